What follows belongs to an exercise in optimizing a design on an open flow for small area, a short achievable clock period and few clock cycles; a production flow would make more cautious choices. Function was checked by simulation only, so behaviour that the tests miss may differ from the original. Order is by start time. A run may have started before the one above it ended, and the first run may already hold edits. Not every run is shown, and edits may drop behaviour that the tests do not exercise.

**run.sh**
```bash
#!/bin/bash
# synth_recipe.tcl (not shown) runs the flow's synth.tcl, then flattens the netlist and writes it again
# the make line also repeats each setting of config.mk as NAME=value (left out here)
make -C /OpenROAD-flow-scripts/flow DESIGN_CONFIG=/design/flow/config.mk WORK_HOME=/design/flow/orfs CLKGATE_MAP_FILE= SYNTH_SCRIPT=/design/flow/synth_recipe.tcl finish
```
**constraint.sdc**
```tcl
create_clock -name core_clock -period 10.0 [get_ports {clk_i}]
set_input_delay 2.0000 -clock core_clock [delete_from_list [all_inputs] [get_ports {clk_i}]]
set_output_delay 2.0000 -clock core_clock [all_outputs]
set_load 0.01 [all_outputs]
```
**design.v**
```verilog
module lm32_adder (
    adder_op_x,
    adder_op_x_n,
    operand_0_x,
    operand_1_x,
    adder_result_x,
    adder_carry_n_x,
    adder_overflow_x
    );
input adder_op_x;                                        
input adder_op_x_n;                                      
input [(32-1):0] operand_0_x;                      
input [(32-1):0] operand_1_x;                      
output [(32-1):0] adder_result_x;                  
wire   [(32-1):0] adder_result_x;
output adder_carry_n_x;                                  
wire   adder_carry_n_x;
output adder_overflow_x;                                 
reg    adder_overflow_x;
wire a_sign;                                             
wire b_sign;                                             
wire result_sign;                                        
lm32_addsub addsub (
    .DataA          (operand_0_x), 
    .DataB          (operand_1_x), 
    .Cin            (adder_op_x), 
    .Add_Sub        (adder_op_x_n), 
    .Result         (adder_result_x), 
    .Cout           (adder_carry_n_x)
    );
assign a_sign = operand_0_x[32-1];
assign b_sign = operand_1_x[32-1];
assign result_sign = adder_result_x[32-1];
always @(*)
begin    
    if  (   (!a_sign & b_sign & result_sign)
         || (a_sign & !b_sign & !result_sign)
        )
        adder_overflow_x = 1'b1;
    else
        adder_overflow_x = 1'b0;
end
endmodule
module lm32_addsub (
    DataA, 
    DataB, 
    Cin, 
    Add_Sub, 
    Result, 
    Cout
    );
input [31:0] DataA;
input [31:0] DataB;
input Cin;
input Add_Sub;
output [31:0] Result;
wire   [31:0] Result;
output Cout;
wire   Cout;
	     wire [32:0] tmp_addResult = DataA + DataB + Cin;
	     wire [32:0] tmp_subResult = DataA - DataB - !Cin;   
	     assign  Result = (Add_Sub == 1) ? tmp_addResult[31:0] : tmp_subResult[31:0];
	     assign  Cout = (Add_Sub == 1) ? tmp_addResult[32] : !tmp_subResult[32];
endmodule
module lm32_logic_op (
    logic_op_x,
    operand_0_x,
    operand_1_x,
    logic_result_x
    );
input [3:0] logic_op_x;
input [(32-1):0] operand_0_x;
input [(32-1):0] operand_1_x;
output [(32-1):0] logic_result_x;
reg    [(32-1):0] logic_result_x;
integer logic_idx;
always @(*)
begin
    for(logic_idx = 0; logic_idx < 32; logic_idx = logic_idx + 1)
        logic_result_x[logic_idx] = logic_op_x[{operand_1_x[logic_idx], operand_0_x[logic_idx]}];
end
endmodule
module lm32_shifter (
    clk_i,
    rst_i,
    stall_x,
    direction_x,
    sign_extend_x,
    operand_0_x,
    operand_1_x,
    shifter_result_m
    );
input clk_i;                                 
input rst_i;                                 
input stall_x;                               
input direction_x;                           
input sign_extend_x;                         
input [(32-1):0] operand_0_x;          
input [(32-1):0] operand_1_x;          
output [(32-1):0] shifter_result_m;    
wire   [(32-1):0] shifter_result_m;
reg direction_m;
wire [32*2-1:0] right_shift_result_x;
reg [(32-1):0] left_shift_result;
reg [(32-1):0] right_shift_result_m;
reg [(32-1):0] left_shift_operand;
wire [(32-1):0] right_shift_operand;
wire fill_value;
wire [(32-1):0] right_shift_in;
integer shift_idx_0;
integer shift_idx_1;
always @(*)
begin
    for (shift_idx_0 = 0; shift_idx_0 < 32; shift_idx_0 = shift_idx_0 + 1)
        left_shift_operand[32-1-shift_idx_0] = operand_0_x[shift_idx_0];
end
assign right_shift_operand = direction_x == 1'b1 ? left_shift_operand : operand_0_x;
assign fill_value = (sign_extend_x == 1'b1) && (direction_x == 1'b0) 
                      ? operand_0_x[32-1] 
                      : 1'b0;
assign right_shift_in = {32{fill_value}};
assign right_shift_result_x = {right_shift_in, right_shift_operand} >> operand_1_x[(5-1):0];
always @(*)
begin
    for (shift_idx_1 = 0; shift_idx_1 < 32; shift_idx_1 = shift_idx_1 + 1)
        left_shift_result[32-1-shift_idx_1] = right_shift_result_m[shift_idx_1];
end
assign shifter_result_m = direction_m == 1'b1 ? left_shift_result : right_shift_result_m;
always @(posedge clk_i )
begin
    if (rst_i == 1'b1)
    begin
        right_shift_result_m <= {32{1'b0}};
        direction_m <= 1'b0;
    end
    else
    begin
        if (stall_x == 1'b0)
        begin
            right_shift_result_m <= right_shift_result_x[(32-1):0];
            direction_m <= direction_x;
        end
    end
end 
endmodule
module lm32_multiplier (
    clk_i,
    rst_i,
    stall_x,
    stall_m,
    operand_0,
    operand_1,
    result
    );
input clk_i;                             
input rst_i;                             
input stall_x;                           
input stall_m;                           
input [(32-1):0] operand_0;     	 
input [(32-1):0] operand_1;     	 
output [(32-1):0] result;       	 
wire   [(32-1):0] result;
reg [((32/2)-1):0] a0, a1, b0, b1;
reg [((32/2)-1):0] c0, c1;
reg [((32/2)-1):0] d1, e1;
reg [((32/2)-1):0] result0, result1;
assign result = {result1, result0};
always @(posedge clk_i )
begin
    if (rst_i == 1'b1)
    begin
        a0 <= {(32/2){1'b0}};
        a1 <= {(32/2){1'b0}};
        b0 <= {(32/2){1'b0}};
        b1 <= {(32/2){1'b0}};
		  c0 <= {(32/2){1'b0}};
		  c1 <= {(32/2){1'b0}};
		  d1 <= {(32/2){1'b0}};
		  e1 <= {(32/2){1'b0}};
        result0 <= {(32/2){1'b0}};
        result1 <= {(32/2){1'b0}};
    end
    else
    begin
        if (stall_x == 1'b0)
        begin    
            {a1, a0} <= operand_0;
            {b1, b0} <= operand_1;
        end
        if (stall_m == 1'b0)
		  begin
            {c1, c0} <= a0 * b0;
				d1 <= a0 * b1;
				e1 <= a1 * b0;
		  end
        result0 <= c0;
		  result1 <= c1 + d1 + e1;
    end
end
endmodule
module lm32_dp_ram(
	clk_i,
	rst_i,
	we_i,
	waddr_i,
	wdata_i,
	raddr_i,
	rdata_o);
parameter addr_width = 32;
parameter addr_depth = 1024;
parameter data_width = 8;
input clk_i;
input rst_i;
input we_i;
input [addr_width-1:0] waddr_i;
input [data_width-1:0] wdata_i;
input [addr_width-1:0] raddr_i;
output [data_width-1:0] rdata_o;
reg [data_width-1:0] ram[addr_depth-1:0];
reg [addr_width-1:0] raddr_r;
assign rdata_o = ram[raddr_r];
always @ (posedge clk_i)
begin
	if (we_i)
		ram[waddr_i] <= wdata_i;
	raddr_r <= raddr_i;
end
endmodule
module lm32_top_medium (
    clk_i,
    rst_i,
    interrupt,
    I_DAT_I,
    I_ACK_I,
    I_ERR_I,
    I_RTY_I,
    D_DAT_I,
    D_ACK_I,
    D_ERR_I,
    D_RTY_I,
    I_DAT_O,
    I_ADR_O,
    I_CYC_O,
    I_SEL_O,
    I_STB_O,
    I_WE_O,
    I_CTI_O,
    I_LOCK_O,
    I_BTE_O,
    D_DAT_O,
    D_ADR_O,
    D_CYC_O,
    D_SEL_O,
    D_STB_O,
    D_WE_O,
    D_CTI_O,
    D_LOCK_O,
    D_BTE_O
    );
parameter eba_reset = 32'h00000000;
parameter sdb_address = 32'h00000000;
input clk_i;
input rst_i;
input [31:0] interrupt;
input [31:0] I_DAT_I;
input I_ACK_I;
input I_ERR_I;
input I_RTY_I;
input [31:0] D_DAT_I;
input D_ACK_I;
input D_ERR_I;
input D_RTY_I;
output [31:0] I_DAT_O;
output [31:0] I_ADR_O;
output I_CYC_O;
output [3:0] I_SEL_O;
output I_STB_O;
output I_WE_O;
output [2:0] I_CTI_O;
output I_LOCK_O;
output [1:0] I_BTE_O;
output [31:0] D_DAT_O;
output [31:0] D_ADR_O;
output D_CYC_O;
output [3:0] D_SEL_O;
output D_STB_O;
output D_WE_O;
output [2:0] D_CTI_O;
output D_LOCK_O;
output [1:0] D_BTE_O;
reg        ireq;             
reg [31:2] iadr;             
reg        ikill;            
reg [31:2] fpc;              
reg        fvalid;           
reg        ibuf_v;           
reg [31:0] ibuf;
reg [31:2] ibuf_pc;
reg        ex_v;             
reg        mem_v;            
reg        mul_v;            
reg [31:0] ir;
reg [31:2] pc_e;
reg [31:0] opa, opb;
reg        e_exc;            
reg        e_load, e_store, e_mul;
reg        ie, eie;
reg [31:0] im, ip;
reg [31:8] eba;
reg [3:0]  edly;
reg [31:0] macc;
reg [31:0] rf [0:31];
wire        iack   = ireq & I_ACK_I;
wire        arrive = iack & ~ikill;
wire [31:0] dinst  = ibuf_v ? ibuf : I_DAT_I;
wire [31:2] dpc    = ibuf_v ? ibuf_pc : iadr;
wire        davail = ibuf_v | arrive;
wire        mem_done  = (ex_v | mem_v) & (e_load | e_store) & D_ACK_I;
wire        ld_done   = mem_done & e_load;
wire        core_free = ~ex_v & ~mul_v & (~mem_v | D_ACK_I);
wire        dec       = davail & core_free;
wire        irq       = ie & (|(ip & im));
wire        dec_irq   = dec & irq;
wire [5:0]  dop = dinst[31:26];
wire [4:0]  dra = dinst[25:21];
wire [4:0]  drb = dinst[20:16];
wire [1:0]  ladr = opa[1:0] + ir[1:0];
reg  [31:0] ld_data;
always @(*)
begin
    casez ({ir[27:26], ladr})
    4'b00_11: ld_data = {{24{ir[28] & D_DAT_I[7]}},  D_DAT_I[7:0]};
    4'b00_10: ld_data = {{24{ir[28] & D_DAT_I[15]}}, D_DAT_I[15:8]};
    4'b00_01: ld_data = {{24{ir[28] & D_DAT_I[23]}}, D_DAT_I[23:16]};
    4'b00_00: ld_data = {{24{ir[28] & D_DAT_I[31]}}, D_DAT_I[31:24]};
    4'b11_1?: ld_data = {{16{ir[28] & D_DAT_I[15]}}, D_DAT_I[15:0]};
    4'b11_0?: ld_data = {{16{ir[28] & D_DAT_I[31]}}, D_DAT_I[31:16]};
    default:  ld_data = D_DAT_I;
    endcase
end
wire [4:0]  e_widx = ir[31] ? ir[15:11] : ir[20:16];
wire        byp_a  = ld_done & (e_widx == dra);
wire        byp_b  = ld_done & (e_widx == drb);
wire [31:0] rfa    = byp_a ? ld_data : rf[dra];
wire [31:0] rfb    = byp_b ? ld_data : rf[drb];
wire d_zext = (dop[4:0] == 5'b01000) | (dop[4:0] == 5'b11100) | (dop[4:0] == 5'b11101)
            | (dop[4:0] == 5'b00001) | (dop[4:0] == 5'b01110) | (dop[4:0] == 5'b01001)
            | (dop[4:0] == 5'b00110);
wire d_hi   = (dop == 6'h18) | (dop == 6'h1e);
wire [31:0] dimm = d_hi ? {dinst[15:0], 16'h0000}
                        : {{16{~d_zext & dinst[15]}}, dinst[15:0]};
wire d_store  = (dop == 6'h03) | (dop == 6'h0c) | (dop == 6'h16);
wire d_condbr = (dop == 6'h11) | (dop == 6'h12) | (dop == 6'h13) | (dop == 6'h14)
              | (dop == 6'h15) | (dop == 6'h17);
wire d_load   = (dop == 6'h04) | (dop == 6'h07) | (dop == 6'h0a) | (dop == 6'h0b) | (dop == 6'h10);
wire d_useimm = ~dop[5] & ~d_store & ~d_condbr;
wire d_breg  = (dop == 6'h30) | (dop == 6'h36);
wire d_redir  = dec & ~irq & d_breg;
wire [5:0]  aop     = I_DAT_I[31:26];
wire        a_jmp   = (aop == 6'h38) | (aop == 6'h3e);
wire        a_cond  = (aop == 6'h11) | (aop == 6'h12) | (aop == 6'h13) | (aop == 6'h14)
                    | (aop == 6'h15) | (aop == 6'h17);
wire        a_take  = a_cond & (I_DAT_I[15] | (aop == 6'h17));
wire        a_fall  = a_cond & ~I_DAT_I[15] & (aop == 6'h11);
wire        a_stop  = (a_cond & ~a_take & ~a_fall) | (aop == 6'h30) | (aop == 6'h36) | (aop == 6'h2b);
wire [31:2] a_off   = a_jmp ? {{4{I_DAT_I[25]}}, I_DAT_I[25:0]}
                            : a_take ? {{14{I_DAT_I[15]}}, I_DAT_I[15:0]} : 30'd1;
wire [31:2] a_next  = iadr + a_off;
wire [5:0]  op = ir[31:26];
wire        e_condbr = (op == 6'h11) | (op == 6'h12) | (op == 6'h13) | (op == 6'h14)
                     | (op == 6'h15) | (op == 6'h17);
wire        e_sub  = (op == 6'h32) | (op[4:0] == 5'b11001) | (op[4:0] == 5'b11010)
                   | (op[4:0] == 5'b11011) | (op[4:0] == 5'b11100) | (op[4:0] == 5'b11101)
                   | (op[4:0] == 5'b11111) | e_condbr;
wire [32:0] sum    = {1'b0, opa} + {1'b0, e_sub ? ~opb : opb} + {32'd0, e_sub};
wire        eq     = (opa == opb);
wire        ovf    = (opa[31] == ~opb[31]) & (sum[31] != opa[31]);
wire        ge_s   = sum[31] == ovf;
wire        ge_u   = sum[32];
reg         cond;
always @(*)
begin
    case (ir[28:26])
    3'b001:  cond = eq;
    3'b111:  cond = ~eq;
    3'b010:  cond = ge_s & ~eq;
    3'b011:  cond = ge_s;
    3'b100:  cond = ge_u;
    3'b101:  cond = ge_u & ~eq;
    default: cond = 1'b1;
    endcase
end
wire        sh_left = (op[4:0] == 5'b01111);
wire        sh_arith = (op[4:0] == 5'b00101);
wire [31:0] sh_rev;
genvar k;
generate
for (k = 0; k < 32; k = k + 1)
begin : g_rev
    assign sh_rev[k] = opa[31-k];
end
endgenerate
wire [31:0] sh_x   = sh_left ? sh_rev : opa;
wire [63:0] sh_ext = {{32{sh_arith & opa[31]}}, sh_x};
wire [31:0] sh_y   = sh_ext >> opb[4:0];
wire [31:0] sh_out;
generate
for (k = 0; k < 32; k = k + 1)
begin : g_sho
    assign sh_out[k] = sh_left ? sh_y[31-k] : sh_y[k];
end
endgenerate
wire [31:0] lg;
generate
for (k = 0; k < 32; k = k + 1)
begin : g_lg
    assign lg[k] = op[{opb[k], opa[k]}];
end
endgenerate
wire [31:0] sext = ir[27] ? {{16{opa[15]}}, opa[15:0]} : {{24{opa[7]}}, opa[7:0]};
reg  [31:0] csr_rd;
always @(*)
begin
    case (ir[24:21])
    4'h0:    csr_rd = {29'd0, 1'b0, eie, ie};
    4'h1:    csr_rd = im;
    4'h2:    csr_rd = ip;
    4'h6:    csr_rd = {6'h02, 4'd0, 4'd0, 6'd32, 8'd0, 4'b1101};
    4'h7:    csr_rd = {eba, 8'h00};
    4'hb:    csr_rd = sdb_address;
    default: csr_rd = 32'd0;
    endcase
end
wire        o_logic = (op[4:0] == 5'b01000) | (op == 6'h18) | (op[4:0] == 5'b00001)
                    | (op[4:0] == 5'b01110) | (op == 6'h1e) | (op[4:0] == 5'b00110)
                    | (op[4:0] == 5'b01001);
wire        o_cmp   = (op[4:0] == 5'b11001) | (op[4:0] == 5'b11010) | (op[4:0] == 5'b11011)
                    | (op[4:0] == 5'b11100) | (op[4:0] == 5'b11101) | (op[4:0] == 5'b11111);
wire        o_shift = sh_left | sh_arith | (op[4:0] == 5'b00000);
wire        o_sext  = (op == 6'h2c) | (op == 6'h37);
wire        o_rcsr  = (op == 6'h24);
wire        o_wcsr  = (op == 6'h34);
wire        o_call  = (op == 6'h36) | (op == 6'h3e);
wire        o_raise = (op == 6'h2b);
wire        o_scall = o_raise & ir[2];
wire        o_bra   = (op == 6'h30) | (op == 6'h38) | e_condbr;
wire        o_eret  = (op == 6'h30) & (ir[25:21] == 5'd30);
wire [31:2] pc_inc = pc_e + 30'd1;
wire [31:2] br_tgt = pc_e + {{14{ir[15]}}, ir[15:0]};
reg  [31:0] ex_res;
always @(*)
begin
    if (e_exc | o_scall)
        ex_res = {pc_e, 2'b00};
    else if (o_call)
        ex_res = {pc_inc, 2'b00};
    else if (o_rcsr)
        ex_res = csr_rd;
    else if (o_sext)
        ex_res = sext;
    else if (o_logic)
        ex_res = lg;
    else if (o_cmp)
        ex_res = {31'd0, cond};
    else if (o_shift)
        ex_res = sh_out;
    else
        ex_res = sum[31:0];
end
wire [15:0] mul_b   = mul_v ? opb[31:16] : opb[15:0];
wire [31:0] mul_p   = opa * mul_b;
wire [31:0] mul_res = {macc[31:16] + mul_p[15:0], macc[15:0]};
wire        ex_wen  = ex_v & (e_exc | o_scall |
                              ~(o_bra | o_raise | e_store | o_wcsr | e_load | e_mul));
wire        wen     = ex_wen | mul_v | ld_done;
wire [4:0]  widx    = (e_exc | o_scall) ? 5'd30 : o_call ? 5'd29 : e_widx;
wire [31:0] wdata   = ld_done ? ld_data : mul_v ? mul_res : ex_res;
always @(posedge clk_i)
    if (wen)
        rf[widx] <= wdata;
wire        p_take  = e_condbr & (ir[15] | (op == 6'h17));
wire        p_fall  = e_condbr & ~ir[15] & (op == 6'h11);
wire        exc     = ex_v & (e_exc | o_scall);
wire        br_red  = ex_v & ~e_exc & e_condbr &
                      ((~p_take & ~p_fall) | (p_take & ~cond) | (p_fall & cond));
wire        brk_red = ex_v & ~e_exc & o_raise & ~ir[2];
wire        ex_red  = exc | br_red | brk_red;
wire [31:2] ex_tgt  = exc ? {eba, e_exc ? 3'd6 : 3'd7, 3'b000}
                          : (e_condbr & cond) ? br_tgt : pc_inc;
wire [31:0] ea = opa + {{16{ir[15]}}, ir[15:0]};
reg  [3:0]  bsel;
always @(*)
begin
    casez ({ir[27:26], ea[1:0]})
    4'b00_11: bsel = 4'b0001;
    4'b00_10: bsel = 4'b0010;
    4'b00_01: bsel = 4'b0100;
    4'b00_00: bsel = 4'b1000;
    4'b11_1?: bsel = 4'b0011;
    4'b11_0?: bsel = 4'b1100;
    default:  bsel = 4'b1111;
    endcase
end
wire d_act = (ex_v | mem_v) & (e_load | e_store);
assign D_STB_O  = d_act;
assign D_CYC_O  = d_act;
assign D_ADR_O  = ea;
assign D_WE_O   = e_store;
assign D_SEL_O  = bsel;
assign D_DAT_O  = (ir[27:26] == 2'b00) ? {4{opb[7:0]}}
                : (ir[27:26] == 2'b11) ? {2{opb[15:0]}} : opb;
assign D_CTI_O  = 3'b111;
assign D_LOCK_O = 1'b0;
assign D_BTE_O  = 2'b00;
assign I_STB_O  = ireq;
assign I_CYC_O  = ireq;
assign I_ADR_O  = {iadr, 2'b00};
assign I_DAT_O  = 32'd0;
assign I_SEL_O  = 4'b1111;
assign I_WE_O   = 1'b0;
assign I_CTI_O  = 3'b111;
assign I_LOCK_O = 1'b0;
assign I_BTE_O  = 2'b00;
wire ex_v_n  = dec;
wire mem_v_n = (ex_v | mem_v) & (e_load | e_store) & ~D_ACK_I;
wire mul_v_n = ex_v & e_mul;
reg        ireq_n, ikill_n, fvalid_n, ibuf_v_n;
reg [31:2] fpc_n, iadr_n;
reg        ibuf_ld;
always @(*)
begin
    ireq_n   = ireq;
    ikill_n  = ikill;
    iadr_n   = iadr;
    fpc_n    = fpc;
    fvalid_n = fvalid;
    ibuf_ld  = 1'b0;
    ibuf_v_n = ibuf_v & ~dec;
    if (iack)
    begin
        ireq_n  = 1'b0;
        ikill_n = 1'b0;
    end
    if (arrive)
    begin
        if (ibuf_v & ~dec)
        begin
            fpc_n    = iadr;
            fvalid_n = 1'b1;
        end
        else
        begin
            fpc_n    = a_next;
            fvalid_n = ~a_stop;
            if (ibuf_v | ~dec)
            begin
                ibuf_ld  = 1'b1;
                ibuf_v_n = 1'b1;
            end
        end
    end
    if (ex_red | d_redir)
    begin
        fpc_n    = ex_red ? ex_tgt : rfa[31:2];
        fvalid_n = 1'b1;
        ibuf_v_n = 1'b0;
        if (ireq & ~I_ACK_I)
            ikill_n = 1'b1;
    end
    if (~ireq_n & fvalid_n & (~ibuf_v_n | (~ex_v_n & ~mul_v_n)))
    begin
        ireq_n   = 1'b1;
        iadr_n   = fpc_n;
        fvalid_n = 1'b0;
        ikill_n  = 1'b0;
    end
end
always @(posedge clk_i)
begin
    if (rst_i)
    begin
        ireq   <= 1'b0;
        ikill  <= 1'b0;
        iadr   <= 30'd0;
        fpc    <= 30'd0;
        fvalid <= 1'b1;
        ibuf_v <= 1'b0;
        ex_v   <= 1'b0;
        mem_v  <= 1'b0;
        mul_v  <= 1'b0;
        e_load <= 1'b0;
        e_store <= 1'b0;
        e_mul  <= 1'b0;
        e_exc  <= 1'b0;
    end
    else
    begin
        ireq   <= ireq_n;
        ikill  <= ikill_n;
        iadr   <= iadr_n;
        fpc    <= fpc_n;
        fvalid <= fvalid_n;
        ibuf_v <= ibuf_v_n;
        ex_v   <= ex_v_n;
        mem_v  <= mem_v_n;
        mul_v  <= mul_v_n;
        if (dec)
        begin
            e_exc   <= irq;
            e_load  <= ~irq & d_load;
            e_store <= ~irq & d_store;
            e_mul   <= ~irq & (dop[4:0] == 5'b00010);
        end
    end
end
always @(posedge clk_i)
begin
    if (ibuf_ld)
    begin
        ibuf    <= I_DAT_I;
        ibuf_pc <= iadr;
    end
    if (dec)
    begin
        ir   <= dinst;
        pc_e <= dpc;
        opa  <= rfa;
        opb  <= d_useimm ? dimm : rfb;
    end
    if (ex_v)
        macc <= mul_p;
end
always @(posedge clk_i)
begin
    if (rst_i)
    begin
        ie   <= 1'b0;
        eie  <= 1'b0;
        im   <= 32'd0;
        ip   <= 32'd0;
        eba  <= eba_reset[31:8];
        edly <= 4'd0;
    end
    else
    begin
        ip <= ip | interrupt;
        if (edly != 4'd0)
            edly <= edly - 4'd1;
        if (edly == 4'd1)
            ie <= eie;
        if (exc)
        begin
            eie <= ie;
            ie  <= 1'b0;
        end
        else if (ex_v & o_eret)
            edly <= 4'd11;
        else if (ex_v & o_wcsr)
        begin
            case (ir[24:21])
            4'h0: begin ie <= opb[0]; eie <= opb[1]; end
            4'h1: im <= opb;
            4'h2: ip <= (ip | interrupt) & ~opb;
            4'h7: eba <= opb[31:8];
            default: ;
            endcase
        end
    end
end
endmodule
```
**config.mk**
```make
export PLATFORM = sky130hd
export DESIGN_NAME = lm32_top_medium
export DESIGN_NICKNAME = lm32_top_medium
export VERILOG_FILES = /design/flow/design.v
export SDC_FILE = /design/flow/constraint.sdc
export NUM_CORES = 4
export LEC_CHECK = 0
export CAP_MARGIN = 20
export CORE_MARGIN = 2
export CORE_UTILIZATION = 40
export SLEW_MARGIN = 20
```
==> results_dict.tcl, run 1 <==
set metrics [dict create \
    cts.sinks 1409 \
    gr-usage-all-layers_pct 33.25 \
    dp_hpwl_mm 270.0 \
    yosysUniqueCellTypes 92 \
    slew_headroom_pct 10.29 \
    min_delay_path_depth 2 \
    die_height_um 485.9 \
    hp-class "register to register" \
    hold_violations 0 \
    final_cell_mix "2675 x nand2_1, 1244 x edfxtp_1, 1097 x nand3_1, 401 x a21oi_1, 376 x inv_1" \
    ctsHtreeMaxLevel 4 \
    drive_gt1_share_pct 8.018 \
    rsz0062_at_grt "false" \
    async_flop_share_pct 0 \
    synth_compound_area_share_pct 12.35 \
    cts_buffer_depth 3 \
    tightestPinTransition_ns 1.308 \
    ys.flop_type "edfxtp_1" \
    cp.required_ns 8.00 \
    preCtsSetupSlack_ns 1.357 \
    min-delay-start "eba[29]" \
    synth_top_area_cell "edfxtp_1" \
    r2r_cells 26 \
    fin_ws_ns 1.231 \
    crit_start "opa[2]" \
    setup_viol 0 \
    path_class "register to output port" \
    grt_pass1_vias 78610 \
    cap_violations 0 \
    firstDrtPassIters 8 \
    postRouteAntennaNets 0 \
    ys_ff_latch 1409 \
    critPathArrivalTime_ns 6.77 \
    ios 258 \
    netlist_instances 10130 \
    routedWlPerCell_um 30.74 \
    drc 0 \
    yosys.area_share.adder_pct 9.489 \
    drt_iter0_drc 12370 \
    vias 83800 \
    die_w_um 485.9 \
    hold_buffers 0 \
    synth_edf_count 1244 \
    worstSetupEndpointType "output port" \
    start_kind "register" \
    finalSetupTns_ns 0 \
    core_area_um2 230300 \
    synthMuxAreaShare_pct 4.176 \
    skew_ns 0.03519 \
    rows 176 \
    min_period_ns 8.769 \
    finalWeightedCongestion 1.028 \
    dieArea_um2 236100 \
    fin_crit_sh_pct 87.69 \
    cts_setup_buffers 0 \
    syn_area_per_cell_um2 9.172 \
    grt_pass1_wl_mm 571.2 \
    status "no timing/DRC/antenna violations" \
    final_common_cell "nand2_1" \
    slew_violations 0 \
    ys_warn_count 1 \
    avgViaCountPerCell 6.368 \
    overflow 0 \
    yosys-top-cells-area "edfxtp_1 40%, nand2_1 11%, fa_1 6.7%" \
    clk_pin_slew_ns 0.06 \
    cts_resized 0 \
    syn_area_um2 92880 \
    r2r-start "mul_v" \
    root_buffer "clkbuf_16" \
    synth_top_family_by_area "simple AND/OR/NAND/NOR gates" \
    finalWirelength_mm 404.6 \
    initial_core_util_pct 40.32 \
    antenna_found_initial 30 \
    nNetsFinal 10620 \
    fin_hold_ws_ns 0.4678 \
    numPortBuffers 202 \
    area_delta_synth_final_pct 11.88 \
    worst_skew_pair.late_latency_ns 0.84 \
    yosysSeqAreaShare_pct 43.78 \
    cts_made_buffers 160 \
    crit_path_max_fanout 9 \
    yosysTopAreaCellShare_pct 40.22 \
    yosys.area_share.xor_xnor_pct 2.687 \
    synthSimpleGateAreaFrac_pct 22.19 \
    cts_tree "built" \
    fmax_mhz 114.0 \
    grt_max_degree 138 \
]
==> Yosys cell counts, types with 26 or more instances <==
library cell and instances:
a211oi_1 132, mux4_2 76, buf_1 111, xnor2_1 172
a22oi_1 44, o211ai_1 35, ha_1 210, o21a_1 27
dfxtp_1 165, edfxtp_1 1244, fa_1 309, and3_1 166
nor3_1 72, a31oi_1 98, clkbuf_1 642, nand2b_1 32
nand2_1 2677, mux2i_1 158, mux2_2 52, nor2_1 368
and2_1 127, a21oi_1 408, a311oi_1 325, nand3_1 1098
a21o_1 60, xor2_1 113, o21ai_0 239, o31ai_1 26
o221ai_1 27, nor2b_1 85, buf_4 63, inv_1 380
==> metrics by stage <==
stage / utilization (%) / cells / instance area, µm²
finish: 45.11 / 13160 / 103900
detailed placement: 42.83 / 12860 / 98660
global route: 45.10 / 13150 / 103900
CTS: 45.08 / 13150 / 103800
floorplan: - / 10180 / 93060
global placement: 42.76 / 12850 / 98490
==> final cells by class <==
type / count / area, µm²
Fill cell: 21670 / 126400
Multi-Input combinational cell: 7536 / 48090
Sequential cell: 1409 / 40670
Timing Repair Buffer: 506 / 4695
Clock buffer: 205 / 4372
Tap cell: 3026 / 3786
Inverter: 386 / 1488
Clock inverter: 85 / 799.5
Antenna cell: 7 / 17.52
==> per-layer routing <==
metal	track usage (%)	wire length (µm)
met1	43.72	154400
met2	50.46	176500
met3	7.382	45750
met4	19.21	27910
met5	0	87
==> logic make-up after synthesis <==
family | Yosys count
other | 2
adder cells (fa/ha/maj) | 519
AO/OA/AOI/OAI | 1659
buffers and inverters | 1231
flip-flops | 1409
AND/OR/NAND/NOR | 4736
XOR/XNOR | 285
multiplexers | 286
==> critical path: stages (launching register included) <==
cell,delay (ns)
edfxtp_1,0.89
ha_1,0.42
a21o_1,0.18
a21oi_1,0.26
o21ai_0,0.20
a41oi_1,1.05
nor3_1,0.19
a2111oi_0,0.56
o31ai_1,0.17
a21oi_1,0.72
nor2b_1,0.13
or2_2,0.31
a21oi_1,0.18
xnor2_1,0.13
clkdlybuf4s50_1,0.55
==> path summary, 6_finish.rpt <==
kind                                    end  slack [ns]
worst max register to register     macc[30]        1.27
worst min register to register      eba[29]        0.47
worst min-delay path                eba[29]        0.47
worst max-delay path            D_ADR_O[26]        1.23
==> registers in the layout, summed over array words and instances (netlist names), 32 cells and up, named ones only <==
signal	cells
ibuf	32
im	32
ip	32
ir	32
macc	32
opa	32
opb	32
rf	1024
Testbench counts, summed over its fixed seeds: cycles 146,751.
Power of run 1 is not shown: the default activity estimate is doubtful for this run.
## Run 2: large edit since run 1, in outline
design.v: 670 -> 3738 lines; modules unchanged: 6
  lm32_top_medium: edited, 442 -> 487 lines
  lm32_pfx_add: new, 37 lines
  lm32_mul_csa: new, 2986 lines, shown in part
==> module lm32_top_medium as of run 2 <==
module lm32_top_medium (
    clk_i,
    rst_i,
    interrupt,
    I_DAT_I,
    I_ACK_I,
    I_ERR_I,
    I_RTY_I,
    D_DAT_I,
    D_ACK_I,
    D_ERR_I,
    D_RTY_I,
    I_DAT_O,
    I_ADR_O,
    I_CYC_O,
    I_SEL_O,
    I_STB_O,
    I_WE_O,
    I_CTI_O,
    I_LOCK_O,
    I_BTE_O,
    D_DAT_O,
    D_ADR_O,
    D_CYC_O,
    D_SEL_O,
    D_STB_O,
    D_WE_O,
    D_CTI_O,
    D_LOCK_O,
    D_BTE_O
    );
parameter eba_reset = 32'h00000000;
parameter sdb_address = 32'h00000000;
input clk_i;
input rst_i;
input [31:0] interrupt;
input [31:0] I_DAT_I;
input I_ACK_I;
input I_ERR_I;
input I_RTY_I;
input [31:0] D_DAT_I;
input D_ACK_I;
input D_ERR_I;
input D_RTY_I;
output [31:0] I_DAT_O;
output [31:0] I_ADR_O;
output I_CYC_O;
output [3:0] I_SEL_O;
output I_STB_O;
output I_WE_O;
output [2:0] I_CTI_O;
output I_LOCK_O;
output [1:0] I_BTE_O;
output [31:0] D_DAT_O;
output [31:0] D_ADR_O;
output D_CYC_O;
output [3:0] D_SEL_O;
output D_STB_O;
output D_WE_O;
output [2:0] D_CTI_O;
output D_LOCK_O;
output [1:0] D_BTE_O;
reg        ireq;             
reg [31:2] iadr;             
reg        ikill;            
reg [31:2] fpc;              
reg        fvalid;           
reg        ibuf_v;           
reg [31:0] ibuf;
reg [31:0] ibuf_sa, ibuf_sb;   
reg [31:2] ibuf_pc;
reg        ex_v;             
reg        mem_v;            
reg        mul_v;            
reg [31:0] ir;
reg [31:2] pc_e;
reg [31:0] opa, opb;
reg        e_exc;            
reg        e_load, e_store, e_mul;
reg        ie, eie;
reg [31:0] im, ip;
reg [31:8] eba;
reg [3:0]  edly;
reg        dstb, dwe;
reg [31:0] dadr, ddat;
reg [3:0]  dsel;
reg [31:0] rf [0:31];
wire        iack   = ireq & I_ACK_I;
wire        arrive = iack & ~ikill;
wire [31:0] dinst  = ibuf;
wire [31:2] dpc    = ibuf_pc;
wire        davail = ibuf_v;
wire        mem_done  = dstb & D_ACK_I;
wire        ld_done   = mem_done & e_load;
wire [4:0]  e_widx = ir[31] ? ir[15:11] : ir[20:16];
wire        mul_dep   = mul_v & ((e_widx == ibuf[25:21]) | (e_widx == ibuf[20:16]));
wire        core_free = ~ex_v & ~mul_dep & (~mem_v | D_ACK_I);
wire        ea_haz    = ld_done & (e_widx == dinst[25:21]) &
                        ((dinst[31:26] == 6'h03) | (dinst[31:26] == 6'h0c) | (dinst[31:26] == 6'h16) |
                         (dinst[31:26] == 6'h04) | (dinst[31:26] == 6'h07) | (dinst[31:26] == 6'h0a) |
                         (dinst[31:26] == 6'h0b) | (dinst[31:26] == 6'h10));
wire        dec       = davail & core_free & ~ea_haz;
wire        irq       = ie & (|(ip & im));
wire        dec_irq   = dec & irq;
wire [5:0]  dop = dinst[31:26];
wire [4:0]  dra = dinst[25:21];
wire [4:0]  drb = dinst[20:16];
wire [1:0]  ladr = dadr[1:0];
reg  [31:0] ld_data;
always @(*)
begin
    casez ({ir[27:26], ladr})
    4'b00_11: ld_data = {{24{ir[28] & D_DAT_I[7]}},  D_DAT_I[7:0]};
    4'b00_10: ld_data = {{24{ir[28] & D_DAT_I[15]}}, D_DAT_I[15:8]};
    4'b00_01: ld_data = {{24{ir[28] & D_DAT_I[23]}}, D_DAT_I[23:16]};
    4'b00_00: ld_data = {{24{ir[28] & D_DAT_I[31]}}, D_DAT_I[31:24]};
    4'b11_1?: ld_data = {{16{ir[28] & D_DAT_I[15]}}, D_DAT_I[15:0]};
    4'b11_0?: ld_data = {{16{ir[28] & D_DAT_I[31]}}, D_DAT_I[31:16]};
    default:  ld_data = D_DAT_I;
    endcase
end
wire        byp_a  = ld_done & (e_widx == dra);
wire        byp_b  = ld_done & (e_widx == drb);
reg  [31:0] rf_ra, rf_rb;
integer q;
always @(*)
begin
    rf_ra = 32'd0;
    rf_rb = 32'd0;
    for (q = 0; q < 32; q = q + 1)
    begin
        rf_ra = rf_ra | ({32{ibuf_sa[q]}} & rf[q]);
        rf_rb = rf_rb | ({32{ibuf_sb[q]}} & rf[q]);
    end
end
wire [31:0] rfa    = byp_a ? ld_data : rf_ra;
wire [31:0] rfb    = byp_b ? ld_data : rf_rb;
wire d_zext = (dop[4:0] == 5'b01000) | (dop[4:0] == 5'b11100) | (dop[4:0] == 5'b11101)
            | (dop[4:0] == 5'b00001) | (dop[4:0] == 5'b01110) | (dop[4:0] == 5'b01001)
            | (dop[4:0] == 5'b00110);
wire d_hi   = (dop == 6'h18) | (dop == 6'h1e);
wire [31:0] dimm = d_hi ? {dinst[15:0], 16'h0000}
                        : {{16{~d_zext & dinst[15]}}, dinst[15:0]};
wire d_store  = (dop == 6'h03) | (dop == 6'h0c) | (dop == 6'h16);
wire d_condbr = (dop == 6'h11) | (dop == 6'h12) | (dop == 6'h13) | (dop == 6'h14)
              | (dop == 6'h15) | (dop == 6'h17);
wire d_load   = (dop == 6'h04) | (dop == 6'h07) | (dop == 6'h0a) | (dop == 6'h0b) | (dop == 6'h10);
wire d_useimm = ~dop[5] & ~d_store & ~d_condbr;
wire d_breg  = (dop == 6'h30) | (dop == 6'h36);
wire [31:0] d_base = rf_ra;
wire [31:0] d_ea;
lm32_pfx_add #(.N(32)) u_ea (.a(d_base), .b({{16{dinst[15]}}, dinst[15:0]}), .ci(1'b0), .s(d_ea), .co());
reg  [3:0]  d_bsel;
always @(*)
begin
    casez ({dop[1:0], d_ea[1:0]})
    4'b00_11: d_bsel = 4'b0001;
    4'b00_10: d_bsel = 4'b0010;
    4'b00_01: d_bsel = 4'b0100;
    4'b00_00: d_bsel = 4'b1000;
    4'b11_1?: d_bsel = 4'b0011;
    4'b11_0?: d_bsel = 4'b1100;
    default:  d_bsel = 4'b1111;
    endcase
end
wire d_redir  = dec & ~irq & d_breg;
wire [5:0]  aop     = I_DAT_I[31:26];
wire        a_jmp   = (aop == 6'h38) | (aop == 6'h3e);
wire        a_cond  = (aop == 6'h11) | (aop == 6'h12) | (aop == 6'h13) | (aop == 6'h14)
                    | (aop == 6'h15) | (aop == 6'h17);
wire        a_take  = a_cond & (I_DAT_I[15] | (aop == 6'h17));
wire        a_fall  = a_cond & ~a_take;
wire        a_stop  = (a_cond & ~a_take & ~a_fall) | (aop == 6'h30) | (aop == 6'h36) | (aop == 6'h2b);
wire [31:2] a_next;
wire [31:2] a_inc, a_t16, a_t26;
lm32_pfx_add #(.N(30)) u_ainc (.a(iadr), .b(30'd0), .ci(1'b1), .s(a_inc), .co());
lm32_pfx_add #(.N(30)) u_at16 (.a(iadr), .b({{14{I_DAT_I[15]}}, I_DAT_I[15:0]}), .ci(1'b0), .s(a_t16), .co());
lm32_pfx_add #(.N(30)) u_at26 (.a(iadr), .b({{4{I_DAT_I[25]}}, I_DAT_I[25:0]}), .ci(1'b0), .s(a_t26), .co());
assign a_next = a_jmp ? a_t26 : a_take ? a_t16 : a_inc;
wire [5:0]  op = ir[31:26];
reg         e_condbr, e_sub, p_take, p_fall;
wire [32:0] sum;
lm32_pfx_add #(.N(32)) u_sum (.a(opa), .b(e_sub ? ~opb : opb), .ci(e_sub), .s(sum[31:0]), .co(sum[32]));
wire        eq     = (opa == opb);
wire        ge_u;
lm32_pfx_add #(.N(32)) u_cmp (.a(opa), .b(~opb), .ci(1'b1), .s(), .co(ge_u));
wire        ge_s   = (opa[31] ^ opb[31]) ? ~opa[31] : ge_u;
reg         cond;
always @(*)
begin
    case (ir[28:26])
    3'b001:  cond = eq;
    3'b111:  cond = ~eq;
    3'b010:  cond = ge_s & ~eq;
    3'b011:  cond = ge_s;
    3'b100:  cond = ge_u;
    3'b101:  cond = ge_u & ~eq;
    default: cond = 1'b1;
    endcase
end
wire        sh_left = (op[4:0] == 5'b01111);
wire        sh_arith = (op[4:0] == 5'b00101);
wire [31:0] sh_rev;
genvar k;
generate
for (k = 0; k < 32; k = k + 1)
begin : g_rev
    assign sh_rev[k] = opa[31-k];
end
endgenerate
wire [31:0] sh_x   = sh_left ? sh_rev : opa;
wire [63:0] sh_ext = {{32{sh_arith & opa[31]}}, sh_x};
wire [31:0] sh_y   = sh_ext >> opb[4:0];
wire [31:0] sh_out;
generate
for (k = 0; k < 32; k = k + 1)
begin : g_sho
    assign sh_out[k] = sh_left ? sh_y[31-k] : sh_y[k];
end
endgenerate
wire [31:0] lg;
generate
for (k = 0; k < 32; k = k + 1)
begin : g_lg
    assign lg[k] = op[{opb[k], opa[k]}];
end
endgenerate
wire [31:0] sext = ir[27] ? {{16{opa[15]}}, opa[15:0]} : {{24{opa[7]}}, opa[7:0]};
reg  [31:0] csr_rd;
always @(*)
begin
    case (ir[24:21])
    4'h0:    csr_rd = {29'd0, 1'b0, eie, ie};
    4'h1:    csr_rd = im;
    4'h2:    csr_rd = ip;
    4'h6:    csr_rd = {6'h02, 4'd0, 4'd0, 6'd32, 8'd0, 4'b1101};
    4'h7:    csr_rd = {eba, 8'h00};
    4'hb:    csr_rd = sdb_address;
    default: csr_rd = 32'd0;
    endcase
end
wire        o_logic = (op[4:0] == 5'b01000) | (op == 6'h18) | (op[4:0] == 5'b00001)
                    | (op[4:0] == 5'b01110) | (op == 6'h1e) | (op[4:0] == 5'b00110)
                    | (op[4:0] == 5'b01001);
wire        o_cmp   = (op[4:0] == 5'b11001) | (op[4:0] == 5'b11010) | (op[4:0] == 5'b11011)
                    | (op[4:0] == 5'b11100) | (op[4:0] == 5'b11101) | (op[4:0] == 5'b11111);
wire        o_shift = sh_left | sh_arith | (op[4:0] == 5'b00000);
wire        o_sext  = (op == 6'h2c) | (op == 6'h37);
wire        o_rcsr  = (op == 6'h24);
wire        o_wcsr  = (op == 6'h34);
wire        o_call  = (op == 6'h36) | (op == 6'h3e);
wire        o_raise = (op == 6'h2b);
wire        o_scall = o_raise & ir[2];
wire        o_bra   = (op == 6'h30) | (op == 6'h38) | e_condbr;
wire        o_eret  = (op == 6'h30) & (ir[25:21] == 5'd30);
wire [31:2] pc_inc, br_tgt;
lm32_pfx_add #(.N(30)) u_pinc (.a(pc_e), .b(30'd0), .ci(1'b1), .s(pc_inc), .co());
lm32_pfx_add #(.N(30)) u_btgt (.a(pc_e), .b({{14{ir[15]}}, ir[15:0]}), .ci(1'b0), .s(br_tgt), .co());
reg  [31:0] ex_res;
always @(*)
begin
    if (e_exc | o_scall)
        ex_res = {pc_e, 2'b00};
    else if (o_call)
        ex_res = {pc_inc, 2'b00};
    else if (o_rcsr)
        ex_res = csr_rd;
    else if (o_sext)
        ex_res = sext;
    else if (o_logic)
        ex_res = lg;
    else if (o_cmp)
        ex_res = {31'd0, cond};
    else if (o_shift)
        ex_res = sh_out;
    else
        ex_res = sum[31:0];
end
reg  [31:0] ms, mc;
wire [31:0] mul_s, mul_c, mul_res;
lm32_mul_csa u_mul (.a(opa), .b(opb), .s(mul_s), .c(mul_c));
lm32_pfx_add #(.N(32)) u_madd (.a(ms), .b(mc), .ci(1'b0), .s(mul_res), .co());
wire        ex_wen  = ex_v & (e_exc | o_scall |
                              ~(o_bra | o_raise | e_store | o_wcsr | e_load | e_mul));
wire        wen     = ex_wen | mul_v | ld_done;
wire [4:0]  widx    = (e_exc | o_scall) ? 5'd30 : o_call ? 5'd29 : e_widx;
wire [31:0] wdata   = ld_done ? ld_data : mul_v ? mul_res : ex_res;
always @(posedge clk_i)
    if (wen)
        rf[widx] <= wdata;
wire        exc     = ex_v & (e_exc | o_scall);
wire        br_red  = ex_v & ~e_exc & e_condbr &
                      ((~p_take & ~p_fall) | (p_take & ~cond) | (p_fall & cond));
wire        brk_red = ex_v & ~e_exc & o_raise & ~ir[2];
wire        ex_red  = exc | br_red | brk_red;
wire [31:2] ex_tgt  = exc ? {eba, e_exc ? 3'd6 : 3'd7, 3'b000}
                          : (e_condbr & cond) ? br_tgt : pc_inc;
assign D_STB_O  = dstb;
assign D_CYC_O  = dstb;
assign D_ADR_O  = dadr;
assign D_WE_O   = dwe;
assign D_SEL_O  = dsel;
assign D_DAT_O  = ddat;
assign D_CTI_O  = 3'b111;
assign D_LOCK_O = 1'b0;
assign D_BTE_O  = 2'b00;
assign I_STB_O  = ireq;
assign I_CYC_O  = ireq;
assign I_ADR_O  = {iadr, 2'b00};
assign I_DAT_O  = 32'd0;
assign I_SEL_O  = 4'b1111;
assign I_WE_O   = 1'b0;
assign I_CTI_O  = 3'b111;
assign I_LOCK_O = 1'b0;
assign I_BTE_O  = 2'b00;
wire ex_v_n  = dec;
wire mem_v_n = dstb & ~D_ACK_I;
wire mul_v_n = ex_v & e_mul;
reg        ireq_n, ikill_n, fvalid_n, ibuf_v_n;
reg [31:2] fpc_n, iadr_n;
reg        ibuf_ld;
always @(*)
begin
    ireq_n   = ireq;
    ikill_n  = ikill;
    iadr_n   = iadr;
    fpc_n    = fpc;
    fvalid_n = fvalid;
    ibuf_ld  = 1'b0;
    ibuf_v_n = ibuf_v & ~dec;
    if (iack)
    begin
        ireq_n  = 1'b0;
        ikill_n = 1'b0;
    end
    if (arrive)
    begin
        if (ibuf_v & ~dec)
        begin
            fpc_n    = iadr;
            fvalid_n = 1'b1;
        end
        else
        begin
            fpc_n    = a_next;
            fvalid_n = ~a_stop;
            if (ibuf_v | ~dec)
            begin
                ibuf_ld  = 1'b1;
                ibuf_v_n = 1'b1;
            end
        end
    end
    if (ex_red | d_redir)
    begin
        fpc_n    = ex_red ? ex_tgt : rfa[31:2];
        fvalid_n = 1'b1;
        ibuf_v_n = 1'b0;
        if (ireq & ~I_ACK_I)
            ikill_n = 1'b1;
    end
    if (~ireq_n & fvalid_n & (~ibuf_v_n | (~ex_v_n & ~mul_v_n)))
    begin
        ireq_n   = 1'b1;
        iadr_n   = fpc_n;
        fvalid_n = 1'b0;
        ikill_n  = 1'b0;
    end
end
always @(posedge clk_i)
begin
    if (rst_i)
    begin
        ireq   <= 1'b0;
        ikill  <= 1'b0;
        iadr   <= 30'd0;
        fpc    <= 30'd0;
        fvalid <= 1'b1;
        ibuf_v <= 1'b0;
        ex_v   <= 1'b0;
        mem_v  <= 1'b0;
        mul_v  <= 1'b0;
        e_load <= 1'b0;
        e_store <= 1'b0;
        e_mul  <= 1'b0;
        e_exc  <= 1'b0;
        dstb   <= 1'b0;
        e_condbr <= 1'b0;
        e_sub  <= 1'b0;
        p_take <= 1'b0;
        p_fall <= 1'b0;
    end
    else
    begin
        ireq   <= ireq_n;
        ikill  <= ikill_n;
        iadr   <= iadr_n;
        fpc    <= fpc_n;
        fvalid <= fvalid_n;
        ibuf_v <= ibuf_v_n;
        ex_v   <= ex_v_n;
        mem_v  <= mem_v_n;
        mul_v  <= mul_v_n;
        if (dec & ~irq & (d_load | d_store))
            dstb <= 1'b1;
        else if (D_ACK_I)
            dstb <= 1'b0;
        if (dec)
        begin
            e_exc   <= irq;
            e_load  <= ~irq & d_load;
            e_store <= ~irq & d_store;
            e_mul   <= ~irq & (dop[4:0] == 5'b00010);
            e_condbr <= d_condbr;
            e_sub   <= (dop == 6'h32) | (dop[4:0] == 5'b11001) | (dop[4:0] == 5'b11010)
                     | (dop[4:0] == 5'b11011) | (dop[4:0] == 5'b11100) | (dop[4:0] == 5'b11101)
                     | (dop[4:0] == 5'b11111) | d_condbr;
            p_take  <= d_condbr & (dinst[15] | (dop == 6'h17));
            p_fall  <= d_condbr & ~dinst[15] & (dop != 6'h17);
        end
    end
end
always @(posedge clk_i)
begin
    if (ibuf_ld)
    begin
        ibuf    <= I_DAT_I;
        ibuf_pc <= iadr;
        ibuf_sa <= 32'd1 << I_DAT_I[25:21];
        ibuf_sb <= 32'd1 << I_DAT_I[20:16];
    end
    if (dec)
    begin
        ir   <= dinst;
        pc_e <= dpc;
        opa  <= rfa;
        opb  <= d_useimm ? dimm : rfb;
        dadr <= d_ea;
        dwe  <= d_store;
        dsel <= d_bsel;
        ddat <= (dop[1:0] == 2'b00) ? {4{rfb[7:0]}}
              : (dop[1:0] == 2'b11) ? {2{rfb[15:0]}} : rfb;
    end
    if (ex_v)
    begin
        ms <= mul_s;
        mc <= mul_c;
    end
end
always @(posedge clk_i)
begin
    if (rst_i)
    begin
        ie   <= 1'b0;
        eie  <= 1'b0;
        im   <= 32'd0;
        ip   <= 32'd0;
        eba  <= eba_reset[31:8];
        edly <= 4'd0;
    end
    else
    begin
        ip <= ip | interrupt;
        if (edly != 4'd0)
            edly <= edly - 4'd1;
        if (edly == 4'd1)
            ie <= eie;
        if (exc)
        begin
            eie <= ie;
            ie  <= 1'b0;
        end
        else if (ex_v & o_eret)
            edly <= 4'd11;
        else if (ex_v & o_wcsr)
        begin
            case (ir[24:21])
            4'h0: begin ie <= opb[0]; eie <= opb[1]; end
            4'h1: im <= opb;
            4'h2: ip <= (ip | interrupt) & ~opb;
            4'h7: eba <= opb[31:8];
            default: ;
            endcase
        end
    end
end
endmodule
==> module lm32_pfx_add as of run 2 <==
module lm32_pfx_add (a, b, ci, s, co);
parameter N = 32;
input  [N-1:0] a;
input  [N-1:0] b;
input          ci;
output [N-1:0] s;
output         co;
localparam L = (N <= 2) ? 1 : (N <= 4) ? 2 : (N <= 8) ? 3 : (N <= 16) ? 4 : (N <= 32) ? 5 : 6;
wire [N-1:0] p0 = a ^ b;
wire [N-1:0] g0 = (a & b) | {{(N-1){1'b0}}, p0[0] & ci};
wire [N*(L+1)-1:0] gg;
wire [N*(L+1)-1:0] pp;
assign gg[N-1:0] = g0;
assign pp[N-1:0] = p0;
genvar l, i;
generate
for (l = 0; l < L; l = l + 1)
begin : g_lvl
    for (i = 0; i < N; i = i + 1)
    begin : g_bit
        if ((i >> l) & 1)
        begin : g_op
            assign gg[N*(l+1)+i] = gg[N*l+i] | (pp[N*l+i] & gg[N*l+((i>>l)<<l)-1]);
            assign pp[N*(l+1)+i] = pp[N*l+i] & pp[N*l+((i>>l)<<l)-1];
        end
        else
        begin : g_pass
            assign gg[N*(l+1)+i] = gg[N*l+i];
            assign pp[N*(l+1)+i] = pp[N*l+i];
        end
    end
end
endgenerate
wire [N-1:0] gl = gg[N*(L+1)-1:N*L];
assign s  = p0 ^ {gl[N-2:0], ci};
assign co = gl[N-1];
endmodule
==> module lm32_mul_csa as of run 2, first 169 of 2986 lines <==
module lm32_mul_csa (a, b, s, c);
input  [31:0] a;
input  [31:0] b;
output [31:0] s;
output [31:0] c;
wire p0;
wire p1;
wire p2;
wire p3;
wire p4;
wire p5;
wire p6;
wire p7;
wire p8;
wire p9;
wire p10;
wire p11;
wire p12;
wire p13;
wire p14;
wire p15;
wire p16;
wire p17;
wire p18;
wire p19;
wire p20;
wire p21;
wire p22;
wire p23;
wire p24;
wire p25;
wire p26;
wire p27;
wire p28;
wire p29;
wire p30;
wire p31;
wire p32;
wire p33;
wire p34;
wire p35;
wire p36;
wire p37;
wire p38;
wire p39;
wire p40;
wire p41;
wire p42;
wire p43;
wire p44;
wire p45;
wire p46;
wire p47;
wire p48;
wire p49;
wire p50;
wire p51;
wire p52;
wire p53;
wire p54;
wire p55;
wire p56;
wire p57;
wire p58;
wire p59;
wire p60;
wire p61;
wire p62;
wire p63;
wire p64;
wire p65;
wire p66;
wire p67;
wire p68;
wire p69;
wire p70;
wire p71;
wire p72;
wire p73;
wire p74;
wire p75;
wire p76;
wire p77;
wire p78;
wire p79;
wire p80;
wire p81;
wire p82;
wire p83;
wire p84;
wire p85;
wire p86;
wire p87;
wire p88;
wire p89;
wire p90;
wire p91;
wire p92;
wire p93;
wire p94;
wire p95;
wire p96;
wire p97;
wire p98;
wire p99;
wire p100;
wire p101;
wire p102;
wire p103;
wire p104;
wire p105;
wire p106;
wire p107;
wire p108;
wire p109;
wire p110;
wire p111;
wire p112;
wire p113;
wire p114;
wire p115;
wire p116;
wire p117;
wire p118;
wire p119;
wire p120;
wire p121;
wire p122;
wire p123;
wire p124;
wire p125;
wire p126;
wire p127;
wire p128;
wire p129;
wire p130;
wire p131;
wire p132;
wire p133;
wire p134;
wire p135;
wire p136;
wire p137;
wire p138;
wire p139;
wire p140;
wire p141;
wire p142;
wire p143;
wire p144;
wire p145;
wire p146;
wire p147;
wire p148;
wire p149;
wire p150;
wire p151;
wire p152;
wire p153;
wire p154;
wire p155;
wire p156;
wire p157;
wire p158;
wire p159;
wire p160;
wire p161;
wire p162;
wire p163;
--- a/config.mk
+++ b/config.mk
@@ -8,4 +8,5 @@
 export CAP_MARGIN = 20
 export CORE_MARGIN = 2
 export CORE_UTILIZATION = 40
+export SETUP_SLACK_MARGIN = 4.5
 export SLEW_MARGIN = 20
==> run 2 against run 1 <==
- still clean
- via count is 0.84% lower
- global-route usage increased by 5.5 points
- area after synthesis is 1.1% higher
- clock skew rose by 0.025 ns
- register-to-register slack improved by 3.1 ns
- first-iteration DRC count is 33% higher
- count of clock-buffer cells in the layout rose by 1
- non-clock buffer count grew 114
- synthesized cell count fell by 18%
- critical path type is now register to register
- largest cell class is now registers
- highest routed layer unchanged
==> results_dict.tcl, run 2 <==
set metrics [dict create \
    grt_pass1_wl_mm 637.5 \
    final_cell_mix "1408 x edfxtp_1, 676 x a22oi_1, 573 x inv_1, 568 x nand2_1, 464 x nor2_1" \
    cts_buffer_depth 3 \
    grt_pass1_vias 77760 \
    initial_core_util_pct 40.30 \
    fin_crit_sh_pct 56.24 \
    routed.top_layer "met5" \
    overflow 0 \
    cp_common_cell "buf_4" \
    ios 258 \
    rows 177 \
    routedWlPerCell_um 40.24 \
    slowest_stage "or4_1" \
    postRouteAntennaNets 0 \
    drive_gt1_share_pct 10.94 \
    rsz0062_at_grt "true" \
    final_common_cell "edfxtp_1" \
    core_area_um2 233000 \
    area_delta_synth_final_pct 14.52 \
    crit_path_max_fanout 28 \
    slew_violations 0 \
    skew_ns 0.06035 \
    syn_area_per_cell_um2 11.32 \
    hold_violations 0 \
    firstDrtPassIters 12 \
    status "no timing/DRC/antenna violations" \
    nNetsFinal 9309 \
    cap_violations 0 \
    hp-class "register to register" \
    yosysTopAreaCellShare_pct 45.03 \
    gr-usage-all-layers_pct 38.72 \
    async_flop_share_pct 0 \
    crit_chain "buf_4 > a22o_1 > a221oi_1 > nand3_1 > or4_1 > ha_1 > nand2_1 > or3_1 > o311ai_4 > buf_4 > a41oi_1 > a211oi_2 > a41o_1 > o21a_1 > nor2_1 > xnor2_1" \
    slew_headroom_pct 6.080 \
    die_w_um 488.5 \
    dpl.cell_count 11420 \
    finalWeightedCongestion 1.064 \
    fin_ws_ns 4.376 \
    cts_made_buffers 167 \
    cts_tree "built" \
    ys_warn_count 1 \
    synth_common_cells "1408 x edfxtp_1, 676 x a22oi_1, 574 x inv_1" \
    syn_area_um2 93890 \
    finalSetupTns_ns 0 \
    root_buffer "clkbuf_16" \
    yosysUniqueCellTypes 93 \
    route.met2.wl_mm 189.4 \
    stdcell_count 11830 \
    synth_top_area_cell "edfxtp_1" \
    ys.flop_type "edfxtp_1" \
    fmax_mhz 177.8 \
    ctsHtreeMaxLevel 4 \
    critPathArrivalTime_ns 6.23 \
    dp_hpwl_mm 305.8 \
    preCtsSetupSlack_ns 2.924 \
    met1_length_mm 161.8 \
    yosysSeqAreaShare_pct 48.66 \
    cp.required_ns 10.60 \
    ys_ff_latch 1578 \
    grt_max_degree 96 \
    worstSetupEndpointType "register" \
    cts.sinks 1578 \
    vias 83100 \
    min_period_ns 5.624 \
    dieArea_um2 238600 \
    top_register "rf" \
    finalWirelength_mm 475.8 \
    critPathMaxStageDelay_ns 0.86 \
    dr_wl_met3_mm 80.36 \
    tightestPinTransition_ns 1.409 \
    netlist_instances 8294 \
    antenna_found_initial 50 \
    worst_skew_pair.late_latency_ns 0.90 \
    yosys-top-cells-area "edfxtp_1 45%, fa_1 9.2%, a22oi_1 5.4%" \
    setup_viol 0 \
    drc 0 \
    path_class "register to register" \
    numPortBuffers 202 \
    clk_pin_slew_ns 0.06 \
    fin_hold_ws_ns 0.4199 \
    synth.most_common_cell "edfxtp_1" \
    die_height_um 488.5 \
    drt_iter0_drc 16440 \
    synth_edf_count 1408 \
    largest_register_ffs 1024 \
    start_kind "register" \
    avgViaCountPerCell 7.027 \
]
==> run 2: changes by cell type after synthesis, sizes merged, moves of 122 or more <==
| cell | delta |
|---|---|
| and2 | +242 |
| inv | +194 |
| fa | +122 |
| a22oi | +631 |
| a311oi | -317 |
| nand2 | -2107 |
| a221oi | +179 |
| nand3 | -935 |
| clkbuf | -175 |
| nand4 | +178 |
| a22o | +186 |
| edfxtp | +164 |
| nor2 | +137 |
| and3 | -132 |
==> run 2: layout make-up <==
type / count / area, µm²
fill: 21460 / 125500
tap: 3132 / 3919
timing repair buffer: 620 / 5605
antenna: 41 / 102.6
inverter: 578 / 2180
clock buffer: 206 / 4439
multi-input combinational: 5571 / 44460
clock inverter: 100 / 1119
sequential: 1578 / 45690
==> run 2: kinds of logic after synthesis <==
logic type      after synthesis  share of synthesized area (%)
flops                      1578                          48.66
fa+ha+maj                   689                          12.63
compound gates             2202                          16.67
other cells                   2                       0.007999
mux                         227                          3.358
simple gates               2160                          11.36
xor+xnor                    241                          2.248
buf+inv                    1195                          5.068
==> run 2: metrics by stage <==
stage	util (%)	instance area, µm²
final	46.15	107500
after global routing	46.11	107400
after CTS	45.79	106700
after detailed placement	43.23	100700
after global placement	43.21	100700
after floorplan	-	94140
==> run 2: routing by layer <==
metal  vias to the layer above  track usage, %
li1                      31420               -
met4                        48           28.11
met2                      8387           53.16
met3                      2357           16.96
met1                     40890           48.09
met5                         -               0
==> run 2: worst paths after layout <==
kind / endpoint / slack [ns] / depth (start not counted) / from
min reg2reg: pc_e[13] / 0.42 / 0 / ibuf_pc[13]
max reg2reg: dadr[31] / 4.38 / 16 / ibuf_sa[22]
min: pc_e[13] / 0.42 / 0 / ibuf_pc[13]
max: dadr[31] / 4.38 / 16 / ibuf_sa[22]
==> run 2: timing repair <==
| item | in CTS | in global routing |
|---|---|---|
| hold buffers | 0 | 0 |
| pin swaps | 7 | 22 |
| gates resized for setup | 60 | 71 |
| setup buffers | 16 | 39 |
| cloned | 2 | 3 |
| setup endpoints to repair | 332 | 480 |
==> run 2: worst max-delay path: cells and delay by family (launching register included) <==
family                   cells  cell delay (ns)
AND/OR/NAND/NOR              5             1.49
XOR/XNOR                     1             0.12
AO/OA/AOI/OAI                7             1.76
flip-flops                   1             0.61
adder cells (fa/ha/maj)      1             0.49
buffers and inverters        2             0.84
Testbench counts for the RTL of run 2, summed over its fixed seeds: cycles 148,963.
Power of run 2 is not shown: the default activity estimate is doubtful for this run.
==> run 3: changes to the inputs <==
==> design.v (replaced) <==
module lm32_adder (
    adder_op_x,
    adder_op_x_n,
    operand_0_x,
    operand_1_x,
    adder_result_x,
    adder_carry_n_x,
    adder_overflow_x
    );
input adder_op_x;                                        
input adder_op_x_n;                                      
input [(32-1):0] operand_0_x;                      
input [(32-1):0] operand_1_x;                      
output [(32-1):0] adder_result_x;                  
wire   [(32-1):0] adder_result_x;
output adder_carry_n_x;                                  
wire   adder_carry_n_x;
output adder_overflow_x;                                 
reg    adder_overflow_x;
wire a_sign;                                             
wire b_sign;                                             
wire result_sign;                                        
lm32_addsub addsub (
    .DataA          (operand_0_x), 
    .DataB          (operand_1_x), 
    .Cin            (adder_op_x), 
    .Add_Sub        (adder_op_x_n), 
    .Result         (adder_result_x), 
    .Cout           (adder_carry_n_x)
    );
assign a_sign = operand_0_x[32-1];
assign b_sign = operand_1_x[32-1];
assign result_sign = adder_result_x[32-1];
always @(*)
begin    
    if  (   (!a_sign & b_sign & result_sign)
         || (a_sign & !b_sign & !result_sign)
        )
        adder_overflow_x = 1'b1;
    else
        adder_overflow_x = 1'b0;
end
endmodule
module lm32_addsub (
    DataA, 
    DataB, 
    Cin, 
    Add_Sub, 
    Result, 
    Cout
    );
input [31:0] DataA;
input [31:0] DataB;
input Cin;
input Add_Sub;
output [31:0] Result;
wire   [31:0] Result;
output Cout;
wire   Cout;
	     wire [32:0] tmp_addResult = DataA + DataB + Cin;
	     wire [32:0] tmp_subResult = DataA - DataB - !Cin;   
	     assign  Result = (Add_Sub == 1) ? tmp_addResult[31:0] : tmp_subResult[31:0];
	     assign  Cout = (Add_Sub == 1) ? tmp_addResult[32] : !tmp_subResult[32];
endmodule
module lm32_logic_op (
    logic_op_x,
    operand_0_x,
    operand_1_x,
    logic_result_x
    );
input [3:0] logic_op_x;
input [(32-1):0] operand_0_x;
input [(32-1):0] operand_1_x;
output [(32-1):0] logic_result_x;
reg    [(32-1):0] logic_result_x;
integer logic_idx;
always @(*)
begin
    for(logic_idx = 0; logic_idx < 32; logic_idx = logic_idx + 1)
        logic_result_x[logic_idx] = logic_op_x[{operand_1_x[logic_idx], operand_0_x[logic_idx]}];
end
endmodule
module lm32_shifter (
    clk_i,
    rst_i,
    stall_x,
    direction_x,
    sign_extend_x,
    operand_0_x,
    operand_1_x,
    shifter_result_m
    );
input clk_i;                                 
input rst_i;                                 
input stall_x;                               
input direction_x;                           
input sign_extend_x;                         
input [(32-1):0] operand_0_x;          
input [(32-1):0] operand_1_x;          
output [(32-1):0] shifter_result_m;    
wire   [(32-1):0] shifter_result_m;
reg direction_m;
wire [32*2-1:0] right_shift_result_x;
reg [(32-1):0] left_shift_result;
reg [(32-1):0] right_shift_result_m;
reg [(32-1):0] left_shift_operand;
wire [(32-1):0] right_shift_operand;
wire fill_value;
wire [(32-1):0] right_shift_in;
integer shift_idx_0;
integer shift_idx_1;
always @(*)
begin
    for (shift_idx_0 = 0; shift_idx_0 < 32; shift_idx_0 = shift_idx_0 + 1)
        left_shift_operand[32-1-shift_idx_0] = operand_0_x[shift_idx_0];
end
assign right_shift_operand = direction_x == 1'b1 ? left_shift_operand : operand_0_x;
assign fill_value = (sign_extend_x == 1'b1) && (direction_x == 1'b0) 
                      ? operand_0_x[32-1] 
                      : 1'b0;
assign right_shift_in = {32{fill_value}};
assign right_shift_result_x = {right_shift_in, right_shift_operand} >> operand_1_x[(5-1):0];
always @(*)
begin
    for (shift_idx_1 = 0; shift_idx_1 < 32; shift_idx_1 = shift_idx_1 + 1)
        left_shift_result[32-1-shift_idx_1] = right_shift_result_m[shift_idx_1];
end
assign shifter_result_m = direction_m == 1'b1 ? left_shift_result : right_shift_result_m;
always @(posedge clk_i )
begin
    if (rst_i == 1'b1)
    begin
        right_shift_result_m <= {32{1'b0}};
        direction_m <= 1'b0;
    end
    else
    begin
        if (stall_x == 1'b0)
        begin
            right_shift_result_m <= right_shift_result_x[(32-1):0];
            direction_m <= direction_x;
        end
    end
end 
endmodule
module lm32_multiplier (
    clk_i,
    rst_i,
    stall_x,
    stall_m,
    operand_0,
    operand_1,
    result
    );
input clk_i;                             
input rst_i;                             
input stall_x;                           
input stall_m;                           
input [(32-1):0] operand_0;     	 
input [(32-1):0] operand_1;     	 
output [(32-1):0] result;       	 
wire   [(32-1):0] result;
reg [((32/2)-1):0] a0, a1, b0, b1;
reg [((32/2)-1):0] c0, c1;
reg [((32/2)-1):0] d1, e1;
reg [((32/2)-1):0] result0, result1;
assign result = {result1, result0};
always @(posedge clk_i )
begin
    if (rst_i == 1'b1)
    begin
        a0 <= {(32/2){1'b0}};
        a1 <= {(32/2){1'b0}};
        b0 <= {(32/2){1'b0}};
        b1 <= {(32/2){1'b0}};
		  c0 <= {(32/2){1'b0}};
		  c1 <= {(32/2){1'b0}};
		  d1 <= {(32/2){1'b0}};
		  e1 <= {(32/2){1'b0}};
        result0 <= {(32/2){1'b0}};
        result1 <= {(32/2){1'b0}};
    end
    else
    begin
        if (stall_x == 1'b0)
        begin    
            {a1, a0} <= operand_0;
            {b1, b0} <= operand_1;
        end
        if (stall_m == 1'b0)
		  begin
            {c1, c0} <= a0 * b0;
				d1 <= a0 * b1;
				e1 <= a1 * b0;
		  end
        result0 <= c0;
		  result1 <= c1 + d1 + e1;
    end
end
endmodule
module lm32_dp_ram(
	clk_i,
	rst_i,
	we_i,
	waddr_i,
	wdata_i,
	raddr_i,
	rdata_o);
parameter addr_width = 32;
parameter addr_depth = 1024;
parameter data_width = 8;
input clk_i;
input rst_i;
input we_i;
input [addr_width-1:0] waddr_i;
input [data_width-1:0] wdata_i;
input [addr_width-1:0] raddr_i;
output [data_width-1:0] rdata_o;
reg [data_width-1:0] ram[addr_depth-1:0];
reg [addr_width-1:0] raddr_r;
assign rdata_o = ram[raddr_r];
always @ (posedge clk_i)
begin
	if (we_i)
		ram[waddr_i] <= wdata_i;
	raddr_r <= raddr_i;
end
endmodule
module lm32_top_medium (
    clk_i,
    rst_i,
    interrupt,
    I_DAT_I,
    I_ACK_I,
    I_ERR_I,
    I_RTY_I,
    D_DAT_I,
    D_ACK_I,
    D_ERR_I,
    D_RTY_I,
    I_DAT_O,
    I_ADR_O,
    I_CYC_O,
    I_SEL_O,
    I_STB_O,
    I_WE_O,
    I_CTI_O,
    I_LOCK_O,
    I_BTE_O,
    D_DAT_O,
    D_ADR_O,
    D_CYC_O,
    D_SEL_O,
    D_STB_O,
    D_WE_O,
    D_CTI_O,
    D_LOCK_O,
    D_BTE_O
    );
parameter eba_reset = 32'h00000000;
parameter sdb_address = 32'h00000000;
input clk_i;
input rst_i;
input [31:0] interrupt;
input [31:0] I_DAT_I;
input I_ACK_I;
input I_ERR_I;
input I_RTY_I;
input [31:0] D_DAT_I;
input D_ACK_I;
input D_ERR_I;
input D_RTY_I;
output [31:0] I_DAT_O;
output [31:0] I_ADR_O;
output I_CYC_O;
output [3:0] I_SEL_O;
output I_STB_O;
output I_WE_O;
output [2:0] I_CTI_O;
output I_LOCK_O;
output [1:0] I_BTE_O;
output [31:0] D_DAT_O;
output [31:0] D_ADR_O;
output D_CYC_O;
output [3:0] D_SEL_O;
output D_STB_O;
output D_WE_O;
output [2:0] D_CTI_O;
output D_LOCK_O;
output [1:0] D_BTE_O;
reg        ireq;             
reg [31:2] iadr;             
reg        ikill;            
reg [31:2] fpc;              
reg        fvalid;           
reg        ibuf_v;           
reg [31:0] ibuf;
reg [31:0] ibuf_sa, ibuf_sb;   
reg [31:2] ibuf_pc;
reg        ex_v;             
reg        mem_v;            
reg        mul_v;            
reg [31:0] ir;
reg [31:2] pc_e;
reg [31:0] opa, opb;
reg        e_exc;            
reg        e_load, e_store, e_mul;
reg        ie, eie;
reg [31:0] im, ip;
reg [31:8] eba;
reg [3:0]  edly;
reg        dstb, dwe;
reg [31:0] dadr, ddat;
reg [3:0]  dsel;
reg [31:0] rf [0:31];
wire        iack   = ireq & I_ACK_I;
wire        arrive = iack & ~ikill;
wire [31:0] dinst  = ibuf;
wire [31:2] dpc    = ibuf_pc;
wire        davail = ibuf_v;
wire        mem_done  = dstb & D_ACK_I;
wire        ld_done   = mem_done & e_load;
wire [4:0]  e_widx = ir[31] ? ir[15:11] : ir[20:16];
wire        mul_dep   = mul_v & ((e_widx == ibuf[25:21]) | (e_widx == ibuf[20:16]));
wire        core_free = ~ex_v & ~mul_dep & (~mem_v | D_ACK_I);
wire        ea_store  = (dinst[31:26] == 6'h03) | (dinst[31:26] == 6'h0c) | (dinst[31:26] == 6'h16);
wire        ea_haz    = ld_done &
                        (((e_widx == dinst[25:21]) &
                          (ea_store | (dinst[31:26] == 6'h04) | (dinst[31:26] == 6'h07) |
                           (dinst[31:26] == 6'h0a) | (dinst[31:26] == 6'h0b) | (dinst[31:26] == 6'h10))) |
                         ((e_widx == dinst[20:16]) & ea_store));
wire        dec       = davail & core_free & ~ea_haz;
wire        irq       = ie & (|(ip & im));
wire        dec_irq   = dec & irq;
wire [5:0]  dop = dinst[31:26];
wire [4:0]  dra = dinst[25:21];
wire [4:0]  drb = dinst[20:16];
wire [1:0]  ladr = dadr[1:0];
reg  [31:0] ld_data;
always @(*)
begin
    casez ({ir[27:26], ladr})
    4'b00_11: ld_data = {{24{ir[28] & D_DAT_I[7]}},  D_DAT_I[7:0]};
    4'b00_10: ld_data = {{24{ir[28] & D_DAT_I[15]}}, D_DAT_I[15:8]};
    4'b00_01: ld_data = {{24{ir[28] & D_DAT_I[23]}}, D_DAT_I[23:16]};
    4'b00_00: ld_data = {{24{ir[28] & D_DAT_I[31]}}, D_DAT_I[31:24]};
    4'b11_1?: ld_data = {{16{ir[28] & D_DAT_I[15]}}, D_DAT_I[15:0]};
    4'b11_0?: ld_data = {{16{ir[28] & D_DAT_I[31]}}, D_DAT_I[31:16]};
    default:  ld_data = D_DAT_I;
    endcase
end
wire        byp_a  = ld_done & (e_widx == dra);
wire        byp_b  = ld_done & (e_widx == drb);
reg  [31:0] rf_ra, rf_rb;
integer q;
always @(*)
begin
    rf_ra = 32'd0;
    rf_rb = 32'd0;
    for (q = 0; q < 32; q = q + 1)
    begin
        rf_ra = rf_ra | ({32{ibuf_sa[q]}} & rf[q]);
        rf_rb = rf_rb | ({32{ibuf_sb[q]}} & rf[q]);
    end
end
wire [31:0] rfa    = byp_a ? ld_data : rf_ra;
wire [31:0] rfb    = byp_b ? ld_data : rf_rb;
wire d_zext = (dop[4:0] == 5'b01000) | (dop[4:0] == 5'b11100) | (dop[4:0] == 5'b11101)
            | (dop[4:0] == 5'b00001) | (dop[4:0] == 5'b01110) | (dop[4:0] == 5'b01001)
            | (dop[4:0] == 5'b00110);
wire d_hi   = (dop == 6'h18) | (dop == 6'h1e);
wire [31:0] dimm = d_hi ? {dinst[15:0], 16'h0000}
                        : {{16{~d_zext & dinst[15]}}, dinst[15:0]};
wire d_store  = (dop == 6'h03) | (dop == 6'h0c) | (dop == 6'h16);
wire d_condbr = (dop == 6'h11) | (dop == 6'h12) | (dop == 6'h13) | (dop == 6'h14)
              | (dop == 6'h15) | (dop == 6'h17);
wire d_load   = (dop == 6'h04) | (dop == 6'h07) | (dop == 6'h0a) | (dop == 6'h0b) | (dop == 6'h10);
wire d_useimm = ~dop[5] & ~d_store & ~d_condbr;
wire d_breg  = (dop == 6'h30) | (dop == 6'h36);
wire [31:0] d_opb = d_useimm ? dimm : rfb;
wire [32:0] d_bx  = {d_opb, 1'b0};
wire [15:0] d_bone, d_btwo, d_bneg;
genvar bk;
generate
for (bk = 0; bk < 16; bk = bk + 1)
begin : g_booth
    assign d_bone[bk] = d_bx[2*bk+1] ^ d_bx[2*bk];
    assign d_btwo[bk] = (d_bx[2*bk+2] & ~d_bx[2*bk+1] & ~d_bx[2*bk]) | (~d_bx[2*bk+2] & d_bx[2*bk+1] & d_bx[2*bk]);
    assign d_bneg[bk] = d_bx[2*bk+2];
end
endgenerate
wire d_rpc   = irq | ((dop == 6'h2b) & dinst[2]);
wire d_call  = (dop == 6'h36) | (dop == 6'h3e);
wire d_rcsr  = (dop == 6'h24);
wire d_sext  = (dop == 6'h2c) | (dop == 6'h37);
wire d_logic = (dop[4:0] == 5'b01000) | (dop == 6'h18) | (dop[4:0] == 5'b00001)
             | (dop[4:0] == 5'b01110) | (dop == 6'h1e) | (dop[4:0] == 5'b00110)
             | (dop[4:0] == 5'b01001);
wire d_cmp   = (dop[4:0] == 5'b11001) | (dop[4:0] == 5'b11010) | (dop[4:0] == 5'b11011)
             | (dop[4:0] == 5'b11100) | (dop[4:0] == 5'b11101) | (dop[4:0] == 5'b11111);
wire d_shift = (dop[4:0] == 5'b01111) | (dop[4:0] == 5'b00101) | (dop[4:0] == 5'b00000);
wire [31:0] d_base = rf_ra;
wire [31:0] d_ea;
lm32_pfx_add #(.N(32)) u_ea (.a(d_base), .b({{16{dinst[15]}}, dinst[15:0]}), .ci(1'b0), .s(d_ea), .co());
reg  [3:0]  d_bsel;
always @(*)
begin
    casez ({dop[1:0], d_ea[1:0]})
    4'b00_11: d_bsel = 4'b0001;
    4'b00_10: d_bsel = 4'b0010;
    4'b00_01: d_bsel = 4'b0100;
    4'b00_00: d_bsel = 4'b1000;
    4'b11_1?: d_bsel = 4'b0011;
    4'b11_0?: d_bsel = 4'b1100;
    default:  d_bsel = 4'b1111;
    endcase
end
wire d_redir  = dec & ~irq & d_breg;
wire [5:0]  aop     = I_DAT_I[31:26];
wire        a_jmp   = (aop == 6'h38) | (aop == 6'h3e);
wire        a_cond  = (aop == 6'h11) | (aop == 6'h12) | (aop == 6'h13) | (aop == 6'h14)
                    | (aop == 6'h15) | (aop == 6'h17);
wire        a_take  = a_cond & (I_DAT_I[15] | (aop == 6'h17));
wire        a_fall  = a_cond & ~a_take;
wire        a_stop  = (a_cond & ~a_take & ~a_fall) | (aop == 6'h30) | (aop == 6'h36) | (aop == 6'h2b);
wire [31:2] a_next;
wire [31:2] a_inc, a_t16, a_t26;
lm32_pfx_add #(.N(30)) u_ainc (.a(iadr), .b(30'd0), .ci(1'b1), .s(a_inc), .co());
lm32_pfx_add #(.N(30)) u_at16 (.a(iadr), .b({{14{I_DAT_I[15]}}, I_DAT_I[15:0]}), .ci(1'b0), .s(a_t16), .co());
lm32_pfx_add #(.N(30)) u_at26 (.a(iadr), .b({{4{I_DAT_I[25]}}, I_DAT_I[25:0]}), .ci(1'b0), .s(a_t26), .co());
assign a_next = a_jmp ? a_t26 : a_take ? a_t16 : a_inc;
wire [5:0]  op = ir[31:26];
reg         e_condbr, e_sub, p_take, p_fall;
wire [32:0] sum;
lm32_pfx_add #(.N(32)) u_sum (.a(opa), .b(e_sub ? ~opb : opb), .ci(e_sub), .s(sum[31:0]), .co(sum[32]));
wire        eq     = (opa == opb);
wire        ge_u;
lm32_pfx_add #(.N(32)) u_cmp (.a(opa), .b(~opb), .ci(1'b1), .s(), .co(ge_u));
wire        ge_s   = (opa[31] ^ opb[31]) ? ~opa[31] : ge_u;
reg         cond;
always @(*)
begin
    case (ir[28:26])
    3'b001:  cond = eq;
    3'b111:  cond = ~eq;
    3'b010:  cond = ge_s & ~eq;
    3'b011:  cond = ge_s;
    3'b100:  cond = ge_u;
    3'b101:  cond = ge_u & ~eq;
    default: cond = 1'b1;
    endcase
end
reg         sh_left, sh_arith;
reg         r_pc, r_call, r_csr, r_sext, r_logic, r_cmp, r_shift, r_add;
wire [31:0] sh_rev;
genvar k;
generate
for (k = 0; k < 32; k = k + 1)
begin : g_rev
    assign sh_rev[k] = opa[31-k];
end
endgenerate
wire [31:0] sh_x   = sh_left ? sh_rev : opa;
wire [63:0] sh_ext = {{32{sh_arith & opa[31]}}, sh_x};
wire [31:0] sh_y   = sh_ext >> opb[4:0];
wire [31:0] sh_out;
generate
for (k = 0; k < 32; k = k + 1)
begin : g_sho
    assign sh_out[k] = sh_left ? sh_y[31-k] : sh_y[k];
end
endgenerate
wire [31:0] lg;
generate
for (k = 0; k < 32; k = k + 1)
begin : g_lg
    assign lg[k] = op[{opb[k], opa[k]}];
end
endgenerate
wire [31:0] sext = ir[27] ? {{16{opa[15]}}, opa[15:0]} : {{24{opa[7]}}, opa[7:0]};
reg  [31:0] csr_rd;
always @(*)
begin
    case (ir[24:21])
    4'h0:    csr_rd = {29'd0, 1'b0, eie, ie};
    4'h1:    csr_rd = im;
    4'h2:    csr_rd = ip;
    4'h6:    csr_rd = {6'h02, 4'd0, 4'd0, 6'd32, 8'd0, 4'b1101};
    4'h7:    csr_rd = {eba, 8'h00};
    4'hb:    csr_rd = sdb_address;
    default: csr_rd = 32'd0;
    endcase
end
wire        o_logic = (op[4:0] == 5'b01000) | (op == 6'h18) | (op[4:0] == 5'b00001)
                    | (op[4:0] == 5'b01110) | (op == 6'h1e) | (op[4:0] == 5'b00110)
                    | (op[4:0] == 5'b01001);
wire        o_cmp   = (op[4:0] == 5'b11001) | (op[4:0] == 5'b11010) | (op[4:0] == 5'b11011)
                    | (op[4:0] == 5'b11100) | (op[4:0] == 5'b11101) | (op[4:0] == 5'b11111);
wire        o_shift = sh_left | sh_arith | (op[4:0] == 5'b00000);
wire        o_sext  = (op == 6'h2c) | (op == 6'h37);
wire        o_rcsr  = (op == 6'h24);
wire        o_wcsr  = (op == 6'h34);
wire        o_call  = (op == 6'h36) | (op == 6'h3e);
wire        o_raise = (op == 6'h2b);
wire        o_scall = o_raise & ir[2];
wire        o_bra   = (op == 6'h30) | (op == 6'h38) | e_condbr;
wire        o_eret  = (op == 6'h30) & (ir[25:21] == 5'd30);
wire [31:2] pc_inc, br_tgt;
lm32_pfx_add #(.N(30)) u_pinc (.a(pc_e), .b(30'd0), .ci(1'b1), .s(pc_inc), .co());
lm32_pfx_add #(.N(30)) u_btgt (.a(pc_e), .b({{14{ir[15]}}, ir[15:0]}), .ci(1'b0), .s(br_tgt), .co());
wire [31:0] ex_res = ({32{r_pc}}    & {pc_e, 2'b00})
                   | ({32{r_call}}  & {pc_inc, 2'b00})
                   | ({32{r_csr}}   & csr_rd)
                   | ({32{r_sext}}  & sext)
                   | ({32{r_logic}} & lg)
                   | ({32{r_cmp}}   & {31'd0, cond})
                   | ({32{r_shift}} & sh_out)
                   | ({32{r_add}}   & sum[31:0]);
reg  [31:0] ms, mc;
reg  [31:0] mopa;                  
reg  [15:0] mb_one, mb_two, mb_neg;
wire [31:0] mul_s, mul_c, mul_res;
lm32_mul_csa u_mul (.a(mopa), .bone(mb_one), .btwo(mb_two), .bneg(mb_neg), .s(mul_s), .c(mul_c));
lm32_pfx_add #(.N(32)) u_madd (.a(ms), .b(mc), .ci(1'b0), .s(mul_res), .co());
wire        ex_wen  = ex_v & (e_exc | o_scall |
                              ~(o_bra | o_raise | e_store | o_wcsr | e_load | e_mul));
wire        wen     = ex_wen | mul_v | ld_done;
wire [4:0]  widx    = (e_exc | o_scall) ? 5'd30 : o_call ? 5'd29 : e_widx;
wire [31:0] wdata   = ld_done ? ld_data : mul_v ? mul_res : ex_res;
always @(posedge clk_i)
    if (wen)
        rf[widx] <= wdata;
wire        exc     = ex_v & (e_exc | o_scall);
wire        br_red  = ex_v & ~e_exc & e_condbr &
                      ((~p_take & ~p_fall) | (p_take & ~cond) | (p_fall & cond));
wire        brk_red = ex_v & ~e_exc & o_raise & ~ir[2];
wire        ex_red  = exc | br_red | brk_red;
wire [31:2] ex_tgt  = exc ? {eba, e_exc ? 3'd6 : 3'd7, 3'b000}
                          : (e_condbr & cond) ? br_tgt : pc_inc;
assign D_STB_O  = dstb;
assign D_CYC_O  = dstb;
assign D_ADR_O  = dadr;
assign D_WE_O   = dwe;
assign D_SEL_O  = dsel;
assign D_DAT_O  = ddat;
assign D_CTI_O  = 3'b111;
assign D_LOCK_O = 1'b0;
assign D_BTE_O  = 2'b00;
assign I_STB_O  = ireq;
assign I_CYC_O  = ireq;
assign I_ADR_O  = {iadr, 2'b00};
assign I_DAT_O  = 32'd0;
assign I_SEL_O  = 4'b1111;
assign I_WE_O   = 1'b0;
assign I_CTI_O  = 3'b111;
assign I_LOCK_O = 1'b0;
assign I_BTE_O  = 2'b00;
wire ex_v_n  = dec;
wire mem_v_n = dstb & ~D_ACK_I;
wire mul_v_n = ex_v & e_mul;
reg        ireq_n, ikill_n, fvalid_n, ibuf_v_n;
reg [31:2] fpc_n;
reg [31:2] iadr_n;
reg        ibuf_ld;
wire        f_red   = ex_red | d_redir;
wire        f_busy  = ireq & ~I_ACK_I;
wire        f_drop  = arrive & ibuf_v & ~dec;
wire        f_room  = ~ibuf_v_n | (~ex_v_n & ~mul_v_n);
wire        f_pred  = arrive & ~f_drop & ~f_red & ~a_stop & f_room;
wire        s_red   = ~f_busy & f_red & f_room;
wire        s_pj    = f_pred & a_jmp;
wire        s_pt    = f_pred & ~a_jmp & a_take;
wire        s_pi    = f_pred & ~a_jmp & ~a_take;
wire        s_fpc   = ~f_busy & ~arrive & ~f_red & fvalid & f_room;
wire        s_keep  = ~(s_red | f_pred | s_fpc);
wire [31:2] red_tgt = ex_red ? ex_tgt : rfa[31:2];
always @(*)
begin
    ireq_n   = ireq;
    ikill_n  = ikill;
    fpc_n    = fpc;
    fvalid_n = fvalid;
    ibuf_ld  = 1'b0;
    ibuf_v_n = ibuf_v & ~dec;
    if (iack)
    begin
        ireq_n  = 1'b0;
        ikill_n = 1'b0;
    end
    if (arrive)
    begin
        if (ibuf_v & ~dec)
        begin
            fpc_n    = iadr;
            fvalid_n = 1'b1;
        end
        else
        begin
            fpc_n    = a_next;
            fvalid_n = ~a_stop;
            if (ibuf_v | ~dec)
            begin
                ibuf_ld  = 1'b1;
                ibuf_v_n = 1'b1;
            end
        end
    end
    if (ex_red | d_redir)
    begin
        fpc_n    = red_tgt;
        fvalid_n = 1'b1;
        ibuf_v_n = 1'b0;
        if (ireq & ~I_ACK_I)
            ikill_n = 1'b1;
    end
    if (~ireq_n & fvalid_n & (~ibuf_v_n | (~ex_v_n & ~mul_v_n)))
    begin
        ireq_n   = 1'b1;
        fvalid_n = 1'b0;
        ikill_n  = 1'b0;
    end
end
always @(*)
    iadr_n = ({30{s_red}} & red_tgt) | ({30{s_pj}} & a_t26) | ({30{s_pt}} & a_t16)
           | ({30{s_pi}} & a_inc) | ({30{s_fpc}} & fpc) | ({30{s_keep}} & iadr);
always @(posedge clk_i)
begin
    if (rst_i)
    begin
        ireq   <= 1'b0;
        ikill  <= 1'b0;
        iadr   <= 30'd0;
        fpc    <= 30'd0;
        fvalid <= 1'b1;
        ibuf_v <= 1'b0;
        ex_v   <= 1'b0;
        mem_v  <= 1'b0;
        mul_v  <= 1'b0;
        e_load <= 1'b0;
        e_store <= 1'b0;
        e_mul  <= 1'b0;
        e_exc  <= 1'b0;
        dstb   <= 1'b0;
        e_condbr <= 1'b0;
        e_sub  <= 1'b0;
        p_take <= 1'b0;
        p_fall <= 1'b0;
    end
    else
    begin
        ireq   <= ireq_n;
        ikill  <= ikill_n;
        iadr   <= iadr_n;
        fpc    <= fpc_n;
        fvalid <= fvalid_n;
        ibuf_v <= ibuf_v_n;
        ex_v   <= ex_v_n;
        mem_v  <= mem_v_n;
        mul_v  <= mul_v_n;
        if (dec & ~irq & (d_load | d_store))
            dstb <= 1'b1;
        else if (D_ACK_I)
            dstb <= 1'b0;
        if (dec)
        begin
            e_exc   <= irq;
            e_load  <= ~irq & d_load;
            e_store <= ~irq & d_store;
            e_mul   <= ~irq & (dop[4:0] == 5'b00010);
            e_condbr <= d_condbr;
            e_sub   <= (dop == 6'h32) | (dop[4:0] == 5'b11001) | (dop[4:0] == 5'b11010)
                     | (dop[4:0] == 5'b11011) | (dop[4:0] == 5'b11100) | (dop[4:0] == 5'b11101)
                     | (dop[4:0] == 5'b11111) | d_condbr;
            p_take  <= d_condbr & (dinst[15] | (dop == 6'h17));
            sh_left <= (dop[4:0] == 5'b01111);
            sh_arith <= (dop[4:0] == 5'b00101);
            r_pc    <= d_rpc;
            r_call  <= ~d_rpc & d_call;
            r_csr   <= ~d_rpc & ~d_call & d_rcsr;
            r_sext  <= ~d_rpc & ~d_call & ~d_rcsr & d_sext;
            r_logic <= ~d_rpc & ~d_call & ~d_rcsr & ~d_sext & d_logic;
            r_cmp   <= ~d_rpc & ~d_call & ~d_rcsr & ~d_sext & ~d_logic & d_cmp;
            r_shift <= ~d_rpc & ~d_call & ~d_rcsr & ~d_sext & ~d_logic & ~d_cmp & d_shift;
            r_add   <= ~d_rpc & ~d_call & ~d_rcsr & ~d_sext & ~d_logic & ~d_cmp & ~d_shift;
            p_fall  <= d_condbr & ~dinst[15] & (dop != 6'h17);
        end
    end
end
always @(posedge clk_i)
begin
    if (ibuf_ld)
    begin
        ibuf    <= I_DAT_I;
        ibuf_pc <= iadr;
        ibuf_sa <= 32'd1 << I_DAT_I[25:21];
        ibuf_sb <= 32'd1 << I_DAT_I[20:16];
    end
    if (dec)
    begin
        ir   <= dinst;
        dadr <= d_ea;
        dwe  <= d_store;
        dsel <= d_bsel;
        ddat <= (dop[1:0] == 2'b00) ? {4{rf_rb[7:0]}}
              : (dop[1:0] == 2'b11) ? {2{rf_rb[15:0]}} : rf_rb;
    end
    pc_e <= dpc;
    opa  <= rfa;
    opb  <= d_opb;
    mopa <= rfa;
    mb_one <= d_bone;
    mb_two <= d_btwo;
    mb_neg <= d_bneg;
    ms   <= mul_s;
    mc   <= mul_c;
end
always @(posedge clk_i)
begin
    if (rst_i)
    begin
        ie   <= 1'b0;
        eie  <= 1'b0;
        im   <= 32'd0;
        ip   <= 32'd0;
        eba  <= eba_reset[31:8];
        edly <= 4'd0;
    end
    else
    begin
        ip <= ip | interrupt;
        if (edly != 4'd0)
            edly <= edly - 4'd1;
        if (edly == 4'd1)
            ie <= eie;
        if (exc)
        begin
            eie <= ie;
            ie  <= 1'b0;
        end
        else if (ex_v & o_eret)
            edly <= 4'd11;
        else if (ex_v & o_wcsr)
        begin
            case (ir[24:21])
            4'h0: begin ie <= opb[0]; eie <= opb[1]; end
            4'h1: im <= opb;
            4'h2: ip <= (ip | interrupt) & ~opb;
            4'h7: eba <= opb[31:8];
            default: ;
            endcase
        end
    end
end
endmodule
module lm32_pfx_add (a, b, ci, s, co);
parameter N = 32;
input  [N-1:0] a;
input  [N-1:0] b;
input          ci;
output [N-1:0] s;
output         co;
localparam L = (N <= 2) ? 1 : (N <= 4) ? 2 : (N <= 8) ? 3 : (N <= 16) ? 4 : (N <= 32) ? 5 : 6;
wire [N-1:0] p0 = a ^ b;
wire [N-1:0] g0 = (a & b) | {{(N-1){1'b0}}, p0[0] & ci};
wire [N*(L+1)-1:0] gg;
wire [N*(L+1)-1:0] pp;
assign gg[N-1:0] = g0;
assign pp[N-1:0] = p0;
genvar l, i;
generate
for (l = 0; l < L; l = l + 1)
begin : g_lvl
    for (i = 0; i < N; i = i + 1)
    begin : g_bit
        if ((i >> l) & 1)
        begin : g_op
            assign gg[N*(l+1)+i] = gg[N*l+i] | (pp[N*l+i] & gg[N*l+((i>>l)<<l)-1]);
            assign pp[N*(l+1)+i] = pp[N*l+i] & pp[N*l+((i>>l)<<l)-1];
        end
        else
        begin : g_pass
            assign gg[N*(l+1)+i] = gg[N*l+i];
            assign pp[N*(l+1)+i] = pp[N*l+i];
        end
    end
end
endgenerate
wire [N-1:0] gl = gg[N*(L+1)-1:N*L];
assign s  = p0 ^ {gl[N-2:0], ci};
assign co = gl[N-1];
endmodule
module lm32_mul_csa (a, bone, btwo, bneg, s, c);
input  [31:0] a;
input  [15:0] bone;
input  [15:0] btwo;
input  [15:0] bneg;
output [31:0] s;
output [31:0] c;
wire one0;
wire two0;
wire neg0;
wire pp0_0;
wire pp0_1;
wire pp0_2;
wire pp0_3;
wire pp0_4;
wire pp0_5;
wire pp0_6;
wire pp0_7;
wire pp0_8;
wire pp0_9;
wire pp0_10;
wire pp0_11;
wire pp0_12;
wire pp0_13;
wire pp0_14;
wire pp0_15;
wire pp0_16;
wire pp0_17;
wire pp0_18;
wire pp0_19;
wire pp0_20;
wire pp0_21;
wire pp0_22;
wire pp0_23;
wire pp0_24;
wire pp0_25;
wire pp0_26;
wire pp0_27;
wire pp0_28;
wire pp0_29;
wire pp0_30;
wire pp0_31;
wire one1;
wire two1;
wire neg1;
wire pp1_2;
wire pp1_3;
wire pp1_4;
wire pp1_5;
wire pp1_6;
wire pp1_7;
wire pp1_8;
wire pp1_9;
wire pp1_10;
wire pp1_11;
wire pp1_12;
wire pp1_13;
wire pp1_14;
wire pp1_15;
wire pp1_16;
wire pp1_17;
wire pp1_18;
wire pp1_19;
wire pp1_20;
wire pp1_21;
wire pp1_22;
wire pp1_23;
wire pp1_24;
wire pp1_25;
wire pp1_26;
wire pp1_27;
wire pp1_28;
wire pp1_29;
wire pp1_30;
wire pp1_31;
wire one2;
wire two2;
wire neg2;
wire pp2_4;
wire pp2_5;
wire pp2_6;
wire pp2_7;
wire pp2_8;
wire pp2_9;
wire pp2_10;
wire pp2_11;
wire pp2_12;
wire pp2_13;
wire pp2_14;
wire pp2_15;
wire pp2_16;
wire pp2_17;
wire pp2_18;
wire pp2_19;
wire pp2_20;
wire pp2_21;
wire pp2_22;
wire pp2_23;
wire pp2_24;
wire pp2_25;
wire pp2_26;
wire pp2_27;
wire pp2_28;
wire pp2_29;
wire pp2_30;
wire pp2_31;
wire one3;
wire two3;
wire neg3;
wire pp3_6;
wire pp3_7;
wire pp3_8;
wire pp3_9;
wire pp3_10;
wire pp3_11;
wire pp3_12;
wire pp3_13;
wire pp3_14;
wire pp3_15;
wire pp3_16;
wire pp3_17;
wire pp3_18;
wire pp3_19;
wire pp3_20;
wire pp3_21;
wire pp3_22;
wire pp3_23;
wire pp3_24;
wire pp3_25;
wire pp3_26;
wire pp3_27;
wire pp3_28;
wire pp3_29;
wire pp3_30;
wire pp3_31;
wire one4;
wire two4;
wire neg4;
wire pp4_8;
wire pp4_9;
wire pp4_10;
wire pp4_11;
wire pp4_12;
wire pp4_13;
wire pp4_14;
wire pp4_15;
wire pp4_16;
wire pp4_17;
wire pp4_18;
wire pp4_19;
wire pp4_20;
wire pp4_21;
wire pp4_22;
wire pp4_23;
wire pp4_24;
wire pp4_25;
wire pp4_26;
wire pp4_27;
wire pp4_28;
wire pp4_29;
wire pp4_30;
wire pp4_31;
wire one5;
wire two5;
wire neg5;
wire pp5_10;
wire pp5_11;
wire pp5_12;
wire pp5_13;
wire pp5_14;
wire pp5_15;
wire pp5_16;
wire pp5_17;
wire pp5_18;
wire pp5_19;
wire pp5_20;
wire pp5_21;
wire pp5_22;
wire pp5_23;
wire pp5_24;
wire pp5_25;
wire pp5_26;
wire pp5_27;
wire pp5_28;
wire pp5_29;
wire pp5_30;
wire pp5_31;
wire one6;
wire two6;
wire neg6;
wire pp6_12;
wire pp6_13;
wire pp6_14;
wire pp6_15;
wire pp6_16;
wire pp6_17;
wire pp6_18;
wire pp6_19;
wire pp6_20;
wire pp6_21;
wire pp6_22;
wire pp6_23;
wire pp6_24;
wire pp6_25;
wire pp6_26;
wire pp6_27;
wire pp6_28;
wire pp6_29;
wire pp6_30;
wire pp6_31;
wire one7;
wire two7;
wire neg7;
wire pp7_14;
wire pp7_15;
wire pp7_16;
wire pp7_17;
wire pp7_18;
wire pp7_19;
wire pp7_20;
wire pp7_21;
wire pp7_22;
wire pp7_23;
wire pp7_24;
wire pp7_25;
wire pp7_26;
wire pp7_27;
wire pp7_28;
wire pp7_29;
wire pp7_30;
wire pp7_31;
wire one8;
wire two8;
wire neg8;
wire pp8_16;
wire pp8_17;
wire pp8_18;
wire pp8_19;
wire pp8_20;
wire pp8_21;
wire pp8_22;
wire pp8_23;
wire pp8_24;
wire pp8_25;
wire pp8_26;
wire pp8_27;
wire pp8_28;
wire pp8_29;
wire pp8_30;
wire pp8_31;
wire one9;
wire two9;
wire neg9;
wire pp9_18;
wire pp9_19;
wire pp9_20;
wire pp9_21;
wire pp9_22;
wire pp9_23;
wire pp9_24;
wire pp9_25;
wire pp9_26;
wire pp9_27;
wire pp9_28;
wire pp9_29;
wire pp9_30;
wire pp9_31;
wire one10;
wire two10;
wire neg10;
wire pp10_20;
wire pp10_21;
wire pp10_22;
wire pp10_23;
wire pp10_24;
wire pp10_25;
wire pp10_26;
wire pp10_27;
wire pp10_28;
wire pp10_29;
wire pp10_30;
wire pp10_31;
wire one11;
wire two11;
wire neg11;
wire pp11_22;
wire pp11_23;
wire pp11_24;
wire pp11_25;
wire pp11_26;
wire pp11_27;
wire pp11_28;
wire pp11_29;
wire pp11_30;
wire pp11_31;
wire one12;
wire two12;
wire neg12;
wire pp12_24;
wire pp12_25;
wire pp12_26;
wire pp12_27;
wire pp12_28;
wire pp12_29;
wire pp12_30;
wire pp12_31;
wire one13;
wire two13;
wire neg13;
wire pp13_26;
wire pp13_27;
wire pp13_28;
wire pp13_29;
wire pp13_30;
wire pp13_31;
wire one14;
wire two14;
wire neg14;
wire pp14_28;
wire pp14_29;
wire pp14_30;
wire pp14_31;
wire one15;
wire two15;
wire neg15;
wire pp15_30;
wire pp15_31;
wire s0;
wire c0;
wire s1;
wire c1;
wire s2;
wire c2;
wire s3;
wire c3;
wire s4;
wire c4;
wire s5;
wire c5;
wire s6;
wire c6;
wire s7;
wire c7;
wire s8;
wire c8;
wire s9;
wire c9;
wire s10;
wire c10;
wire s11;
wire c11;
wire s12;
wire c12;
wire s13;
wire c13;
wire s14;
wire c14;
wire s15;
wire c15;
wire s16;
wire c16;
wire s17;
wire c17;
wire s18;
wire c18;
wire s19;
wire c19;
wire s20;
wire c20;
wire s21;
wire c21;
wire s22;
wire c22;
wire s23;
wire c23;
wire s24;
wire c24;
wire s25;
wire c25;
wire s26;
wire c26;
wire s27;
wire c27;
wire s28;
wire c28;
wire s29;
wire c29;
wire s30;
wire c30;
wire s31;
wire c31;
wire s32;
wire c32;
wire s33;
wire c33;
wire s34;
wire c34;
wire s35;
wire c35;
wire s36;
wire c36;
wire s37;
wire c37;
wire s38;
wire c38;
wire s39;
wire c39;
wire s40;
wire c40;
wire s41;
wire c41;
wire s42;
wire c42;
wire s43;
wire c43;
wire s44;
wire c44;
wire s45;
wire c45;
wire s46;
wire c46;
wire s47;
wire c47;
wire s48;
wire c48;
wire s49;
wire c49;
wire s50;
wire c50;
wire s51;
wire c51;
wire s52;
wire c52;
wire s53;
wire c53;
wire s54;
wire c54;
wire s55;
wire c55;
wire s56;
wire c56;
wire s57;
wire c57;
wire s58;
wire c58;
wire s59;
wire c59;
wire s60;
wire c60;
wire s61;
wire c61;
wire s62;
wire c62;
wire s63;
wire c63;
wire s64;
wire c64;
wire s65;
wire c65;
wire s66;
wire c66;
wire s67;
wire c67;
wire s68;
wire c68;
wire s69;
wire c69;
wire s70;
wire c70;
wire s71;
wire c71;
wire s72;
wire c72;
wire s73;
wire c73;
wire s74;
wire c74;
wire s75;
wire c75;
wire s76;
wire c76;
wire s77;
wire c77;
wire s78;
wire c78;
wire s79;
wire c79;
wire s80;
wire c80;
wire s81;
wire c81;
wire s82;
wire c82;
wire s83;
wire c83;
wire s84;
wire c84;
wire s85;
wire c85;
wire s86;
wire c86;
wire s87;
wire c87;
wire s88;
wire c88;
wire s89;
wire c89;
wire s90;
wire c90;
wire s91;
wire c91;
wire s92;
wire c92;
wire s93;
wire c93;
wire s94;
wire c94;
wire s95;
wire c95;
wire s96;
wire c96;
wire s97;
wire c97;
wire s98;
wire c98;
wire s99;
wire c99;
wire s100;
wire c100;
wire s101;
wire c101;
wire s102;
wire c102;
wire s103;
wire c103;
wire s104;
wire c104;
wire s105;
wire c105;
wire s106;
wire c106;
wire s107;
wire c107;
wire s108;
wire c108;
wire s109;
wire c109;
wire s110;
wire c110;
wire s111;
wire c111;
wire s112;
wire c112;
wire s113;
wire c113;
wire s114;
wire c114;
wire s115;
wire c115;
wire s116;
wire c116;
wire s117;
wire c117;
wire s118;
wire c118;
wire s119;
wire c119;
wire s120;
wire c120;
wire s121;
wire c121;
wire s122;
wire c122;
wire s123;
wire c123;
wire s124;
wire c124;
wire s125;
wire c125;
wire s126;
wire c126;
wire s127;
wire c127;
wire s128;
wire c128;
wire s129;
wire c129;
wire s130;
wire c130;
wire s131;
wire c131;
wire s132;
wire c132;
wire s133;
wire c133;
wire s134;
wire c134;
wire s135;
wire c135;
wire s136;
wire c136;
wire s137;
wire c137;
wire s138;
wire c138;
wire s139;
wire c139;
wire s140;
wire c140;
wire s141;
wire c141;
wire s142;
wire c142;
wire s143;
wire c143;
wire s144;
wire c144;
wire s145;
wire c145;
wire s146;
wire c146;
wire s147;
wire c147;
wire s148;
wire c148;
wire s149;
wire c149;
wire s150;
wire c150;
wire s151;
wire c151;
wire s152;
wire c152;
wire s153;
wire c153;
wire s154;
wire c154;
wire s155;
wire c155;
wire s156;
wire c156;
wire s157;
wire c157;
wire s158;
wire c158;
wire s159;
wire c159;
wire s160;
wire c160;
wire s161;
wire c161;
wire s162;
wire c162;
wire s163;
wire c163;
wire s164;
wire c164;
wire s165;
wire c165;
wire s166;
wire c166;
wire s167;
wire c167;
wire s168;
wire c168;
wire s169;
wire c169;
wire s170;
wire c170;
wire s171;
wire c171;
wire s172;
wire c172;
wire s173;
wire c173;
wire s174;
wire c174;
wire s175;
wire c175;
wire s176;
wire c176;
wire s177;
wire c177;
wire s178;
wire c178;
wire s179;
wire c179;
wire s180;
wire c180;
wire s181;
wire c181;
wire s182;
wire c182;
wire s183;
wire c183;
wire s184;
wire c184;
wire s185;
wire c185;
wire s186;
wire c186;
wire s187;
wire c187;
wire s188;
wire c188;
wire s189;
wire c189;
wire s190;
wire c190;
wire s191;
wire c191;
wire s192;
wire c192;
wire s193;
wire c193;
wire s194;
wire c194;
wire s195;
wire c195;
wire s196;
wire c196;
wire s197;
wire c197;
wire s198;
wire c198;
wire s199;
wire c199;
wire s200;
wire c200;
wire s201;
wire c201;
wire s202;
wire c202;
wire s203;
wire c203;
wire s204;
wire c204;
wire s205;
wire c205;
wire s206;
wire c206;
wire s207;
wire c207;
wire s208;
wire c208;
wire s209;
wire c209;
wire s210;
wire c210;
wire s211;
wire c211;
wire s212;
wire c212;
wire s213;
wire c213;
wire s214;
wire c214;
wire s215;
wire c215;
wire s216;
wire c216;
wire s217;
wire c217;
wire s218;
wire c218;
wire s219;
wire c219;
wire s220;
wire c220;
wire s221;
wire c221;
wire s222;
wire c222;
wire s223;
wire c223;
wire s224;
wire c224;
wire s225;
wire c225;
wire s226;
wire c226;
wire s227;
wire c227;
wire s228;
wire c228;
wire s229;
wire c229;
wire s230;
wire c230;
wire s231;
wire c231;
wire s232;
wire c232;
wire s233;
wire c233;
wire s234;
wire c234;
wire s235;
wire c235;
wire s236;
wire c236;
wire s237;
wire c237;
wire s238;
wire c238;
wire s239;
wire c239;
assign one0 = bone[0];
assign two0 = btwo[0];
assign neg0 = bneg[0];
assign pp0_0 = ((one0 & a[0]) | (two0 & 1'b0)) ^ neg0;
assign pp0_1 = ((one0 & a[1]) | (two0 & a[0])) ^ neg0;
assign pp0_2 = ((one0 & a[2]) | (two0 & a[1])) ^ neg0;
assign pp0_3 = ((one0 & a[3]) | (two0 & a[2])) ^ neg0;
assign pp0_4 = ((one0 & a[4]) | (two0 & a[3])) ^ neg0;
assign pp0_5 = ((one0 & a[5]) | (two0 & a[4])) ^ neg0;
assign pp0_6 = ((one0 & a[6]) | (two0 & a[5])) ^ neg0;
assign pp0_7 = ((one0 & a[7]) | (two0 & a[6])) ^ neg0;
assign pp0_8 = ((one0 & a[8]) | (two0 & a[7])) ^ neg0;
assign pp0_9 = ((one0 & a[9]) | (two0 & a[8])) ^ neg0;
assign pp0_10 = ((one0 & a[10]) | (two0 & a[9])) ^ neg0;
assign pp0_11 = ((one0 & a[11]) | (two0 & a[10])) ^ neg0;
assign pp0_12 = ((one0 & a[12]) | (two0 & a[11])) ^ neg0;
assign pp0_13 = ((one0 & a[13]) | (two0 & a[12])) ^ neg0;
assign pp0_14 = ((one0 & a[14]) | (two0 & a[13])) ^ neg0;
assign pp0_15 = ((one0 & a[15]) | (two0 & a[14])) ^ neg0;
assign pp0_16 = ((one0 & a[16]) | (two0 & a[15])) ^ neg0;
assign pp0_17 = ((one0 & a[17]) | (two0 & a[16])) ^ neg0;
assign pp0_18 = ((one0 & a[18]) | (two0 & a[17])) ^ neg0;
assign pp0_19 = ((one0 & a[19]) | (two0 & a[18])) ^ neg0;
assign pp0_20 = ((one0 & a[20]) | (two0 & a[19])) ^ neg0;
assign pp0_21 = ((one0 & a[21]) | (two0 & a[20])) ^ neg0;
assign pp0_22 = ((one0 & a[22]) | (two0 & a[21])) ^ neg0;
assign pp0_23 = ((one0 & a[23]) | (two0 & a[22])) ^ neg0;
assign pp0_24 = ((one0 & a[24]) | (two0 & a[23])) ^ neg0;
assign pp0_25 = ((one0 & a[25]) | (two0 & a[24])) ^ neg0;
assign pp0_26 = ((one0 & a[26]) | (two0 & a[25])) ^ neg0;
assign pp0_27 = ((one0 & a[27]) | (two0 & a[26])) ^ neg0;
assign pp0_28 = ((one0 & a[28]) | (two0 & a[27])) ^ neg0;
assign pp0_29 = ((one0 & a[29]) | (two0 & a[28])) ^ neg0;
assign pp0_30 = ((one0 & a[30]) | (two0 & a[29])) ^ neg0;
assign pp0_31 = ((one0 & a[31]) | (two0 & a[30])) ^ neg0;
assign one1 = bone[1];
assign two1 = btwo[1];
assign neg1 = bneg[1];
assign pp1_2 = ((one1 & a[0]) | (two1 & 1'b0)) ^ neg1;
assign pp1_3 = ((one1 & a[1]) | (two1 & a[0])) ^ neg1;
assign pp1_4 = ((one1 & a[2]) | (two1 & a[1])) ^ neg1;
assign pp1_5 = ((one1 & a[3]) | (two1 & a[2])) ^ neg1;
assign pp1_6 = ((one1 & a[4]) | (two1 & a[3])) ^ neg1;
assign pp1_7 = ((one1 & a[5]) | (two1 & a[4])) ^ neg1;
assign pp1_8 = ((one1 & a[6]) | (two1 & a[5])) ^ neg1;
assign pp1_9 = ((one1 & a[7]) | (two1 & a[6])) ^ neg1;
assign pp1_10 = ((one1 & a[8]) | (two1 & a[7])) ^ neg1;
assign pp1_11 = ((one1 & a[9]) | (two1 & a[8])) ^ neg1;
assign pp1_12 = ((one1 & a[10]) | (two1 & a[9])) ^ neg1;
assign pp1_13 = ((one1 & a[11]) | (two1 & a[10])) ^ neg1;
assign pp1_14 = ((one1 & a[12]) | (two1 & a[11])) ^ neg1;
assign pp1_15 = ((one1 & a[13]) | (two1 & a[12])) ^ neg1;
assign pp1_16 = ((one1 & a[14]) | (two1 & a[13])) ^ neg1;
assign pp1_17 = ((one1 & a[15]) | (two1 & a[14])) ^ neg1;
assign pp1_18 = ((one1 & a[16]) | (two1 & a[15])) ^ neg1;
assign pp1_19 = ((one1 & a[17]) | (two1 & a[16])) ^ neg1;
assign pp1_20 = ((one1 & a[18]) | (two1 & a[17])) ^ neg1;
assign pp1_21 = ((one1 & a[19]) | (two1 & a[18])) ^ neg1;
assign pp1_22 = ((one1 & a[20]) | (two1 & a[19])) ^ neg1;
assign pp1_23 = ((one1 & a[21]) | (two1 & a[20])) ^ neg1;
assign pp1_24 = ((one1 & a[22]) | (two1 & a[21])) ^ neg1;
assign pp1_25 = ((one1 & a[23]) | (two1 & a[22])) ^ neg1;
assign pp1_26 = ((one1 & a[24]) | (two1 & a[23])) ^ neg1;
assign pp1_27 = ((one1 & a[25]) | (two1 & a[24])) ^ neg1;
assign pp1_28 = ((one1 & a[26]) | (two1 & a[25])) ^ neg1;
assign pp1_29 = ((one1 & a[27]) | (two1 & a[26])) ^ neg1;
assign pp1_30 = ((one1 & a[28]) | (two1 & a[27])) ^ neg1;
assign pp1_31 = ((one1 & a[29]) | (two1 & a[28])) ^ neg1;
assign one2 = bone[2];
assign two2 = btwo[2];
assign neg2 = bneg[2];
assign pp2_4 = ((one2 & a[0]) | (two2 & 1'b0)) ^ neg2;
assign pp2_5 = ((one2 & a[1]) | (two2 & a[0])) ^ neg2;
assign pp2_6 = ((one2 & a[2]) | (two2 & a[1])) ^ neg2;
assign pp2_7 = ((one2 & a[3]) | (two2 & a[2])) ^ neg2;
assign pp2_8 = ((one2 & a[4]) | (two2 & a[3])) ^ neg2;
assign pp2_9 = ((one2 & a[5]) | (two2 & a[4])) ^ neg2;
assign pp2_10 = ((one2 & a[6]) | (two2 & a[5])) ^ neg2;
assign pp2_11 = ((one2 & a[7]) | (two2 & a[6])) ^ neg2;
assign pp2_12 = ((one2 & a[8]) | (two2 & a[7])) ^ neg2;
assign pp2_13 = ((one2 & a[9]) | (two2 & a[8])) ^ neg2;
assign pp2_14 = ((one2 & a[10]) | (two2 & a[9])) ^ neg2;
assign pp2_15 = ((one2 & a[11]) | (two2 & a[10])) ^ neg2;
assign pp2_16 = ((one2 & a[12]) | (two2 & a[11])) ^ neg2;
assign pp2_17 = ((one2 & a[13]) | (two2 & a[12])) ^ neg2;
assign pp2_18 = ((one2 & a[14]) | (two2 & a[13])) ^ neg2;
assign pp2_19 = ((one2 & a[15]) | (two2 & a[14])) ^ neg2;
assign pp2_20 = ((one2 & a[16]) | (two2 & a[15])) ^ neg2;
assign pp2_21 = ((one2 & a[17]) | (two2 & a[16])) ^ neg2;
assign pp2_22 = ((one2 & a[18]) | (two2 & a[17])) ^ neg2;
assign pp2_23 = ((one2 & a[19]) | (two2 & a[18])) ^ neg2;
assign pp2_24 = ((one2 & a[20]) | (two2 & a[19])) ^ neg2;
assign pp2_25 = ((one2 & a[21]) | (two2 & a[20])) ^ neg2;
assign pp2_26 = ((one2 & a[22]) | (two2 & a[21])) ^ neg2;
assign pp2_27 = ((one2 & a[23]) | (two2 & a[22])) ^ neg2;
assign pp2_28 = ((one2 & a[24]) | (two2 & a[23])) ^ neg2;
assign pp2_29 = ((one2 & a[25]) | (two2 & a[24])) ^ neg2;
assign pp2_30 = ((one2 & a[26]) | (two2 & a[25])) ^ neg2;
assign pp2_31 = ((one2 & a[27]) | (two2 & a[26])) ^ neg2;
assign one3 = bone[3];
assign two3 = btwo[3];
assign neg3 = bneg[3];
assign pp3_6 = ((one3 & a[0]) | (two3 & 1'b0)) ^ neg3;
assign pp3_7 = ((one3 & a[1]) | (two3 & a[0])) ^ neg3;
assign pp3_8 = ((one3 & a[2]) | (two3 & a[1])) ^ neg3;
assign pp3_9 = ((one3 & a[3]) | (two3 & a[2])) ^ neg3;
assign pp3_10 = ((one3 & a[4]) | (two3 & a[3])) ^ neg3;
assign pp3_11 = ((one3 & a[5]) | (two3 & a[4])) ^ neg3;
assign pp3_12 = ((one3 & a[6]) | (two3 & a[5])) ^ neg3;
assign pp3_13 = ((one3 & a[7]) | (two3 & a[6])) ^ neg3;
assign pp3_14 = ((one3 & a[8]) | (two3 & a[7])) ^ neg3;
assign pp3_15 = ((one3 & a[9]) | (two3 & a[8])) ^ neg3;
assign pp3_16 = ((one3 & a[10]) | (two3 & a[9])) ^ neg3;
assign pp3_17 = ((one3 & a[11]) | (two3 & a[10])) ^ neg3;
assign pp3_18 = ((one3 & a[12]) | (two3 & a[11])) ^ neg3;
assign pp3_19 = ((one3 & a[13]) | (two3 & a[12])) ^ neg3;
assign pp3_20 = ((one3 & a[14]) | (two3 & a[13])) ^ neg3;
assign pp3_21 = ((one3 & a[15]) | (two3 & a[14])) ^ neg3;
assign pp3_22 = ((one3 & a[16]) | (two3 & a[15])) ^ neg3;
assign pp3_23 = ((one3 & a[17]) | (two3 & a[16])) ^ neg3;
assign pp3_24 = ((one3 & a[18]) | (two3 & a[17])) ^ neg3;
assign pp3_25 = ((one3 & a[19]) | (two3 & a[18])) ^ neg3;
assign pp3_26 = ((one3 & a[20]) | (two3 & a[19])) ^ neg3;
assign pp3_27 = ((one3 & a[21]) | (two3 & a[20])) ^ neg3;
assign pp3_28 = ((one3 & a[22]) | (two3 & a[21])) ^ neg3;
assign pp3_29 = ((one3 & a[23]) | (two3 & a[22])) ^ neg3;
assign pp3_30 = ((one3 & a[24]) | (two3 & a[23])) ^ neg3;
assign pp3_31 = ((one3 & a[25]) | (two3 & a[24])) ^ neg3;
assign one4 = bone[4];
assign two4 = btwo[4];
assign neg4 = bneg[4];
assign pp4_8 = ((one4 & a[0]) | (two4 & 1'b0)) ^ neg4;
assign pp4_9 = ((one4 & a[1]) | (two4 & a[0])) ^ neg4;
assign pp4_10 = ((one4 & a[2]) | (two4 & a[1])) ^ neg4;
assign pp4_11 = ((one4 & a[3]) | (two4 & a[2])) ^ neg4;
assign pp4_12 = ((one4 & a[4]) | (two4 & a[3])) ^ neg4;
assign pp4_13 = ((one4 & a[5]) | (two4 & a[4])) ^ neg4;
assign pp4_14 = ((one4 & a[6]) | (two4 & a[5])) ^ neg4;
assign pp4_15 = ((one4 & a[7]) | (two4 & a[6])) ^ neg4;
assign pp4_16 = ((one4 & a[8]) | (two4 & a[7])) ^ neg4;
assign pp4_17 = ((one4 & a[9]) | (two4 & a[8])) ^ neg4;
assign pp4_18 = ((one4 & a[10]) | (two4 & a[9])) ^ neg4;
assign pp4_19 = ((one4 & a[11]) | (two4 & a[10])) ^ neg4;
assign pp4_20 = ((one4 & a[12]) | (two4 & a[11])) ^ neg4;
assign pp4_21 = ((one4 & a[13]) | (two4 & a[12])) ^ neg4;
assign pp4_22 = ((one4 & a[14]) | (two4 & a[13])) ^ neg4;
assign pp4_23 = ((one4 & a[15]) | (two4 & a[14])) ^ neg4;
assign pp4_24 = ((one4 & a[16]) | (two4 & a[15])) ^ neg4;
assign pp4_25 = ((one4 & a[17]) | (two4 & a[16])) ^ neg4;
assign pp4_26 = ((one4 & a[18]) | (two4 & a[17])) ^ neg4;
assign pp4_27 = ((one4 & a[19]) | (two4 & a[18])) ^ neg4;
assign pp4_28 = ((one4 & a[20]) | (two4 & a[19])) ^ neg4;
assign pp4_29 = ((one4 & a[21]) | (two4 & a[20])) ^ neg4;
assign pp4_30 = ((one4 & a[22]) | (two4 & a[21])) ^ neg4;
assign pp4_31 = ((one4 & a[23]) | (two4 & a[22])) ^ neg4;
assign one5 = bone[5];
assign two5 = btwo[5];
assign neg5 = bneg[5];
assign pp5_10 = ((one5 & a[0]) | (two5 & 1'b0)) ^ neg5;
assign pp5_11 = ((one5 & a[1]) | (two5 & a[0])) ^ neg5;
assign pp5_12 = ((one5 & a[2]) | (two5 & a[1])) ^ neg5;
assign pp5_13 = ((one5 & a[3]) | (two5 & a[2])) ^ neg5;
assign pp5_14 = ((one5 & a[4]) | (two5 & a[3])) ^ neg5;
assign pp5_15 = ((one5 & a[5]) | (two5 & a[4])) ^ neg5;
assign pp5_16 = ((one5 & a[6]) | (two5 & a[5])) ^ neg5;
assign pp5_17 = ((one5 & a[7]) | (two5 & a[6])) ^ neg5;
assign pp5_18 = ((one5 & a[8]) | (two5 & a[7])) ^ neg5;
assign pp5_19 = ((one5 & a[9]) | (two5 & a[8])) ^ neg5;
assign pp5_20 = ((one5 & a[10]) | (two5 & a[9])) ^ neg5;
assign pp5_21 = ((one5 & a[11]) | (two5 & a[10])) ^ neg5;
assign pp5_22 = ((one5 & a[12]) | (two5 & a[11])) ^ neg5;
assign pp5_23 = ((one5 & a[13]) | (two5 & a[12])) ^ neg5;
assign pp5_24 = ((one5 & a[14]) | (two5 & a[13])) ^ neg5;
assign pp5_25 = ((one5 & a[15]) | (two5 & a[14])) ^ neg5;
assign pp5_26 = ((one5 & a[16]) | (two5 & a[15])) ^ neg5;
assign pp5_27 = ((one5 & a[17]) | (two5 & a[16])) ^ neg5;
assign pp5_28 = ((one5 & a[18]) | (two5 & a[17])) ^ neg5;
assign pp5_29 = ((one5 & a[19]) | (two5 & a[18])) ^ neg5;
assign pp5_30 = ((one5 & a[20]) | (two5 & a[19])) ^ neg5;
assign pp5_31 = ((one5 & a[21]) | (two5 & a[20])) ^ neg5;
assign one6 = bone[6];
assign two6 = btwo[6];
assign neg6 = bneg[6];
assign pp6_12 = ((one6 & a[0]) | (two6 & 1'b0)) ^ neg6;
assign pp6_13 = ((one6 & a[1]) | (two6 & a[0])) ^ neg6;
assign pp6_14 = ((one6 & a[2]) | (two6 & a[1])) ^ neg6;
assign pp6_15 = ((one6 & a[3]) | (two6 & a[2])) ^ neg6;
assign pp6_16 = ((one6 & a[4]) | (two6 & a[3])) ^ neg6;
assign pp6_17 = ((one6 & a[5]) | (two6 & a[4])) ^ neg6;
assign pp6_18 = ((one6 & a[6]) | (two6 & a[5])) ^ neg6;
assign pp6_19 = ((one6 & a[7]) | (two6 & a[6])) ^ neg6;
assign pp6_20 = ((one6 & a[8]) | (two6 & a[7])) ^ neg6;
assign pp6_21 = ((one6 & a[9]) | (two6 & a[8])) ^ neg6;
assign pp6_22 = ((one6 & a[10]) | (two6 & a[9])) ^ neg6;
assign pp6_23 = ((one6 & a[11]) | (two6 & a[10])) ^ neg6;
assign pp6_24 = ((one6 & a[12]) | (two6 & a[11])) ^ neg6;
assign pp6_25 = ((one6 & a[13]) | (two6 & a[12])) ^ neg6;
assign pp6_26 = ((one6 & a[14]) | (two6 & a[13])) ^ neg6;
assign pp6_27 = ((one6 & a[15]) | (two6 & a[14])) ^ neg6;
assign pp6_28 = ((one6 & a[16]) | (two6 & a[15])) ^ neg6;
assign pp6_29 = ((one6 & a[17]) | (two6 & a[16])) ^ neg6;
assign pp6_30 = ((one6 & a[18]) | (two6 & a[17])) ^ neg6;
assign pp6_31 = ((one6 & a[19]) | (two6 & a[18])) ^ neg6;
assign one7 = bone[7];
assign two7 = btwo[7];
assign neg7 = bneg[7];
assign pp7_14 = ((one7 & a[0]) | (two7 & 1'b0)) ^ neg7;
assign pp7_15 = ((one7 & a[1]) | (two7 & a[0])) ^ neg7;
assign pp7_16 = ((one7 & a[2]) | (two7 & a[1])) ^ neg7;
assign pp7_17 = ((one7 & a[3]) | (two7 & a[2])) ^ neg7;
assign pp7_18 = ((one7 & a[4]) | (two7 & a[3])) ^ neg7;
assign pp7_19 = ((one7 & a[5]) | (two7 & a[4])) ^ neg7;
assign pp7_20 = ((one7 & a[6]) | (two7 & a[5])) ^ neg7;
assign pp7_21 = ((one7 & a[7]) | (two7 & a[6])) ^ neg7;
assign pp7_22 = ((one7 & a[8]) | (two7 & a[7])) ^ neg7;
assign pp7_23 = ((one7 & a[9]) | (two7 & a[8])) ^ neg7;
assign pp7_24 = ((one7 & a[10]) | (two7 & a[9])) ^ neg7;
assign pp7_25 = ((one7 & a[11]) | (two7 & a[10])) ^ neg7;
assign pp7_26 = ((one7 & a[12]) | (two7 & a[11])) ^ neg7;
assign pp7_27 = ((one7 & a[13]) | (two7 & a[12])) ^ neg7;
assign pp7_28 = ((one7 & a[14]) | (two7 & a[13])) ^ neg7;
assign pp7_29 = ((one7 & a[15]) | (two7 & a[14])) ^ neg7;
assign pp7_30 = ((one7 & a[16]) | (two7 & a[15])) ^ neg7;
assign pp7_31 = ((one7 & a[17]) | (two7 & a[16])) ^ neg7;
assign one8 = bone[8];
assign two8 = btwo[8];
assign neg8 = bneg[8];
assign pp8_16 = ((one8 & a[0]) | (two8 & 1'b0)) ^ neg8;
assign pp8_17 = ((one8 & a[1]) | (two8 & a[0])) ^ neg8;
assign pp8_18 = ((one8 & a[2]) | (two8 & a[1])) ^ neg8;
assign pp8_19 = ((one8 & a[3]) | (two8 & a[2])) ^ neg8;
assign pp8_20 = ((one8 & a[4]) | (two8 & a[3])) ^ neg8;
assign pp8_21 = ((one8 & a[5]) | (two8 & a[4])) ^ neg8;
assign pp8_22 = ((one8 & a[6]) | (two8 & a[5])) ^ neg8;
assign pp8_23 = ((one8 & a[7]) | (two8 & a[6])) ^ neg8;
assign pp8_24 = ((one8 & a[8]) | (two8 & a[7])) ^ neg8;
assign pp8_25 = ((one8 & a[9]) | (two8 & a[8])) ^ neg8;
assign pp8_26 = ((one8 & a[10]) | (two8 & a[9])) ^ neg8;
assign pp8_27 = ((one8 & a[11]) | (two8 & a[10])) ^ neg8;
assign pp8_28 = ((one8 & a[12]) | (two8 & a[11])) ^ neg8;
assign pp8_29 = ((one8 & a[13]) | (two8 & a[12])) ^ neg8;
assign pp8_30 = ((one8 & a[14]) | (two8 & a[13])) ^ neg8;
assign pp8_31 = ((one8 & a[15]) | (two8 & a[14])) ^ neg8;
assign one9 = bone[9];
assign two9 = btwo[9];
assign neg9 = bneg[9];
assign pp9_18 = ((one9 & a[0]) | (two9 & 1'b0)) ^ neg9;
assign pp9_19 = ((one9 & a[1]) | (two9 & a[0])) ^ neg9;
assign pp9_20 = ((one9 & a[2]) | (two9 & a[1])) ^ neg9;
assign pp9_21 = ((one9 & a[3]) | (two9 & a[2])) ^ neg9;
assign pp9_22 = ((one9 & a[4]) | (two9 & a[3])) ^ neg9;
assign pp9_23 = ((one9 & a[5]) | (two9 & a[4])) ^ neg9;
assign pp9_24 = ((one9 & a[6]) | (two9 & a[5])) ^ neg9;
assign pp9_25 = ((one9 & a[7]) | (two9 & a[6])) ^ neg9;
assign pp9_26 = ((one9 & a[8]) | (two9 & a[7])) ^ neg9;
assign pp9_27 = ((one9 & a[9]) | (two9 & a[8])) ^ neg9;
assign pp9_28 = ((one9 & a[10]) | (two9 & a[9])) ^ neg9;
assign pp9_29 = ((one9 & a[11]) | (two9 & a[10])) ^ neg9;
assign pp9_30 = ((one9 & a[12]) | (two9 & a[11])) ^ neg9;
assign pp9_31 = ((one9 & a[13]) | (two9 & a[12])) ^ neg9;
assign one10 = bone[10];
assign two10 = btwo[10];
assign neg10 = bneg[10];
assign pp10_20 = ((one10 & a[0]) | (two10 & 1'b0)) ^ neg10;
assign pp10_21 = ((one10 & a[1]) | (two10 & a[0])) ^ neg10;
assign pp10_22 = ((one10 & a[2]) | (two10 & a[1])) ^ neg10;
assign pp10_23 = ((one10 & a[3]) | (two10 & a[2])) ^ neg10;
assign pp10_24 = ((one10 & a[4]) | (two10 & a[3])) ^ neg10;
assign pp10_25 = ((one10 & a[5]) | (two10 & a[4])) ^ neg10;
assign pp10_26 = ((one10 & a[6]) | (two10 & a[5])) ^ neg10;
assign pp10_27 = ((one10 & a[7]) | (two10 & a[6])) ^ neg10;
assign pp10_28 = ((one10 & a[8]) | (two10 & a[7])) ^ neg10;
assign pp10_29 = ((one10 & a[9]) | (two10 & a[8])) ^ neg10;
assign pp10_30 = ((one10 & a[10]) | (two10 & a[9])) ^ neg10;
assign pp10_31 = ((one10 & a[11]) | (two10 & a[10])) ^ neg10;
assign one11 = bone[11];
assign two11 = btwo[11];
assign neg11 = bneg[11];
assign pp11_22 = ((one11 & a[0]) | (two11 & 1'b0)) ^ neg11;
assign pp11_23 = ((one11 & a[1]) | (two11 & a[0])) ^ neg11;
assign pp11_24 = ((one11 & a[2]) | (two11 & a[1])) ^ neg11;
assign pp11_25 = ((one11 & a[3]) | (two11 & a[2])) ^ neg11;
assign pp11_26 = ((one11 & a[4]) | (two11 & a[3])) ^ neg11;
assign pp11_27 = ((one11 & a[5]) | (two11 & a[4])) ^ neg11;
assign pp11_28 = ((one11 & a[6]) | (two11 & a[5])) ^ neg11;
assign pp11_29 = ((one11 & a[7]) | (two11 & a[6])) ^ neg11;
assign pp11_30 = ((one11 & a[8]) | (two11 & a[7])) ^ neg11;
assign pp11_31 = ((one11 & a[9]) | (two11 & a[8])) ^ neg11;
assign one12 = bone[12];
assign two12 = btwo[12];
assign neg12 = bneg[12];
assign pp12_24 = ((one12 & a[0]) | (two12 & 1'b0)) ^ neg12;
assign pp12_25 = ((one12 & a[1]) | (two12 & a[0])) ^ neg12;
assign pp12_26 = ((one12 & a[2]) | (two12 & a[1])) ^ neg12;
assign pp12_27 = ((one12 & a[3]) | (two12 & a[2])) ^ neg12;
assign pp12_28 = ((one12 & a[4]) | (two12 & a[3])) ^ neg12;
assign pp12_29 = ((one12 & a[5]) | (two12 & a[4])) ^ neg12;
assign pp12_30 = ((one12 & a[6]) | (two12 & a[5])) ^ neg12;
assign pp12_31 = ((one12 & a[7]) | (two12 & a[6])) ^ neg12;
assign one13 = bone[13];
assign two13 = btwo[13];
assign neg13 = bneg[13];
assign pp13_26 = ((one13 & a[0]) | (two13 & 1'b0)) ^ neg13;
assign pp13_27 = ((one13 & a[1]) | (two13 & a[0])) ^ neg13;
assign pp13_28 = ((one13 & a[2]) | (two13 & a[1])) ^ neg13;
assign pp13_29 = ((one13 & a[3]) | (two13 & a[2])) ^ neg13;
assign pp13_30 = ((one13 & a[4]) | (two13 & a[3])) ^ neg13;
assign pp13_31 = ((one13 & a[5]) | (two13 & a[4])) ^ neg13;
assign one14 = bone[14];
assign two14 = btwo[14];
assign neg14 = bneg[14];
assign pp14_28 = ((one14 & a[0]) | (two14 & 1'b0)) ^ neg14;
assign pp14_29 = ((one14 & a[1]) | (two14 & a[0])) ^ neg14;
assign pp14_30 = ((one14 & a[2]) | (two14 & a[1])) ^ neg14;
assign pp14_31 = ((one14 & a[3]) | (two14 & a[2])) ^ neg14;
assign one15 = bone[15];
assign two15 = btwo[15];
assign neg15 = bneg[15];
assign pp15_30 = ((one15 & a[0]) | (two15 & 1'b0)) ^ neg15;
assign pp15_31 = ((one15 & a[1]) | (two15 & a[0])) ^ neg15;
assign s0 = pp0_24 ^ pp1_24;
assign c0 = pp0_24 & pp1_24;
assign s1 = pp0_25 ^ pp1_25;
assign c1 = pp0_25 & pp1_25;
assign s2 = pp0_26 ^ pp1_26 ^ pp2_26;
assign c2 = (pp0_26 & pp1_26) | (pp0_26 & pp2_26) | (pp1_26 & pp2_26);
assign s3 = pp3_26 ^ pp4_26;
assign c3 = pp3_26 & pp4_26;
assign s4 = pp0_27 ^ pp1_27 ^ pp2_27;
assign c4 = (pp0_27 & pp1_27) | (pp0_27 & pp2_27) | (pp1_27 & pp2_27);
assign s5 = pp3_27 ^ pp4_27;
assign c5 = pp3_27 & pp4_27;
assign s6 = pp0_28 ^ pp1_28 ^ pp2_28;
assign c6 = (pp0_28 & pp1_28) | (pp0_28 & pp2_28) | (pp1_28 & pp2_28);
assign s7 = pp3_28 ^ pp4_28 ^ pp5_28;
assign c7 = (pp3_28 & pp4_28) | (pp3_28 & pp5_28) | (pp4_28 & pp5_28);
assign s8 = pp6_28 ^ pp7_28;
assign c8 = pp6_28 & pp7_28;
assign s9 = pp0_29 ^ pp1_29 ^ pp2_29;
assign c9 = (pp0_29 & pp1_29) | (pp0_29 & pp2_29) | (pp1_29 & pp2_29);
assign s10 = pp3_29 ^ pp4_29 ^ pp5_29;
assign c10 = (pp3_29 & pp4_29) | (pp3_29 & pp5_29) | (pp4_29 & pp5_29);
assign s11 = pp6_29 ^ pp7_29;
assign c11 = pp6_29 & pp7_29;
assign s12 = pp0_30 ^ pp1_30 ^ pp2_30;
assign c12 = (pp0_30 & pp1_30) | (pp0_30 & pp2_30) | (pp1_30 & pp2_30);
assign s13 = pp3_30 ^ pp4_30 ^ pp5_30;
assign c13 = (pp3_30 & pp4_30) | (pp3_30 & pp5_30) | (pp4_30 & pp5_30);
assign s14 = pp6_30 ^ pp7_30 ^ pp8_30;
assign c14 = (pp6_30 & pp7_30) | (pp6_30 & pp8_30) | (pp7_30 & pp8_30);
assign s15 = pp9_30 ^ pp10_30;
assign c15 = pp9_30 & pp10_30;
assign s16 = pp0_31 ^ pp1_31 ^ pp2_31;
assign c16 = (pp0_31 & pp1_31) | (pp0_31 & pp2_31) | (pp1_31 & pp2_31);
assign s17 = pp3_31 ^ pp4_31 ^ pp5_31;
assign c17 = (pp3_31 & pp4_31) | (pp3_31 & pp5_31) | (pp4_31 & pp5_31);
assign s18 = pp6_31 ^ pp7_31 ^ pp8_31;
assign c18 = (pp6_31 & pp7_31) | (pp6_31 & pp8_31) | (pp7_31 & pp8_31);
assign s19 = pp9_31 ^ pp10_31;
assign c19 = pp9_31 & pp10_31;
assign s20 = pp0_16 ^ pp1_16;
assign c20 = pp0_16 & pp1_16;
assign s21 = pp0_17 ^ pp1_17;
assign c21 = pp0_17 & pp1_17;
assign s22 = pp0_18 ^ pp1_18 ^ pp2_18;
assign c22 = (pp0_18 & pp1_18) | (pp0_18 & pp2_18) | (pp1_18 & pp2_18);
assign s23 = pp3_18 ^ pp4_18;
assign c23 = pp3_18 & pp4_18;
assign s24 = pp0_19 ^ pp1_19 ^ pp2_19;
assign c24 = (pp0_19 & pp1_19) | (pp0_19 & pp2_19) | (pp1_19 & pp2_19);
assign s25 = pp3_19 ^ pp4_19;
assign c25 = pp3_19 & pp4_19;
assign s26 = pp0_20 ^ pp1_20 ^ pp2_20;
assign c26 = (pp0_20 & pp1_20) | (pp0_20 & pp2_20) | (pp1_20 & pp2_20);
assign s27 = pp3_20 ^ pp4_20 ^ pp5_20;
assign c27 = (pp3_20 & pp4_20) | (pp3_20 & pp5_20) | (pp4_20 & pp5_20);
assign s28 = pp6_20 ^ pp7_20;
assign c28 = pp6_20 & pp7_20;
assign s29 = pp0_21 ^ pp1_21 ^ pp2_21;
assign c29 = (pp0_21 & pp1_21) | (pp0_21 & pp2_21) | (pp1_21 & pp2_21);
assign s30 = pp3_21 ^ pp4_21 ^ pp5_21;
assign c30 = (pp3_21 & pp4_21) | (pp3_21 & pp5_21) | (pp4_21 & pp5_21);
assign s31 = pp6_21 ^ pp7_21;
assign c31 = pp6_21 & pp7_21;
assign s32 = pp0_22 ^ pp1_22 ^ pp2_22;
assign c32 = (pp0_22 & pp1_22) | (pp0_22 & pp2_22) | (pp1_22 & pp2_22);
assign s33 = pp3_22 ^ pp4_22 ^ pp5_22;
assign c33 = (pp3_22 & pp4_22) | (pp3_22 & pp5_22) | (pp4_22 & pp5_22);
assign s34 = pp6_22 ^ pp7_22 ^ pp8_22;
assign c34 = (pp6_22 & pp7_22) | (pp6_22 & pp8_22) | (pp7_22 & pp8_22);
assign s35 = pp9_22 ^ pp10_22;
assign c35 = pp9_22 & pp10_22;
assign s36 = pp0_23 ^ pp1_23 ^ pp2_23;
assign c36 = (pp0_23 & pp1_23) | (pp0_23 & pp2_23) | (pp1_23 & pp2_23);
assign s37 = pp3_23 ^ pp4_23 ^ pp5_23;
assign c37 = (pp3_23 & pp4_23) | (pp3_23 & pp5_23) | (pp4_23 & pp5_23);
assign s38 = pp6_23 ^ pp7_23 ^ pp8_23;
assign c38 = (pp6_23 & pp7_23) | (pp6_23 & pp8_23) | (pp7_23 & pp8_23);
assign s39 = pp9_23 ^ pp10_23;
assign c39 = pp9_23 & pp10_23;
assign s40 = pp2_24 ^ pp3_24 ^ pp4_24;
assign c40 = (pp2_24 & pp3_24) | (pp2_24 & pp4_24) | (pp3_24 & pp4_24);
assign s41 = pp5_24 ^ pp6_24 ^ pp7_24;
assign c41 = (pp5_24 & pp6_24) | (pp5_24 & pp7_24) | (pp6_24 & pp7_24);
assign s42 = pp8_24 ^ pp9_24 ^ pp10_24;
assign c42 = (pp8_24 & pp9_24) | (pp8_24 & pp10_24) | (pp9_24 & pp10_24);
assign s43 = pp11_24 ^ pp12_24 ^ neg12;
assign c43 = (pp11_24 & pp12_24) | (pp11_24 & neg12) | (pp12_24 & neg12);
assign s44 = pp2_25 ^ pp3_25 ^ pp4_25;
assign c44 = (pp2_25 & pp3_25) | (pp2_25 & pp4_25) | (pp3_25 & pp4_25);
assign s45 = pp5_25 ^ pp6_25 ^ pp7_25;
assign c45 = (pp5_25 & pp6_25) | (pp5_25 & pp7_25) | (pp6_25 & pp7_25);
assign s46 = pp8_25 ^ pp9_25 ^ pp10_25;
assign c46 = (pp8_25 & pp9_25) | (pp8_25 & pp10_25) | (pp9_25 & pp10_25);
assign s47 = pp11_25 ^ pp12_25 ^ c0;
assign c47 = (pp11_25 & pp12_25) | (pp11_25 & c0) | (pp12_25 & c0);
assign s48 = pp5_26 ^ pp6_26 ^ pp7_26;
assign c48 = (pp5_26 & pp6_26) | (pp5_26 & pp7_26) | (pp6_26 & pp7_26);
assign s49 = pp8_26 ^ pp9_26 ^ pp10_26;
assign c49 = (pp8_26 & pp9_26) | (pp8_26 & pp10_26) | (pp9_26 & pp10_26);
assign s50 = pp11_26 ^ pp12_26 ^ pp13_26;
assign c50 = (pp11_26 & pp12_26) | (pp11_26 & pp13_26) | (pp12_26 & pp13_26);
assign s51 = neg13 ^ c1 ^ s2;
assign c51 = (neg13 & c1) | (neg13 & s2) | (c1 & s2);
assign s52 = pp5_27 ^ pp6_27 ^ pp7_27;
assign c52 = (pp5_27 & pp6_27) | (pp5_27 & pp7_27) | (pp6_27 & pp7_27);
assign s53 = pp8_27 ^ pp9_27 ^ pp10_27;
assign c53 = (pp8_27 & pp9_27) | (pp8_27 & pp10_27) | (pp9_27 & pp10_27);
assign s54 = pp11_27 ^ pp12_27 ^ pp13_27;
assign c54 = (pp11_27 & pp12_27) | (pp11_27 & pp13_27) | (pp12_27 & pp13_27);
assign s55 = c2 ^ c3 ^ s4;
assign c55 = (c2 & c3) | (c2 & s4) | (c3 & s4);
assign s56 = pp8_28 ^ pp9_28 ^ pp10_28;
assign c56 = (pp8_28 & pp9_28) | (pp8_28 & pp10_28) | (pp9_28 & pp10_28);
assign s57 = pp11_28 ^ pp12_28 ^ pp13_28;
assign c57 = (pp11_28 & pp12_28) | (pp11_28 & pp13_28) | (pp12_28 & pp13_28);
assign s58 = pp14_28 ^ neg14 ^ c4;
assign c58 = (pp14_28 & neg14) | (pp14_28 & c4) | (neg14 & c4);
assign s59 = c5 ^ s6 ^ s7;
assign c59 = (c5 & s6) | (c5 & s7) | (s6 & s7);
assign s60 = pp8_29 ^ pp9_29 ^ pp10_29;
assign c60 = (pp8_29 & pp9_29) | (pp8_29 & pp10_29) | (pp9_29 & pp10_29);
assign s61 = pp11_29 ^ pp12_29 ^ pp13_29;
assign c61 = (pp11_29 & pp12_29) | (pp11_29 & pp13_29) | (pp12_29 & pp13_29);
assign s62 = pp14_29 ^ c6 ^ c7;
assign c62 = (pp14_29 & c6) | (pp14_29 & c7) | (c6 & c7);
assign s63 = c8 ^ s9 ^ s10;
assign c63 = (c8 & s9) | (c8 & s10) | (s9 & s10);
assign s64 = pp11_30 ^ pp12_30 ^ pp13_30;
assign c64 = (pp11_30 & pp12_30) | (pp11_30 & pp13_30) | (pp12_30 & pp13_30);
assign s65 = pp14_30 ^ pp15_30 ^ neg15;
assign c65 = (pp14_30 & pp15_30) | (pp14_30 & neg15) | (pp15_30 & neg15);
assign s66 = c9 ^ c10 ^ c11;
assign c66 = (c9 & c10) | (c9 & c11) | (c10 & c11);
assign s67 = s12 ^ s13 ^ s14;
assign c67 = (s12 & s13) | (s12 & s14) | (s13 & s14);
assign s68 = pp11_31 ^ pp12_31 ^ pp13_31;
assign c68 = (pp11_31 & pp12_31) | (pp11_31 & pp13_31) | (pp12_31 & pp13_31);
assign s69 = pp14_31 ^ pp15_31 ^ c12;
assign c69 = (pp14_31 & pp15_31) | (pp14_31 & c12) | (pp15_31 & c12);
assign s70 = c13 ^ c14 ^ c15;
assign c70 = (c13 & c14) | (c13 & c15) | (c14 & c15);
assign s71 = s16 ^ s17 ^ s18;
assign c71 = (s16 & s17) | (s16 & s18) | (s17 & s18);
assign s72 = pp0_10 ^ pp1_10;
assign c72 = pp0_10 & pp1_10;
assign s73 = pp0_11 ^ pp1_11;
assign c73 = pp0_11 & pp1_11;
assign s74 = pp0_12 ^ pp1_12 ^ pp2_12;
assign c74 = (pp0_12 & pp1_12) | (pp0_12 & pp2_12) | (pp1_12 & pp2_12);
assign s75 = pp3_12 ^ pp4_12;
assign c75 = pp3_12 & pp4_12;
assign s76 = pp0_13 ^ pp1_13 ^ pp2_13;
assign c76 = (pp0_13 & pp1_13) | (pp0_13 & pp2_13) | (pp1_13 & pp2_13);
assign s77 = pp3_13 ^ pp4_13;
assign c77 = pp3_13 & pp4_13;
assign s78 = pp0_14 ^ pp1_14 ^ pp2_14;
assign c78 = (pp0_14 & pp1_14) | (pp0_14 & pp2_14) | (pp1_14 & pp2_14);
assign s79 = pp3_14 ^ pp4_14 ^ pp5_14;
assign c79 = (pp3_14 & pp4_14) | (pp3_14 & pp5_14) | (pp4_14 & pp5_14);
assign s80 = pp6_14 ^ pp7_14;
assign c80 = pp6_14 & pp7_14;
assign s81 = pp0_15 ^ pp1_15 ^ pp2_15;
assign c81 = (pp0_15 & pp1_15) | (pp0_15 & pp2_15) | (pp1_15 & pp2_15);
assign s82 = pp3_15 ^ pp4_15 ^ pp5_15;
assign c82 = (pp3_15 & pp4_15) | (pp3_15 & pp5_15) | (pp4_15 & pp5_15);
assign s83 = pp6_15 ^ pp7_15;
assign c83 = pp6_15 & pp7_15;
assign s84 = pp2_16 ^ pp3_16 ^ pp4_16;
assign c84 = (pp2_16 & pp3_16) | (pp2_16 & pp4_16) | (pp3_16 & pp4_16);
assign s85 = pp5_16 ^ pp6_16 ^ pp7_16;
assign c85 = (pp5_16 & pp6_16) | (pp5_16 & pp7_16) | (pp6_16 & pp7_16);
assign s86 = pp8_16 ^ neg8 ^ s20;
assign c86 = (pp8_16 & neg8) | (pp8_16 & s20) | (neg8 & s20);
assign s87 = pp2_17 ^ pp3_17 ^ pp4_17;
assign c87 = (pp2_17 & pp3_17) | (pp2_17 & pp4_17) | (pp3_17 & pp4_17);
assign s88 = pp5_17 ^ pp6_17 ^ pp7_17;
assign c88 = (pp5_17 & pp6_17) | (pp5_17 & pp7_17) | (pp6_17 & pp7_17);
assign s89 = pp8_17 ^ c20 ^ s21;
assign c89 = (pp8_17 & c20) | (pp8_17 & s21) | (c20 & s21);
assign s90 = pp5_18 ^ pp6_18 ^ pp7_18;
assign c90 = (pp5_18 & pp6_18) | (pp5_18 & pp7_18) | (pp6_18 & pp7_18);
assign s91 = pp8_18 ^ pp9_18 ^ neg9;
assign c91 = (pp8_18 & pp9_18) | (pp8_18 & neg9) | (pp9_18 & neg9);
assign s92 = c21 ^ s22 ^ s23;
assign c92 = (c21 & s22) | (c21 & s23) | (s22 & s23);
assign s93 = pp5_19 ^ pp6_19 ^ pp7_19;
assign c93 = (pp5_19 & pp6_19) | (pp5_19 & pp7_19) | (pp6_19 & pp7_19);
assign s94 = pp8_19 ^ pp9_19 ^ c22;
assign c94 = (pp8_19 & pp9_19) | (pp8_19 & c22) | (pp9_19 & c22);
assign s95 = c23 ^ s24 ^ s25;
assign c95 = (c23 & s24) | (c23 & s25) | (s24 & s25);
assign s96 = pp8_20 ^ pp9_20 ^ pp10_20;
assign c96 = (pp8_20 & pp9_20) | (pp8_20 & pp10_20) | (pp9_20 & pp10_20);
assign s97 = neg10 ^ c24 ^ c25;
assign c97 = (neg10 & c24) | (neg10 & c25) | (c24 & c25);
assign s98 = s26 ^ s27 ^ s28;
assign c98 = (s26 & s27) | (s26 & s28) | (s27 & s28);
assign s99 = pp8_21 ^ pp9_21 ^ pp10_21;
assign c99 = (pp8_21 & pp9_21) | (pp8_21 & pp10_21) | (pp9_21 & pp10_21);
assign s100 = c26 ^ c27 ^ c28;
assign c100 = (c26 & c27) | (c26 & c28) | (c27 & c28);
assign s101 = s29 ^ s30 ^ s31;
assign c101 = (s29 & s30) | (s29 & s31) | (s30 & s31);
assign s102 = pp11_22 ^ neg11 ^ c29;
assign c102 = (pp11_22 & neg11) | (pp11_22 & c29) | (neg11 & c29);
assign s103 = c30 ^ c31 ^ s32;
assign c103 = (c30 & c31) | (c30 & s32) | (c31 & s32);
assign s104 = s33 ^ s34 ^ s35;
assign c104 = (s33 & s34) | (s33 & s35) | (s34 & s35);
assign s105 = pp11_23 ^ c32 ^ c33;
assign c105 = (pp11_23 & c32) | (pp11_23 & c33) | (c32 & c33);
assign s106 = c34 ^ c35 ^ s36;
assign c106 = (c34 & c35) | (c34 & s36) | (c35 & s36);
assign s107 = s37 ^ s38 ^ s39;
assign c107 = (s37 & s38) | (s37 & s39) | (s38 & s39);
assign s108 = s0 ^ c36 ^ c37;
assign c108 = (s0 & c36) | (s0 & c37) | (c36 & c37);
assign s109 = c38 ^ c39 ^ s40;
assign c109 = (c38 & c39) | (c38 & s40) | (c39 & s40);
assign s110 = s41 ^ s42 ^ s43;
assign c110 = (s41 & s42) | (s41 & s43) | (s42 & s43);
assign s111 = s1 ^ c40 ^ c41;
assign c111 = (s1 & c40) | (s1 & c41) | (c40 & c41);
assign s112 = c42 ^ c43 ^ s44;
assign c112 = (c42 & c43) | (c42 & s44) | (c43 & s44);
assign s113 = s45 ^ s46 ^ s47;
assign c113 = (s45 & s46) | (s45 & s47) | (s46 & s47);
assign s114 = s3 ^ c44 ^ c45;
assign c114 = (s3 & c44) | (s3 & c45) | (c44 & c45);
assign s115 = c46 ^ c47 ^ s48;
assign c115 = (c46 & c47) | (c46 & s48) | (c47 & s48);
assign s116 = s49 ^ s50 ^ s51;
assign c116 = (s49 & s50) | (s49 & s51) | (s50 & s51);
assign s117 = s5 ^ c48 ^ c49;
assign c117 = (s5 & c48) | (s5 & c49) | (c48 & c49);
assign s118 = c50 ^ c51 ^ s52;
assign c118 = (c50 & c51) | (c50 & s52) | (c51 & s52);
assign s119 = s53 ^ s54 ^ s55;
assign c119 = (s53 & s54) | (s53 & s55) | (s54 & s55);
assign s120 = s8 ^ c52 ^ c53;
assign c120 = (s8 & c52) | (s8 & c53) | (c52 & c53);
assign s121 = c54 ^ c55 ^ s56;
assign c121 = (c54 & c55) | (c54 & s56) | (c55 & s56);
assign s122 = s57 ^ s58 ^ s59;
assign c122 = (s57 & s58) | (s57 & s59) | (s58 & s59);
assign s123 = s11 ^ c56 ^ c57;
assign c123 = (s11 & c56) | (s11 & c57) | (c56 & c57);
assign s124 = c58 ^ c59 ^ s60;
assign c124 = (c58 & c59) | (c58 & s60) | (c59 & s60);
assign s125 = s61 ^ s62 ^ s63;
assign c125 = (s61 & s62) | (s61 & s63) | (s62 & s63);
assign s126 = s15 ^ c60 ^ c61;
assign c126 = (s15 & c60) | (s15 & c61) | (c60 & c61);
assign s127 = c62 ^ c63 ^ s64;
assign c127 = (c62 & c63) | (c62 & s64) | (c63 & s64);
assign s128 = s65 ^ s66 ^ s67;
assign c128 = (s65 & s66) | (s65 & s67) | (s66 & s67);
assign s129 = s19 ^ c64 ^ c65;
assign c129 = (s19 & c64) | (s19 & c65) | (c64 & c65);
assign s130 = c66 ^ c67 ^ s68;
assign c130 = (c66 & c67) | (c66 & s68) | (c67 & s68);
assign s131 = s69 ^ s70 ^ s71;
assign c131 = (s69 & s70) | (s69 & s71) | (s70 & s71);
assign s132 = pp0_6 ^ pp1_6;
assign c132 = pp0_6 & pp1_6;
assign s133 = pp0_7 ^ pp1_7;
assign c133 = pp0_7 & pp1_7;
assign s134 = pp0_8 ^ pp1_8 ^ pp2_8;
assign c134 = (pp0_8 & pp1_8) | (pp0_8 & pp2_8) | (pp1_8 & pp2_8);
assign s135 = pp3_8 ^ pp4_8;
assign c135 = pp3_8 & pp4_8;
assign s136 = pp0_9 ^ pp1_9 ^ pp2_9;
assign c136 = (pp0_9 & pp1_9) | (pp0_9 & pp2_9) | (pp1_9 & pp2_9);
assign s137 = pp3_9 ^ pp4_9;
assign c137 = pp3_9 & pp4_9;
assign s138 = pp2_10 ^ pp3_10 ^ pp4_10;
assign c138 = (pp2_10 & pp3_10) | (pp2_10 & pp4_10) | (pp3_10 & pp4_10);
assign s139 = pp5_10 ^ neg5 ^ s72;
assign c139 = (pp5_10 & neg5) | (pp5_10 & s72) | (neg5 & s72);
assign s140 = pp2_11 ^ pp3_11 ^ pp4_11;
assign c140 = (pp2_11 & pp3_11) | (pp2_11 & pp4_11) | (pp3_11 & pp4_11);
assign s141 = pp5_11 ^ c72 ^ s73;
assign c141 = (pp5_11 & c72) | (pp5_11 & s73) | (c72 & s73);
assign s142 = pp5_12 ^ pp6_12 ^ neg6;
assign c142 = (pp5_12 & pp6_12) | (pp5_12 & neg6) | (pp6_12 & neg6);
assign s143 = c73 ^ s74 ^ s75;
assign c143 = (c73 & s74) | (c73 & s75) | (s74 & s75);
assign s144 = pp5_13 ^ pp6_13 ^ c74;
assign c144 = (pp5_13 & pp6_13) | (pp5_13 & c74) | (pp6_13 & c74);
assign s145 = c75 ^ s76 ^ s77;
assign c145 = (c75 & s76) | (c75 & s77) | (s76 & s77);
assign s146 = neg7 ^ c76 ^ c77;
assign c146 = (neg7 & c76) | (neg7 & c77) | (c76 & c77);
assign s147 = s78 ^ s79 ^ s80;
assign c147 = (s78 & s79) | (s78 & s80) | (s79 & s80);
assign s148 = c78 ^ c79 ^ c80;
assign c148 = (c78 & c79) | (c78 & c80) | (c79 & c80);
assign s149 = s81 ^ s82 ^ s83;
assign c149 = (s81 & s82) | (s81 & s83) | (s82 & s83);
assign s150 = c81 ^ c82 ^ c83;
assign c150 = (c81 & c82) | (c81 & c83) | (c82 & c83);
assign s151 = s84 ^ s85 ^ s86;
assign c151 = (s84 & s85) | (s84 & s86) | (s85 & s86);
assign s152 = c84 ^ c85 ^ c86;
assign c152 = (c84 & c85) | (c84 & c86) | (c85 & c86);
assign s153 = s87 ^ s88 ^ s89;
assign c153 = (s87 & s88) | (s87 & s89) | (s88 & s89);
assign s154 = c87 ^ c88 ^ c89;
assign c154 = (c87 & c88) | (c87 & c89) | (c88 & c89);
assign s155 = s90 ^ s91 ^ s92;
assign c155 = (s90 & s91) | (s90 & s92) | (s91 & s92);
assign s156 = c90 ^ c91 ^ c92;
assign c156 = (c90 & c91) | (c90 & c92) | (c91 & c92);
assign s157 = s93 ^ s94 ^ s95;
assign c157 = (s93 & s94) | (s93 & s95) | (s94 & s95);
assign s158 = c93 ^ c94 ^ c95;
assign c158 = (c93 & c94) | (c93 & c95) | (c94 & c95);
assign s159 = s96 ^ s97 ^ s98;
assign c159 = (s96 & s97) | (s96 & s98) | (s97 & s98);
assign s160 = c96 ^ c97 ^ c98;
assign c160 = (c96 & c97) | (c96 & c98) | (c97 & c98);
assign s161 = s99 ^ s100 ^ s101;
assign c161 = (s99 & s100) | (s99 & s101) | (s100 & s101);
assign s162 = c99 ^ c100 ^ c101;
assign c162 = (c99 & c100) | (c99 & c101) | (c100 & c101);
assign s163 = s102 ^ s103 ^ s104;
assign c163 = (s102 & s103) | (s102 & s104) | (s103 & s104);
assign s164 = c102 ^ c103 ^ c104;
assign c164 = (c102 & c103) | (c102 & c104) | (c103 & c104);
assign s165 = s105 ^ s106 ^ s107;
assign c165 = (s105 & s106) | (s105 & s107) | (s106 & s107);
assign s166 = c105 ^ c106 ^ c107;
assign c166 = (c105 & c106) | (c105 & c107) | (c106 & c107);
assign s167 = s108 ^ s109 ^ s110;
assign c167 = (s108 & s109) | (s108 & s110) | (s109 & s110);
assign s168 = c108 ^ c109 ^ c110;
assign c168 = (c108 & c109) | (c108 & c110) | (c109 & c110);
assign s169 = s111 ^ s112 ^ s113;
assign c169 = (s111 & s112) | (s111 & s113) | (s112 & s113);
assign s170 = c111 ^ c112 ^ c113;
assign c170 = (c111 & c112) | (c111 & c113) | (c112 & c113);
assign s171 = s114 ^ s115 ^ s116;
assign c171 = (s114 & s115) | (s114 & s116) | (s115 & s116);
assign s172 = c114 ^ c115 ^ c116;
assign c172 = (c114 & c115) | (c114 & c116) | (c115 & c116);
assign s173 = s117 ^ s118 ^ s119;
assign c173 = (s117 & s118) | (s117 & s119) | (s118 & s119);
assign s174 = c117 ^ c118 ^ c119;
assign c174 = (c117 & c118) | (c117 & c119) | (c118 & c119);
assign s175 = s120 ^ s121 ^ s122;
assign c175 = (s120 & s121) | (s120 & s122) | (s121 & s122);
assign s176 = c120 ^ c121 ^ c122;
assign c176 = (c120 & c121) | (c120 & c122) | (c121 & c122);
assign s177 = s123 ^ s124 ^ s125;
assign c177 = (s123 & s124) | (s123 & s125) | (s124 & s125);
assign s178 = c123 ^ c124 ^ c125;
assign c178 = (c123 & c124) | (c123 & c125) | (c124 & c125);
assign s179 = s126 ^ s127 ^ s128;
assign c179 = (s126 & s127) | (s126 & s128) | (s127 & s128);
assign s180 = c126 ^ c127 ^ c128;
assign c180 = (c126 & c127) | (c126 & c128) | (c127 & c128);
assign s181 = s129 ^ s130 ^ s131;
assign c181 = (s129 & s130) | (s129 & s131) | (s130 & s131);
assign s182 = pp0_4 ^ pp1_4;
assign c182 = pp0_4 & pp1_4;
assign s183 = pp0_5 ^ pp1_5;
assign c183 = pp0_5 & pp1_5;
assign s184 = pp2_6 ^ pp3_6 ^ neg3;
assign c184 = (pp2_6 & pp3_6) | (pp2_6 & neg3) | (pp3_6 & neg3);
assign s185 = pp2_7 ^ pp3_7 ^ c132;
assign c185 = (pp2_7 & pp3_7) | (pp2_7 & c132) | (pp3_7 & c132);
assign s186 = neg4 ^ c133 ^ s134;
assign c186 = (neg4 & c133) | (neg4 & s134) | (c133 & s134);
assign s187 = c134 ^ c135 ^ s136;
assign c187 = (c134 & c135) | (c134 & s136) | (c135 & s136);
assign s188 = c136 ^ c137 ^ s138;
assign c188 = (c136 & c137) | (c136 & s138) | (c137 & s138);
assign s189 = c138 ^ c139 ^ s140;
assign c189 = (c138 & c139) | (c138 & s140) | (c139 & s140);
assign s190 = c140 ^ c141 ^ s142;
assign c190 = (c140 & c141) | (c140 & s142) | (c141 & s142);
assign s191 = c142 ^ c143 ^ s144;
assign c191 = (c142 & c143) | (c142 & s144) | (c143 & s144);
assign s192 = c144 ^ c145 ^ s146;
assign c192 = (c144 & c145) | (c144 & s146) | (c145 & s146);
assign s193 = c146 ^ c147 ^ s148;
assign c193 = (c146 & c147) | (c146 & s148) | (c147 & s148);
assign s194 = c148 ^ c149 ^ s150;
assign c194 = (c148 & c149) | (c148 & s150) | (c149 & s150);
assign s195 = c150 ^ c151 ^ s152;
assign c195 = (c150 & c151) | (c150 & s152) | (c151 & s152);
assign s196 = c152 ^ c153 ^ s154;
assign c196 = (c152 & c153) | (c152 & s154) | (c153 & s154);
assign s197 = c154 ^ c155 ^ s156;
assign c197 = (c154 & c155) | (c154 & s156) | (c155 & s156);
assign s198 = c156 ^ c157 ^ s158;
assign c198 = (c156 & c157) | (c156 & s158) | (c157 & s158);
assign s199 = c158 ^ c159 ^ s160;
assign c199 = (c158 & c159) | (c158 & s160) | (c159 & s160);
assign s200 = c160 ^ c161 ^ s162;
assign c200 = (c160 & c161) | (c160 & s162) | (c161 & s162);
assign s201 = c162 ^ c163 ^ s164;
assign c201 = (c162 & c163) | (c162 & s164) | (c163 & s164);
assign s202 = c164 ^ c165 ^ s166;
assign c202 = (c164 & c165) | (c164 & s166) | (c165 & s166);
assign s203 = c166 ^ c167 ^ s168;
assign c203 = (c166 & c167) | (c166 & s168) | (c167 & s168);
assign s204 = c168 ^ c169 ^ s170;
assign c204 = (c168 & c169) | (c168 & s170) | (c169 & s170);
assign s205 = c170 ^ c171 ^ s172;
assign c205 = (c170 & c171) | (c170 & s172) | (c171 & s172);
assign s206 = c172 ^ c173 ^ s174;
assign c206 = (c172 & c173) | (c172 & s174) | (c173 & s174);
assign s207 = c174 ^ c175 ^ s176;
assign c207 = (c174 & c175) | (c174 & s176) | (c175 & s176);
assign s208 = c176 ^ c177 ^ s178;
assign c208 = (c176 & c177) | (c176 & s178) | (c177 & s178);
assign s209 = c178 ^ c179 ^ s180;
assign c209 = (c178 & c179) | (c178 & s180) | (c179 & s180);
assign s210 = pp0_2 ^ pp1_2;
assign c210 = pp0_2 & pp1_2;
assign s211 = pp0_3 ^ pp1_3;
assign c211 = pp0_3 & pp1_3;
assign s212 = pp2_4 ^ neg2 ^ s182;
assign c212 = (pp2_4 & neg2) | (pp2_4 & s182) | (neg2 & s182);
assign s213 = pp2_5 ^ c182 ^ s183;
assign c213 = (pp2_5 & c182) | (pp2_5 & s183) | (c182 & s183);
assign s214 = s132 ^ c183 ^ s184;
assign c214 = (s132 & c183) | (s132 & s184) | (c183 & s184);
assign s215 = s133 ^ c184 ^ s185;
assign c215 = (s133 & c184) | (s133 & s185) | (c184 & s185);
assign s216 = s135 ^ c185 ^ s186;
assign c216 = (s135 & c185) | (s135 & s186) | (c185 & s186);
assign s217 = s137 ^ c186 ^ s187;
assign c217 = (s137 & c186) | (s137 & s187) | (c186 & s187);
assign s218 = s139 ^ c187 ^ s188;
assign c218 = (s139 & c187) | (s139 & s188) | (c187 & s188);
assign s219 = s141 ^ c188 ^ s189;
assign c219 = (s141 & c188) | (s141 & s189) | (c188 & s189);
assign s220 = s143 ^ c189 ^ s190;
assign c220 = (s143 & c189) | (s143 & s190) | (c189 & s190);
assign s221 = s145 ^ c190 ^ s191;
assign c221 = (s145 & c190) | (s145 & s191) | (c190 & s191);
assign s222 = s147 ^ c191 ^ s192;
assign c222 = (s147 & c191) | (s147 & s192) | (c191 & s192);
assign s223 = s149 ^ c192 ^ s193;
assign c223 = (s149 & c192) | (s149 & s193) | (c192 & s193);
assign s224 = s151 ^ c193 ^ s194;
assign c224 = (s151 & c193) | (s151 & s194) | (c193 & s194);
assign s225 = s153 ^ c194 ^ s195;
assign c225 = (s153 & c194) | (s153 & s195) | (c194 & s195);
assign s226 = s155 ^ c195 ^ s196;
assign c226 = (s155 & c195) | (s155 & s196) | (c195 & s196);
assign s227 = s157 ^ c196 ^ s197;
assign c227 = (s157 & c196) | (s157 & s197) | (c196 & s197);
assign s228 = s159 ^ c197 ^ s198;
assign c228 = (s159 & c197) | (s159 & s198) | (c197 & s198);
assign s229 = s161 ^ c198 ^ s199;
assign c229 = (s161 & c198) | (s161 & s199) | (c198 & s199);
assign s230 = s163 ^ c199 ^ s200;
assign c230 = (s163 & c199) | (s163 & s200) | (c199 & s200);
assign s231 = s165 ^ c200 ^ s201;
assign c231 = (s165 & c200) | (s165 & s201) | (c200 & s201);
assign s232 = s167 ^ c201 ^ s202;
assign c232 = (s167 & c201) | (s167 & s202) | (c201 & s202);
assign s233 = s169 ^ c202 ^ s203;
assign c233 = (s169 & c202) | (s169 & s203) | (c202 & s203);
assign s234 = s171 ^ c203 ^ s204;
assign c234 = (s171 & c203) | (s171 & s204) | (c203 & s204);
assign s235 = s173 ^ c204 ^ s205;
assign c235 = (s173 & c204) | (s173 & s205) | (c204 & s205);
assign s236 = s175 ^ c205 ^ s206;
assign c236 = (s175 & c205) | (s175 & s206) | (c205 & s206);
assign s237 = s177 ^ c206 ^ s207;
assign c237 = (s177 & c206) | (s177 & s207) | (c206 & s207);
assign s238 = s179 ^ c207 ^ s208;
assign c238 = (s179 & c207) | (s179 & s208) | (c207 & s208);
assign s239 = s181 ^ c208 ^ s209;
assign c239 = (s181 & c208) | (s181 & s209) | (c208 & s209);
assign s[0] = pp0_0;
assign c[0] = neg0;
assign s[1] = pp0_1;
assign c[1] = 1'b0;
assign s[2] = neg1;
assign c[2] = s210;
assign s[3] = c210;
assign c[3] = s211;
assign s[4] = c211;
assign c[4] = s212;
assign s[5] = c212;
assign c[5] = s213;
assign s[6] = c213;
assign c[6] = s214;
assign s[7] = c214;
assign c[7] = s215;
assign s[8] = c215;
assign c[8] = s216;
assign s[9] = c216;
assign c[9] = s217;
assign s[10] = c217;
assign c[10] = s218;
assign s[11] = c218;
assign c[11] = s219;
assign s[12] = c219;
assign c[12] = s220;
assign s[13] = c220;
assign c[13] = s221;
assign s[14] = c221;
assign c[14] = s222;
assign s[15] = c222;
assign c[15] = s223;
assign s[16] = c223;
assign c[16] = s224;
assign s[17] = c224;
assign c[17] = s225;
assign s[18] = c225;
assign c[18] = s226;
assign s[19] = c226;
assign c[19] = s227;
assign s[20] = c227;
assign c[20] = s228;
assign s[21] = c228;
assign c[21] = s229;
assign s[22] = c229;
assign c[22] = s230;
assign s[23] = c230;
assign c[23] = s231;
assign s[24] = c231;
assign c[24] = s232;
assign s[25] = c232;
assign c[25] = s233;
assign s[26] = c233;
assign c[26] = s234;
assign s[27] = c234;
assign c[27] = s235;
assign s[28] = c235;
assign c[28] = s236;
assign s[29] = c236;
assign c[29] = s237;
assign s[30] = c237;
assign c[30] = s238;
assign s[31] = c238;
assign c[31] = s239;
endmodule
--- a/config.mk
+++ b/config.mk
@@ -6,7 +6,9 @@
 export NUM_CORES = 4
 export LEC_CHECK = 0
 export CAP_MARGIN = 20
+export CELL_PAD_IN_SITES_DETAIL_PLACEMENT = 1
+export CELL_PAD_IN_SITES_GLOBAL_PLACEMENT = 2
 export CORE_MARGIN = 2
-export CORE_UTILIZATION = 40
-export SETUP_SLACK_MARGIN = 4.5
+export CORE_UTILIZATION = 35
+export SETUP_SLACK_MARGIN = 5
 export SLEW_MARGIN = 20
==> run 3 against run 2 <==
- cell area decreased by 1.5%
- area after synthesis fell by 5.3%
- final cell count is 1.2% lower
- sequential cell count rose by 41
- fmax rose by 5.7%
- count of clock-buffer cells in the layout is 22 higher
- register-to-register slack improved by 0.30 ns
- die area grew 8.1%
- non-clock buffer count grew 79
- critical endpoint unchanged
- global-route usage fell by 0.57 points
- still clean on timing, DRC and antenna
- sequential share of layout area rose by 0.071 points
==> results_dict.tcl, run 3 <==
set metrics [dict create \
    status "no timing/DRC/antenna violations" \
    utilization_pct 41.82 \
    finalWirelength_mm 508.2 \
    synth_top_area_cell "edfxtp_1" \
    worstSetupEndpointType "register" \
    hold_buffers 0 \
    top_register "rf" \
    yosys-top-cells-area "edfxtp_1 43%, a22oi_1 9.3%, dfxtp_1 8.1%" \
    grt_max_degree 73 \
    grt_pass1_wl_mm 675.7 \
    ctsHtreeMaxLevel 4 \
    antenna_found_initial 28 \
    cts_buffer_depth 3 \
    final_cell_mix "1261 x edfxtp_1, 1094 x a22oi_1, 486 x nand2_1, 385 x xnor2_1, 385 x nor2_1" \
    synth.most_common_cell "edfxtp_1" \
    drive_gt1_share_pct 14.17 \
    netlist_instances 7835 \
    drc 0 \
    fin_crit_sh_pct 53.22 \
    cts.sinks 1619 \
    finalWeightedCongestion 0.9100 \
    multiInputGateArea_um2 41700 \
    gr-usage-all-layers_pct 38.15 \
    area_delta_synth_final_pct 19.14 \
    vias 77980 \
    synth_edf_count 1261 \
    die_height_um 507.9 \
    slew_violations 0 \
    critPathArrivalTime_ns 5.86 \
    clk_pin_slew_ns 0.06 \
    min_delay_path_depth 0 \
    core_area_um2 253200 \
    initial_core_util_pct 35.10 \
    nNetsFinal 8709 \
    crit_path_max_fanout 23 \
    cts_tree "built" \
    postRouteAntennaNets 0 \
    r2r_cells 20 \
    hold_end "pc_e[10]" \
    ios 258 \
    rsz0062_at_grt "true" \
    ys_warn_count 1 \
    r2r-end "dadr[31]" \
    tightestPinTransition_ns 1.235 \
    largest_register_ffs 1024 \
    grt_pass1_vias 76400 \
    min_period_ns 5.322 \
    root_buffer "clkbuf_16" \
    skew_ns 0.1131 \
    r2r_slack_ns 4.68 \
    routedWlPerCell_um 43.47 \
    regArea_um2 45070 \
    finalSetupTns_ns 0 \
    path_class "register to register" \
    overflow 0 \
    cap_violations 0 \
    ys.flop_type "edfxtp_1" \
    yosysTopAreaCellShare_pct 42.60 \
    hp-class "register to register" \
    cts_made_buffers 190 \
    setup_viol 0 \
    hold_violations 0 \
    dieArea_um2 258000 \
    cp.required_ns 10.54 \
    slew_headroom_pct 17.24 \
    yosysSeqAreaShare_pct 50.67 \
    fill_cells 26730 \
    worst_skew_pair.late_latency_ns 0.89 \
    numPortBuffers 202 \
    syn_area_um2 88880 \
    synth_common_cells "1261 x edfxtp_1, 1099 x a22oi_1, 488 x nand2_1" \
    syn_area_per_cell_um2 11.34 \
    ys_ff_latch 1619 \
    fmax_mhz 187.9 \
    final_common_cell "edfxtp_1" \
    die_w_um 507.9 \
    dp_hpwl_mm 328.4 \
    rows 185 \
    r2r-start "ibuf_sa[24]" \
    avgViaCountPerCell 6.670 \
    start_kind "register" \
    yosysUniqueCellTypes 98 \
    firstDrtPassIters 9 \
    async_flop_share_pct 0 \
    min-delay-start "ibuf_pc[10]" \
    drt_iter0_drc 11110 \
]
run 3: final cells by class:
cell class | instances | area share, %
antenna | 17 | 0.04017
multi-input combinational | 5314 | 39.38
tap | 3366 | 3.977
timing repair buffer | 699 | 6.537
sequential | 1619 | 42.57
clock buffer | 228 | 4.710
timing repair inverter | 3 | 0.01654
clock inverter | 122 | 1.602
inverter | 322 | 1.167
run 3: cells by family (layout without fill, tap and decap cells):
logic type,Yosys count,count (layout),share of synthesized area [%]
AOI/OAI and AO/OA,2456,2459,19.80
DFF,1619,1619,50.67
and+or+nand+nor,1616,1619,8.652
buffers and inverters,957,1374,4.343
xor gates and xnor gates,524,524,5.164
adders and majority gates,456,456,8.201
muxes,205,205,3.166
other,2,68,0.008450
run 3: through the flow:
step / setup slack (ns) / area, µm² / hold WS, ns / cells
finish: 4.678 / 105900 / 0.3275 / 11690
global route: 4.573 / 105900 / 0.3217 / 11680
CTS: 4.606 / 104900 / 0.3150 / 11630
detailed placement: 2.467 / 96110 / 0.3285 / 11170
global placement: 2.446 / 95970 / 0.3245 / 11160
floorplan: 3.910 / 89390 / 0.3233 / 7884
run 3: worst max path at each step:
stage	cells past startpoint	end	slack, ns	startpoint
floorplan	8	ibuf[0]	3.91	D_ACK_I
global placement	15	iadr[27]	2.45	D_ACK_I
detailed placement	15	iadr[27]	2.47	D_ACK_I
CTS	20	dadr[31]	4.61	ibuf_sa[15]
global route	20	dadr[31]	4.57	ibuf_sa[20]
finish	20	dadr[31]	4.68	ibuf_sa[24]
run 3: repair_timing:
action	4_1_cts	5_1_grt
cloned	10	7
setup endpoints to repair	1806	538
pin swaps	52	28
resized for setup	224	106
buffers inserted	99	38
run 3: worst max-delay path, stage by stage, from the launching register on:
cell	delay, ns
edfxtp_1	0.36
buf_4	0.24
buf_12	0.25
a22oi_1	0.24
nand3_1	0.11
or4_4	0.65
ha_4	0.21
fa_2	0.37
a21o_1	0.18
a21o_4	0.23
a2111oi_4	0.35
o21bai_2	0.10
o31a_1	0.36
o2bb2ai_1	0.17
buf_4	0.16
a221o_1	0.36
nand4_1	0.13
a31oi_2	0.13
a21oi_2	0.17
o21bai_1	0.09
xnor2_1	0.12
run 3: routing by layer:
layer	global-route usage [%]	wire [µm]
met4	26.67	43060
met5	0	218
met1	46.21	186200
met2	60.61	230700
met3	8.124	47940
Testbench counts for the RTL of run 3, summed over its fixed seeds: cycles 149,204.
Power of run 3 is not shown: the default activity estimate is doubtful for this run.
==> run 4: changes to the inputs <==
--- a/design.v
+++ b/design.v
@@ -400,8 +400,12 @@
              | (dop[4:0] == 5'b11100) | (dop[4:0] == 5'b11101) | (dop[4:0] == 5'b11111);
 wire d_shift = (dop[4:0] == 5'b01111) | (dop[4:0] == 5'b00101) | (dop[4:0] == 5'b00000);
 wire [31:0] d_base = rf_ra;
-wire [31:0] d_ea;
-lm32_pfx_add #(.N(32)) u_ea (.a(d_base), .b({{16{dinst[15]}}, dinst[15:0]}), .ci(1'b0), .s(d_ea), .co());
+wire [15:0] ea_lo, ea_inc, ea_dec;
+wire        ea_c;
+lm32_pfx_add #(.N(16)) u_eal (.a(d_base[15:0]), .b(dinst[15:0]), .ci(1'b0), .s(ea_lo), .co(ea_c));
+lm32_pfx_add #(.N(16)) u_eai (.a(d_base[31:16]), .b(16'h0000), .ci(1'b1), .s(ea_inc), .co());
+lm32_pfx_add #(.N(16)) u_ead (.a(d_base[31:16]), .b(16'hffff), .ci(1'b0), .s(ea_dec), .co());
+wire [31:0] d_ea = {(dinst[15] == ea_c) ? d_base[31:16] : ea_c ? ea_inc : ea_dec, ea_lo};
 reg  [3:0]  d_bsel;
 always @(*)
 begin
@@ -695,6 +699,13 @@
         ibuf_sa <= 32'd1 << I_DAT_I[25:21];
         ibuf_sb <= 32'd1 << I_DAT_I[20:16];
     end
+    if (dec & (dop[4:0] == 5'b00010))
+    begin
+        mopa   <= rfa;
+        mb_one <= d_bone;
+        mb_two <= d_btwo;
+        mb_neg <= d_bneg;
+    end
     if (dec)
     begin
         ir   <= dinst;
@@ -707,10 +718,6 @@
     pc_e <= dpc;
     opa  <= rfa;
     opb  <= d_opb;
-    mopa <= rfa;
-    mb_one <= d_bone;
-    mb_two <= d_btwo;
-    mb_neg <= d_bneg;
     ms   <= mul_s;
     mc   <= mul_c;
 end
==> run 4 against run 3 <==
- wire length up 0.52%
- sequential cell count grew 49
- hold slack got worse by 0.022 ns
- area after synthesis increased by 2.6%
- final cell count up 1.2%
- synthesized cell count increased by 1.5%
- fmax increased by 4.0%
- non-clock buffer count fell by 34
- highest routed layer unchanged
==> results_dict.tcl, run 4 <==
set metrics [dict create \
    slew_violations 0 \
    antenna_found_initial 30 \
    cap_violations 0 \
    final_cell_mix "1341 x edfxtp_1, 1074 x a22oi_1, 483 x nand2_1, 393 x nor2_1, 380 x buf_4" \
    path_class "primary input to register" \
    r2r-end "rf[9][2]" \
    critPathArrivalTime_ns 5.88 \
    syn_area_per_cell_um2 11.46 \
    overflow 0 \
    postRouteAntennaNets 0 \
    nNetsFinal 8797 \
    top_register "rf" \
    grt_max_degree 87 \
    firstDrtPassIters 10 \
    r2r_slack_ns 4.94 \
    fin_hold_ws_ns 0.3056 \
    ys.flop_type "edfxtp_1" \
    die_height_um 514.4 \
    ys_warn_count 1 \
    cts_made_buffers 188 \
    vias 79220 \
    yosysSeqAreaShare_pct 51.35 \
    finalSetupTns_ns 0 \
    gr-usage-all-layers_pct 37.42 \
    finalWeightedCongestion 0.9363 \
    synth_common_cells "1341 x edfxtp_1, 1085 x a22oi_1, 485 x nand2_1" \
    clk_pin_slew_ns 0.06 \
    cp.required_ns 10.77 \
    grt_pass1_wl_mm 679.7 \
    finalWirelength_mm 510.8 \
    numPortBuffers 202 \
    ctsHtreeMaxLevel 4 \
    yosysUniqueCellTypes 110 \
    routedWlPerCell_um 43.17 \
    status "no timing/DRC/antenna violations" \
    fin_crit_sh_pct 51.15 \
    min-delay-start "ibuf_pc[2]" \
    yosys-top-cells-area "edfxtp_1 44%, a22oi_1 8.9%, dfxtp_1 7.2%" \
    area_delta_synth_final_pct 17.76 \
    grt_pass1_vias 77260 \
    start_kind "primary input" \
    fmax_mhz 195.5 \
    syn_area_um2 91160 \
    drc 0 \
    utilization_pct 41.41 \
    hold_end "pc_e[2]" \
    rsz0062_at_grt "true" \
    worst_skew_pair.late_latency_ns 0.91 \
    core_area_um2 259200 \
    async_flop_share_pct 0 \
    min_period_ns 5.115 \
    die_w_um 514.4 \
    skew_ns 0.07863 \
    cts.sinks 1668 \
    r2r-start "ir[27]" \
    netlist_instances 7955 \
    hp-class "register to register" \
    slew_headroom_pct 8.649 \
    dp_hpwl_mm 328.9 \
    synth_top_area_cell "edfxtp_1" \
    yosysTopAreaCellShare_pct 44.17 \
    avgViaCountPerCell 6.695 \
    r2r_cells 10 \
    worstSetupEndpointType "register" \
    crit_path_max_fanout 8 \
    cts_buffer_depth 3 \
    drt_iter0_drc 11790 \
    ys_ff_latch 1668 \
    final_common_cell "edfxtp_1" \
    synth_edf_count 1341 \
    hold_violations 0 \
    min_delay_path_depth 0 \
    setup_viol 0 \
    dieArea_um2 264600 \
    largest_register_ffs 1024 \
    synth.most_common_cell "edfxtp_1" \
    drive_gt1_share_pct 13.29 \
    rows 187 \
    tightestPinTransition_ns 1.361 \
    ios 258 \
    initial_core_util_pct 35.16 \
    root_buffer "clkbuf_16" \
    cts_tree "built" \
]
==> run 4: area by class of cell <==
cell class,instances,area (µm²)
Inverter,331,1266
Clock inverter,125,1627
Clock buffer,229,4982
Multi-Input combinational cell,5392,42030
Timing Repair Buffer,665,6311
Antenna cell,21,52.55
Sequential cell,1668,46830
Fill cell,27280,151900
Tap cell,3402,4257
==> run 4: logic make-up (layout without fill, tap and decap cells) <==
family	Yosys count	in the layout	share of synthesized area (%)
AO/OA/AOI/OAI	2502	2505	19.66
flip-flops	1668	1668	51.35
AND/OR/NAND/NOR	1665	1668	8.768
buffers and inverters	950	1350	4.225
XOR/XNOR	515	515	4.948
adder cells (fa/ha/maj)	447	447	7.864
multiplexers	206	206	3.176
other	2	72	0.008238
==> run 4: worst max path at each step <==
stage	from	endpoint	slack [ns]
5_1_grt	I_DAT_I[15]	fpc[31]	4.95
4_1_cts	ibuf_sa[29]	dadr[29]	4.98
6_report	D_DAT_I[15]	iadr[15]	4.88
2_1_floorplan	D_ACK_I	ibuf[0]	3.57
3_3_place_gp	D_ACK_I	iadr[16]	2.66
3_5_place_dp	D_ACK_I	iadr[21]	2.62
==> run 4: critical path, cell delays in order <==
cell and delay, ns:
clkdlybuf4s50_1 0.72, mux2_2 0.23, a2bb2oi_1 0.08, o32ai_1 0.27
and2_1 0.42, or3_1 0.16, o21ai_0 0.41, a21oi_2 1.02
and2_1 0.28, o21ai_0 0.09, a31oi_1 0.18
==> run 4: what timing repair did <==
| action | 4_1_cts | 5_1_grt |
|---|---|---|
| setup endpoints to repair | 1371 | 505 |
| gates resized for setup | 114 | 119 |
| gates cloned | 10 | 5 |
| hold buffers | 0 | 0 |
| pin swaps | 22 | 22 |
| setup buffers | 67 | 45 |
==> run 4: metrics by stage <==
step,setup WS [ns],cell area (µm²),instances
5_1_grt,4.950,107300,11810
3_5_place_dp,2.616,98360,11330
6_report,4.885,107400,11830
4_1_cts,4.980,106200,11760
2_1_floorplan,3.569,91540,8004
3_3_place_gp,2.658,98320,11330
==> run 4: layer usage <==
layer | share of wire, % | GRT usage, %
met5 | 0.016 | 0
met4 | 7.2 | 22.50
met1 | 38 | 47.08
met2 | 45 | 58.53
met3 | 10 | 8.590
Testbench counts for the RTL of run 4, summed over its fixed seeds: cycles 149,204.
Power of run 4 is not shown: the default activity estimate is doubtful for this run.
==> run 5: changes to the inputs <==
--- a/design.v
+++ b/design.v
@@ -378,6 +378,9 @@
 wire d_useimm = ~dop[5] & ~d_store & ~d_condbr;
 wire d_breg  = (dop == 6'h30) | (dop == 6'h36);
 wire [31:0] d_opb = d_useimm ? dimm : rfb;
+wire d_sub = (dop == 6'h32) | (dop[4:0] == 5'b11001) | (dop[4:0] == 5'b11010)
+           | (dop[4:0] == 5'b11011) | (dop[4:0] == 5'b11100) | (dop[4:0] == 5'b11101)
+           | (dop[4:0] == 5'b11111) | d_condbr;
 wire [32:0] d_bx  = {d_opb, 1'b0};
 wire [15:0] d_bone, d_btwo, d_bneg;
 genvar bk;
@@ -436,11 +439,11 @@
 wire [5:0]  op = ir[31:26];
 reg         e_condbr, e_sub, p_take, p_fall;
 wire [32:0] sum;
-lm32_pfx_add #(.N(32)) u_sum (.a(opa), .b(e_sub ? ~opb : opb), .ci(e_sub), .s(sum[31:0]), .co(sum[32]));
-wire        eq     = (opa == opb);
+lm32_pfx_add #(.N(32)) u_sum (.a(opa), .b(opb), .ci(e_sub), .s(sum[31:0]), .co(sum[32]));
+wire        eq     = &(opa ^ opb);
 wire        ge_u;
-lm32_pfx_add #(.N(32)) u_cmp (.a(opa), .b(~opb), .ci(1'b1), .s(), .co(ge_u));
-wire        ge_s   = (opa[31] ^ opb[31]) ? ~opa[31] : ge_u;
+lm32_pfx_add #(.N(32)) u_cmp (.a(opa), .b(opb), .ci(1'b1), .s(), .co(ge_u));
+wire        ge_s   = (opa[31] == opb[31]) ? ~opa[31] : ge_u;
 reg         cond;
 always @(*)
 begin
@@ -672,9 +675,7 @@
             e_store <= ~irq & d_store;
             e_mul   <= ~irq & (dop[4:0] == 5'b00010);
             e_condbr <= d_condbr;
-            e_sub   <= (dop == 6'h32) | (dop[4:0] == 5'b11001) | (dop[4:0] == 5'b11010)
-                     | (dop[4:0] == 5'b11011) | (dop[4:0] == 5'b11100) | (dop[4:0] == 5'b11101)
-                     | (dop[4:0] == 5'b11111) | d_condbr;
+            e_sub   <= d_sub;
             p_take  <= d_condbr & (dinst[15] | (dop == 6'h17));
             sh_left <= (dop[4:0] == 5'b01111);
             sh_arith <= (dop[4:0] == 5'b00101);
@@ -717,7 +718,7 @@
     end
     pc_e <= dpc;
     opa  <= rfa;
-    opb  <= d_opb;
+    opb  <= d_sub ? ~d_opb : d_opb;
     ms   <= mul_s;
     mc   <= mul_c;
 end
==> run 5 against run 4 <==
- critical path type is now register to register
- die area is 0.64% lower
- global-route usage grew 0.46 points
- sequential share of layout area up 0.31 points
- critical endpoint is now dadr[31]
- highest routed layer unchanged
==> results_dict.tcl, run 5 <==
set metrics [dict create \
    crit_path_max_fanout 18 \
    slowest_stage "or4_4" \
    routedWlPerCell_um 44.05 \
    fin_crit_sh_pct 50.65 \
    cts_buffer_depth 4 \
    syn_area_per_cell_um2 11.52 \
    syn_area_um2 90570 \
    ys_ff_latch 1668 \
    root_buffer "clkbuf_16" \
    critPathMaxStageDelay_ns 0.53 \
    hp-class "register to register" \
    cts_tree "built" \
    worst_skew_pair.late_latency_ns 0.94 \
    grt_pass1_wl_mm 683.8 \
    cp.required_ns 10.65 \
    skew_ns 0.1152 \
    finalWeightedCongestion 0.9102 \
    antenna_found_initial 33 \
    largest_register_ffs 1024 \
    initial_core_util_pct 35.22 \
    r2r-start "ibuf_sa[20]" \
    yosysTopAreaCellShare_pct 44.46 \
    grt_pass1_vias 77100 \
    r2r-end "dadr[31]" \
    multiInputGateArea_um2 41340 \
    overflow 0 \
    regArea_um2 46830 \
    setup_viol 0 \
    min-delay-start "ibuf_pc[10]" \
    slew_headroom_pct 15.55 \
    postRouteAntennaNets 0 \
    drt_iter0_drc 11370 \
    final_cell_mix "1341 x edfxtp_1, 1097 x a22oi_1, 445 x nor2_1, 434 x nand2_1, 374 x buf_4" \
    critPathArrivalTime_ns 5.72 \
    tightestPinTransition_ns 1.253 \
    start_kind "register" \
    finalSetupTns_ns 0 \
    numPortBuffers 202 \
    cap_violations 0 \
    crit_chain "buf_4 > a22oi_1 > nand3_1 > or4_4 > ha_4 > fa_2 > a21o_1 > a21o_1 > a2111oi_4 > or3_4 > and3_4 > nor3_4 > or3_4 > buf_6 > or3_1 > o21ai_1 > nand2_1 > xnor2_1" \
    ios 258 \
    drive_gt1_share_pct 13.14 \
    cts.sinks 1668 \
    area_delta_synth_final_pct 17.69 \
    avgViaCountPerCell 6.709 \
    critPathTopFamily "simple AND/OR/NAND/NOR gates" \
    clk_pin_slew_ns 0.06 \
    fmax_mhz 197.4 \
    crit_buf_inv 2 \
    final_common_cell "edfxtp_1" \
    core_area_um2 257200 \
    hold_end "pc_e[10]" \
    hold_violations 0 \
    fill_cells 27010 \
    yosys-top-cells-area "edfxtp_1 44%, a22oi_1 9.1%, dfxtp_1 7.2%" \
    nNetsFinal 8677 \
    rows 186 \
    dieArea_um2 262900 \
    netlist_instances 7860 \
    finalWirelength_mm 515.7 \
    worstSetupEndpointType "register" \
    drc 0 \
    status "no timing/DRC/antenna violations" \
    rsz0062_at_grt "true" \
    min_delay_path_depth 0 \
    cts_made_buffers 199 \
    r2r_slack_ns 4.94 \
    die_height_um 512.7 \
    die_w_um 512.7 \
    path_class "register to register" \
    top_register "rf" \
    gr-usage-all-layers_pct 37.88 \
    yosysUniqueCellTypes 100 \
    grt_max_degree 96 \
    synth_top_area_cell "edfxtp_1" \
    yosysSeqAreaShare_pct 51.69 \
    r2r_cells 18 \
    min_period_ns 5.065 \
    vias 78530 \
    synth.most_common_cell "edfxtp_1" \
    dp_hpwl_mm 331.3 \
    firstDrtPassIters 6 \
    synth_common_cells "1341 x edfxtp_1, 1098 x a22oi_1, 486 x nor2_1" \
    ys.flop_type "edfxtp_1" \
    slew_violations 0 \
    ys_warn_count 1 \
    ctsHtreeMaxLevel 4 \
    synth_edf_count 1341 \
    async_flop_share_pct 0 \
]
==> run 5: changes by cell type after synthesis, moves of 19 or more <==
cell | previous run | this run
a222oi_1 | 40 | 19
a22o_1 | 122 | 142
clkbuf_1 | 430 | 449
ha_1 | 237 | 203
inv_1 | 322 | 293
mux2i_1 | 107 | 131
nand2_1 | 485 | 440
nor2_1 | 432 | 486
o21ai_0 | 258 | 212
xor2_1 | 231 | 207
==> run 5: final cells by class <==
cell class	count	area share, %
flip-flops and latches	1668	43.93
inverters	302	1.096
multi-input cells	5321	38.78
clock inverters	112	1.222
repair inverters	1	0.01526
diodes	9	0.02113
clock buffers	242	4.970
repair buffers	666	5.990
well taps	3384	3.972
==> run 5: how the worst max path moves through the flow <==
stage	from	endpoint	depth (start not counted)
2_1_floorplan	ibuf_sa[24]	dadr[28]	20
5_1_grt	ibuf_sa[24]	dadr[31]	20
3_3_place_gp	D_ACK_I	iadr[3]	18
4_1_cts	ibuf_sa[24]	dadr[31]	20
6_report	ibuf_sa[20]	dadr[31]	18
3_5_place_dp	D_ACK_I	iadr[3]	18
==> run 5: cells by family after synthesis <==
family          share of synthesized area, %
other cells                         0.008292
fa+ha+maj                              7.468
buf+inv                                4.091
compound gates                         19.19
xor+xnor                               4.874
mux                                    3.767
simple gates                           8.910
flops                                  51.69
==> run 5: through the flow <==
stage,hold WS (ns),cell area (µm²),utilization [%],setup WS [ns],cells
after floorplan,0.3233,90880,-,5.004,7909
after detailed placement,0.3286,97580,37.94,2.876,11190
after global routing,0.3219,106600,41.44,4.854,11700
after CTS,0.3027,105900,41.19,4.975,11650
final,0.3130,106600,41.45,4.935,11710
after global placement,0.3256,97530,37.93,2.873,11190
==> run 5: repair_timing <==
action | in CTS | in global routing
resized for setup | 151 | 74
setup endpoints to repair | 1554 | 772
setup buffers | 101 | 39
gates cloned | 8 | 2
pin swaps | 46 | 13
hold buffers | 0 | 0
==> run 5: worst register-to-register path, stage by stage (launching register included) <==
cell and delay [ns]:
edfxtp_1 0.35, buf_4 0.27, a22oi_1 0.46, nand3_1 0.14, or4_4 0.53, ha_4 0.18
fa_2 0.38, a21o_1 0.20, a21o_1 0.22, a2111oi_4 0.33, or3_4 0.20, and3_4 0.22
nor3_4 0.05, or3_4 0.47, buf_6 0.18, or3_1 0.30, o21ai_1 0.08, nand2_1 0.08
xnor2_1 0.12
==> run 5: metal layers <==
| layer | global-route usage (%) | wire length (µm) |
|---|---|---|
| met1 | 47.27 | 194200 |
| met2 | 58.45 | 228200 |
| met3 | 8.445 | 50520 |
| met4 | 26.01 | 42540 |
| met5 | 0 | 177 |
Testbench counts for the RTL of run 5, summed over its fixed seeds: cycles 149,204.
Power of run 5 is not shown: the default activity estimate is doubtful for this run.
==> run 6: changes to the inputs <==
--- a/design.v
+++ b/design.v
@@ -524,10 +524,10 @@
                    | ({32{r_shift}} & sh_out)
                    | ({32{r_add}}   & sum[31:0]);
 reg  [31:0] ms, mc;
-reg  [31:0] mopa;                  
+reg  [31:0] mopa_n;                  
 reg  [15:0] mb_one, mb_two, mb_neg;
 wire [31:0] mul_s, mul_c, mul_res;
-lm32_mul_csa u_mul (.a(mopa), .bone(mb_one), .btwo(mb_two), .bneg(mb_neg), .s(mul_s), .c(mul_c));
+lm32_mul_csa u_mul (.a(~mopa_n), .bone(mb_one), .btwo(mb_two), .bneg(mb_neg), .s(mul_s), .c(mul_c));
 lm32_pfx_add #(.N(32)) u_madd (.a(ms), .b(mc), .ci(1'b0), .s(mul_res), .co());
 wire        ex_wen  = ex_v & (e_exc | o_scall |
                               ~(o_bra | o_raise | e_store | o_wcsr | e_load | e_mul));
@@ -700,13 +700,6 @@
         ibuf_sa <= 32'd1 << I_DAT_I[25:21];
         ibuf_sb <= 32'd1 << I_DAT_I[20:16];
     end
-    if (dec & (dop[4:0] == 5'b00010))
-    begin
-        mopa   <= rfa;
-        mb_one <= d_bone;
-        mb_two <= d_btwo;
-        mb_neg <= d_bneg;
-    end
     if (dec)
     begin
         ir   <= dinst;
@@ -719,6 +712,10 @@
     pc_e <= dpc;
     opa  <= rfa;
     opb  <= d_sub ? ~d_opb : d_opb;
+    mopa_n <= ~rfa;
+    mb_one <= d_bone;
+    mb_two <= d_btwo;
+    mb_neg <= d_bneg;
     ms   <= mul_s;
     mc   <= mul_c;
 end
--- a/config.mk
+++ b/config.mk
@@ -10,5 +10,7 @@
 export CELL_PAD_IN_SITES_GLOBAL_PLACEMENT = 2
 export CORE_MARGIN = 2
 export CORE_UTILIZATION = 35
+export CTS_BUF_LIST = sky130_fd_sc_hd__clkbuf_8
+export CTS_CLUSTER_SIZE = 20
 export SETUP_SLACK_MARGIN = 5
 export SLEW_MARGIN = 20
==> run 6 against run 5 <==
- final cell count grew 2.0%
- critical endpoint is now rf[3][25]
- die area decreased by 0.51%
- clock skew grew 0.023 ns
- area after synthesis down 0.52%
- fmax rose by 1.2%
- cell area is 2.0% lower
- worst setup slack improved by 0.060 ns
==> results_dict.tcl, run 6 <==
set metrics [dict create \
    synth.most_common_cell "edfxtp_1" \
    fmax_mhz 199.8 \
    routedWlPerCell_um 44.17 \
    slew_headroom_pct 16.56 \
    skew_ns 0.1381 \
    syn_area_per_cell_um2 11.35 \
    syn_area_um2 90100 \
    start_kind "register" \
    slowest_stage "a31oi_1" \
    antenna_found_initial 39 \
    cts_made_buffers 314 \
    avgViaCountPerCell 6.705 \
    final_common_cell "edfxtp_1" \
    final_cell_mix "1261 x edfxtp_1, 847 x a22oi_1, 452 x inv_1, 416 x nand2_1, 389 x dfxtp_1" \
    worstSetupEndpointType "register" \
    drive_gt1_share_pct 13.87 \
    root_buffer "clkbuf_8" \
    r2r_slack_ns 5.00 \
    critPathTopFamily "compound AO/OA/AOI/OAI gates" \
    ys_warn_count 1 \
    crit_buf_inv 3 \
    fin_crit_sh_pct 50.05 \
    crit_chain "buf_4 > buf_6 > mux4_2 > mux2_2 > mux2i_1 > nor2_1 > o31ai_1 > mux2i_1 > a221o_1 > a31oi_1 > a211oi_4 > buf_8" \
    firstDrtPassIters 7 \
    status "no timing/DRC/antenna violations" \
    finalWirelength_mm 527.6 \
    die_w_um 511.4 \
    largest_register_ffs 1024 \
    drt_iter0_drc 11440 \
    die_height_um 511.4 \
    critPathMaxStageDelay_ns 0.74 \
    vias 80080 \
    yosys-top-cells-area "edfxtp_1 42%, dfxtp_1 9.0%, a22oi_1 7.1%" \
    nNetsFinal 8813 \
    cts.sinks 1668 \
    min_period_ns 5.005 \
    hold_violations 0 \
    dieArea_um2 261500 \
    dp_hpwl_mm 346.7 \
    cp_common_cell "mux2i_1" \
    top_register "rf" \
    core_area_um2 256500 \
    synth_edf_count 1261 \
    cts_tree "built" \
    ys_ff_latch 1668 \
    rows 186 \
    initial_core_util_pct 35.13 \
    gr-usage-all-layers_pct 38.98 \
    netlist_instances 7941 \
    ctsHtreeMaxLevel 5 \
    yosysSeqAreaShare_pct 51.07 \
    area_delta_synth_final_pct 15.96 \
    setup_viol 0 \
    clk_pin_slew_ns 0.06 \
    crit_path_max_fanout 33 \
    slew_violations 0 \
    finalSetupTns_ns 0 \
    numPortBuffers 202 \
    worst_skew_pair.late_latency_ns 1.05 \
    synth_top_area_cell "edfxtp_1" \
    critPathArrivalTime_ns 5.76 \
    yosysUniqueCellTypes 101 \
    synth_common_cells "1261 x edfxtp_1, 848 x a22oi_1, 445 x clkbuf_1" \
    postRouteAntennaNets 0 \
    drc 0 \
    tightestPinTransition_ns 1.252 \
    cts_buffer_depth 4 \
    cp.required_ns 10.75 \
    cap_violations 0 \
    ios 258 \
    rsz0062_at_grt "true" \
    yosysTopAreaCellShare_pct 42.03 \
    overflow 0 \
    ys.flop_type "edfxtp_1" \
    async_flop_share_pct 0 \
    grt_pass1_wl_mm 700.3 \
    path_class "register to register" \
    hold_buffers 0 \
    finalWeightedCongestion 0.9675 \
    hp-class "register to register" \
    grt_pass1_vias 79230 \
    grt_max_degree 59 \
]
-- run 6: cell types whose count changed after synthesis, moves of 20 or more --
cell / delta
o22ai_1: +266
a22oi_1: -250
dfxtp_1: +80
edfxtp_1: -80
inv_1: +79
nor2_1: -71
nand2b_1: +28
a222oi_1: +22
o21ai_0: +21
a221oi_1: -20
nand2_1: -20
-- run 6: path summary, 6_finish.rpt --
path,endpoint,cells past startpoint,startpoint
setup / recovery,rf[3][25],12,sh_left
hold / removal,pc_e[7],0,ibuf_pc[7]
hold reg to reg,pc_e[7],0,ibuf_pc[7]
setup reg to reg,rf[3][25],12,sh_left
-- run 6: per-stage QoR --
stage	area (µm²)	hold WS, ns	std cells	worst slack [ns]	utilization (%)
floorplan	90330	0.3233	7990	3.707	-
global placement	97170	0.3244	11300	3.376	37.89
detailed placement	97230	0.3285	11300	3.311	37.91
CTS	103900	0.3399	11900	4.950	40.52
global route	104500	0.3455	11930	4.955	40.73
finish	104500	0.3358	11940	4.995	40.74
-- run 6: kinds of logic (layout without fill, tap and decap cells) --
family	after synthesis	count (layout)	synth area share [%]
xor gates and xnor gates	489	489	4.753
AOI/OAI and AO/OA	2481	2483	19.40
other	2	77	0.008335
adders and majority gates	419	419	7.576
buffers and inverters	996	1535	4.444
DFF	1668	1668	51.07
and+or+nand+nor	1644	1647	8.926
muxes	242	242	3.823
-- run 6: timing repair --
item | 4_1_cts | 5_1_grt
endpoints found under the setup margin | 361 | 603
pin swaps | 15 | 21
cloned | 4 | 2
buffers inserted | 31 | 20
resized for setup | 114 | 80
-- run 6: layout make-up --
cell class                 count  area [µm²]
clock inverter               225        1434
sequential                  1668       46050
multi-input combinational   5331       41260
clock buffer                 335        4611
timing repair buffer         587        5330
tap                         3384        4234
inverter                     388        1506
fill                       27320      152000
antenna                       26       65.06
-- run 6: routing by layer --
layer | GRT usage, % | vias to the layer above | part of all wire (%)
met5 | 0 | - | 0.016
met4 | 27.34 | 14 | 8.4
li1 | - | 31350 | -
met2 | 60.80 | 5591 | 45
met3 | 8.423 | 1674 | 9.6
met1 | 48.02 | 41450 | 37
Testbench counts for the RTL of run 6, summed over its fixed seeds: cycles 149,204.
Power of run 6 is not shown: the default activity estimate is doubtful for this run.
==> run 7: changes to the inputs <==
--- a/config.mk
+++ b/config.mk
@@ -10,7 +10,5 @@
 export CELL_PAD_IN_SITES_GLOBAL_PLACEMENT = 2
 export CORE_MARGIN = 2
 export CORE_UTILIZATION = 35
-export CTS_BUF_LIST = sky130_fd_sc_hd__clkbuf_8
-export CTS_CLUSTER_SIZE = 20
 export SETUP_SLACK_MARGIN = 5
 export SLEW_MARGIN = 20
==> run 7 against run 6 <==
- area after synthesis unchanged
- first-iteration DRC count is 2.3% lower
- clock skew down 0.046 ns
- worst setup slack improved by 0.022 ns
- critical path depth is 4 higher
==> results_dict.tcl, run 7 <==
set metrics [dict create \
    ys_ff_latch 1668 \
    critPathArrivalTime_ns 5.70 \
    async_flop_share_pct 0 \
    yosysSeqAreaShare_pct 51.07 \
    grt_pass1_vias 77950 \
    antenna_found_initial 39 \
    ys.flop_type "edfxtp_1" \
    largest_register_ffs 1024 \
    dp_hpwl_mm 346.7 \
    cts.sinks 1668 \
    fmax_mhz 200.7 \
    overflow 0 \
    synth_edf_count 1261 \
    cts_made_buffers 190 \
    critPathMaxStageDelay_ns 0.68 \
    start_kind "register" \
    crit_path_max_fanout 21 \
    firstDrtPassIters 10 \
    worst_skew_pair.late_latency_ns 0.91 \
    grt_max_degree 59 \
    vias 79270 \
    root_buffer "clkbuf_16" \
    slew_violations 0 \
    grt_pass1_wl_mm 696.1 \
    initial_core_util_pct 35.13 \
    ctsHtreeMaxLevel 4 \
    yosys-top-cells-area "edfxtp_1 42%, dfxtp_1 9.0%, a22oi_1 7.1%" \
    syn_area_um2 90100 \
    avgViaCountPerCell 6.754 \
    r2r_slack_ns 5.02 \
    hold_violations 0 \
    cts_buffer_depth 3 \
    final_cell_mix "1261 x edfxtp_1, 847 x a22oi_1, 416 x nand2_1, 390 x dfxtp_1, 376 x nor2_1" \
    netlist_instances 7941 \
    numPortBuffers 202 \
    dieArea_um2 261500 \
    path_class "register to register" \
    tightestPinTransition_ns 1.240 \
    slowest_stage "or4_4" \
    drive_gt1_share_pct 12.80 \
    final_common_cell "edfxtp_1" \
    cts_tree "built" \
    cp_common_cell "buf_4" \
    crit_buf_inv 5 \
    synth_common_cells "1261 x edfxtp_1, 848 x a22oi_1, 445 x clkbuf_1" \
    yosysUniqueCellTypes 101 \
    setup_viol 0 \
    cap_violations 0 \
    hp-class "register to register" \
    routedWlPerCell_um 44.74 \
    die_w_um 511.4 \
    syn_area_per_cell_um2 11.35 \
    yosysTopAreaCellShare_pct 42.03 \
    die_height_um 511.4 \
    synth_top_area_cell "edfxtp_1" \
    drt_iter0_drc 11170 \
    rows 186 \
    ys_warn_count 1 \
    skew_ns 0.09177 \
    nNetsFinal 8697 \
    rsz0062_at_grt "true" \
    utilization_pct 40.94 \
    crit_chain "buf_4 > buf_4 > a22oi_1 > nand3_1 > or4_4 > ha_1 > o21ai_1 > a21boi_1 > o311a_1 > o311ai_2 > buf_4 > a31oi_4 > buf_6 > bufbuf_16 > o22ai_1 > xor2_1" \
    min_period_ns 4.983 \
    critPathTopFamily "compound AO/OA/AOI/OAI gates" \
    status "no timing/DRC/antenna violations" \
    finalSetupTns_ns 0 \
    fill_cells 27150 \
    postRouteAntennaNets 0 \
    gr-usage-all-layers_pct 38.86 \
    top_register "rf" \
    worstSetupEndpointType "register" \
    synth.most_common_cell "edfxtp_1" \
    finalWeightedCongestion 0.9675 \
    core_area_um2 256500 \
    finalWirelength_mm 525.1 \
    ios 258 \
    cp.required_ns 10.72 \
    clk_pin_slew_ns 0.06 \
    slew_headroom_pct 17.30 \
    drc 0 \
    fin_crit_sh_pct 49.83 \
    area_delta_synth_final_pct 16.53 \
]
[run 7: cell counts after synthesis]
Identical to the previous run, type by type.
[run 7: repair_timing]
action,CTS,global route
hold buffers,0,0
endpoints found under the setup margin,426,523
setup buffers,36,21
pin swaps,21,17
cloned,5,3
resized for setup,114,100
[run 7: cells by family (layout without fill, tap and decap cells)]
logic type / Yosys count / after routing / share of synthesized area, %
XOR/XNOR: 489 / 489 / 4.753
AO/OA/AOI/OAI: 2481 / 2483 / 19.40
AND/OR/NAND/NOR: 1644 / 1646 / 8.926
multiplexers: 242 / 242 / 3.823
flip-flops: 1668 / 1668 / 51.07
other: 2 / 74 / 0.008335
buffers and inverters: 996 / 1332 / 4.444
adder cells (fa/ha/maj): 419 / 419 / 7.576
[run 7: per-layer routing]
metal | up-vias | routed length [µm] | global-route usage [%]
li1 | 31050 | - | -
met1 | 41160 | 195100 | 47.70
met2 | 5464 | 233900 | 60.71
met3 | 1584 | 52230 | 8.951
met4 | 24 | 43820 | 26.60
met5 | - | 146 | 0
[run 7: final timing paths]
kind | from | to | cells after the start
max reg2reg | ibuf_sa[15] | dadr[25] | 16
min | ibuf_pc[7] | pc_e[7] | 0
max | ibuf_sa[15] | dadr[25] | 16
min reg2reg | ibuf_pc[7] | pc_e[7] | 0
[run 7: worst register-to-register path, cell delays in order (launching register included)]
cell	delay (ns)
edfxtp_1	0.36
buf_4	0.32
buf_4	0.40
a22oi_1	0.28
nand3_1	0.13
or4_4	0.68
ha_1	0.38
o21ai_1	0.12
a21boi_1	0.10
o311a_1	0.43
o311ai_2	0.27
buf_4	0.22
a31oi_4	0.17
buf_6	0.20
bufbuf_16	0.27
o22ai_1	0.19
xor2_1	0.27
[run 7: final cells by class]
cell class	instances	area, µm²	share of cell area, %
antenna	23	57.56	0.05482
clock buffer	243	5129	4.885
clock inverter	105	1297	1.236
inverter	388	1500	1.429
multi-input combinational	5330	41310	39.35
sequential	1668	46050	43.86
tap	3384	4234	4.033
timing repair buffer	595	5411	5.154
timing repair inverter	1	5.005	0.004767
[run 7: through the flow]
| step | hold slack, ns | cell area (µm²) | std cells | setup WS, ns |
|---|---|---|---|---|
| 6_report | 0.3391 | 105000 | 11740 | 5.017 |
| 5_1_grt | 0.3456 | 105000 | 11720 | 4.971 |
| 4_1_cts | 0.3394 | 104400 | 11690 | 5.005 |
| 3_5_place_dp | 0.3285 | 97230 | 11300 | 3.311 |
| 3_3_place_gp | 0.3244 | 97170 | 11300 | 3.376 |
| 2_1_floorplan | 0.3233 | 90330 | 7990 | 3.707 |
Power of run 7 is not shown: the default activity estimate is doubtful for this run.
==> run 8: changes to the inputs <==
--- a/config.mk
+++ b/config.mk
@@ -10,5 +10,8 @@
 export CELL_PAD_IN_SITES_GLOBAL_PLACEMENT = 2
 export CORE_MARGIN = 2
 export CORE_UTILIZATION = 35
+export CTS_BUF_LIST = sky130_fd_sc_hd__clkbuf_16
+export CTS_CLUSTER_DIAMETER = 80
+export CTS_CLUSTER_SIZE = 20
 export SETUP_SLACK_MARGIN = 5
 export SLEW_MARGIN = 20
==> run 8 against run 7 <==
- still clean
- fmax increased by 0.23%
- cell area fell by 2.4%
- via count is 0.65% lower
- die area unchanged
- sequential share of layout area is 1.1 points higher
- wire length decreased by 0.38%
- sequential cell count unchanged
- worst setup slack better by 0.011 ns
- synthesized cell count unchanged
- utilization is 1.0 points lower
- clock skew grew 0.028 ns
- largest cell class unchanged
- highest routed layer unchanged
==> results_dict.tcl, run 8 <==
set metrics [dict create \
    fmax_mhz 201.1 \
    firstDrtPassIters 8 \
    design_area_um2 102400 \
    skew_ns 0.1194 \
    ys.flop_type "edfxtp_1" \
    preCtsSetupSlack_ns 3.311 \
    netlist_instances 7941 \
    crit_cells 19 \
    gr-usage-all-layers_pct 38.68 \
    largest_register_ffs 1024 \
    fin_crit_sh_pct 49.71 \
    overflow 0 \
    routedWlPerCell_um 45.15 \
    r2r_cells 19 \
    clk_pin_slew_ns 0.09 \
    root_buffer "clkbuf_16" \
    crit_path_max_fanout 19 \
    r2r_slack_ns 5.03 \
    route.met2.wl_mm 234.6 \
    grt_pass1_wl_mm 693.4 \
    cts.sinks 1668 \
    worst_skew_pair.late_latency_ns 0.91 \
    synth_edf_count 1261 \
    syn_area_per_cell_um2 11.35 \
    yosysSeqAreaShare_pct 51.07 \
    min_period_ns 4.971 \
    top_register "rf" \
    synth_common_cells "1261 x edfxtp_1, 848 x a22oi_1, 445 x clkbuf_1" \
    synth.most_common_cell "edfxtp_1" \
    fin_ws_ns 5.029 \
    setup_viol 0 \
    avgViaCountPerCell 6.796 \
    crit_chain "buf_6 > buf_12 > a22oi_1 > nand4_1 > or4_4 > ha_1 > inv_1 > fa_2 > nor2b_1 > o21ai_1 > a21boi_1 > o311a_1 > o311ai_2 > buf_4 > a31oi_4 > buf_12 > buf_4 > a21oi_1 > o21ai_0" \
    slowest_stage "or4_4" \
    syn_area_um2 90100 \
    finalSetupTns_ns 0 \
    critPathArrivalTime_ns 5.48 \
    ios 258 \
    postRouteAntennaNets 0 \
    hp-class "register to register" \
    rows 186 \
    die_w_um 511.4 \
    vias 78750 \
    finalWirelength_mm 523.2 \
    rsz0062_at_grt "true" \
    grt_pass1_vias 77360 \
    slew_violations 0 \
    grt_max_degree 59 \
    ys_ff_latch 1668 \
    yosysTopAreaCellShare_pct 42.03 \
    ctsHtreeMaxLevel 3 \
    critPathTopFamily "compound AO/OA/AOI/OAI gates" \
    hold_buffers 0 \
    async_flop_share_pct 0 \
    final_cell_mix "1261 x edfxtp_1, 847 x a22oi_1, 416 x nand2_1, 389 x dfxtp_1, 376 x nor2_1" \
    die_height_um 511.4 \
    tightestPinTransition_ns 1.243 \
    fin_hold_ws_ns 0.3127 \
    numPortBuffers 202 \
    cts_buffer_depth 3 \
    drive_gt1_share_pct 11.87 \
    cts_made_buffers 121 \
    synth_top_area_cell "edfxtp_1" \
    dr_wl_met3_mm 49.41 \
    start_kind "register" \
    routed.top_layer "met5" \
    finalWeightedCongestion 0.9675 \
    initial_core_util_pct 35.13 \
    path_class "register to register" \
    area_delta_synth_final_pct 13.69 \
    cap_violations 0 \
    min_delay_path_depth 0 \
    cts_tree "built" \
    ys_warn_count 1 \
    worstSetupEndpointType "register" \
    hold_violations 0 \
    cp.required_ns 10.51 \
    slew_headroom_pct 17.11 \
    final_common_cell "edfxtp_1" \
    status "no timing/DRC/antenna violations" \
    nNetsFinal 8625 \
    crit_buf_inv 6 \
    dpl_cell_area_um2 97230 \
    yosys-top-cells-area "edfxtp_1 42%, dfxtp_1 9.0%, a22oi_1 7.1%" \
    dieArea_um2 261500 \
    dp_hpwl_mm 346.7 \
    critPathMaxStageDelay_ns 0.65 \
    drt_iter0_drc 11290 \
    antenna_found_initial 45 \
    core_area_um2 256500 \
    yosysUniqueCellTypes 101 \
    drc 0 \
    met1_length_mm 196.5 \
]
[run 8: cell counts after synthesis]
Identical to the previous run, type by type.
[run 8: timing repair]
item / 4_1_cts / 5_1_grt
gates cloned: 5 / 1
resized for setup: 125 / 81
endpoints found under the setup margin: 374 / 510
buffers inserted: 35 / 21
pin swaps: 20 / 16
[run 8: final timing paths]
check | to | startpoint
worst max-delay path | dadr[20] | ibuf_sa[8]
worst min-delay path | pc_e[6] | ibuf_pc[6]
worst max register to register | dadr[20] | ibuf_sa[8]
worst min register to register | pc_e[6] | ibuf_pc[6]
[run 8: layout make-up]
type | instances | area [µm²]
antenna | 21 | 52.55
clock buffer | 123 | 3078
clock inverter | 81 | 862.1
fill | 27240 | 154000
inverter | 388 | 1500
multi-input combinational | 5330 | 41290
sequential | 1668 | 46050
tap | 3384 | 4234
timing repair buffer | 592 | 5366
timing repair inverter | 1 | 5.005
[run 8: kinds of logic after synthesis]
logic type / after synthesis / synth area share [%]
AO/OA/AOI/OAI: 2481 / 19.40
flip-flops: 1668 / 51.07
AND/OR/NAND/NOR: 1644 / 8.926
buffers and inverters: 996 / 4.444
XOR/XNOR: 489 / 4.753
adder cells (fa/ha/maj): 419 / 7.576
multiplexers: 242 / 3.823
other: 2 / 0.008335
[run 8: metrics by stage]
step / utilization (%) / cells
6_report: 39.94 / 11590
5_1_grt: 39.93 / 11570
3_5_place_dp: 37.91 / 11300
3_3_place_gp: 37.89 / 11300
4_1_cts: 39.74 / 11550
2_1_floorplan: - / 7990
[run 8: metal layers]
layer  GRT usage (%)  up-vias
met5               0        -
met4           26.02       25
met3           7.920     1481
met2           60.79     5330
met1           47.99    41110
li1                -    30810
[run 8: worst register-to-register path: stages, from the launching register on]
cell and delay, ns:
edfxtp_1 0.40, buf_6 0.24, buf_12 0.34, a22oi_1 0.23, nand4_1 0.15, or4_4 0.65
ha_1 0.22, inv_1 0.07, fa_2 0.20, nor2b_1 0.05, o21ai_1 0.16, a21boi_1 0.10
o311a_1 0.43, o311ai_2 0.28, buf_4 0.22, a31oi_4 0.17, buf_12 0.23, buf_4 0.15
a21oi_1 0.13, o21ai_0 0.17
Power of run 8 is not shown: the default activity estimate is doubtful for this run.
==> run 9: changes to the inputs <==
--- a/config.mk
+++ b/config.mk
@@ -11,7 +11,8 @@
 export CORE_MARGIN = 2
 export CORE_UTILIZATION = 35
 export CTS_BUF_LIST = sky130_fd_sc_hd__clkbuf_16
-export CTS_CLUSTER_DIAMETER = 80
-export CTS_CLUSTER_SIZE = 20
+export CTS_CLUSTER_DIAMETER = 90
+export CTS_CLUSTER_SIZE = 24
+export PLACE_DENSITY = 0.65
 export SETUP_SLACK_MARGIN = 5
 export SLEW_MARGIN = 20
==> run 9 against run 8 <==
- register-to-register slack worse by 0.05 ns
- synthesized cell count did not move
- sequential cell count unchanged
- area after synthesis did not move
- still clean
==> results_dict.tcl, run 9 <==
set metrics [dict create \
    status "no timing/DRC/antenna violations" \
    finalWeightedCongestion 0.9735 \
    yosysSeqAreaShare_pct 51.07 \
    fin_crit_sh_pct 50.17 \
    gr-usage-all-layers_pct 36.63 \
    worstSetupEndpointType "register" \
    hold_buffers 0 \
    grt_pass1_wl_mm 663.9 \
    synth_common_cells "1261 x edfxtp_1, 848 x a22oi_1, 445 x clkbuf_1" \
    rsz0062_at_grt "true" \
    numPortBuffers 202 \
    yosysTopAreaCellShare_pct 42.03 \
    syn_area_per_cell_um2 11.35 \
    yosys-top-cells-area "edfxtp_1 42%, dfxtp_1 9.0%, a22oi_1 7.1%" \
    ys_ff_latch 1668 \
    ios 258 \
    top_register "rf" \
    core_area_um2 256500 \
    netlist_instances 7941 \
    ys_warn_count 1 \
    cts_made_buffers 102 \
    ctsHtreeMaxLevel 3 \
    grt_pass1_vias 76600 \
    drc 0 \
    syn_area_um2 90100 \
    crit_path_max_fanout 21 \
    synth.most_common_cell "edfxtp_1" \
    die_w_um 511.4 \
    dieArea_um2 261500 \
    cap_violations 0 \
    vias 78110 \
    cp.required_ns 10.62 \
    cts_tree "built" \
    skew_ns 0.1125 \
    start_kind "register" \
    root_buffer "clkbuf_16" \
    die_height_um 511.4 \
    dp_hpwl_mm 325.3 \
    final_common_cell "edfxtp_1" \
    worst_skew_pair.late_latency_ns 0.87 \
    drt_iter0_drc 12730 \
    final_cell_mix "1261 x edfxtp_1, 847 x a22oi_1, 418 x nand2_1, 389 x dfxtp_1, 376 x nor2_1" \
    avgViaCountPerCell 6.786 \
    slew_violations 0 \
    cts.sinks 1668 \
    initial_core_util_pct 35.13 \
    finalSetupTns_ns 0 \
    min_period_ns 5.017 \
    fill_cells 27410 \
    async_flop_share_pct 0 \
    hold_violations 0 \
    path_class "register to register" \
    antenna_found_initial 34 \
    setup_viol 0 \
    yosysUniqueCellTypes 101 \
    firstDrtPassIters 6 \
    cts_buffer_depth 3 \
    routedWlPerCell_um 43.10 \
    fmax_mhz 199.3 \
    postRouteAntennaNets 0 \
    largest_register_ffs 1024 \
    finalWirelength_mm 496.1 \
    tightestPinTransition_ns 1.221 \
    critPathArrivalTime_ns 5.64 \
    synth_edf_count 1261 \
    synth_top_area_cell "edfxtp_1" \
    clk_pin_slew_ns 0.09 \
    nNetsFinal 8570 \
    ys.flop_type "edfxtp_1" \
    drive_gt1_share_pct 11.18 \
    slew_headroom_pct 18.62 \
    fin_hold_ws_ns 0.3417 \
    area_delta_synth_final_pct 12.69 \
    grt_max_degree 84 \
    rows 186 \
    hp-class "register to register" \
    overflow 0 \
]
[run 9: cell counts after synthesis]
Identical to the previous run, type by type.
[run 9: path summary, 6_finish.rpt]
kind	from	endpoint	slack, ns	depth (start not counted)
worst min register to register	ibuf_pc[14]	pc_e[14]	0.34	0
worst max register to register	ibuf_sa[21]	dadr[25]	4.98	14
worst min-delay path	ibuf_pc[14]	pc_e[14]	0.34	0
worst max-delay path	ibuf_sa[21]	dadr[25]	4.98	14
[run 9: through the flow]
stage,cells,instance area [µm²],utilization [%],setup slack [ns]
2_1_floorplan,7990,90330,-,3.707
3_3_place_gp,11290,97030,37.83,3.192
3_5_place_dp,11290,97070,37.85,3.147
4_1_cts,11480,101000,39.37,4.993
5_1_grt,11500,101500,39.59,4.989
6_report,11510,101500,39.59,4.983
[run 9: repair_timing]
| item | CTS | global route |
|---|---|---|
| cloned | 1 | 0 |
| endpoints found under the setup margin | 990 | 754 |
| buffers inserted | 20 | 16 |
| gates resized for setup | 87 | 107 |
| endpoints found under the hold margin | 0 | 0 |
| pin swaps | 10 | 11 |
[run 9: metal layers]
layer	vias up	track usage [%]	part of all wire [%]	routed length [µm]
met3	1512	8.345	11	54250
met5	-	0	0.016	78
met2	5562	56.68	44	219300
met1	40380	45.81	37	181600
met4	10	24.23	8.2	40860
li1	30640	-	-	-
[run 9: layout make-up]
class | instances | area (µm²) | area share, %
diodes | 14 | 35.03 | 0.03450
multi-input cells | 5327 | 41350 | 40.72
repair buffers | 560 | 4991 | 4.915
inverters | 388 | 1489 | 1.466
clock buffers | 104 | 2603 | 2.563
well taps | 3384 | 4234 | 4.170
flip-flops and latches | 1668 | 46040 | 45.34
clock inverters | 64 | 799.5 | 0.7874
[run 9: critical path, stage by stage (launching register included)]
cell and delay, ns:
edfxtp_1 0.37, buf_4 0.36, buf_4 0.38, a22o_1 0.24
a221oi_1 0.21, nand3_1 0.13, or4_1 0.83, inv_1 0.14
ha_1 0.25, nand3_1 0.39, nor4_1 0.59, ha_1 0.23
nand2_1 0.05, o22ai_1 0.25, xor2_2 0.35
[run 9: logic make-up after synthesis]
family                   after synthesis  share of synthesized area (%)
AO/OA/AOI/OAI                       2481                          19.40
flip-flops                          1668                          51.07
AND/OR/NAND/NOR                     1644                          8.926
buffers and inverters                996                          4.444
XOR/XNOR                             489                          4.753
adder cells (fa/ha/maj)              419                          7.576
multiplexers                         242                          3.823
other                                  2                       0.008335
Power of run 9 is not shown: the default activity estimate is doubtful for this run.

-- re-timing with driven ports --
No port has a modelled driver above. Below, the same layouts with a new extraction and two added sets of constraints. Step 1 assumes that a clkbuf_16 drives the clock port and a buf_2 every other input. Step 2 times the ports against the registers' clock, not the clock port: input delays grow and output delays shrink by t, the midpoint of the rising clock arrivals with the driver on. a / b / c = no drivers / after step 1 / after step 2; a / b = the first two.
run	shift t [ns]	setup WS [ns]	hold slack, ns
run 1	0.911	1.231 / 1.138 / 1.272	0.468 / 0.468 / 0.468
run 2	0.970	4.376 / 4.376 / 3.479	0.420 / 0.420 / 0.420
run 3	0.936	4.678 / 4.678 / 4.029	0.328 / 0.328 / 0.328
run 4	0.960	4.885 / 4.941 / 3.981	0.306 / 0.306 / 0.306
run 5	0.983	4.935 / 4.935 / 4.074	0.313 / 0.313 / 0.313
run 6	1.081	4.995 / 4.877 / 3.796	0.336 / 0.336 / 0.336
run 7	0.960	5.017 / 4.915 / 3.955	0.339 / 0.339 / 0.339
run 8	0.955	5.029 / 5.011 / 4.056	0.313 / 0.313 / 0.313
run 9	0.917	4.983 / 4.973 / 4.056	0.342 / 0.342 / 0.342
After both steps setup and hold are still met in every run listed. For run 6, which loses most, drivers alone change the setup slack by -0.118 ns; drivers and shift together by -1.199 ns.
